This is an optimization exercise on Yosys and OpenROAD, whose aim is small area, not a production implementation. Only simulation tests tie the RTL to the original design; equivalence was not proved. Order is by start time. A run may have started before the one above it ended, and the first run may already hold edits. Not every run is shown, and edits may drop behaviour that the tests do not exercise. Power figures rest on the tool's default switching activity, not on a simulated workload.

==> flow/design.v <==
`timescale 1ns / 1ps
    module uart_rx #(
    parameter CLK_FREQ = 100_000_000,
    parameter BAUD_RATE = 115200
)(
    input wire clk,
    input wire rst_n,
    input wire rx,             
    output reg [7:0] rx_data,  
    output reg rx_done         
);
    localparam BAUD_DIV = CLK_FREQ / BAUD_RATE;
    reg [15:0] baud_cnt;
    reg [3:0] bit_idx;
    reg [9:0] rx_shift;
    reg rx_busy;
    reg rx_d1, rx_d2;
    always @(posedge clk) begin
        rx_d1 <= rx;
        rx_d2 <= rx_d1;
    end
    always @(posedge clk or negedge rst_n) begin
        if (!rst_n) begin
            baud_cnt <= 0;
            bit_idx <= 0;
            rx_busy <= 0;
            rx_done <= 0;
            rx_data <= 8'b0;
        end else begin
            rx_done <= 0;
            if (!rx_busy) begin
                if (rx_d2 == 0) begin  
                    rx_busy <= 1;
                    baud_cnt <= BAUD_DIV / 2; 
                    bit_idx <= 0;
                end
            end else begin
                if (baud_cnt == BAUD_DIV - 1) begin
                    baud_cnt <= 0;
                    bit_idx <= bit_idx + 1;
                    case (bit_idx)
                        0: ; 
                        1,2,3,4,5,6,7,8: rx_shift[bit_idx-1] <= rx_d2;
                        9: begin
                            rx_busy <= 0;
                            rx_data <= rx_shift[7:0];
                            rx_done <= 1;
                        end
                    endcase
                end else begin
                    baud_cnt <= baud_cnt + 1;
                end
            end
        end
    end
endmodule
`timescale 1ns / 1ps
module uart_tx #(
    parameter CLK_FREQ = 100000000,
    parameter BAUD_RATE = 115200
)(
    input wire clk,
    input wire rst_n,
    input wire tx_start,         
    input wire [7:0] tx_data,    
    output reg tx,               
    output reg tx_busy           
);
    localparam BAUD_DIV = CLK_FREQ / BAUD_RATE;
    reg [15:0] baud_cnt;
    reg [3:0] bit_idx;
    reg [9:0] tx_shift;
    always @(posedge clk or negedge rst_n) begin
        if(!rst_n) begin
            baud_cnt <= 0;
            bit_idx <= 0;
            tx_shift <= 10'b1111111111;
            tx <= 1'b1;
            tx_busy <= 1'b0;
        end else begin
            if(tx_start && !tx_busy) begin
                tx_shift <= {1'b1, tx_data, 1'b0};
                tx_busy <= 1'b1;
                baud_cnt <= 0;
                bit_idx <= 0;
            end else if(tx_busy) begin
                if(baud_cnt < BAUD_DIV - 1) begin
                    baud_cnt <= baud_cnt + 1;
                end else begin
                    baud_cnt <= 0;
                    tx <= tx_shift[0];
                    tx_shift <= {1'b1, tx_shift[9:1]};  
                    bit_idx <= bit_idx + 1;
                    if(bit_idx == 9) begin
                        tx_busy <= 1'b0;
                    end
                end
            end
        end
    end
endmodule
`timescale 1ns / 1ps
module config_manager (
    input wire clk,
    input wire rst_n,
    input wire [1:0] dip_sw,            
    output reg [2:0] max_per_type,     
    output reg config_changed         
);
reg [1:0] prev_dip_sw;
always @(posedge clk or negedge rst_n) begin
    if (!rst_n) begin
        prev_dip_sw <= 2'b00;
        config_changed <= 1'b0;
    end else begin
        prev_dip_sw <= dip_sw;
        if (prev_dip_sw != dip_sw) begin
            config_changed <= 1'b1;
        end else begin
            config_changed <= 1'b0;
        end
    end
end
always @(*) begin
    case(dip_sw)
        2'b00: max_per_type = 3'd2;   
        2'b01: max_per_type = 3'd3;   
        2'b10: max_per_type = 3'd4;   
        2'b11: max_per_type = 3'd5;   
        default: max_per_type = 3'd2;  
    endcase
end
endmodule
`timescale 1ns/1ps
module storage #(
    parameter MAX_MATRICES = 12,
    parameter MAX_PER_TYPE = 2
)(
    input wire clk,
    input wire rst_n,
    input wire [2:0] max_per_type,
    input wire wr_en,
    input wire [2:0] wr_rows,
    input wire [2:0] wr_cols,
    input wire [99:0] wr_data,
    output reg wr_done,
    output reg [3:0] wr_matrix_id,
    input wire query_en,
    input wire [3:0] query_id,
    output reg [2:0] q_rows,
    output reg [2:0] q_cols,
    output reg [99:0] q_data,
    output reg q_valid,
    output reg [3:0] total_matrices,
    output wire [124:0] matrix_info_flat
);
reg [99:0] matrix_data [0:MAX_MATRICES-1];
reg [2:0] matrix_rows [0:MAX_MATRICES-1];
reg [2:0] matrix_cols [0:MAX_MATRICES-1];
reg matrix_valid [0:MAX_MATRICES-1];
reg [4:0] matrix_spec [0:MAX_MATRICES-1];
reg [31:0] matrix_time [0:MAX_MATRICES-1];  
reg [4:0] spec_count [0:24];   
reg [31:0] global_time_counter;
localparam WR_IDLE = 1'b0;
localparam WR_DO   = 1'b1;
reg wr_state;
reg [4:0] current_spec;
reg [3:0] write_pos;
function [4:0] calc_spec_index;
    input [2:0] rows;
    input [2:0] cols;
    begin
        if (rows >= 1 && rows <= 5 && cols >= 1 && cols <= 5)
            calc_spec_index = (rows - 1) * 5 + (cols - 1);   
        else
            calc_spec_index = 5'd31;  
    end
endfunction
function [3:0] find_write_position;
    input [4:0] spec_idx;
    input [2:0] max_pt;
    integer i;
    reg [3:0] result_pos;
    reg found_empty;
    reg [31:0] oldest_time;
    begin
        if (spec_count[spec_idx] >= max_pt && spec_idx != 5'd31) begin
            oldest_time = 32'hFFFFFFFF;
            result_pos = 0;
            for (i = 0; i < MAX_MATRICES; i = i + 1) begin
                if (matrix_valid[i] && matrix_spec[i] == spec_idx) begin
                    if (matrix_time[i] < oldest_time) begin
                        oldest_time = matrix_time[i];
                        result_pos = i;
                    end
                end
            end
            find_write_position = result_pos;
        end 
        else begin
            found_empty = 1'b0;
            for (i = 0; i < MAX_MATRICES; i = i + 1) begin
                if (!found_empty && !matrix_valid[i]) begin 
                    result_pos = i;
                    found_empty = 1'b1; 
                end
            end
            if (found_empty) begin
                find_write_position = result_pos;
            end else begin
                oldest_time = 32'hFFFFFFFF;
                result_pos = 0;
                for (i = 0; i < MAX_MATRICES; i = i + 1) begin
                    if (matrix_valid[i] && matrix_time[i] < oldest_time) begin
                        oldest_time = matrix_time[i];
                        result_pos = i;
                    end
                end
                find_write_position = result_pos;
            end
        end
    end
endfunction
genvar gi;
generate
    for (gi = 0; gi < 25; gi = gi + 1) begin : spec_flat_gen
        assign matrix_info_flat[gi*5 +: 5] = spec_count[gi];
    end
endgenerate
integer j, k;  
reg was_valid;
reg [4:0] old_spec;
always @(posedge clk or negedge rst_n) begin
    if (!rst_n) begin
        wr_state <= WR_IDLE;
        wr_done <= 0;
        wr_matrix_id <= 0;
        total_matrices <= 0;
        q_valid <= 0;
        global_time_counter <= 0;
        for (j = 0; j < 25; j = j + 1) begin
            spec_count[j] <= 0;
        end
        for (k = 0; k < MAX_MATRICES; k = k + 1) begin
            matrix_valid[k] <= 0;
            matrix_rows[k] <= 0;
            matrix_cols[k] <= 0;
            matrix_data[k] <= 0;
            matrix_spec[k] <= 0;
            matrix_time[k] <= 0;
        end
        q_rows <= 0;
        q_cols <= 0;
        q_data <= 0;
    end else begin
        wr_done <= 0;
        q_valid <= 0;
        global_time_counter <= global_time_counter + 1;
        case (wr_state)
            WR_IDLE: begin
                if (wr_en) begin
                    current_spec <= calc_spec_index(wr_rows, wr_cols);
                    write_pos <= find_write_position(
                        calc_spec_index(wr_rows, wr_cols), 
                        max_per_type
                    );
                    wr_state <= WR_DO;
                end
            end
            WR_DO: begin
                wr_done <= 1'b1;
                was_valid = matrix_valid[write_pos];
                old_spec = matrix_spec[write_pos];
                matrix_valid[write_pos] <= 1'b1;
                matrix_rows[write_pos] <= wr_rows;
                matrix_cols[write_pos] <= wr_cols;
                matrix_data[write_pos] <= wr_data;
                matrix_spec[write_pos] <= current_spec;
                matrix_time[write_pos] <= global_time_counter;
                if (!was_valid) begin
                    total_matrices <= total_matrices + 1;
                    spec_count[current_spec] <= spec_count[current_spec] + 1;
                end else if (old_spec != current_spec) begin
                    spec_count[old_spec] <= spec_count[old_spec] - 1;
                    spec_count[current_spec] <= spec_count[current_spec] + 1;
                end
                wr_matrix_id <= write_pos;
                wr_state <= WR_IDLE;
            end
        endcase
        if (query_en) begin
            if (query_id < MAX_MATRICES) begin
                if (matrix_valid[query_id]) begin
                    q_rows <= matrix_rows[query_id];
                    q_cols <= matrix_cols[query_id];
                    q_data <= matrix_data[query_id];
                    q_valid <= 1'b1;
                end
            end
        end
    end
end
endmodule
`timescale 1ns / 1ps
module matrix_in #(
    parameter CLK_FREQ = 100_000_000,
    parameter BAUD_RATE = 115200,
    parameter SEND_END_MS = 50  
) (
    input wire clk,
    input wire rst_n,
    input wire en,
    input wire rx_done,
    input wire [7:0] rx_data,   
    output reg [2:0] matrix_rows,
    output reg [2:0] matrix_cols,
    output [99:0] matrix_data_flat,  
    output reg [4:0] data_index,    
    output reg input_rows_done,
    output reg input_cols_done,
    output reg input_data_done,
    output reg dimension_error,      
    output reg element_error,        
    output need_restart,
    output reg error_latched
);
integer i;
integer total;   
integer provided;   
localparam SEND_END_CYCLES = (CLK_FREQ/1000) * SEND_END_MS;
reg [7:0] matrix_raw [0:26];    
reg [3:0] matrix_data [0:26];   
reg [5:0] recv_count;           
reg [31:0] rx_quiet_cnt;       
reg element_err_tmp;           
always @(posedge clk or negedge rst_n) begin
    if (!rst_n) begin
        for (i = 0; i < 27; i = i + 1) begin
            matrix_raw[i] <= 8'd0;
            matrix_data[i] <= 4'd0;
        end
        recv_count <= 6'd0;
        rx_quiet_cnt <= 32'd0;
        error_latched <= 1'b0;
        dimension_error <= 1'b0;
        element_error <= 1'b0;
        input_rows_done <= 1'b0;
        input_cols_done <= 1'b0;
        input_data_done <= 1'b0;
        matrix_rows <= 3'd0;
        matrix_cols <= 3'd0;
        data_index <= 5'd0;
    end else begin
        input_data_done <= 1'b0;
        if (en && rx_done) begin
            if (recv_count < 6'd27) begin
                matrix_raw[recv_count] <= rx_data;   
                matrix_data[recv_count] <= rx_data[3:0];   
                recv_count <= recv_count + 1'b1;
            end
            rx_quiet_cnt <= 32'd0;  
        end else begin
            if (en && recv_count != 6'd0) begin
                if (rx_quiet_cnt < 32'hFFFFFFFF) rx_quiet_cnt <= rx_quiet_cnt + 1'b1;
            end else begin
                rx_quiet_cnt <= 32'd0;
            end
        end
        if (en && recv_count != 6'd0 && rx_quiet_cnt >= SEND_END_CYCLES) begin
            input_rows_done <= 1'b0;
            input_cols_done <= 1'b0;
            input_data_done <= 1'b0;
            dimension_error <= 1'b0;
            element_error <= 1'b0;
            error_latched <= 1'b0;
            if (recv_count >= 2) begin
                matrix_rows <= matrix_raw[0][2:0];   
                matrix_cols <= matrix_raw[1][2:0];
                input_rows_done <= 1'b1;
                input_cols_done <= 1'b1;
                if (matrix_raw[0] < 8'd1 || matrix_raw[0] > 8'd5 ||
                    matrix_raw[1] < 8'd1 || matrix_raw[1] > 8'd5) begin
                    dimension_error <= 1'b1;
                    error_latched <= 1'b1;
                end else begin
                    total = matrix_raw[0] * matrix_raw[1];
                    provided = recv_count - 2;  
                    element_err_tmp = 1'b0;
                    for (i = 0; i < 25; i = i + 1) begin   
                        if (i < provided) begin
                            if (matrix_raw[i+2] >= 8'd10) begin
                                element_err_tmp = 1'b1;
                            end
                        end
                    end
                    if (element_err_tmp) begin
                        element_error <= 1'b1;
                        error_latched <= 1'b1;
                    end else begin
                        data_index <= total[4:0];
                        input_data_done <= 1'b1;
                        for (i = 0; i < 25; i = i + 1) begin
                            matrix_data[i] <= (i < total && i < provided) ? matrix_data[i+2] : 4'd0;
                        end
                    end
                end
            end
            recv_count <= 6'd0;
            rx_quiet_cnt <= 32'd0;
        end
    end
end
genvar gi;
generate
    for (gi = 0; gi < 25; gi = gi + 1) begin : FLATTEN
        assign matrix_data_flat[(gi*4)+3 : (gi*4)] = matrix_data[gi];
    end
endgenerate
assign need_restart = 1'b0;  
endmodule
`timescale 1ns / 1ps
module gen #(
    parameter CLK_FREQ = 100_000_000,
    parameter BAUD_RATE = 115200,
    parameter SEND_END_MS = 50,
    parameter SUPPORT_MODE = 1,
    parameter MAX_MATRICES = 12,
    parameter MAX_ELEMENTS = 25,
    parameter RAND_SEED = 32'h87654321
) (
    input wire clk,
    input wire rst_n,
    input wire en,
    input wire rx_done,
    input wire [7:0] rx_data,
    output reg wr_en,
    output reg [2:0] wr_rows,
    output reg [2:0] wr_cols,
    output reg [99:0] wr_data,
    output reg [3:0] wr_matrix_id,
    output reg wr_done,
    output reg param_valid,
    output reg input_complete,
    output reg gen_done,
    output reg [3:0] gen_count,
    output reg error,
    output reg [2:0] error_code,
    output reg error_latched
);
localparam [2:0]
    STATE_IDLE        = 3'b000,
    STATE_RECV_PARAMS = 3'b001,
    STATE_CHECK_PARAMS= 3'b010,
    STATE_GEN_MATRIX  = 3'b011,
    STATE_WRITE_MATRIX= 3'b100,
    STATE_GEN_DONE    = 3'b101,
    STATE_ERROR       = 3'b110;
localparam [2:0]
    ERR_NONE       = 3'b000,
    ERR_DIMENSION  = 3'b001,
    ERR_COUNT      = 3'b010,
    ERR_MODE       = 3'b011,
    ERR_PARAM_CNT  = 3'b100;
reg [2:0] state;
reg [5:0] recv_count;
reg [3:0] expected_k;
reg [31:0] random_seed;
reg [7:0] param_raw [0:3];
reg [2:0] m_reg, n_reg;
reg [3:0] k_reg;
reg [1:0] mode_reg;
reg [4:0] total_elements;
localparam SEND_END_CYCLES = (CLK_FREQ/1000) * SEND_END_MS;
reg [31:0] rx_quiet_cnt;
reg [5:0] recv_index;
reg [3:0] matrix_counter;
reg [4:0] element_counter;
reg [3:0] current_matrix_id;
reg [99:0] current_matrix_data;
reg [4:0] elements_per_matrix;
reg [31:0] lfsr_reg;
wire [31:0] lfsr_next;
assign lfsr_next = {lfsr_reg[30:0], lfsr_reg[31] ^ lfsr_reg[21] ^ lfsr_reg[1] ^ lfsr_reg[0]};
wire [2:0] expected_params = (SUPPORT_MODE == 1) ? 3'd4 : 3'd3;
wire [2:0] row_idx;
wire [2:0] col_idx;
wire [3:0] lfsr_low;
wire [3:0] random_mod10;
assign row_idx = element_counter / n_reg;
assign col_idx = element_counter % n_reg;
assign lfsr_low = lfsr_reg[3:0];
assign random_mod10 = (lfsr_low >= 4'd10) ? (lfsr_low - 4'd10) : lfsr_low;
reg [3:0] elem_value;
always @* begin
    case (mode_reg)
        2'b00: begin 
            elem_value = random_mod10;
        end
        2'b01: begin 
            elem_value = element_counter % 4'd10;
        end
        2'b10: begin 
            elem_value = (row_idx + col_idx) % 4'd10;
        end
        2'b11: begin 
            elem_value = (row_idx == col_idx) ? 4'd1 : 4'd0;
        end
        default: begin
            elem_value = random_mod10;
        end
    endcase
end
integer i;
integer bit_offset;
reg chk_err;
always @(posedge clk or negedge rst_n) begin
    if (!rst_n) begin
        state <= STATE_IDLE;
        recv_index <= 6'd0;
        rx_quiet_cnt <= 32'd0;
        param_valid <= 1'b0;
        input_complete <= 1'b0;
        gen_done <= 1'b0;
        error <= 1'b0;
        error_code <= ERR_NONE;
        error_latched <= 1'b0;
        matrix_counter <= 4'd0;
        element_counter <= 5'd0;
        wr_en <= 1'b0;
        wr_done <= 1'b0;
        wr_rows <= 3'd0;
        wr_cols <= 3'd0;
        wr_data <= 100'd0;
        wr_matrix_id <= 4'd0;
        m_reg <= 3'd0;
        n_reg <= 3'd0;
        k_reg <= 4'd0;
        mode_reg <= 2'd0;
        total_elements <= 5'd0;
        elements_per_matrix <= 5'd0;
        expected_k <= 4'd0;
        current_matrix_id <= 4'd0;
        current_matrix_data <= 100'd0;
        random_seed <= RAND_SEED;
        lfsr_reg <= RAND_SEED;
        for (i = 0; i < 4; i = i + 1) begin
            param_raw[i] <= 8'd0;
        end
    end else begin
        wr_en <= 1'b0;
        wr_done <= 1'b0;
        case (state)
            STATE_IDLE: begin
                if (en) begin
                    state <= STATE_RECV_PARAMS;
                    recv_index <= 6'd0;
                    rx_quiet_cnt <= 32'd0;
                    param_valid <= 1'b0;
                    input_complete <= 1'b0;
                    gen_done <= 1'b0;
                    error <= 1'b0;
                    error_code <= ERR_NONE;
                    error_latched <= 1'b0;
                    matrix_counter <= 4'd0;
                    expected_k <= 4'd0;
                    recv_count <= 6'd0;
                    for (i = 0; i < 4; i = i + 1) begin
                        param_raw[i] <= 8'd0;
                    end
                    lfsr_reg <= random_seed;
                end
            end
            STATE_RECV_PARAMS: begin
                if (rx_done && recv_index < 4) begin
                    param_raw[recv_index] <= rx_data;
                    recv_index <= recv_index + 1'b1;
                    recv_count <= recv_index + 1'b1;
                    rx_quiet_cnt <= 32'd0;
                end else if (recv_index > 0) begin
                    if (rx_quiet_cnt < SEND_END_CYCLES) begin
                        rx_quiet_cnt <= rx_quiet_cnt + 1'b1;
                    end
                end
                if ((recv_index >= 3 && rx_quiet_cnt >= SEND_END_CYCLES) || 
                    (recv_index >= 4)) begin
                    state <= STATE_CHECK_PARAMS;
                    input_complete <= 1'b1;
                end
                if (!en) begin
                    state <= STATE_IDLE;
                end
            end
            STATE_CHECK_PARAMS: begin
                chk_err = 1'b0;
                error <= 1'b0;
                error_latched <= 1'b0;
                error_code <= ERR_NONE;
                if (recv_index < 3) begin
                    chk_err = 1'b1;
                    error_code <= ERR_PARAM_CNT;
                end else begin
                    m_reg <= param_raw[0][2:0];
                    if (param_raw[0] < 8'd1 || param_raw[0] > 8'd5) begin
                        chk_err = 1'b1;
                        error_code <= ERR_DIMENSION;
                    end
                    n_reg <= param_raw[1][2:0];
                    if (param_raw[1] < 8'd1 || param_raw[1] > 8'd5) begin
                        chk_err = 1'b1;
                        error_code <= ERR_DIMENSION;
                    end
                    k_reg <= param_raw[2][3:0];
                    if (param_raw[2] < 8'd1 || param_raw[2] > MAX_MATRICES) begin
                        chk_err = 1'b1;
                        error_code <= ERR_COUNT;
                    end
                    if (SUPPORT_MODE == 1) begin
                        if (recv_index >= 4) begin
                            mode_reg <= param_raw[3][1:0];
                        end else begin
                            mode_reg <= 2'b00;
                        end
                    end else begin
                        mode_reg <= 2'b00;
                    end
                end
                if (!chk_err) begin
                    param_valid <= 1'b1;
                    expected_k <= param_raw[2][3:0];
                    elements_per_matrix <= param_raw[0][2:0] * param_raw[1][2:0];
                    total_elements <= param_raw[0][2:0] * param_raw[1][2:0];
                    matrix_counter <= 4'd0;
                    current_matrix_id <= 4'd0;
                    element_counter <= 5'd0;
                    current_matrix_data <= 100'd0;
                    state <= STATE_GEN_MATRIX;
                end else begin
                    error <= 1'b1;
                    error_latched <= 1'b1;
                    state <= STATE_ERROR;
                end
            end
            STATE_GEN_MATRIX: begin
                if (matrix_counter < k_reg) begin
                    if (element_counter < elements_per_matrix) begin
                        bit_offset = element_counter * 4;
                        case (bit_offset)
                            0:   current_matrix_data[3:0]   <= elem_value;
                            4:   current_matrix_data[7:4]   <= elem_value;
                            8:   current_matrix_data[11:8]  <= elem_value;
                            12:  current_matrix_data[15:12] <= elem_value;
                            16:  current_matrix_data[19:16] <= elem_value;
                            20:  current_matrix_data[23:20] <= elem_value;
                            24:  current_matrix_data[27:24] <= elem_value;
                            28:  current_matrix_data[31:28] <= elem_value;
                            32:  current_matrix_data[35:32] <= elem_value;
                            36:  current_matrix_data[39:36] <= elem_value;
                            40:  current_matrix_data[43:40] <= elem_value;
                            44:  current_matrix_data[47:44] <= elem_value;
                            48:  current_matrix_data[51:48] <= elem_value;
                            52:  current_matrix_data[55:52] <= elem_value;
                            56:  current_matrix_data[59:56] <= elem_value;
                            60:  current_matrix_data[63:60] <= elem_value;
                            64:  current_matrix_data[67:64] <= elem_value;
                            68:  current_matrix_data[71:68] <= elem_value;
                            72:  current_matrix_data[75:72] <= elem_value;
                            76:  current_matrix_data[79:76] <= elem_value;
                            80:  current_matrix_data[83:80] <= elem_value;
                            84:  current_matrix_data[87:84] <= elem_value;
                            88:  current_matrix_data[91:88] <= elem_value;
                            92:  current_matrix_data[95:92] <= elem_value;
                            96:  current_matrix_data[99:96] <= elem_value;
                            default: current_matrix_data[3:0] <= elem_value;
                        endcase
                        lfsr_reg <= lfsr_next;
                        random_seed <= lfsr_next;
                        element_counter <= element_counter + 1'b1;
                    end else begin
                        element_counter <= 5'd0;
                        state <= STATE_WRITE_MATRIX;
                    end
                end else begin
                    state <= STATE_GEN_DONE;
                end
            end
            STATE_WRITE_MATRIX: begin
                wr_rows <= m_reg;
                wr_cols <= n_reg;
                wr_data <= current_matrix_data;
                wr_matrix_id <= current_matrix_id;
                wr_en <= 1'b1;
                wr_done <= 1'b1;
                matrix_counter <= matrix_counter + 1'b1;
                gen_count <= matrix_counter + 1'b1;
                current_matrix_id <= current_matrix_id + 1'b1;
                current_matrix_data <= 100'd0;
                if (matrix_counter + 1 >= k_reg) begin
                    state <= STATE_GEN_DONE;
                end else begin
                    state <= STATE_GEN_MATRIX;
                end
            end
            STATE_GEN_DONE: begin
                gen_done <= 1'b1;
                if (!en) begin
                    state <= STATE_IDLE;
                end
            end
            STATE_ERROR: begin
                if (!en) begin
                    state <= STATE_IDLE;
                end
            end
        endcase
    end
end
endmodule
`timescale 1ns/1ps
module matrix_display #(
    parameter CLK_FREQ = 100_000_000,       
    parameter BAUD_RATE = 115200,          
    parameter MAX_MATRICES = 12            
)(
    input wire clk,
    input wire rst_n,
    input wire display_en,                  
    output reg query_en,                    
    output reg [3:0] query_id,               
    input wire [2:0] q_rows,                
    input wire [2:0] q_cols,                
    input wire [99:0] q_data,               
    input wire q_valid,                     
    input wire [3:0] total_matrices,        
    input wire [124:0] matrix_info_flat,    
    output reg uart_tx_start,                
    output reg [7:0] uart_tx_data,           
    input wire uart_tx_busy,                 
    output reg display_done,                
    output reg [3:0] disp_state             
);
localparam ST_IDLE      = 4'b0000;  
localparam ST_START     = 4'b0001;  
localparam ST_QUERY     = 4'b0010;  
localparam ST_WAIT_DATA = 4'b0011;  
localparam ST_SEND_HDR  = 4'b0100;  
localparam ST_SEND_DATA = 4'b0101;  
localparam ST_NEXT      = 4'b0110;  
localparam ST_SEND_STAT = 4'b0111;  
localparam ST_DONE      = 4'b1000;  
reg [3:0] state, next_state;
reg [3:0] matrix_id;                
reg [2:0] row_idx;                 
reg [2:0] col_idx;                 
reg [99:0] data_buffer;            
reg [2:0] rows_buffer;             
reg [2:0] cols_buffer;             
reg [4:0] byte_counter;            
reg [2:0] char_counter;            
reg [7:0] tx_buffer;               
reg data_ready;
reg sep_phase;                      
wire tx_ready = !uart_tx_busy && !uart_tx_start;
wire [4:0] stat_last = (total_matrices >= 10) ? 5'd17 : 5'd16;                    
localparam ASCII_SPACE  = 8'h20;   
localparam ASCII_CR     = 8'h0D;   
localparam ASCII_LF     = 8'h0A;   
localparam ASCII_COLON  = 8'h3A;   
localparam ASCII_LBRACK = 8'h5B;    
localparam ASCII_RBRACK = 8'h5D;    
localparam ASCII_DASH   = 8'h2D;    
function [7:0] hex_to_ascii;
    input [3:0] hex;
    begin
        if (hex <= 4'h9)
            hex_to_ascii = 8'h30 + hex;   
        else
            hex_to_ascii = 8'h41 + (hex - 4'hA);   
    end
endfunction
always @(posedge clk or negedge rst_n) begin
    if (!rst_n) begin
        state <= ST_IDLE;
        disp_state <= ST_IDLE;
    end else begin
        state <= next_state;
        disp_state <= state;
    end
end
always @(*) begin
    next_state = state;
    case (state)
        ST_IDLE: begin
            if (display_en) begin
                next_state = ST_START;
            end
        end
        ST_START: begin
            next_state = ST_QUERY;
        end
        ST_QUERY: begin
            next_state = ST_WAIT_DATA;
        end
        ST_WAIT_DATA: begin
            if (data_ready) begin
                next_state = ST_SEND_HDR;
            end else if (matrix_id >= total_matrices) begin
                next_state = ST_SEND_STAT;
            end else if (!display_en) begin
                next_state = ST_IDLE;
            end
        end
        ST_SEND_HDR: begin
            if (byte_counter == 5'd19 && tx_ready) begin
                next_state = ST_SEND_DATA;
            end
        end
        ST_SEND_DATA: begin
            if (row_idx >= rows_buffer && tx_ready) begin
                next_state = ST_NEXT;
            end
        end
        ST_NEXT: begin
            if (matrix_id < total_matrices) begin
                next_state = ST_QUERY;
            end else begin
                next_state = ST_SEND_STAT;
            end
        end
        ST_SEND_STAT: begin
            if (byte_counter == stat_last && tx_ready) begin
                next_state = ST_DONE;
            end
        end
        ST_DONE: begin
            if (!display_en) begin
                next_state = ST_IDLE;
            end
        end
        default: next_state = ST_IDLE;
    endcase
end
always @(posedge clk or negedge rst_n) begin
    if (!rst_n) begin
        query_en <= 1'b0;
        query_id <= 4'b0;
        matrix_id <= 4'b0;
        uart_tx_start <= 1'b0;
        uart_tx_data <= 8'b0;
        display_done <= 1'b0;
        byte_counter <= 5'b0;
        char_counter <= 3'b0;
        row_idx <= 3'b0;
        col_idx <= 3'b0;
        data_buffer <= 100'b0;
        rows_buffer <= 3'b0;
        cols_buffer <= 3'b0;
        data_ready <= 1'b0;
        sep_phase <= 1'b0;
    end else begin
        query_en <= 1'b0;
        uart_tx_start <= 1'b0;
        case (state)
            ST_IDLE: begin
                matrix_id <= 4'b0;
                display_done <= 1'b0;
                data_ready <= 1'b0;
            end
            ST_START: begin
                matrix_id <= 4'b0;
                data_ready <= 1'b0;
            end
            ST_QUERY: begin
                if (matrix_id < total_matrices) begin
                    query_en <= 1'b1;
                    query_id <= matrix_id;
                    data_ready <= 1'b0;
                end
            end
            ST_WAIT_DATA: begin
                if (q_valid) begin
                    data_buffer <= q_data;
                    rows_buffer <= q_rows;
                    cols_buffer <= q_cols;
                    data_ready <= 1'b1;
                end
            end
            ST_SEND_HDR: begin
                if (tx_ready) begin
                    uart_tx_start <= 1'b1;
                    case (byte_counter)
                        5'd0:  uart_tx_data <= ASCII_CR;
                        5'd1:  uart_tx_data <= ASCII_LF;
                        5'd2:  uart_tx_data <= 8'h4D;   
                        5'd3:  uart_tx_data <= 8'h61;   
                        5'd4:  uart_tx_data <= 8'h74;   
                        5'd5:  uart_tx_data <= 8'h72;   
                        5'd6:  uart_tx_data <= 8'h69;   
                        5'd7:  uart_tx_data <= 8'h78;   
                        5'd8:  uart_tx_data <= ASCII_SPACE;
                        5'd9:  uart_tx_data <= 8'h23;   
                        5'd10: uart_tx_data <= hex_to_ascii(matrix_id[3:0]);
                        5'd11: uart_tx_data <= ASCII_COLON;
                        5'd12: uart_tx_data <= ASCII_SPACE;
                        5'd13: uart_tx_data <= ASCII_LBRACK;
                        5'd14: uart_tx_data <= hex_to_ascii({1'b0, rows_buffer});
                        5'd15: uart_tx_data <= 8'h78;   
                        5'd16: uart_tx_data <= hex_to_ascii({1'b0, cols_buffer});
                        5'd17: uart_tx_data <= ASCII_RBRACK;
                        5'd18: uart_tx_data <= ASCII_COLON;
                        5'd19: uart_tx_data <= ASCII_SPACE;
                        default: ; 
                    endcase
                    if (byte_counter < 5'd19) begin
                        byte_counter <= byte_counter + 1;
                    end else begin
                        byte_counter <= 5'd0;
                        row_idx <= 3'b0;
                        col_idx <= 3'b0;
                        sep_phase <= 1'b0;
                    end
                end
            end
            ST_SEND_DATA: begin
                if (tx_ready) begin
                    if (row_idx < rows_buffer) begin
                        uart_tx_start <= 1'b1;
                        if (!sep_phase) begin
                            uart_tx_data <= hex_to_ascii(
                                data_buffer[(row_idx * cols_buffer + col_idx) * 4 +: 4]
                            );
                            sep_phase <= 1'b1;
                        end else begin
                            sep_phase <= 1'b0;
                            if (col_idx + 1 < cols_buffer) begin
                                uart_tx_data <= ASCII_SPACE;
                                col_idx <= col_idx + 1;
                            end else begin
                                uart_tx_data <= ASCII_CR;
                                col_idx <= 3'b0;
                                row_idx <= row_idx + 1;
                            end
                        end
                    end
                end
            end
            ST_NEXT: begin
                sep_phase <= 1'b0;
                matrix_id <= matrix_id + 1;
                data_ready <= 1'b0;
                byte_counter <= 5'b0;
            end
            ST_SEND_STAT: begin
                if (tx_ready) begin
                    uart_tx_start <= 1'b1;
                    case (byte_counter)
                        5'd0:  uart_tx_data <= ASCII_CR;
                        5'd1:  uart_tx_data <= ASCII_LF;
                        5'd2:  uart_tx_data <= ASCII_DASH;
                        5'd3:  uart_tx_data <= ASCII_DASH;
                        5'd4:  uart_tx_data <= ASCII_DASH;
                        5'd5:  uart_tx_data <= ASCII_CR;
                        5'd6:  uart_tx_data <= ASCII_LF;
                        5'd7:  uart_tx_data <= 8'h54;   
                        5'd8:  uart_tx_data <= 8'h6F;   
                        5'd9:  uart_tx_data <= 8'h74;   
                        5'd10: uart_tx_data <= 8'h61;   
                        5'd11: uart_tx_data <= 8'h6C;   
                        5'd12: uart_tx_data <= ASCII_COLON;
                        5'd13: uart_tx_data <= ASCII_SPACE;
                        5'd14: begin
                            if (total_matrices < 10) begin
                                uart_tx_data <= 8'h30 + total_matrices;
                            end else begin
                                uart_tx_data <= 8'h30 + (total_matrices / 10);
                            end
                        end
                        5'd15: begin
                            if (total_matrices >= 10) begin
                                uart_tx_data <= 8'h30 + (total_matrices % 10);
                            end else begin
                                uart_tx_data <= ASCII_CR;
                            end
                        end
                        5'd16: begin
                            if (total_matrices >= 10) begin
                                uart_tx_data <= ASCII_CR;
                            end else begin
                                uart_tx_data <= ASCII_LF;
                            end
                        end
                        5'd17: begin
                            if (total_matrices >= 10) begin
                                uart_tx_data <= ASCII_LF;
                            end else begin
                                uart_tx_start <= 1'b0;
                            end
                        end
                        default: ; 
                    endcase
                    if (byte_counter < stat_last) begin
                        byte_counter <= byte_counter + 1;
                    end else begin
                        byte_counter <= 5'd0;
                    end
                end
            end
            ST_DONE: begin
                display_done <= 1'b1;
            end
        endcase
    end
end
endmodule
`timescale 1ns / 1ps
module top #(
    parameter CNT_MAX = 21'd63,   
    parameter CNT_WIDTH = 21            
) (
    input  wire clk,                     
    input  wire rst_n,      
    input  wire [7:0] key,              
    input  wire uart_rx,                 
    output wire uart_tx,                 
    output reg [4:0] state,             
    input  uart_tx_rst_n,                
    input  uart_rx_rst_n,                
    input  send_one,                    
    input  send_two,                     
    input  wire [1:0] mode,             
    output reg input_error,              
    output uart_tx_work,
    output uart_rx_work,
    output work
);
assign work = rst_n;
assign uart_rx_work = uart_rx_rst_n;
assign uart_tx_work = uart_tx_rst_n;
localparam IDLE       = 5'b00001;
localparam MATRIX_IN  = 5'b00010;
localparam MATRIX_GEN = 5'b00100;
localparam MATRIX_DIS = 5'b01000;
localparam MATRIX_OP  = 5'b10000;
wire [7:0] rx_data;
wire rx_done;
uart_rx #(
    .CLK_FREQ(100_000_000),
    .BAUD_RATE(6_250_000)
) uart_rx_inst (
    .clk(clk),
    .rst_n(uart_rx_rst_n),
    .rx(uart_rx),
    .rx_data(rx_data),
    .rx_done(rx_done)
);
reg send_one_d1, send_one_d2;
always @(posedge clk or negedge uart_tx_rst_n) begin
    if (!uart_tx_rst_n) begin
        send_one_d1 <= 1'b0;
        send_one_d2 <= 1'b0;
    end else begin 
        send_one_d1 <= send_one;
        send_one_d2 <= send_one_d1;
    end
end
wire send_flag = ~send_one_d1 & send_one_d2;
reg [CNT_WIDTH-1:0] cnt_20ms;
reg key_flag;
reg key_sync1, key_sync2;      
always @(posedge clk or negedge uart_tx_rst_n) begin
    if (!uart_tx_rst_n) begin
        key_sync1 <= 1'b0;  
        key_sync2 <= 1'b0;
    end else begin
        key_sync1 <= send_two;
        key_sync2 <= key_sync1;  
    end
end
always @(posedge clk or negedge uart_tx_rst_n) begin
    if (!uart_tx_rst_n) begin
        cnt_20ms <= {CNT_WIDTH{1'b0}};  
    end else if (key_sync2 == 1'b0) begin  
        cnt_20ms <= {CNT_WIDTH{1'b0}};
    end else if (cnt_20ms < CNT_MAX) begin  
        cnt_20ms <= cnt_20ms + 1'b1;
    end else begin
        cnt_20ms <= cnt_20ms;  
    end
end
always @(posedge clk or negedge uart_tx_rst_n) begin
    if (!uart_tx_rst_n) begin
        key_flag <= 1'b0;
    end else if (cnt_20ms == CNT_MAX - 1'b1) begin  
        key_flag <= 1'b1;
    end else begin
        key_flag <= 1'b0;
    end
end
wire [2:0] max_per_type;
wire config_changed;
config_manager config_manager_inst (
    .clk(clk),
    .rst_n(rst_n),
    .dip_sw(key[1:0]),            
    .max_per_type(max_per_type),
    .config_changed(config_changed)
);
wire storage_rst_n = rst_n && !config_changed;
wire storage_wr_done;
wire [3:0] storage_wr_matrix_id;
wire [2:0] storage_q_rows;
wire [2:0] storage_q_cols;
wire [99:0] storage_q_data;
wire storage_q_valid;
wire [3:0] storage_total_matrices;
wire [124:0] storage_matrix_info_flat; 
wire [2:0] matrix_rows;
wire [2:0] matrix_cols;
wire [99:0] matrix_data_flat;
wire [4:0] data_index;
wire input_rows_done;
wire input_cols_done;
wire input_data_done;
wire need_restart;
wire error_latched;
wire dimension_error;
wire element_error;
wire en_matrix_in = (state == MATRIX_IN);
wire gen_wr_en;
wire [2:0] gen_wr_rows;
wire [2:0] gen_wr_cols;
wire [99:0] gen_wr_data;
wire [3:0] gen_wr_matrix_id;
wire gen_wr_done;
wire gen_param_valid;
wire gen_input_complete;
wire gen_done;
wire [3:0] gen_count;
wire gen_error;
wire [2:0] gen_error_code;
wire gen_error_latched;
wire matrix_in_wr_en = (state == MATRIX_IN) && input_data_done && !error_latched;
wire display_done;
wire [4:0] disp_state;
wire display_query_en;
wire [3:0] display_query_id;
wire display_tx_start;
wire [7:0] display_tx_data;
wire en_display = (state == MATRIX_DIS);
reg [1:0] matrix_in_wr_cnt;
reg [2:0] matrix_in_rows_latched;
reg [2:0] matrix_in_cols_latched;
reg [99:0] matrix_in_data_latched;
reg [1:0] gen_wr_cnt;
reg [2:0] gen_rows_latched;
reg [2:0] gen_cols_latched;
reg [99:0] gen_data_latched;
reg [1:0] wr_done_cnt;
reg [1:0] q_valid_cnt;
reg [2:0] q_rows_latched;
reg [2:0] q_cols_latched;
reg [99:0] q_data_latched;
wire matrix_in_wr_en_wide = (matrix_in_wr_cnt > 0);
wire gen_wr_en_wide = (gen_wr_cnt > 0);
wire storage_wr_done_wide = (wr_done_cnt > 0);
wire storage_q_valid_wide = (q_valid_cnt > 0);
wire storage_wr_en = matrix_in_wr_en_wide || gen_wr_en_wide;
wire [2:0] storage_wr_rows = matrix_in_wr_en_wide ? matrix_in_rows_latched : gen_rows_latched;
wire [2:0] storage_wr_cols = matrix_in_wr_en_wide ? matrix_in_cols_latched : gen_cols_latched;
wire [99:0] storage_wr_data = matrix_in_wr_en_wide ? matrix_in_data_latched : gen_data_latched;
wire en_gen = (state == MATRIX_GEN);
gen #(
    .CLK_FREQ(100_000),
    .BAUD_RATE(6_250_000),
    .SEND_END_MS(3),
    .SUPPORT_MODE(1),           
    .MAX_MATRICES(12),
    .MAX_ELEMENTS(25),
    .RAND_SEED(32'h87654321)
) gen_inst (
    .clk(clk),
    .rst_n(rst_n),
    .en(en_gen),                 
    .rx_done(rx_done),
    .rx_data(rx_data),
    .wr_en(gen_wr_en),
    .wr_rows(gen_wr_rows),
    .wr_cols(gen_wr_cols),
    .wr_data(gen_wr_data),
    .wr_matrix_id(gen_wr_matrix_id),
    .wr_done(gen_wr_done),
    .param_valid(gen_param_valid),
    .input_complete(gen_input_complete),
    .gen_done(gen_done),
    .gen_count(gen_count),
    .error(gen_error),
    .error_code(gen_error_code),
    .error_latched(gen_error_latched)
);
wire storage_query_en = display_query_en;
wire [3:0] storage_query_id = display_query_id;
storage #(
    .MAX_MATRICES(12)
) storage_inst (
    .clk(clk),
    .rst_n(storage_rst_n),
    .max_per_type(max_per_type),
    .wr_en(storage_wr_en),
    .wr_rows(storage_wr_rows),
    .wr_cols(storage_wr_cols),
    .wr_data(storage_wr_data),
    .wr_done(storage_wr_done),
    .wr_matrix_id(storage_wr_matrix_id),
    .query_en(storage_query_en),
    .query_id(storage_query_id),
    .q_rows(storage_q_rows),
    .q_cols(storage_q_cols),
    .q_data(storage_q_data),
    .q_valid(storage_q_valid),
    .total_matrices(storage_total_matrices),
    .matrix_info_flat(storage_matrix_info_flat)
);
matrix_in #(
    .CLK_FREQ(100_000),
    .BAUD_RATE(6_250_000),
    .SEND_END_MS(3)
) matrix_in_inst (
    .clk(clk),
    .rst_n(rst_n),
    .en(en_matrix_in),
    .rx_done(rx_done),
    .rx_data(rx_data),
    .matrix_rows(matrix_rows),
    .matrix_cols(matrix_cols),
    .matrix_data_flat(matrix_data_flat),
    .data_index(data_index),
    .input_rows_done(input_rows_done),
    .input_cols_done(input_cols_done),
    .input_data_done(input_data_done),
    .dimension_error(dimension_error),
    .element_error(element_error),
    .need_restart(need_restart),
    .error_latched(error_latched)
);
wire tx_busy;
matrix_display #(
    .CLK_FREQ(100_000_000),
    .BAUD_RATE(6_250_000),
    .MAX_MATRICES(12)  
) display_inst (
    .clk(clk),
    .rst_n(rst_n),
    .display_en(en_display),
    .query_en(display_query_en),
    .query_id(display_query_id),
    .q_rows(q_rows_latched),
    .q_cols(q_cols_latched),
    .q_data(q_data_latched),
    .q_valid(storage_q_valid_wide),
    .total_matrices(storage_total_matrices),
    .matrix_info_flat(storage_matrix_info_flat),
    .uart_tx_start(display_tx_start),
    .uart_tx_data(display_tx_data),
    .uart_tx_busy(tx_busy),
    .display_done(display_done),
    .disp_state(disp_state[3:0])   
);
wire uart_tx_start_sel = (state == MATRIX_DIS) ? display_tx_start : send_flag;
wire [7:0] uart_tx_data_sel = (state == MATRIX_DIS) ? display_tx_data : key;
uart_tx #(
    .CLK_FREQ(100_000_000),
    .BAUD_RATE(6_250_000)
) uart_tx_inst (
    .clk(clk),
    .rst_n(uart_tx_rst_n),
    .tx_start(uart_tx_start_sel),
    .tx_data(uart_tx_data_sel),
    .tx(uart_tx),
    .tx_busy(tx_busy)
);
always @(posedge clk or negedge rst_n) begin
    if (!rst_n) begin
        matrix_in_wr_cnt <= 2'b00;
        matrix_in_rows_latched <= 3'b0;
        matrix_in_cols_latched <= 3'b0;
        matrix_in_data_latched <= 100'b0;
    end else begin
        if (matrix_in_wr_en) begin
            matrix_in_rows_latched <= matrix_rows;
            matrix_in_cols_latched <= matrix_cols;
            matrix_in_data_latched <= matrix_data_flat;
            matrix_in_wr_cnt <= 2'b10;   
        end else if (matrix_in_wr_cnt > 0) begin
            matrix_in_wr_cnt <= matrix_in_wr_cnt - 1'b1;
        end
    end
end
always @(posedge clk or negedge rst_n) begin
    if (!rst_n) begin
        gen_wr_cnt <= 2'b00;
        gen_rows_latched <= 3'b0;
        gen_cols_latched <= 3'b0;
        gen_data_latched <= 100'b0;
    end else begin
        if (gen_wr_done) begin
            gen_rows_latched <= gen_wr_rows;
            gen_cols_latched <= gen_wr_cols;
            gen_data_latched <= gen_wr_data;
            gen_wr_cnt <= 2'b10;   
        end else if (gen_wr_cnt > 0) begin
            gen_wr_cnt <= gen_wr_cnt - 1'b1;
        end
    end
end
always @(posedge clk or negedge rst_n) begin
    if (!rst_n) begin
        wr_done_cnt <= 2'b00;
    end else begin
        if (storage_wr_done) begin
            wr_done_cnt <= 2'b10;   
        end else if (wr_done_cnt > 0) begin
            wr_done_cnt <= wr_done_cnt - 1'b1;
        end
    end
end
always @(posedge clk or negedge rst_n) begin
    if (!rst_n) begin
        q_valid_cnt <= 2'b00;
        q_rows_latched <= 3'b0;
        q_cols_latched <= 3'b0;
        q_data_latched <= 100'b0;
    end else begin
        if (storage_q_valid) begin
            q_rows_latched <= storage_q_rows;
            q_cols_latched <= storage_q_cols;
            q_data_latched <= storage_q_data;
            q_valid_cnt <= 2'b10;   
        end else if (q_valid_cnt > 0) begin
            q_valid_cnt <= q_valid_cnt - 1'b1;
        end
    end
end
reg [CNT_WIDTH-1:0] err_cnt;
always @(posedge clk or negedge rst_n) begin
    if (!rst_n) begin
        input_error <= 1'b0;
        err_cnt <= {CNT_WIDTH{1'b0}};
    end else begin
        if (error_latched || gen_error_latched) begin
            err_cnt <= {CNT_WIDTH{1'b0}};
            input_error <= 1'b1;
        end else begin
            if (err_cnt < CNT_MAX) begin
                err_cnt <= err_cnt + 1'b1;
            end else begin
                input_error <= 1'b0;
            end
        end
    end
end
reg [4:0] next_state;
always @(posedge clk or negedge rst_n) begin
    if (!rst_n) begin
        state <= IDLE;
    end else begin
        state <= next_state;
    end
end
always @(*) begin
    next_state = state;
    case (state)
        IDLE: begin
            if (key_flag) begin
                case (mode)
                    2'b00: next_state = MATRIX_IN;
                    2'b01: next_state = MATRIX_GEN;
                    2'b10: next_state = MATRIX_DIS;
                    2'b11: next_state = MATRIX_OP;
                    default: next_state = IDLE;
                endcase
            end
        end
        MATRIX_IN: begin
            if (matrix_in_wr_en) begin
                next_state = IDLE;
            end
            else if (key_flag && (mode != 2'b00)) begin
                next_state = IDLE;
            end
        end
        MATRIX_GEN: begin
            if (gen_done) begin
                next_state = IDLE;
            end
            else if (key_flag && (mode != 2'b01)) begin
                next_state = IDLE;
            end
        end
        MATRIX_DIS: begin
            if (display_done) begin
                next_state = IDLE;
            end
            else if (key_flag && (mode != 2'b10)) begin
                next_state = IDLE;
            end
        end
        MATRIX_OP: begin
            if (key_flag && (mode != 2'b11)) begin
                next_state = IDLE;
            end
        end
        default: next_state = IDLE;
    endcase
end
endmodule
==> flow/run.sh <==
#!/bin/bash
# synth_recipe.tcl (not shown) runs the flow's synth.tcl, then flattens the netlist and writes it again
# the make line also repeats each setting of config.mk as NAME=value (left out here)
make -C /OpenROAD-flow-scripts/flow DESIGN_CONFIG=/design/flow/config.mk WORK_HOME=/design/flow/orfs CLKGATE_MAP_FILE= SYNTH_SCRIPT=/design/flow/synth_recipe.tcl finish
==> flow/config.mk <==
export PLATFORM = sky130hd
export DESIGN_NAME = top
export DESIGN_NICKNAME = top
export VERILOG_FILES = /design/flow/design.v
export SDC_FILE = /design/flow/constraint.sdc
export NUM_CORES = 4
export LEC_CHECK = 0
export CAP_MARGIN = 20
export CORE_MARGIN = 2
export CORE_UTILIZATION = 40
export SLEW_MARGIN = 20
==> flow/constraint.sdc <==
create_clock -name core_clock -period 44.0 [get_ports {clk}]
set_input_delay 8.8000 -clock core_clock [delete_from_list [all_inputs] [get_ports {clk}]]
set_output_delay 8.8000 -clock core_clock [all_outputs]
set_load 0.01 [all_outputs]
==> results of run 1 <==
-- report_power, final --
group          switching, mW  leakage (nW)  internal [mW]  total [mW]
clock                   1.32          6.01           1.84        3.16
combinational         0.0793          40.9         0.0129      0.0922
sequential           0.00539          45.3           3.05        3.06
-- synthesized netlist by cell type, types with 49 or more instances --
| master | instances | area, um2 |
|---|---|---|
| o21ai_0 | 1283 | 6420 |
| nand3_1 | 147 | 736 |
| nor4_1 | 86 | 538 |
| and2_1 | 116 | 726 |
| xnor2_1 | 120 | 1050 |
| inv_1 | 680 | 2550 |
| mux2_2 | 1317 | 14800 |
| nor2b_1 | 159 | 995 |
| and3_1 | 69 | 432 |
| o31ai_1 | 73 | 548 |
| dfrtp_1 | 3248 | 81300 |
| nand2_1 | 1835 | 6890 |
| nor3_1 | 169 | 846 |
| nor2_1 | 1725 | 6470 |
| nand4_1 | 312 | 1950 |
| clkbuf_1 | 997 | 3740 |
| a22oi_1 | 589 | 4420 |
| xor2_1 | 54 | 473 |
| o22ai_1 | 125 | 782 |
| o21ai_1 | 49 | 245 |
| a31oi_1 | 87 | 544 |
| a22o_1 | 75 | 657 |
| ha_1 | 848 | 10600 |
| a21o_1 | 131 | 983 |
| buf_1 | 132 | 495 |
| a21oi_1 | 1686 | 8440 |
| nand2b_1 | 127 | 795 |
| mux2i_1 | 369 | 3690 |
-- worst max-delay path: cells and delay by family, from the launching register on --
| kind | cells | cell delay (ns) |
|---|---|---|
| compound gates | 86 | 17.20 |
| simple gates | 63 | 10.29 |
| fa+ha+maj | 15 | 5.06 |
| buf+inv | 19 | 4.58 |
| mux | 5 | 2.03 |
| xor+xnor | 2 | 0.70 |
| flops | 1 | 0.39 |
-- cell type report --
| type | count | area [um2] |
|---|---|---|
| antenna | 15 | 37.5 |
| clock buffer | 534 | 10700 |
| clock inverter | 114 | 1580 |
| fill | 40400 | 234000 |
| inverter | 689 | 2590 |
| multi-input combinational | 12200 | 81300 |
| sequential | 3304 | 82800 |
| tap | 5663 | 7090 |
| timing repair buffer | 355 | 3090 |
-- stage by stage --
stage | utilization (%) | hold WS [ns] | area (um2)
after detailed placement | 41.7 | 0.323 | 177000
final | 44.7 | 0.330 | 189000
after CTS | 44.6 | 0.337 | 189000
after global placement | 41.7 | 0.320 | 177000
after global routing | 44.7 | 0.350 | 189000
after floorplan | - | 0.310 | 170000
-- per-layer routing --
metal	wire, um	up-vias	part of all wire [%]
met2	246000	4223	44
met1	253000	65600	46
met5	30	-	0.0054
met3	35500	926	6.4
met4	18300	4	3.3
li1	-	60200	-
-- worst paths after layout --
| path | to | start | cells past startpoint | slack, ns |
|---|---|---|---|---|
| setup / recovery | storage_inst.write_pos[2] | matrix_in_wr_cnt[0] | 190 | 3.27 |
| hold / removal | uart_rx_inst.rx_d2 | uart_rx_inst.rx_d1 | 0 | 0.33 |
| setup reg to reg | storage_inst.write_pos[2] | matrix_in_wr_cnt[0] | 190 | 3.27 |
| hold reg to reg | uart_rx_inst.rx_d2 | uart_rx_inst.rx_d1 | 0 | 0.33 |
| max in group asynchronous | storage_inst.matrix_data[10][17] | rst_n | 8 | 30.70 |
| min in group asynchronous | storage_inst.matrix_time[1][26] | config_manager_inst.config_changed | 1 | 0.43 |
-- kinds of logic after synthesis --
group | count (synthesis) | synth area share, %
simple gates | 4897 | 12.6
compound gates | 4446 | 15.4
flops | 3304 | 48.6
buf+inv | 1836 | 4.08
mux | 1749 | 11.5
fa+ha+maj | 902 | 6.82
xor+xnor | 176 | 0.915
other cells | 1 | 0.00220
-- placed cells by master (no fill, tap or decap), drive strengths merged, types with 370 or more instances in the layout --
cell,n
clkbuf,534
o21ai,1332
mux2,1350
nor2,1726
a22oi,589
mux2i,370
a21oi,1688
ha,848
inv,698
nand2,1835
dfrtp,3248
==> impl_results.md, run 1 <==
* Status: complete, no violations
* Setup TNS at 0 ns
* Post-synth EDFFs at 17
* Crit path time final at about 40 ns
* Final Power at about 6.3 mW
* First-pass GRT wire length at approximately 840 mm
* GRT met1 Usage at 36.6%
* Initial drt markers at 12.7k
* CTS Sinks at between 3k and 4k
* Area Growth Syn to Fin at 11.2%
* Post-Place Setup Slack at slightly above 2 ns
* Placed cell count at about 22k
* Initial antenna violation count at 15
* Met3 Track Usage GR at 3.26%
* Final WL at ~550 mm
* Mean Syn Cell Area at about 9.8 um2
* Total CTS buffers at ~370
* Vias in the first global route at ~130k
* Synthesized cell area at roughly 170,000 um2
* Worst Path Required at 44.71 ns
* Max incr delay on CP at ~0.68 ns
* Via Count at roughly 130k
* CTS Hold Bufs at 0
* Remaining Overflow, GRT at 0
* Initial core utilization at 40.2%
* Number of port buffers at 26
* Largest registers: storage_inst.matrix_data x1200, storage_inst.matrix_time x384, matrix_in_inst.matrix_raw x193
* FP Rows at between 200 and 250
* Met2 layer usage reported by global route at between 30% and 40%
* Slowest-stage cell, CP: mux2i_4
* Number of flip-flops under the largest register name at about 1.2k
* Hold crit path type: reg2reg
* Final ANT Viol Nets at 0
* Post-DP HPWL at 364 mm
* GRT busiest layer: met2
* CTS clock-pin slew for the worst setup and hold paths at 0.06 ns
* Root Buffer: clkbuf_16
* Worst setup margin at between 3 and 4 ns
* Setup Buffers After CTS at 0
* Post-CTS resize count at 0
* Primary FF master, synth: dfrtp_1
* Startpoint types: register
* VDD IR-drop max at 0.0000306 V
* Finish-stage setup viols at 0
* PwrDens at ~33 nW/um2
* Crit Path Max Fanout at 69
* Ratio of cells with drive above 1 in the final layout at ~15%
* Post-Syn Instances at 17.3k
* Crit. End Element: register
* Sequential share of the synthesized area at around half
* H-Tree Depth at 5
* Routed WL per cell at around 24 um
* Ys async rst share at 99.4%
* IO Pins at 27
* Clk latency of the worst-skew pair at roughly 1 ns
* Leakage at 92.3 nW
* Core ar. at around 420,000 um2
* Nets at 17.8k
* # DRC at 0
* CTS tree: built
* Largest net degree at the start of global routing at 214
* Period Utilization, post-route at 92.6%
* First-pass iteration count of the detailed router at 8
* Max Root-Sink Buffers at 4
* Fmax at about 25 MHz
* Biggest register: storage_inst.matrix_data
* Worst-margin pin slew at 1.25 ns
* Warnings, synthesis at 22
* Distinct cells, synth at about 120
* Final Hold Viols at 0
* Non-Filler Instances at ~23k
* Final Skew at about 0.086 ns
* Crit path DAT at around 41 ns
* Final Max Tran Viols at 0
* Most used cell along the critical path: a21oi_1
* GR Util All Layers at between 20% and 30%
* DIE HEIGHT at approximately 660 um
* Via density at approximately 5.7
* Max Cap Violations at 0
* GPL Wtd Cong at between 0.9 and 1
* Kind of critical path: reg2reg
* DIE AREA at around 430,000 um2
* Die width at 656 um
* Unrepaired setup endpoints after global routing: no
* Max-slew headroom at between 15 and 20%
* Synthesis-stage register bit count at roughly 3.3k
==> inputs of run 2 (changes only) <==
==> flow/design.v (replaced) <==
`timescale 1ns / 1ps
module uart_rx (
    input  wire       clk,
    input  wire       rst_n,
    input  wire       rx,
    output reg  [7:0] rx_data,
    output reg        rx_done
);
    reg [3:0] baud_cnt;
    reg [3:0] bit_idx;
    reg       rx_busy;
    reg       rx_d1, rx_d2;
    always @(posedge clk) begin
        rx_d1 <= rx;
        rx_d2 <= rx_d1;
    end
    wire tick = rx_busy && (baud_cnt == 4'd15);
    always @(posedge clk or negedge rst_n) begin
        if (!rst_n) begin
            baud_cnt <= 4'd0;
            bit_idx  <= 4'd0;
            rx_busy  <= 1'b0;
            rx_done  <= 1'b0;
        end else begin
            rx_done <= 1'b0;
            if (!rx_busy) begin
                if (!rx_d2) begin
                    rx_busy  <= 1'b1;
                    baud_cnt <= 4'd8;
                    bit_idx  <= 4'd0;
                end
            end else begin
                baud_cnt <= baud_cnt + 4'd1;
                if (tick) begin
                    bit_idx <= bit_idx + 4'd1;
                    if (bit_idx == 4'd9) begin
                        rx_busy <= 1'b0;
                        rx_done <= 1'b1;
                    end
                end
            end
        end
    end
    always @(posedge clk)
        if (tick && bit_idx != 4'd0 && bit_idx != 4'd9)
            rx_data <= {rx_d2, rx_data[7:1]};
endmodule
`timescale 1ns / 1ps
module uart_tx (
    input  wire       clk,
    input  wire       rst_n,
    input  wire       tx_start,
    input  wire [7:0] tx_data,
    output wire       tx,
    output wire       tx_busy
);
    reg [10:0] sh;
    reg [3:0]  baud_cnt;
    assign tx      = sh[0];
    assign tx_busy = |sh[10:1];
    always @(posedge clk or negedge rst_n) begin
        if (!rst_n) begin
            sh       <= 11'd1;
            baud_cnt <= 4'd0;
        end else if (tx_start && !tx_busy) begin
            sh <= {1'b1, tx_data, 1'b0, 1'b1};
        end else if (tx_busy) begin
            baud_cnt <= baud_cnt + 4'd1;
            if (baud_cnt == 4'd15)
                sh <= {1'b0, sh[10:1]};
        end
    end
endmodule
`timescale 1ns / 1ps
module config_manager (
    input  wire       clk,
    input  wire       rst_n,
    input  wire [1:0] dip_sw,
    output reg        config_changed
);
    reg [1:0] prev_dip_sw;
    always @(posedge clk or negedge rst_n) begin
        if (!rst_n) begin
            prev_dip_sw    <= 2'b00;
            config_changed <= 1'b0;
        end else begin
            prev_dip_sw    <= dip_sw;
            config_changed <= (prev_dip_sw != dip_sw);
        end
    end
endmodule
`timescale 1ns/1ps
module storage (
    input  wire        clk,
    input  wire        rst_n,        
    input  wire        srst_n,       
    input  wire [1:0]  dip_sw,       
    input  wire        wr_en,
    input  wire        wr_sel_in,    
    input  wire [2:0]  in_rows,
    input  wire [2:0]  in_cols,
    input  wire [2:0]  gen_rows,
    input  wire [2:0]  gen_cols,
    input  wire [4:0]  gen_off,
    input  wire        mw_en,        
    input  wire [3:0]  mw_dig,
    input  wire        gw_en,        
    input  wire [3:0]  gw_dig,
    input  wire        query_en,
    input  wire [3:0]  query_id,
    output reg         q_valid,
    output reg  [2:0]  q_rows,
    output reg  [2:0]  q_cols,
    input  wire [4:0]  rd_idx,       
    output wire [3:0]  rd_dig,
    output reg  [3:0]  total_matrices,
    output reg  [4:0]  ph
);
    localparam NB = 14;
    localparam [3:0] IN_BUF0 = 4'd12, GEN_BUF0 = 4'd13;
    always @(posedge clk or negedge rst_n)
        if (!rst_n) ph <= 5'd0;
        else        ph <= (ph == 5'd24) ? 5'd0 : ph + 5'd1;
    reg [3:0] in_buf, gen_buf;
    wire [3:0] tap [0:NB-1];
    genvar gb;
    generate
        for (gb = 0; gb < NB; gb = gb + 1) begin : ring
            reg [99:0] r;
            assign tap[gb] = r[3:0];
            wire [3:0] din = (gw_en && gen_buf == gb) ? gw_dig :
                             (mw_en && in_buf  == gb) ? mw_dig : r[3:0];
            always @(posedge clk)
                r <= {din, r[99:4]};
        end
    endgenerate
    reg [99:0] snap;
    reg [4:0]  copy_cnt;
    reg [3:0]  copy_src;
    reg [4:0]  snap_off;
    wire       copying = (copy_cnt != 5'd0);
    always @(posedge clk)
        snap <= {copying ? tap[copy_src] : snap[3:0], snap[99:4]};
    wire [5:0] rk0 = {1'b0, rd_idx} + {1'b0, snap_off};
    wire [5:0] rk1 = (rk0 >= 6'd25) ? rk0 - 6'd25 : rk0;
    wire [5:0] rk2 = (rk1 >= {1'b0, ph}) ? rk1 - {1'b0, ph} : rk1 + 6'd25 - {1'b0, ph};
    assign rd_dig = snap[rk2[4:0]*4 +: 4];
    reg  [35:0] s_rows;    
    reg  [35:0] s_cols;
    reg  [59:0] s_off;     
    reg  [143:0] older;    
    wire [2:0] w_rows = wr_sel_in ? in_rows : gen_rows;
    wire [2:0] w_cols = wr_sel_in ? in_cols : gen_cols;
    wire [2:0] max_pt = {1'b0, dip_sw} + 3'd2;
    reg  [11:0] same, valid;
    reg  [3:0]  same_cnt;
    integer i, j;
    always @(*) begin
        same_cnt = 4'd0;
        for (i = 0; i < 12; i = i + 1) begin
            valid[i] = (i < total_matrices);
            same[i]  = valid[i] && s_rows[3*i +: 3] == w_rows && s_cols[3*i +: 3] == w_cols;
            same_cnt = same_cnt + {3'd0, same[i]};
        end
    end
    wire        use_same = (same_cnt >= {1'b0, max_pt});
    wire [11:0] cand = use_same ? same : valid;
    reg [11:0] oldest;
    reg [3:0]  oldest_pos;
    always @(*) begin
        oldest_pos = 4'd0;
        for (i = 0; i < 12; i = i + 1) begin
            oldest[i] = cand[i];
            for (j = 0; j < 12; j = j + 1) begin
                if (j < i) oldest[i] = oldest[i] & (!cand[j] | !older[12*j+i]);
                if (j > i) oldest[i] = oldest[i] & (!cand[j] |  older[12*i+j]);
            end
            if (oldest[i]) oldest_pos = oldest_pos | i;
        end
    end
    wire [3:0] find_pos = (use_same || total_matrices == 4'd12) ? oldest_pos : total_matrices;
    reg       wr_state;
    reg [3:0] write_pos;
    reg [2:0] cur_rows, cur_cols;
    reg       cur_in;
    always @(posedge clk) begin
        if (!wr_state && wr_en) begin
            write_pos <= find_pos;
            cur_rows  <= w_rows;
            cur_cols  <= w_cols;
            cur_in    <= wr_sel_in;
        end
    end
    always @(posedge clk or negedge srst_n) begin
        if (!srst_n) begin
            wr_state       <= 1'b0;
            total_matrices <= 4'd0;
            q_valid        <= 1'b0;
        end else begin
            q_valid <= 1'b0;
            if (!wr_state) begin
                if (wr_en) wr_state <= 1'b1;
            end else begin
                wr_state <= 1'b0;
                if (write_pos == total_matrices)
                    total_matrices <= total_matrices + 4'd1;
            end
            if (query_en && query_id < total_matrices)
                q_valid <= 1'b1;
        end
    end
    always @(posedge clk) begin
        if (wr_state) begin
            for (i = 0; i < 12; i = i + 1) begin
                if (write_pos == i) begin
                    s_rows[3*i +: 3] <= cur_rows;
                    s_cols[3*i +: 3] <= cur_cols;
                    s_off[5*i +: 5]  <= cur_in ? 5'd0 : gen_off;
                end
                for (j = i + 1; j < 12; j = j + 1) begin
                    if (write_pos == j) older[12*i+j] <= 1'b1;
                    if (write_pos == i) older[12*i+j] <= 1'b0;
                end
            end
        end
    end
    reg [47:0] map;        
    wire [3:0] old_buf = map[4*write_pos +: 4];
    always @(posedge clk or negedge rst_n) begin
        if (!rst_n) begin
            map     <= {4'd11, 4'd10, 4'd9, 4'd8, 4'd7, 4'd6, 4'd5, 4'd4, 4'd3, 4'd2, 4'd1, 4'd0};
            in_buf  <= IN_BUF0;
            gen_buf <= GEN_BUF0;
        end else if (wr_state) begin
            map[4*write_pos +: 4] <= cur_in ? in_buf : gen_buf;
            if (cur_in) in_buf  <= old_buf;
            else        gen_buf <= old_buf;
        end
    end
    wire q_acc = query_en && (query_id < total_matrices);
    always @(posedge clk or negedge rst_n) begin
        if (!rst_n) begin
            copy_cnt <= 5'd0;
        end else if (q_acc) begin
            copy_cnt <= 5'd25;
        end else if (copying) begin
            copy_cnt <= copy_cnt - 5'd1;
        end
    end
    always @(posedge clk) begin
        if (q_acc) begin
            copy_src <= map[4*query_id +: 4];
            snap_off <= s_off[5*query_id +: 5];
            q_rows   <= s_rows[3*query_id +: 3];
            q_cols   <= s_cols[3*query_id +: 3];
        end
    end
endmodule
`timescale 1ns / 1ps
module matrix_in (
    input  wire       clk,
    input  wire       rst_n,
    input  wire       en,
    input  wire       rx_done,
    input  wire [7:0] rx_data,
    input  wire [4:0] ph,
    output reg  [2:0] matrix_rows,
    output reg  [2:0] matrix_cols,
    output reg        input_data_done,
    output reg        error_latched,
    output wire       mw_en,
    output wire [3:0] mw_dig
);
    reg [4:0] recv_count;     
    reg [8:0] rx_quiet_cnt;   
    reg       dim_bad;
    reg       elem_bad;
    reg       pend;           
    wire quiet_end = rx_quiet_cnt[8] & rx_quiet_cnt[5] & rx_quiet_cnt[3] & rx_quiet_cnt[2];
    wire commit    = en && (recv_count != 5'd0) && quiet_end;
    wire bad_dim   = (rx_data == 8'd0) || (rx_data > 8'd5);
    wire [4:0] n_elem = (recv_count >= 5'd2) ? recv_count - 5'd2 : 5'd0;
    wire       place  = pend && (ph == recv_count - 5'd3);
    wire       zero   = (recv_count != 5'd0) && (ph >= n_elem);
    assign mw_en  = place | zero;
    assign mw_dig = place ? rx_data[3:0] : 4'd0;
    always @(posedge clk or negedge rst_n) begin
        if (!rst_n) begin
            recv_count      <= 5'd0;
            rx_quiet_cnt    <= 9'd0;
            dim_bad         <= 1'b0;
            elem_bad        <= 1'b0;
            pend            <= 1'b0;
            error_latched   <= 1'b0;
            input_data_done <= 1'b0;
            matrix_rows     <= 3'd0;
            matrix_cols     <= 3'd0;
        end else begin
            input_data_done <= 1'b0;
            if (en && rx_done) begin
                if (recv_count < 5'd27 && !commit) begin
                    recv_count <= recv_count + 5'd1;
                    if (recv_count == 5'd0) begin
                        matrix_rows <= rx_data[2:0];
                        dim_bad     <= bad_dim;
                        elem_bad    <= 1'b0;
                    end else if (recv_count == 5'd1) begin
                        matrix_cols <= rx_data[2:0];
                        dim_bad     <= dim_bad | bad_dim;
                    end else begin
                        elem_bad <= elem_bad | (rx_data > 8'd9);
                        pend     <= 1'b1;
                    end
                end
                rx_quiet_cnt <= 9'd0;
            end else if (en && recv_count != 5'd0) begin
                rx_quiet_cnt <= rx_quiet_cnt + 9'd1;
            end else begin
                rx_quiet_cnt <= 9'd0;
            end
            if (commit) begin
                error_latched <= 1'b0;
                if (recv_count >= 5'd2) begin
                    if (dim_bad || elem_bad)
                        error_latched <= 1'b1;
                    else
                        input_data_done <= 1'b1;
                end
                recv_count   <= 5'd0;
                rx_quiet_cnt <= 9'd0;
            end
            if (place)
                pend <= 1'b0;
        end
    end
endmodule
`timescale 1ns / 1ps
module gen #(
    parameter RAND_SEED = 32'h87654321
) (
    input  wire       clk,
    input  wire       rst_n,
    input  wire       en,
    input  wire       rx_done,
    input  wire [7:0] rx_data,
    input  wire [4:0] ph,
    output reg  [2:0] m_reg,
    output reg  [2:0] n_reg,
    output reg        wr_done,
    output reg        gen_done,
    output reg        error_latched,
    output wire       gw_en,
    output wire [3:0] gw_dig,
    output reg  [4:0] gen_off
);
    localparam [2:0]
        S_IDLE  = 3'd0,
        S_RECV  = 3'd1,
        S_CHECK = 3'd2,
        S_GEN   = 3'd3,
        S_WRITE = 3'd4,
        S_DONE  = 3'd5,
        S_ERROR = 3'd6;
    reg [2:0]  state;
    reg [2:0]  recv_index;    
    reg [8:0]  rx_quiet_cnt;  
    reg [3:0]  k_reg;
    reg [1:0]  mode_reg;
    reg        dim_bad, k_bad;
    reg [3:0]  matrix_counter;
    reg [2:0]  row, col;      
    reg [3:0]  e_mod10;       
    reg [31:0] lfsr_reg;
    wire [31:0] lfsr_next = {lfsr_reg[30:0], lfsr_reg[31] ^ lfsr_reg[21] ^ lfsr_reg[1] ^ lfsr_reg[0]};
    wire quiet_end = rx_quiet_cnt[8] & rx_quiet_cnt[5] & rx_quiet_cnt[3] & rx_quiet_cnt[2];
    wire bad_dim   = (rx_data == 8'd0) || (rx_data > 8'd5);
    wire elem      = (state == S_GEN) && (row < m_reg);
    reg [3:0] elem_value;
    always @(*) begin
        case (mode_reg)
            2'b00: elem_value = (lfsr_reg[3:0] >= 4'd10) ? lfsr_reg[3:0] - 4'd10 : lfsr_reg[3:0];
            2'b01: elem_value = e_mod10;
            2'b10: elem_value = {1'b0, row} + {1'b0, col};
            default: elem_value = {3'b000, row == col};
        endcase
    end
    always @(posedge clk or negedge rst_n) begin
        if (!rst_n) begin
            state          <= S_IDLE;
            recv_index     <= 3'd0;
            rx_quiet_cnt   <= 9'd0;
            gen_done       <= 1'b0;
            error_latched  <= 1'b0;
            matrix_counter <= 4'd0;
            wr_done        <= 1'b0;
            m_reg          <= 3'd0;
            n_reg          <= 3'd0;
            k_reg          <= 4'd0;
            mode_reg       <= 2'd0;
            dim_bad        <= 1'b0;
            k_bad          <= 1'b0;
            row            <= 3'd0;
            col            <= 3'd0;
            e_mod10        <= 4'd0;
            lfsr_reg       <= RAND_SEED;
        end else begin
            wr_done <= 1'b0;
            case (state)
                S_IDLE: begin
                    if (en) begin
                        state         <= S_RECV;
                        recv_index    <= 3'd0;
                        rx_quiet_cnt  <= 9'd0;
                        gen_done      <= 1'b0;
                        error_latched <= 1'b0;
                    end
                end
                S_RECV: begin
                    if (rx_done && recv_index < 3'd4) begin
                        case (recv_index[1:0])
                            2'd0: begin
                                m_reg    <= rx_data[2:0];
                                dim_bad  <= bad_dim;
                                mode_reg <= 2'd0;
                            end
                            2'd1: begin
                                n_reg   <= rx_data[2:0];
                                dim_bad <= dim_bad | bad_dim;
                            end
                            2'd2: begin
                                k_reg <= rx_data[3:0];
                                k_bad <= (rx_data == 8'd0) || (rx_data > 8'd12);
                            end
                            default: mode_reg <= rx_data[1:0];
                        endcase
                        recv_index   <= recv_index + 3'd1;
                        rx_quiet_cnt <= 9'd0;
                    end else if (recv_index != 3'd0) begin
                        if (!quiet_end)
                            rx_quiet_cnt <= rx_quiet_cnt + 9'd1;
                    end
                    if ((recv_index >= 3'd3 && quiet_end) || recv_index[2])
                        state <= S_CHECK;
                    if (!en)
                        state <= S_IDLE;
                end
                S_CHECK: begin
                    matrix_counter <= 4'd0;
                    row            <= 3'd0;
                    col            <= 3'd0;
                    e_mod10        <= 4'd0;
                    if (dim_bad || k_bad || recv_index < 3'd3) begin
                        error_latched <= 1'b1;
                        state         <= S_ERROR;
                    end else begin
                        error_latched <= 1'b0;
                        state         <= S_GEN;
                    end
                end
                S_GEN: begin
                    if (elem) begin
                        lfsr_reg <= lfsr_next;
                        e_mod10  <= (e_mod10 == 4'd9) ? 4'd0 : e_mod10 + 4'd1;
                        if (col + 3'd1 == n_reg) begin
                            col <= 3'd0;
                            row <= row + 3'd1;
                        end else begin
                            col <= col + 3'd1;
                        end
                    end else begin
                        row     <= 3'd0;
                        col     <= 3'd0;
                        e_mod10 <= 4'd0;
                        state   <= S_WRITE;
                    end
                end
                S_WRITE: begin
                    wr_done        <= 1'b1;
                    matrix_counter <= matrix_counter + 4'd1;
                    if (matrix_counter + 4'd1 >= k_reg)
                        state <= S_DONE;
                    else
                        state <= S_GEN;
                end
                S_DONE: begin
                    gen_done <= 1'b1;
                    if (!en) state <= S_IDLE;
                end
                S_ERROR: begin
                    if (!en) state <= S_IDLE;
                end
                default: state <= S_IDLE;
            endcase
        end
    end
    reg [3:0] pv;
    reg       pv5;
    reg [3:0] pd1, pd2, pd3, pd4;
    always @(posedge clk or negedge rst_n) begin
        if (!rst_n) begin
            pv  <= 4'd0;
            pv5 <= 1'b0;
        end else begin
            pv  <= {pv[2:0], elem};
            pv5 <= pv[3];
        end
    end
    always @(posedge clk) begin
        pd1 <= elem_value;
        pd2 <= pd1;
        pd3 <= pd2;
        pd4 <= pd3;
        if (pv[3] && !pv5)
            gen_off <= ph;
    end
    assign gw_en  = pv[3];
    assign gw_dig = pd4;
endmodule
`timescale 1ns/1ps
module matrix_display (
    input  wire       clk,
    input  wire       rst_n,
    input  wire       display_en,
    output reg        query_en,
    output reg  [3:0] matrix_id,
    input  wire [2:0] q_rows,
    input  wire [2:0] q_cols,
    input  wire       q_valid,
    output wire [4:0] rd_idx,
    input  wire [3:0] rd_dig,
    input  wire [3:0] total_matrices,
    output reg        uart_tx_start,
    output reg  [7:0] uart_tx_data,
    input  wire       uart_tx_busy,
    output reg        display_done
);
    localparam ST_IDLE      = 4'd0;
    localparam ST_START     = 4'd1;
    localparam ST_QUERY     = 4'd2;
    localparam ST_WAIT_DATA = 4'd3;
    localparam ST_SEND_HDR  = 4'd4;
    localparam ST_SEND_DATA = 4'd5;
    localparam ST_NEXT      = 4'd6;
    localparam ST_SEND_STAT = 4'd7;
    localparam ST_DONE      = 4'd8;
    reg [3:0] state, next_state;
    reg [2:0] row_idx, col_idx;
    reg [4:0] byte_counter;
    reg       data_ready;
    reg       sep_phase;
    wire tx_ready = !uart_tx_busy && !uart_tx_start;
    wire ge10 = (total_matrices >= 4'd10);
    wire [4:0] stat_last = ge10 ? 5'd17 : 5'd16;
    wire has_more = (matrix_id < total_matrices);
    assign rd_idx = row_idx * q_cols + col_idx;
    always @(posedge clk or negedge rst_n) begin
        if (!rst_n) state <= ST_IDLE;
        else        state <= next_state;
    end
    always @(*) begin
        next_state = state;
        case (state)
            ST_IDLE:      if (display_en) next_state = ST_START;
            ST_START:     next_state = ST_QUERY;
            ST_QUERY:     next_state = ST_WAIT_DATA;
            ST_WAIT_DATA: begin
                if (data_ready)       next_state = ST_SEND_HDR;
                else if (!has_more)   next_state = ST_SEND_STAT;
                else if (!display_en) next_state = ST_IDLE;
            end
            ST_SEND_HDR:  if (byte_counter == 5'd19 && tx_ready) next_state = ST_SEND_DATA;
            ST_SEND_DATA: if (row_idx >= q_rows && tx_ready) next_state = ST_NEXT;
            ST_NEXT:      next_state = has_more ? ST_QUERY : ST_SEND_STAT;
            ST_SEND_STAT: if (byte_counter == stat_last && tx_ready) next_state = ST_DONE;
            ST_DONE:      if (!display_en) next_state = ST_IDLE;
            default:      next_state = ST_IDLE;
        endcase
    end
    reg [7:0] hdr;
    always @(*) begin
        case (byte_counter)
            5'd0:  hdr = 8'h0D;
            5'd1:  hdr = 8'h0A;
            5'd2:  hdr = 8'h4D;
            5'd3:  hdr = 8'h61;
            5'd4:  hdr = 8'h74;
            5'd5:  hdr = 8'h72;
            5'd6:  hdr = 8'h69;
            5'd7:  hdr = 8'h78;
            5'd8:  hdr = 8'h20;
            5'd9:  hdr = 8'h23;
            5'd10: hdr = (matrix_id > 4'd9) ? 8'h37 + {4'd0, matrix_id} : 8'h30 + {4'd0, matrix_id};
            5'd11: hdr = 8'h3A;
            5'd12: hdr = 8'h20;
            5'd13: hdr = 8'h5B;
            5'd14: hdr = 8'h30 + {5'd0, q_rows};
            5'd15: hdr = 8'h78;
            5'd16: hdr = 8'h30 + {5'd0, q_cols};
            5'd17: hdr = 8'h5D;
            5'd18: hdr = 8'h3A;
            default: hdr = 8'h20;
        endcase
    end
    reg [7:0] stat;
    always @(*) begin
        case (byte_counter)
            5'd0:  stat = 8'h0D;
            5'd1:  stat = 8'h0A;
            5'd2:  stat = 8'h2D;
            5'd3:  stat = 8'h2D;
            5'd4:  stat = 8'h2D;
            5'd5:  stat = 8'h0D;
            5'd6:  stat = 8'h0A;
            5'd7:  stat = 8'h54;
            5'd8:  stat = 8'h6F;
            5'd9:  stat = 8'h74;
            5'd10: stat = 8'h61;
            5'd11: stat = 8'h6C;
            5'd12: stat = 8'h3A;
            5'd13: stat = 8'h20;
            5'd14: stat = ge10 ? 8'h31 : 8'h30 + {4'd0, total_matrices};
            5'd15: stat = ge10 ? 8'h30 + {4'd0, total_matrices - 4'd10} : 8'h0D;
            5'd16: stat = ge10 ? 8'h0D : 8'h0A;
            default: stat = 8'h0A;
        endcase
    end
    always @(posedge clk or negedge rst_n) begin
        if (!rst_n) begin
            query_en      <= 1'b0;
            matrix_id     <= 4'd0;
            uart_tx_start <= 1'b0;
            uart_tx_data  <= 8'd0;
            display_done  <= 1'b0;
            byte_counter  <= 5'd0;
            row_idx       <= 3'd0;
            col_idx       <= 3'd0;
            data_ready    <= 1'b0;
            sep_phase     <= 1'b0;
        end else begin
            query_en      <= 1'b0;
            uart_tx_start <= 1'b0;
            case (state)
                ST_IDLE: begin
                    matrix_id    <= 4'd0;
                    display_done <= 1'b0;
                    data_ready   <= 1'b0;
                end
                ST_START: begin
                    matrix_id  <= 4'd0;
                    data_ready <= 1'b0;
                end
                ST_QUERY: begin
                    if (has_more) begin
                        query_en   <= 1'b1;
                        data_ready <= 1'b0;
                    end
                end
                ST_WAIT_DATA: begin
                    if (q_valid) data_ready <= 1'b1;
                end
                ST_SEND_HDR: begin
                    if (tx_ready) begin
                        uart_tx_start <= 1'b1;
                        uart_tx_data  <= hdr;
                        if (byte_counter < 5'd19) begin
                            byte_counter <= byte_counter + 5'd1;
                        end else begin
                            byte_counter <= 5'd0;
                            row_idx      <= 3'd0;
                            col_idx      <= 3'd0;
                            sep_phase    <= 1'b0;
                        end
                    end
                end
                ST_SEND_DATA: begin
                    if (tx_ready && row_idx < q_rows) begin
                        uart_tx_start <= 1'b1;
                        if (!sep_phase) begin
                            uart_tx_data <= {4'h3, rd_dig};
                            sep_phase    <= 1'b1;
                        end else begin
                            sep_phase <= 1'b0;
                            if (col_idx + 3'd1 < q_cols) begin
                                uart_tx_data <= 8'h20;
                                col_idx      <= col_idx + 3'd1;
                            end else begin
                                uart_tx_data <= 8'h0D;
                                col_idx      <= 3'd0;
                                row_idx      <= row_idx + 3'd1;
                            end
                        end
                    end
                end
                ST_NEXT: begin
                    sep_phase    <= 1'b0;
                    matrix_id    <= matrix_id + 4'd1;
                    data_ready   <= 1'b0;
                    byte_counter <= 5'd0;
                end
                ST_SEND_STAT: begin
                    if (tx_ready) begin
                        uart_tx_start <= (byte_counter != 5'd17) || ge10;
                        if (byte_counter != 5'd17 || ge10)
                            uart_tx_data <= stat;
                        byte_counter <= (byte_counter < stat_last) ? byte_counter + 5'd1 : 5'd0;
                    end
                end
                ST_DONE: begin
                    display_done <= 1'b1;
                end
                default: ;
            endcase
        end
    end
endmodule
`timescale 1ns / 1ps
module top #(
    parameter CNT_MAX = 6'd63
) (
    input  wire clk,
    input  wire rst_n,
    input  wire [7:0] key,
    input  wire uart_rx,
    output wire uart_tx,
    output reg [4:0] state,
    input  uart_tx_rst_n,
    input  uart_rx_rst_n,
    input  send_one,
    input  send_two,
    input  wire [1:0] mode,
    output reg input_error,
    output uart_tx_work,
    output uart_rx_work,
    output work
);
assign work = rst_n;
assign uart_rx_work = uart_rx_rst_n;
assign uart_tx_work = uart_tx_rst_n;
localparam IDLE       = 5'b00001;
localparam MATRIX_IN  = 5'b00010;
localparam MATRIX_GEN = 5'b00100;
localparam MATRIX_DIS = 5'b01000;
localparam MATRIX_OP  = 5'b10000;
wire [7:0] rx_data;
wire rx_done;
uart_rx uart_rx_inst (
    .clk(clk), .rst_n(uart_rx_rst_n), .rx(uart_rx),
    .rx_data(rx_data), .rx_done(rx_done)
);
reg send_one_d1, send_one_d2;
always @(posedge clk or negedge uart_tx_rst_n) begin
    if (!uart_tx_rst_n) begin
        send_one_d1 <= 1'b0;
        send_one_d2 <= 1'b0;
    end else begin
        send_one_d1 <= send_one;
        send_one_d2 <= send_one_d1;
    end
end
wire send_flag = ~send_one_d1 & send_one_d2;
reg [5:0] cnt_20ms;
reg key_flag;
reg key_sync1, key_sync2;
always @(posedge clk or negedge uart_tx_rst_n) begin
    if (!uart_tx_rst_n) begin
        key_sync1 <= 1'b0;
        key_sync2 <= 1'b0;
        cnt_20ms  <= 6'd0;
        key_flag  <= 1'b0;
    end else begin
        key_sync1 <= send_two;
        key_sync2 <= key_sync1;
        if (!key_sync2)
            cnt_20ms <= 6'd0;
        else if (cnt_20ms != CNT_MAX)
            cnt_20ms <= cnt_20ms + 6'd1;
        key_flag <= (cnt_20ms == CNT_MAX - 6'd1);
    end
end
wire config_changed;
config_manager config_manager_inst (
    .clk(clk), .rst_n(rst_n), .dip_sw(key[1:0]), .config_changed(config_changed)
);
wire storage_rst_n = rst_n && !config_changed;
wire [4:0] ph;
wire [2:0] in_rows, in_cols;
wire input_data_done, error_latched;
wire mw_en;
wire [3:0] mw_dig;
matrix_in matrix_in_inst (
    .clk(clk), .rst_n(rst_n), .en(state == MATRIX_IN),
    .rx_done(rx_done), .rx_data(rx_data), .ph(ph),
    .matrix_rows(in_rows), .matrix_cols(in_cols),
    .input_data_done(input_data_done), .error_latched(error_latched),
    .mw_en(mw_en), .mw_dig(mw_dig)
);
wire matrix_in_wr_en = (state == MATRIX_IN) && input_data_done && !error_latched;
wire [2:0] gen_rows, gen_cols;
wire gen_wr_done, gen_done, gen_error_latched;
wire gw_en;
wire [3:0] gw_dig;
wire [4:0] gen_off;
gen #(.RAND_SEED(32'h87654321)) gen_inst (
    .clk(clk), .rst_n(rst_n), .en(state == MATRIX_GEN),
    .rx_done(rx_done), .rx_data(rx_data), .ph(ph),
    .m_reg(gen_rows), .n_reg(gen_cols),
    .wr_done(gen_wr_done), .gen_done(gen_done), .error_latched(gen_error_latched),
    .gw_en(gw_en), .gw_dig(gw_dig), .gen_off(gen_off)
);
reg [1:0] matrix_in_wr_cnt, gen_wr_cnt, q_valid_cnt;
wire storage_q_valid;
always @(posedge clk or negedge rst_n) begin
    if (!rst_n) begin
        matrix_in_wr_cnt <= 2'd0;
        gen_wr_cnt       <= 2'd0;
        q_valid_cnt      <= 2'd0;
    end else begin
        if (matrix_in_wr_en)            matrix_in_wr_cnt <= 2'd2;
        else if (matrix_in_wr_cnt != 0) matrix_in_wr_cnt <= matrix_in_wr_cnt - 2'd1;
        if (gen_wr_done)                gen_wr_cnt <= 2'd2;
        else if (gen_wr_cnt != 0)       gen_wr_cnt <= gen_wr_cnt - 2'd1;
        if (storage_q_valid)            q_valid_cnt <= 2'd2;
        else if (q_valid_cnt != 0)      q_valid_cnt <= q_valid_cnt - 2'd1;
    end
end
wire matrix_in_wr_en_wide = (matrix_in_wr_cnt != 2'd0);
wire gen_wr_en_wide = (gen_wr_cnt != 2'd0);
wire display_query_en;
wire [3:0] display_query_id;
wire [2:0] q_rows, q_cols;
wire [4:0] rd_idx;
wire [3:0] rd_dig;
wire [3:0] total_matrices;
storage storage_inst (
    .clk(clk), .rst_n(rst_n), .srst_n(storage_rst_n), .dip_sw(key[1:0]),
    .wr_en(matrix_in_wr_en_wide || gen_wr_en_wide), .wr_sel_in(matrix_in_wr_en_wide),
    .in_rows(in_rows), .in_cols(in_cols),
    .gen_rows(gen_rows), .gen_cols(gen_cols), .gen_off(gen_off),
    .mw_en(mw_en), .mw_dig(mw_dig), .gw_en(gw_en), .gw_dig(gw_dig),
    .query_en(display_query_en), .query_id(display_query_id),
    .q_valid(storage_q_valid), .q_rows(q_rows), .q_cols(q_cols),
    .rd_idx(rd_idx), .rd_dig(rd_dig),
    .total_matrices(total_matrices), .ph(ph)
);
wire tx_busy;
wire display_done;
wire display_tx_start;
wire [7:0] display_tx_data;
matrix_display display_inst (
    .clk(clk), .rst_n(rst_n), .display_en(state == MATRIX_DIS),
    .query_en(display_query_en), .matrix_id(display_query_id),
    .q_rows(q_rows), .q_cols(q_cols), .q_valid(q_valid_cnt != 2'd0),
    .rd_idx(rd_idx), .rd_dig(rd_dig),
    .total_matrices(total_matrices),
    .uart_tx_start(display_tx_start), .uart_tx_data(display_tx_data),
    .uart_tx_busy(tx_busy), .display_done(display_done)
);
wire dis = (state == MATRIX_DIS);
uart_tx uart_tx_inst (
    .clk(clk), .rst_n(uart_tx_rst_n),
    .tx_start(dis ? display_tx_start : send_flag),
    .tx_data(dis ? display_tx_data : key),
    .tx(uart_tx), .tx_busy(tx_busy)
);
reg [5:0] err_cnt;
always @(posedge clk or negedge rst_n) begin
    if (!rst_n) begin
        input_error <= 1'b0;
        err_cnt <= 6'd0;
    end else if (error_latched || gen_error_latched) begin
        err_cnt <= 6'd0;
        input_error <= 1'b1;
    end else if (err_cnt != CNT_MAX) begin
        err_cnt <= err_cnt + 6'd1;
    end else begin
        input_error <= 1'b0;
    end
end
reg [4:0] next_state;
always @(posedge clk or negedge rst_n) begin
    if (!rst_n) state <= IDLE;
    else        state <= next_state;
end
always @(*) begin
    next_state = state;
    case (state)
        IDLE: begin
            if (key_flag) begin
                case (mode)
                    2'b00: next_state = MATRIX_IN;
                    2'b01: next_state = MATRIX_GEN;
                    2'b10: next_state = MATRIX_DIS;
                    default: next_state = MATRIX_OP;
                endcase
            end
        end
        MATRIX_IN:  if (matrix_in_wr_en || (key_flag && mode != 2'b00)) next_state = IDLE;
        MATRIX_GEN: if (gen_done || (key_flag && mode != 2'b01)) next_state = IDLE;
        MATRIX_DIS: if (display_done || (key_flag && mode != 2'b10)) next_state = IDLE;
        MATRIX_OP:  if (key_flag && mode != 2'b11) next_state = IDLE;
        default: next_state = IDLE;
    endcase
end
endmodule
==> run 2 against run 1 <==
Register-to-register slack improved by 32 ns. Clock skew fell by 0.018 ns. Final cell count fell by 70%. Global-route usage fell by 9.6 points. Setup slack improved by 22 ns. Worst hold slack got worse by 0.039 ns. Flip-flop and latch count fell by 1281. Synthesized cell count fell by 73%. Critical path depth fell by 188.
==> impl_results.md, run 2 <==
* Status: complete, no violations
* Total CTS buffers at approximately 190
* # DRC at 0
* Primary FF master, synth: dfxtp_1
* Flip-flop and latch area at about 44,000 um2
* Placed cell count at 6,510
* Synthesis-stage register bit count at between 2k and 2.5k
* Synthesized cell area at 61,000 um2
* Setup Buffers After CTS at 0
* Initial drt markers at between 2k and 2.5k
* Nets at between 4k and 5k
* Final Max Tran Viols at 0
* Post-CTS resize count at 0
* Fill count at 13.5k
* Post-Place Setup Slack at about 25 ns
* Kind of critical path: in2out
* Remaining Overflow, GRT at 0
* CP Launch Point: uart_rx_rst_n
* Distinct cells, synth at between 90 and 100
* FP Rows at roughly 140
* CTS clock-pin slew for the worst setup and hold paths at about 0.06 ns
* Post-synth EDFFs at about 240
* First-pass GRT wire length at roughly 190 mm
* Largest net degree at the start of global routing at a little under 100
* Hold crit path type: reg2reg
* Max Cap Violations at 0
* Worst-margin pin slew at 1.11 ns
* Root Buffer: clkbuf_16
* DIE AREA at 156,000 um2
* CTS tree: built
* Crit path time final at between 15 and 20 ns
* Footprint of the multi-input gates at approximately 16,000 um2
* Fmax at 52.7 MHz
* Count leader, synth: dfxtp_1
* Initial antenna violation count at 5
* Reg2reg start: matrix_in_wr_cnt[0]
* First-pass iteration count of the detailed router at 5
* Post-synth top area cell: dfxtp_1
* Clk latency of the worst-skew pair at 0.84 ns
* Final WL at between 100 and 150 mm
* CP endpoint: uart_rx_work
* Period Utilization, post-route at approximately 43%
* Vias in the first global route at roughly 33k
* Crit. path cell count at 2
* Slowest-stage cell, CP: clkdlybuf4s50_1
* Worst setup margin at 25.01 ns
* Routed WL per cell at about 18 um
* Largest registers: storage_inst.ring.r x1400, storage_inst.snap x100, storage_inst.older x66
* Worst Reg-to-Reg Cells at 27
* CTS Sinks at roughly 2.0k
* DIE HEIGHT at between 300 and 400 um
* Final Hold Viols at 0
* Max-slew headroom at 25.2%
* Setup TNS at 0 ns
* Most used cell along the critical path: clkdlybuf4s50_1
* Die width at slightly below 400 um
* CTS Hold Bufs at 0
* Via Count at between 30k and 40k
* Mean Syn Cell Area at 13.3 um2
* GPL Wtd Cong at 0.895
* CP delay by family, top: buffers and inverters
* Number of flip-flops under the largest register name at roughly 1.4k
* Crit Path Max Fanout at 11
* WP buf/inv at 2
* Area contributors post-synth: dfxtp_1, edfxtp_1, dfrtp_1
* Worst reg-to-reg setup slack at 35.06 ns
* Worst Path Required at 35.20 ns
* Non-Filler Instances at 6,871
* Reg-to-Reg End: storage_inst.write_pos[0]
* Crit. End Element: output pin
* Warnings, synthesis at 8
* Sequential share of the synthesized area at 72.5%
* Highest-count cells in the layout ignoring fill and taps: dfxtp_1, nand2_1, edfxtp_1
* Top-area cell type share of the netlist area at ~50%
* Max incr delay on CP at between 0.7 and 0.8 ns
* IO Pins at 27
* Area Growth Syn to Fin at 15.2%
* Core ar. at 152,000 um2
* H-Tree Depth at 4
* Via density at 4.85
* Initial core utilization at between 40% and 50%
* Ratio of cells with drive above 1 in the final layout at between 10% and 20%
* Unrepaired setup endpoints after global routing: no
* Post-DP HPWL at just over 80 mm
* Startpoint types: input port
* Commonest non-fill, non-tap cell in the layout: dfxtp_1
* Crit path DAT at around 10 ns
* Number of port buffers at 26
* Biggest register: storage_inst.ring.r
* GR Util All Layers at 15.5%
* Final ANT Viol Nets at 0
* Final Skew at ~0.068 ns
* Ys async rst share at 13.2%
* Max Root-Sink Buffers at 3
* Finish-stage setup viols at 0
* Sequence of cells on the critical path: clkdlybuf4s50_1, clkdlybuf4s50_1
* Post-synth top cells: dfxtp_1, nand2_1, edfxtp_1
* Post-Syn Instances at 4,591
run 2: cell count changes in the layout (fill, tap and decap cells not counted), sizes merged, moves of 740 or more:
cell / delta
nand2: -1394
a21oi: -1559
nor2: -1506
mux2: -1322
dfrtp: -3020
o21ai: -1117
dfxtp: +1516
ha: -740
run 2: worst register-to-register path, stage by stage (launching register included):
cell       delay (ns)
dfrtp_1          0.39
inv_1            0.06
ha_1             0.73
mux2i_4          0.79
xnor2_1          0.13
or4_1            0.60
nor4_2           0.31
ha_1             0.32
fa_1             0.54
inv_1            0.06
fa_1             0.50
fa_1             0.54
inv_1            0.05
fa_1             0.44
inv_1            0.09
fa_1             0.43
inv_1            0.08
ha_1             0.13
a21oi_1          0.04
o21ai_1          0.14
buf_4            0.24
o2bb2a_1         0.52
inv_1            0.12
a222oi_1         0.39
nand4_1          0.17
a2111oi_0        0.60
a31o_2           0.23
o32a_1           0.15
run 2: worst min path at each step:
stage,from,to,slack [ns],depth (start not counted)
after floorplan,config_manager_inst.config_changed,storage_inst.q_valid,0.27,1
after global placement,storage_inst.ring[0].r[47],storage_inst.ring[0].r[43],0.31,0
after detailed placement,storage_inst.ring[0].r[28],storage_inst.ring[0].r[24],0.31,0
after CTS,storage_inst.snap[15],storage_inst.snap[11],0.28,0
after global routing,storage_inst.ring[3].r[16],storage_inst.ring[3].r[12],0.29,0
final,storage_inst.ring[3].r[16],storage_inst.ring[3].r[12],0.29,0
run 2: area by class of cell:
| cell class | instances | share of cell area [%] |
|---|---|---|
| Sequential cell | 2023 | 63.0 |
| Multi-Input combinational cell | 2238 | 22.1 |
| Clock buffer | 257 | 7.74 |
| Tap cell | 2030 | 3.61 |
| Clock inverter | 96 | 1.95 |
| Inverter | 160 | 0.855 |
| Timing Repair Buffer | 59 | 0.730 |
| Antenna cell | 8 | 0.0285 |
run 2: cell families (layout without fill, tap and decap cells):
family / after synthesis / after routing / synth area share, %
compound gates: 727 / 727 / 7.85
xor+xnor: 149 / 149 / 2.14
fa+ha+maj: 124 / 124 / 2.72
buf+inv: 330 / 572 / 2.14
flops: 2023 / 2023 / 72.5
mux: 213 / 213 / 4.86
other cells: 0 / 8 / 0
simple gates: 1025 / 1025 / 7.76
run 2: through the flow:
step           hold WS (ns)  utilization, %  cell area, um2
6_report              0.291            46.3           70300
3_5_place_dp          0.312            41.8           63400
5_1_grt               0.292            46.3           70300
4_1_cts               0.284            46.3           70300
2_1_floorplan         0.266               -           61000
3_3_place_gp          0.310            41.8           63400
run 2: metal layers:
metal,track usage (%),vias up,wire length [um]
met5,0,-,20
met2,23.2,789,53000
li1,-,16100,-
met1,22.6,16200,59700
met4,5.22,2,3040
met3,2.98,222,5700
Power of run 2 is not shown: the default activity estimate is doubtful for this run.
==> inputs of run 3 (changes only) <==
--- a/flow/design.v
+++ b/flow/design.v
@@ -111,7 +111,7 @@
     output reg         q_valid,
     output reg  [2:0]  q_rows,
     output reg  [2:0]  q_cols,
-    input  wire [4:0]  rd_idx,       
+    input  wire        rd_adv,       
     output wire [3:0]  rd_dig,
     output reg  [3:0]  total_matrices,
     output reg  [4:0]  ph
@@ -137,14 +137,11 @@
     reg [99:0] snap;
     reg [4:0]  copy_cnt;
     reg [3:0]  copy_src;
-    reg [4:0]  snap_off;
     wire       copying = (copy_cnt != 5'd0);
     always @(posedge clk)
         snap <= {copying ? tap[copy_src] : snap[3:0], snap[99:4]};
-    wire [5:0] rk0 = {1'b0, rd_idx} + {1'b0, snap_off};
-    wire [5:0] rk1 = (rk0 >= 6'd25) ? rk0 - 6'd25 : rk0;
-    wire [5:0] rk2 = (rk1 >= {1'b0, ph}) ? rk1 - {1'b0, ph} : rk1 + 6'd25 - {1'b0, ph};
-    assign rd_dig = snap[rk2[4:0]*4 +: 4];
+    reg [4:0] rd_ptr;
+    assign rd_dig = snap[rd_ptr*4 +: 4];
     reg  [35:0] s_rows;    
     reg  [35:0] s_cols;
     reg  [59:0] s_off;     
@@ -247,10 +244,18 @@
             copy_cnt <= copy_cnt - 5'd1;
         end
     end
+    wire [4:0] q_off = s_off[5*query_id +: 5];
+    wire [5:0] qp0 = {1'b0, q_off} - {1'b0, ph} - 6'd1;
+    wire [5:0] qp1 = qp0[5] ? qp0 + 6'd25 : qp0;
+    always @(posedge clk) begin
+        if (q_acc)
+            rd_ptr <= qp1[4:0];
+        else if (!rd_adv)
+            rd_ptr <= (rd_ptr == 5'd0) ? 5'd24 : rd_ptr - 5'd1;
+    end
     always @(posedge clk) begin
         if (q_acc) begin
             copy_src <= map[4*query_id +: 4];
-            snap_off <= s_off[5*query_id +: 5];
             q_rows   <= s_rows[3*query_id +: 3];
             q_cols   <= s_cols[3*query_id +: 3];
         end
@@ -279,6 +284,21 @@
     wire quiet_end = rx_quiet_cnt[8] & rx_quiet_cnt[5] & rx_quiet_cnt[3] & rx_quiet_cnt[2];
     wire commit    = en && (recv_count != 5'd0) && quiet_end;
     wire bad_dim   = (rx_data == 8'd0) || (rx_data > 8'd5);
+    wire take = en && rx_done && recv_count < 5'd27 && !commit;
+    always @(posedge clk) begin
+        if (take) begin
+            if (recv_count == 5'd0) begin
+                matrix_rows <= rx_data[2:0];
+                dim_bad     <= bad_dim;
+                elem_bad    <= 1'b0;
+            end else if (recv_count == 5'd1) begin
+                matrix_cols <= rx_data[2:0];
+                dim_bad     <= dim_bad | bad_dim;
+            end else begin
+                elem_bad <= elem_bad | (rx_data > 8'd9);
+            end
+        end
+    end
     wire [4:0] n_elem = (recv_count >= 5'd2) ? recv_count - 5'd2 : 5'd0;
     wire       place  = pend && (ph == recv_count - 5'd3);
     wire       zero   = (recv_count != 5'd0) && (ph >= n_elem);
@@ -288,29 +308,16 @@
         if (!rst_n) begin
             recv_count      <= 5'd0;
             rx_quiet_cnt    <= 9'd0;
-            dim_bad         <= 1'b0;
-            elem_bad        <= 1'b0;
             pend            <= 1'b0;
             error_latched   <= 1'b0;
             input_data_done <= 1'b0;
-            matrix_rows     <= 3'd0;
-            matrix_cols     <= 3'd0;
         end else begin
             input_data_done <= 1'b0;
             if (en && rx_done) begin
                 if (recv_count < 5'd27 && !commit) begin
                     recv_count <= recv_count + 5'd1;
-                    if (recv_count == 5'd0) begin
-                        matrix_rows <= rx_data[2:0];
-                        dim_bad     <= bad_dim;
-                        elem_bad    <= 1'b0;
-                    end else if (recv_count == 5'd1) begin
-                        matrix_cols <= rx_data[2:0];
-                        dim_bad     <= dim_bad | bad_dim;
-                    end else begin
-                        elem_bad <= elem_bad | (rx_data > 8'd9);
-                        pend     <= 1'b1;
-                    end
+                    if (recv_count >= 5'd2)
+                        pend <= 1'b1;
                 end
                 rx_quiet_cnt <= 9'd0;
             end else if (en && recv_count != 5'd0) begin
@@ -375,6 +382,7 @@
     wire quiet_end = rx_quiet_cnt[8] & rx_quiet_cnt[5] & rx_quiet_cnt[3] & rx_quiet_cnt[2];
     wire bad_dim   = (rx_data == 8'd0) || (rx_data > 8'd5);
     wire elem      = (state == S_GEN) && (row < m_reg);
+    wire take      = (state == S_RECV) && rx_done && (recv_index < 3'd4);
     reg [3:0] elem_value;
     always @(*) begin
         case (mode_reg)
@@ -386,23 +394,13 @@
     end
     always @(posedge clk or negedge rst_n) begin
         if (!rst_n) begin
-            state          <= S_IDLE;
-            recv_index     <= 3'd0;
-            rx_quiet_cnt   <= 9'd0;
-            gen_done       <= 1'b0;
-            error_latched  <= 1'b0;
-            matrix_counter <= 4'd0;
-            wr_done        <= 1'b0;
-            m_reg          <= 3'd0;
-            n_reg          <= 3'd0;
-            k_reg          <= 4'd0;
-            mode_reg       <= 2'd0;
-            dim_bad        <= 1'b0;
-            k_bad          <= 1'b0;
-            row            <= 3'd0;
-            col            <= 3'd0;
-            e_mod10        <= 4'd0;
-            lfsr_reg       <= RAND_SEED;
+            state         <= S_IDLE;
+            recv_index    <= 3'd0;
+            rx_quiet_cnt  <= 9'd0;
+            gen_done      <= 1'b0;
+            error_latched <= 1'b0;
+            wr_done       <= 1'b0;
+            lfsr_reg      <= RAND_SEED;
         end else begin
             wr_done <= 1'b0;
             case (state)
@@ -416,23 +414,7 @@
                     end
                 end
                 S_RECV: begin
-                    if (rx_done && recv_index < 3'd4) begin
-                        case (recv_index[1:0])
-                            2'd0: begin
-                                m_reg    <= rx_data[2:0];
-                                dim_bad  <= bad_dim;
-                                mode_reg <= 2'd0;
-                            end
-                            2'd1: begin
-                                n_reg   <= rx_data[2:0];
-                                dim_bad <= dim_bad | bad_dim;
-                            end
-                            2'd2: begin
-                                k_reg <= rx_data[3:0];
-                                k_bad <= (rx_data == 8'd0) || (rx_data > 8'd12);
-                            end
-                            default: mode_reg <= rx_data[1:0];
-                        endcase
+                    if (take) begin
                         recv_index   <= recv_index + 3'd1;
                         rx_quiet_cnt <= 9'd0;
                     end else if (recv_index != 3'd0) begin
@@ -445,10 +427,6 @@
                         state <= S_IDLE;
                 end
                 S_CHECK: begin
-                    matrix_counter <= 4'd0;
-                    row            <= 3'd0;
-                    col            <= 3'd0;
-                    e_mod10        <= 4'd0;
                     if (dim_bad || k_bad || recv_index < 3'd3) begin
                         error_latched <= 1'b1;
                         state         <= S_ERROR;
@@ -458,25 +436,13 @@
                     end
                 end
                 S_GEN: begin
-                    if (elem) begin
+                    if (elem)
                         lfsr_reg <= lfsr_next;
-                        e_mod10  <= (e_mod10 == 4'd9) ? 4'd0 : e_mod10 + 4'd1;
-                        if (col + 3'd1 == n_reg) begin
-                            col <= 3'd0;
-                            row <= row + 3'd1;
-                        end else begin
-                            col <= col + 3'd1;
-                        end
-                    end else begin
-                        row     <= 3'd0;
-                        col     <= 3'd0;
-                        e_mod10 <= 4'd0;
-                        state   <= S_WRITE;
-                    end
+                    else
+                        state <= S_WRITE;
                 end
                 S_WRITE: begin
-                    wr_done        <= 1'b1;
-                    matrix_counter <= matrix_counter + 4'd1;
+                    wr_done <= 1'b1;
                     if (matrix_counter + 4'd1 >= k_reg)
                         state <= S_DONE;
                     else
@@ -493,6 +459,43 @@
             endcase
         end
     end
+    always @(posedge clk) begin
+        if (take) begin
+            case (recv_index[1:0])
+                2'd0: begin
+                    m_reg    <= rx_data[2:0];
+                    dim_bad  <= bad_dim;
+                    mode_reg <= 2'd0;
+                end
+                2'd1: begin
+                    n_reg   <= rx_data[2:0];
+                    dim_bad <= dim_bad | bad_dim;
+                end
+                2'd2: begin
+                    k_reg <= rx_data[3:0];
+                    k_bad <= (rx_data == 8'd0) || (rx_data > 8'd12);
+                end
+                default: mode_reg <= rx_data[1:0];
+            endcase
+        end
+        if (state == S_CHECK)
+            matrix_counter <= 4'd0;
+        else if (state == S_WRITE)
+            matrix_counter <= matrix_counter + 4'd1;
+        if (elem) begin
+            e_mod10 <= (e_mod10 == 4'd9) ? 4'd0 : e_mod10 + 4'd1;
+            if (col + 3'd1 == n_reg) begin
+                col <= 3'd0;
+                row <= row + 3'd1;
+            end else begin
+                col <= col + 3'd1;
+            end
+        end else if (state == S_CHECK || state == S_GEN) begin
+            row     <= 3'd0;
+            col     <= 3'd0;
+            e_mod10 <= 4'd0;
+        end
+    end
     reg [3:0] pv;
     reg       pv5;
     reg [3:0] pd1, pd2, pd3, pd4;
@@ -526,7 +529,7 @@
     input  wire [2:0] q_rows,
     input  wire [2:0] q_cols,
     input  wire       q_valid,
-    output wire [4:0] rd_idx,
+    output wire       rd_adv,
     input  wire [3:0] rd_dig,
     input  wire [3:0] total_matrices,
     output reg        uart_tx_start,
@@ -552,7 +555,7 @@
     wire ge10 = (total_matrices >= 4'd10);
     wire [4:0] stat_last = ge10 ? 5'd17 : 5'd16;
     wire has_more = (matrix_id < total_matrices);
-    assign rd_idx = row_idx * q_cols + col_idx;
+    assign rd_adv = (state == ST_SEND_DATA) && tx_ready && (row_idx < q_rows) && sep_phase;
     always @(posedge clk or negedge rst_n) begin
         if (!rst_n) state <= ST_IDLE;
         else        state <= next_state;
@@ -828,7 +831,7 @@
 wire display_query_en;
 wire [3:0] display_query_id;
 wire [2:0] q_rows, q_cols;
-wire [4:0] rd_idx;
+wire rd_adv;
 wire [3:0] rd_dig;
 wire [3:0] total_matrices;
 storage storage_inst (
@@ -839,7 +842,7 @@
     .mw_en(mw_en), .mw_dig(mw_dig), .gw_en(gw_en), .gw_dig(gw_dig),
     .query_en(display_query_en), .query_id(display_query_id),
     .q_valid(storage_q_valid), .q_rows(q_rows), .q_cols(q_cols),
-    .rd_idx(rd_idx), .rd_dig(rd_dig),
+    .rd_adv(rd_adv), .rd_dig(rd_dig),
     .total_matrices(total_matrices), .ph(ph)
 );
 wire tx_busy;
@@ -850,7 +853,7 @@
     .clk(clk), .rst_n(rst_n), .display_en(state == MATRIX_DIS),
     .query_en(display_query_en), .matrix_id(display_query_id),
     .q_rows(q_rows), .q_cols(q_cols), .q_valid(q_valid_cnt != 2'd0),
-    .rd_idx(rd_idx), .rd_dig(rd_dig),
+    .rd_adv(rd_adv), .rd_dig(rd_dig),
     .total_matrices(total_matrices),
     .uart_tx_start(display_tx_start), .uart_tx_data(display_tx_data),
     .uart_tx_busy(tx_busy), .display_done(display_done)
--- a/flow/config.mk
+++ b/flow/config.mk
@@ -5,7 +5,12 @@
 export SDC_FILE = /design/flow/constraint.sdc
 export NUM_CORES = 4
 export LEC_CHECK = 0
+export ABC_AREA = 1
 export CAP_MARGIN = 20
 export CORE_MARGIN = 2
-export CORE_UTILIZATION = 40
+export CORE_UTILIZATION = 60
+export CTS_BUF_LIST = sky130_fd_sc_hd__clkbuf_16
+export CTS_CLUSTER_DIAMETER = 70
+export CTS_CLUSTER_SIZE = 28
+export PLACE_DENSITY = 0.7
 export SLEW_MARGIN = 20
==> run 3 against run 2 <==
Core utilization is 19 points higher. Critical path depth is 1 higher. First-iteration DRC count rose by 21%. Final cell count down 2.0%. Count of clock-buffer cells in the layout fell by 159. Clock skew fell by 0.033 ns. Wire length is 0.90% higher. Worst hold slack better by 0.022 ns. Fmax is essentially flat. Sequential share of layout area rose by 5.5 points. Flip-flop and latch count stayed put. Cell area is 7.8% lower. Critical path type unchanged. Critical endpoint is now uart_tx_work. Largest cell class unchanged.
==> impl_results.md, run 3 <==
* Status: complete, no violations
* Most used cell along the critical path: clkdlybuf4s50_1
* Biggest register: storage_inst.ring.r
* Primary FF master, synth: dfxtp_1
* VDD IR-drop max at between 0.00004 and 0.00005 V
* PwrDens at 45.0 nW/um2
* Initial antenna violation count at 0
* Final Max Tran Viols at 0
* Via density at approximately 5.2
* DIE HEIGHT at about 320 um
* Final Power at 2.92 mW
* Unrepaired setup endpoints after global routing: no
* CTS tree: built
* Crit path time final at around 19 ns
* IO Pins at 27
* Post-DP HPWL at around 83 mm
* Nets at between 5k and 6k
* Cell internal pwr at 2.32 mW
* Final Hold Viols at 0
* CTS Hold Bufs at 0
* Count leader, synth: dfxtp_1
* Mean Syn Cell Area at roughly 11 um2
* Combinational share of power at 0.7%
* Setup Buffers After CTS at 0
* Final WL at ~120 mm
* Core ar. at roughly 100,000 um2
* Startpoint types: input port
* Leakage at 27.6 nW
* Clock share of power at between 30% and 40%
* Number of flip-flops under the largest register name at roughly 1.4k
* Number of port buffers at 26
* # DRC at 0
* First-pass iteration count of the detailed router at 6
* Root Buffer: clkbuf_16
* Initial drt markers at around 2.9k
* Crit Path Max Fanout at 27
* Via Count at between 30k and 40k
* Largest net degree at the start of global routing at 80
* Flop pwr share at between 60% and 70%
* Finish-stage setup viols at 0
* Warnings, synthesis at 8
* Sequential share of the synthesized area at about three quarters
* Hold crit path type: reg2reg
* Max incr delay on CP at ~0.6 ns
* Fill count at 7,602
* Placed cell count at 6,580
* Post-synth EDFFs at ~270
* Max-slew headroom at a little under a quarter
* Clk latency of the worst-skew pair at about 0.70 ns
* Synthesized cell area at ~60,000 um2
* Remaining Overflow, GRT at 0
* Worst reg-to-reg setup slack at 35.54 ns
* Post-synth top area cell: dfxtp_1
* Area Growth Syn to Fin at 7.74%
* CTS clock-pin slew for the worst setup and hold paths at 0.10 ns
* Synthesis-stage register bit count at 2,023
* Distinct cells, synth at 64
* Non-Filler Instances at 6,731
* Commonest non-fill, non-tap cell in the layout: dfxtp_1
* Fmax at about 53 MHz
* Largest registers: storage_inst.ring.r x1400, storage_inst.snap x100, storage_inst.older x66
* GR Util All Layers at between 20% and 30%
* Vias in the first global route at roughly 34k
* Total CTS buffers at 96
* CTS Sinks at approximately 2.0k
* Crit. End Element: output pin
* Ratio of cells with drive above 1 in the final layout at under 10%
* Max Root-Sink Buffers at 3
* First-pass GRT wire length at ~190 mm
* GPL Wtd Cong at between 0.9 and 1
* Slowest-stage cell, CP: clkdlybuf4s50_1
* FP Rows at 116
* Area contributors post-synth: dfxtp_1, edfxtp_1, dfrtp_1
* Highest-count cells in the layout ignoring fill and taps: dfxtp_1, nand2_1, inv_1
* Post-synth top cells: dfxtp_1, nand2_1, inv_1
* Period Utilization, post-route at 43.1%
* Net Switching at between 0.6 and 0.7 mW
* H-Tree Depth at 3
* Hold_ws at 0.313 ns
* Sw frac at 20.6%
* Initial core utilization at 60.3%
* Util after Layout at roughly two thirds
* Routed WL per cell at around 18 um
* Final ANT Viol Nets at 0
* Top-area cell type share of the netlist area at about half
* Post-CTS resize count at 0
* Setup TNS at 0 ns
* Final Skew at 0.0348 ns
* Ys async rst share at approximately 11%
* DIE AREA at roughly 100,000 um2
* Die width at 321 um
* Post-Syn Instances at 5,344
* Sequence of cells on the critical path: clkdlybuf4s50_1, buf_4, clkdlybuf4s50_1
* Worst-margin pin slew at about 1.2 ns
* Kind of critical path: in2out
* Crit path DAT at 10.18 ns
* Max Cap Violations at 0
* Worst Path Required at 35.20 ns
==> run 3: changes by cell type after synthesis, moves of 61 or more <==
cell,before,now
inv_1,155,489
mux2i_1,121,1
mux4_2,61,0
nand2_1,441,1025
nand3_1,77,214
nor2_1,220,422
o21ai_0,210,443
xnor2_1,105,18
==> run 3: final timing paths <==
path | to | start | cells past startpoint
worst max-delay path | uart_tx_work | uart_tx_rst_n | 3
worst min-delay path | storage_inst.ring[0].r[47] | storage_inst.ring[0].r[51] | 0
worst max register to register | storage_inst.write_pos[1] | matrix_in_wr_cnt[0] | 33
worst min register to register | storage_inst.ring[0].r[47] | storage_inst.ring[0].r[51] | 0
max in group asynchronous | gen_inst.lfsr_reg[28] | rst_n | 3
min in group asynchronous | storage_inst.q_valid | config_manager_inst.config_changed | 1
==> run 3: cells by family (layout without fill, tap and decap cells) <==
family                     Yosys count  count (layout)  synth area share, %
other                                0               1                    0
adders and majority gates          100             100                 2.19
muxes                                3               3               0.0541
AOI/OAI and AO/OA                  785             785                 7.30
and+or+nand+nor                   1761            1761                 11.9
buffers and inverters              624             712                 4.09
DFF                               2023            2023                 73.8
xor gates and xnor gates            48              48                0.699
==> run 3: per-layer routing <==
| layer | GRT usage, % | vias up | wire length, um |
|---|---|---|---|
| li1 | - | 17300 | - |
| met1 | 33.4 | 16600 | 55700 |
| met2 | 38.7 | 988 | 56300 |
| met3 | 3.09 | 242 | 6170 |
| met4 | 9.01 | 0 | 4440 |
| met5 | 0 | - | 0 |
==> run 3: power by group through the flow <==
stage	logic [mW]	clock network, mW	registers (mW)
3_5_place_dp	0.0194	0	1.92
6_report	0.0193	1.02	1.88
3_3_place_gp	0.0181	0	1.92
2_1_floorplan	0.00965	0	1.92
5_1_grt	0.0218	1.11	1.88
4_1_cts	0.0197	1.05	1.88
==> run 3: final cells by class <==
| cell class | instances | area, um2 | area share [%] |
|---|---|---|---|
| Antenna cell | 1 | 2.50 | 0.00386 |
| Clock buffer | 98 | 2450 | 3.78 |
| Clock inverter | 52 | 614 | 0.948 |
| Inverter | 509 | 1920 | 2.96 |
| Multi-Input combinational cell | 2697 | 13300 | 20.6 |
| Sequential cell | 2023 | 44400 | 68.5 |
| Tap cell | 1298 | 1620 | 2.51 |
| Timing Repair Buffer | 53 | 467 | 0.720 |
==> run 3: metrics by stage <==
| step | setup WS, ns | cell area, um2 |
|---|---|---|
| finish | 25.02 | 64800 |
| global route | 24.92 | 64800 |
| CTS | 25.00 | 64800 |
| detailed placement | 25.00 | 61700 |
| global placement | 25.00 | 61700 |
| floorplan | 26.28 | 60200 |
==> run 3: critical path, delay by kind of cell <==
| family | cells | cell delay [ns] |
|---|---|---|
| buffers and inverters | 3 | 1.36 |
==> inputs of run 4 (changes only) <==
--- a/flow/config.mk
+++ b/flow/config.mk
@@ -9,8 +9,8 @@
 export CAP_MARGIN = 20
 export CORE_MARGIN = 2
 export CORE_UTILIZATION = 60
-export CTS_BUF_LIST = sky130_fd_sc_hd__clkbuf_16
-export CTS_CLUSTER_DIAMETER = 70
-export CTS_CLUSTER_SIZE = 28
+export CTS_BUF_LIST = sky130_fd_sc_hd__clkbuf_8
+export CTS_CLUSTER_DIAMETER = 50
+export CTS_CLUSTER_SIZE = 16
 export PLACE_DENSITY = 0.7
 export SLEW_MARGIN = 20
==> run 4 against run 3 <==
Critical path depth unchanged. Clock skew increased by 0.016 ns. Count of clock-buffer cells in the layout grew 69. Setup slack improved by 0.0012 ns. Power shrank 1.7%. First-iteration DRC count shrank 7.3%. Register-to-register slack improved by 0.06 ns. Final cell count grew 1.5%. Worst hold slack worse by 0.0079 ns.
==> impl_results.md, run 4 <==
* Met3 Track Usage GR at between 3 and 4%
* Sequence of cells on the critical path: clkdlybuf4s50_1, buf_4, clkdlybuf4s50_1
* DIE AREA at 103,000 um2
* DIE HEIGHT at about 320 um
* GRT busiest layer: met2
* Crit path time final at between 15 and 20 ns
* Sequential share of the synthesized area at approximately 74%
* Biggest register: storage_inst.ring.r
* Largest registers: storage_inst.ring.r x1400, storage_inst.snap x100, storage_inst.older x66
* Final Power at 2.87 mW
* Via density at 5.18
* Initial antenna violation count at 3
* Startpoint types: input port
* CTS tree: built
* Max Cap Violations at 0
* Setup Buffers After CTS at 0
* Max incr delay on CP at ~0.6 ns
* Nets at 5,564
* Worst-margin pin slew at approximately 1.2 ns
* Design Area, Final at 64,700 um2
* CTS clock-pin slew for the worst setup and hold paths at ~0.11 ns
* First-pass GRT wire length at 189 mm
* Post-synth EDFFs at around 270
* Vias in the first global route at about 34k
* Period Utilization, post-route at approximately 43%
* Final ANT Viol Nets at 0
* Crit Path Max Fanout at 27
* Final Hold Viols at 0
* GPL Wtd Cong at about 0.98
* Final WL at around 120 mm
* GRT met1 Usage at roughly a third
* Post-synth top cells: dfxtp_1, nand2_1, inv_1
* Count leader, synth: dfxtp_1
* Area contributors post-synth: dfxtp_1, edfxtp_1, dfrtp_1
* Synthesis-stage register bit count at a little over 2k
* Met2 layer usage reported by global route at 37.5%
* Post-Syn Instances at 5,344
* Initial core utilization at between 60% and 70%
* Area Growth Syn to Fin at 7.62%
* Max-slew headroom at between 20% and 30%
* Finish-stage setup viols at 0
* Number of flip-flops under the largest register name at about 1.4k
* Status: complete, no violations
* Via Count at about 35k
* Kind of critical path: in2out
* Util after Layout at ~65%
* Most used cell along the critical path: clkdlybuf4s50_1
* Fmax at ~53 MHz
* Footprint of the multi-input gates at 13,300 um2
* Final Skew at around 0.051 ns
* Final Max Tran Viols at 0
* VDD IR-drop max at 0.0000424 V
* CTS Sinks at approximately 2k
* Highest-count cells in the layout ignoring fill and taps: dfxtp_1, nand2_1, inv_1
* Remaining Overflow, GRT at 0
* Slowest-stage cell, CP: clkdlybuf4s50_1
* # DRC at 0
* Root Buffer: clkbuf_8
* Fill count at approximately 7.6k
* Core ar. at 99,700 um2
* Worst Path Required at between 30 and 40 ns
* Die width at about 320 um
* Clk latency of the worst-skew pair at just under 0.9 ns
* Post-synth top area cell: dfxtp_1
* Placed Area at around 60,000 um2
* GR Util All Layers at 23.8%
* Post-CTS resize count at 0
* Number of port buffers at 26
* Hold crit path type: reg2reg
* First-pass iteration count of the detailed router at 6
* Routed WL per cell at about 18 um
* Distinct cells, synth at 64
* Ratio of cells with drive above 1 in the final layout at 6.18%
* Initial drt markers at between 2k and 3k
* Unrepaired setup endpoints after global routing: no
* Synthesized cell area at approximately 60,000 um2
* Leakage at 27.7 nW
* Warnings, synthesis at 8
* Max Root-Sink Buffers at 3
* CTS Hold Bufs at 0
* Flip-flop and latch area at 44,400 um2
* Mean Syn Cell Area at between 10 and 15 um2
* Top-area cell type share of the netlist area at between 50% and 60%
* Total CTS buffers at around 160
* Crit. End Element: output pin
* PwrDens at 44.3 nW/um2
* H-Tree Depth at 4
* Ys async rst share at a little under an eighth
* Primary FF master, synth: dfxtp_1
* Largest net degree at the start of global routing at 80
* Setup TNS at 0 ns
* Commonest non-fill, non-tap cell in the layout: dfxtp_1
* IO Pins at 27
* FP Rows at 116
* Post-DP HPWL at between 80 and 90 mm
* Crit path DAT at 10.18 ns
[run 4: cell counts after synthesis]
Identical to the previous run, type by type.
[run 4: logic make-up (layout without fill, tap and decap cells)]
family | after synthesis | after routing | synth area share [%]
compound gates | 785 | 785 | 7.30
xor+xnor | 48 | 48 | 0.699
fa+ha+maj | 100 | 100 | 2.19
buf+inv | 624 | 810 | 4.09
flops | 2023 | 2023 | 73.8
mux | 3 | 3 | 0.0541
other cells | 0 | 4 | 0
simple gates | 1761 | 1761 | 11.9
[run 4: final cells by class]
type	count	area share (%)
sequential	2023	68.6
multi-input combinational	2697	20.6
clock buffer	167	3.55
inverter	509	2.96
tap	1298	2.51
clock inverter	81	1.06
timing repair buffer	53	0.721
antenna	4	0.0155
[run 4: worst paths after layout]
check	startpoint	to	slack [ns]	cells past startpoint
max	uart_tx_rst_n	uart_tx_work	25.02	3
min	storage_inst.ring[13].r[25]	storage_inst.ring[13].r[21]	0.31	0
max reg2reg	matrix_in_wr_cnt[0]	storage_inst.write_pos[1]	35.60	33
min reg2reg	storage_inst.ring[13].r[25]	storage_inst.ring[13].r[21]	0.31	0
max in group asynchronous	rst_n	gen_inst.lfsr_reg[15]	33.85	3
min in group asynchronous	config_manager_inst.config_changed	storage_inst.q_valid	0.46	1
[run 4: per-stage QoR]
| stage | hold WS, ns | worst slack (ns) | std cells |
|---|---|---|---|
| global route | 0.311 | 24.92 | 6830 |
| global placement | 0.310 | 25.00 | 6580 |
| finish | 0.305 | 25.02 | 6832 |
| detailed placement | 0.312 | 25.00 | 6580 |
| CTS | 0.296 | 25.00 | 6828 |
| floorplan | 0.254 | 26.28 | 5344 |
[run 4: routing by layer]
layer	routed length, um	part of all wire, %
met1	55600	46
met2	55000	45
met3	5880	4.8
met4	4930	4.1
met5	0	0
[run 4: where the power goes]
group | switching (mW) | total (mW) | internal [mW] | leakage, nW
logic | 0.0126 | 0.0192 | 0.00662 | 8.07
registers | 0.00375 | 1.88 | 1.87 | 18.0
clock network | 0.585 | 0.975 | 0.390 | 1.62
total | 0.601 | 2.87 | 2.27 | 27.7
[run 4: worst max-delay path, delay by kind of cell]
kind / cells / cell delay (ns)
buffers and inverters: 3 / 1.36
==> inputs of run 5 (changes only) <==
--- a/flow/design.v
+++ b/flow/design.v
@@ -138,10 +138,24 @@
     reg [4:0]  copy_cnt;
     reg [3:0]  copy_src;
     wire       copying = (copy_cnt != 5'd0);
+    reg [3:0] src_tap;
+    integer sb;
+    always @(*) begin
+        src_tap = 4'd0;
+        for (sb = 0; sb < NB; sb = sb + 1)
+            if (copy_src == sb) src_tap = tap[sb];
+    end
     always @(posedge clk)
-        snap <= {copying ? tap[copy_src] : snap[3:0], snap[99:4]};
+        snap <= {copying ? src_tap : snap[3:0], snap[99:4]};
     reg [4:0] rd_ptr;
-    assign rd_dig = snap[rd_ptr*4 +: 4];
+    reg [3:0] rd_sel;
+    integer c;
+    always @(*) begin
+        rd_sel = 4'd0;
+        for (c = 0; c < 25; c = c + 1)
+            if (rd_ptr == c) rd_sel = snap[4*c +: 4];
+    end
+    assign rd_dig = rd_sel;
     reg  [35:0] s_rows;    
     reg  [35:0] s_cols;
     reg  [59:0] s_off;     
@@ -222,14 +236,21 @@
         end
     end
     reg [47:0] map;        
-    wire [3:0] old_buf = map[4*write_pos +: 4];
+    reg [3:0] old_buf;
+    integer mb;
+    always @(*) begin
+        old_buf = 4'd0;
+        for (mb = 0; mb < 12; mb = mb + 1)
+            if (write_pos == mb) old_buf = map[4*mb +: 4];
+    end
     always @(posedge clk or negedge rst_n) begin
         if (!rst_n) begin
             map     <= {4'd11, 4'd10, 4'd9, 4'd8, 4'd7, 4'd6, 4'd5, 4'd4, 4'd3, 4'd2, 4'd1, 4'd0};
             in_buf  <= IN_BUF0;
             gen_buf <= GEN_BUF0;
         end else if (wr_state) begin
-            map[4*write_pos +: 4] <= cur_in ? in_buf : gen_buf;
+            for (mb = 0; mb < 12; mb = mb + 1)
+                if (write_pos == mb) map[4*mb +: 4] <= cur_in ? in_buf : gen_buf;
             if (cur_in) in_buf  <= old_buf;
             else        gen_buf <= old_buf;
         end
@@ -244,7 +265,20 @@
             copy_cnt <= copy_cnt - 5'd1;
         end
     end
-    wire [4:0] q_off = s_off[5*query_id +: 5];
+    reg [4:0] q_off;
+    reg [3:0] q_buf;
+    reg [2:0] q_r, q_c;
+    integer qb;
+    always @(*) begin
+        q_off = 5'd0; q_buf = 4'd0; q_r = 3'd0; q_c = 3'd0;
+        for (qb = 0; qb < 12; qb = qb + 1)
+            if (query_id == qb) begin
+                q_off = s_off[5*qb +: 5];
+                q_buf = map[4*qb +: 4];
+                q_r   = s_rows[3*qb +: 3];
+                q_c   = s_cols[3*qb +: 3];
+            end
+    end
     wire [5:0] qp0 = {1'b0, q_off} - {1'b0, ph} - 6'd1;
     wire [5:0] qp1 = qp0[5] ? qp0 + 6'd25 : qp0;
     always @(posedge clk) begin
@@ -255,9 +289,9 @@
     end
     always @(posedge clk) begin
         if (q_acc) begin
-            copy_src <= map[4*query_id +: 4];
-            q_rows   <= s_rows[3*query_id +: 3];
-            q_cols   <= s_cols[3*query_id +: 3];
+            copy_src <= q_buf;
+            q_rows   <= q_r;
+            q_cols   <= q_c;
         end
     end
 endmodule
@@ -274,14 +308,14 @@
     output reg        input_data_done,
     output reg        error_latched,
     output wire       mw_en,
-    output wire [3:0] mw_dig
+    output wire [3:0] mw_dig,
+    input  wire       quiet_end,   
+    output wire       quiet_inc    
 );
     reg [4:0] recv_count;     
-    reg [8:0] rx_quiet_cnt;   
     reg       dim_bad;
     reg       elem_bad;
     reg       pend;           
-    wire quiet_end = rx_quiet_cnt[8] & rx_quiet_cnt[5] & rx_quiet_cnt[3] & rx_quiet_cnt[2];
     wire commit    = en && (recv_count != 5'd0) && quiet_end;
     wire bad_dim   = (rx_data == 8'd0) || (rx_data > 8'd5);
     wire take = en && rx_done && recv_count < 5'd27 && !commit;
@@ -302,12 +336,12 @@
     wire [4:0] n_elem = (recv_count >= 5'd2) ? recv_count - 5'd2 : 5'd0;
     wire       place  = pend && (ph == recv_count - 5'd3);
     wire       zero   = (recv_count != 5'd0) && (ph >= n_elem);
+    assign quiet_inc = en && !rx_done && (recv_count != 5'd0) && !commit;
     assign mw_en  = place | zero;
     assign mw_dig = place ? rx_data[3:0] : 4'd0;
     always @(posedge clk or negedge rst_n) begin
         if (!rst_n) begin
             recv_count      <= 5'd0;
-            rx_quiet_cnt    <= 9'd0;
             pend            <= 1'b0;
             error_latched   <= 1'b0;
             input_data_done <= 1'b0;
@@ -319,11 +353,6 @@
                     if (recv_count >= 5'd2)
                         pend <= 1'b1;
                 end
-                rx_quiet_cnt <= 9'd0;
-            end else if (en && recv_count != 5'd0) begin
-                rx_quiet_cnt <= rx_quiet_cnt + 9'd1;
-            end else begin
-                rx_quiet_cnt <= 9'd0;
             end
             if (commit) begin
                 error_latched <= 1'b0;
@@ -334,7 +363,6 @@
                         input_data_done <= 1'b1;
                 end
                 recv_count   <= 5'd0;
-                rx_quiet_cnt <= 9'd0;
             end
             if (place)
                 pend <= 1'b0;
@@ -358,7 +386,10 @@
     output reg        error_latched,
     output wire       gw_en,
     output wire [3:0] gw_dig,
-    output reg  [4:0] gen_off
+    output reg  [4:0] gen_off,
+    input  wire       quiet_end,   
+    output wire       quiet_inc,   
+    output wire       quiet_hold   
 );
     localparam [2:0]
         S_IDLE  = 3'd0,
@@ -370,7 +401,6 @@
         S_ERROR = 3'd6;
     reg [2:0]  state;
     reg [2:0]  recv_index;    
-    reg [8:0]  rx_quiet_cnt;  
     reg [3:0]  k_reg;
     reg [1:0]  mode_reg;
     reg        dim_bad, k_bad;
@@ -379,10 +409,12 @@
     reg [3:0]  e_mod10;       
     reg [31:0] lfsr_reg;
     wire [31:0] lfsr_next = {lfsr_reg[30:0], lfsr_reg[31] ^ lfsr_reg[21] ^ lfsr_reg[1] ^ lfsr_reg[0]};
-    wire quiet_end = rx_quiet_cnt[8] & rx_quiet_cnt[5] & rx_quiet_cnt[3] & rx_quiet_cnt[2];
     wire bad_dim   = (rx_data == 8'd0) || (rx_data > 8'd5);
     wire elem      = (state == S_GEN) && (row < m_reg);
     wire take      = (state == S_RECV) && rx_done && (recv_index < 3'd4);
+    wire counting   = (state == S_RECV) && !take && (recv_index != 3'd0);
+    assign quiet_inc  = counting && !quiet_end;
+    assign quiet_hold = counting && quiet_end;
     reg [3:0] elem_value;
     always @(*) begin
         case (mode_reg)
@@ -396,7 +428,6 @@
         if (!rst_n) begin
             state         <= S_IDLE;
             recv_index    <= 3'd0;
-            rx_quiet_cnt  <= 9'd0;
             gen_done      <= 1'b0;
             error_latched <= 1'b0;
             wr_done       <= 1'b0;
@@ -408,19 +439,13 @@
                     if (en) begin
                         state         <= S_RECV;
                         recv_index    <= 3'd0;
-                        rx_quiet_cnt  <= 9'd0;
-                        gen_done      <= 1'b0;
+                                    gen_done      <= 1'b0;
                         error_latched <= 1'b0;
                     end
                 end
                 S_RECV: begin
-                    if (take) begin
-                        recv_index   <= recv_index + 3'd1;
-                        rx_quiet_cnt <= 9'd0;
-                    end else if (recv_index != 3'd0) begin
-                        if (!quiet_end)
-                            rx_quiet_cnt <= rx_quiet_cnt + 9'd1;
-                    end
+                    if (take)
+                        recv_index <= recv_index + 3'd1;
                     if ((recv_index >= 3'd3 && quiet_end) || recv_index[2])
                         state <= S_CHECK;
                     if (!en)
@@ -627,21 +652,20 @@
             default: stat = 8'h0A;
         endcase
     end
+    wire send_hdr  = (state == ST_SEND_HDR)  && tx_ready;
+    wire send_data = (state == ST_SEND_DATA) && tx_ready && (row_idx < q_rows);
+    wire send_stat = (state == ST_SEND_STAT) && tx_ready;
     always @(posedge clk or negedge rst_n) begin
         if (!rst_n) begin
             query_en      <= 1'b0;
             matrix_id     <= 4'd0;
             uart_tx_start <= 1'b0;
-            uart_tx_data  <= 8'd0;
             display_done  <= 1'b0;
             byte_counter  <= 5'd0;
-            row_idx       <= 3'd0;
-            col_idx       <= 3'd0;
             data_ready    <= 1'b0;
-            sep_phase     <= 1'b0;
         end else begin
             query_en      <= 1'b0;
-            uart_tx_start <= 1'b0;
+            uart_tx_start <= send_hdr || send_data || (send_stat && (byte_counter != 5'd17 || ge10));
             case (state)
                 ST_IDLE: begin
                     matrix_id    <= 4'd0;
@@ -662,51 +686,17 @@
                     if (q_valid) data_ready <= 1'b1;
                 end
                 ST_SEND_HDR: begin
-                    if (tx_ready) begin
-                        uart_tx_start <= 1'b1;
-                        uart_tx_data  <= hdr;
-                        if (byte_counter < 5'd19) begin
-                            byte_counter <= byte_counter + 5'd1;
-                        end else begin
-                            byte_counter <= 5'd0;
-                            row_idx      <= 3'd0;
-                            col_idx      <= 3'd0;
-                            sep_phase    <= 1'b0;
-                        end
-                    end
-                end
-                ST_SEND_DATA: begin
-                    if (tx_ready && row_idx < q_rows) begin
-                        uart_tx_start <= 1'b1;
-                        if (!sep_phase) begin
-                            uart_tx_data <= {4'h3, rd_dig};
-                            sep_phase    <= 1'b1;
-                        end else begin
-                            sep_phase <= 1'b0;
-                            if (col_idx + 3'd1 < q_cols) begin
-                                uart_tx_data <= 8'h20;
-                                col_idx      <= col_idx + 3'd1;
-                            end else begin
-                                uart_tx_data <= 8'h0D;
-                                col_idx      <= 3'd0;
-                                row_idx      <= row_idx + 3'd1;
-                            end
-                        end
-                    end
+                    if (tx_ready)
+                        byte_counter <= (byte_counter < 5'd19) ? byte_counter + 5'd1 : 5'd0;
                 end
                 ST_NEXT: begin
-                    sep_phase    <= 1'b0;
                     matrix_id    <= matrix_id + 4'd1;
                     data_ready   <= 1'b0;
                     byte_counter <= 5'd0;
                 end
                 ST_SEND_STAT: begin
-                    if (tx_ready) begin
-                        uart_tx_start <= (byte_counter != 5'd17) || ge10;
-                        if (byte_counter != 5'd17 || ge10)
-                            uart_tx_data <= stat;
+                    if (tx_ready)
                         byte_counter <= (byte_counter < stat_last) ? byte_counter + 5'd1 : 5'd0;
-                    end
                 end
                 ST_DONE: begin
                     display_done <= 1'b1;
@@ -715,6 +705,36 @@
             endcase
         end
     end
+    always @(posedge clk) begin
+        if (send_hdr) begin
+            uart_tx_data <= hdr;
+            if (byte_counter == 5'd19) begin
+                row_idx   <= 3'd0;
+                col_idx   <= 3'd0;
+                sep_phase <= 1'b0;
+            end
+        end
+        if (send_data) begin
+            if (!sep_phase) begin
+                uart_tx_data <= {4'h3, rd_dig};
+                sep_phase    <= 1'b1;
+            end else begin
+                sep_phase <= 1'b0;
+                if (col_idx + 3'd1 < q_cols) begin
+                    uart_tx_data <= 8'h20;
+                    col_idx      <= col_idx + 3'd1;
+                end else begin
+                    uart_tx_data <= 8'h0D;
+                    col_idx      <= 3'd0;
+                    row_idx      <= row_idx + 3'd1;
+                end
+            end
+        end
+        if (state == ST_NEXT)
+            sep_phase <= 1'b0;
+        if (send_stat && (byte_counter != 5'd17 || ge10))
+            uart_tx_data <= stat;
+    end
 endmodule
 `timescale 1ns / 1ps
 module top #(
@@ -786,6 +806,17 @@
 );
 wire storage_rst_n = rst_n && !config_changed;
 wire [4:0] ph;
+reg [8:0] quiet_cnt;
+wire quiet_end = quiet_cnt[8] & quiet_cnt[5] & quiet_cnt[3] & quiet_cnt[2];
+wire in_quiet_inc, gen_quiet_inc, gen_quiet_hold;
+always @(posedge clk or negedge rst_n) begin
+    if (!rst_n)
+        quiet_cnt <= 9'd0;
+    else if (in_quiet_inc || gen_quiet_inc)
+        quiet_cnt <= quiet_cnt + 9'd1;
+    else if (!gen_quiet_hold)
+        quiet_cnt <= 9'd0;
+end
 wire [2:0] in_rows, in_cols;
 wire input_data_done, error_latched;
 wire mw_en;
@@ -795,7 +826,8 @@
     .rx_done(rx_done), .rx_data(rx_data), .ph(ph),
     .matrix_rows(in_rows), .matrix_cols(in_cols),
     .input_data_done(input_data_done), .error_latched(error_latched),
-    .mw_en(mw_en), .mw_dig(mw_dig)
+    .mw_en(mw_en), .mw_dig(mw_dig),
+    .quiet_end(quiet_end), .quiet_inc(in_quiet_inc)
 );
 wire matrix_in_wr_en = (state == MATRIX_IN) && input_data_done && !error_latched;
 wire [2:0] gen_rows, gen_cols;
@@ -808,7 +840,8 @@
     .rx_done(rx_done), .rx_data(rx_data), .ph(ph),
     .m_reg(gen_rows), .n_reg(gen_cols),
     .wr_done(gen_wr_done), .gen_done(gen_done), .error_latched(gen_error_latched),
-    .gw_en(gw_en), .gw_dig(gw_dig), .gen_off(gen_off)
+    .gw_en(gw_en), .gw_dig(gw_dig), .gen_off(gen_off),
+    .quiet_end(quiet_end), .quiet_inc(gen_quiet_inc), .quiet_hold(gen_quiet_hold)
 );
 reg [1:0] matrix_in_wr_cnt, gen_wr_cnt, q_valid_cnt;
 wire storage_q_valid;
--- a/flow/config.mk
+++ b/flow/config.mk
@@ -8,9 +8,9 @@
 export ABC_AREA = 1
 export CAP_MARGIN = 20
 export CORE_MARGIN = 2
-export CORE_UTILIZATION = 60
+export CORE_UTILIZATION = 75
 export CTS_BUF_LIST = sky130_fd_sc_hd__clkbuf_8
 export CTS_CLUSTER_DIAMETER = 50
 export CTS_CLUSTER_SIZE = 16
-export PLACE_DENSITY = 0.7
+export PLACE_DENSITY = 0.82
 export SLEW_MARGIN = 20
==> run 5 against run 4 <==
First-iteration DRC count up 67%. Register-to-register slack worse by 0.26 ns. Cell area down 2.1%. Non-clock buffer count down 5. Synthesized cell count down 7.1%. Via count up 5.6%. Critical endpoint is now work. Still clean on timing, DRC and antenna. Clock power up 2%. Flip-flop and latch count down 9.
==> impl_results.md, run 5 <==
* Post-Syn Instances at just under 5k
* Largest net degree at the start of global routing at slightly below 100
* Sequential share of the synthesized area at around three quarters
* Number of flip-flops under the largest register name at roughly 1.4k
* First-pass iteration count of the detailed router at 7
* Finish-stage setup viols at 0
* Hold crit path type: reg2reg
* Die width at 285 um
* Remaining Overflow, GRT at 0
* First-pass GRT wire length at between 200 and 250 mm
* Max incr delay on CP at 0.73 ns
* Area contributors post-synth: dfxtp_1, edfxtp_1, dfrtp_1
* Status: complete, no violations
* FP Rows at around 100
* Warnings, synthesis at 8
* Worst Reg-to-Reg Cells at 36
* Footprint of the multi-input gates at about 13,000 um2
* Post-synth top cells: dfxtp_1, nand2_1, inv_1
* Mean Syn Cell Area at 11.9 um2
* WP buf/inv at 2
* Hold_sp: storage_inst.ring[10].r[65]
* Root Buffer: clkbuf_8
* Min-Delay Endpoint: storage_inst.ring[10].r[61]
* Final Max Tran Viols at 0
* Mux cell area share after synthesis at 0.104%
* Post-CTS resize count at 0
* Post-DP HPWL at roughly 94 mm
* Setup Buffers After CTS at 0
* Final Power at 2.88 mW
* Hold Path Depth at 0
* Max-slew headroom at 25.5%
* DIE HEIGHT at approximately 280 um
* Distinct cells, synth at 76
* Post-synth top area cell: dfxtp_1
* Crit path time final at between 15 and 20 ns
* Synth Area in Compound Gates at 7.88%
* CTS Hold Bufs at 0
* Crit path DAT at a little over 10 ns
* Max Root-Sink Buffers at 3
* CP delay by family, top: buffers and inverters
* Final ANT Viol Nets at 0
* VDD IR-drop max at ~0.000044 V
* IO Pins at 27
* Max Cap Violations at 0
* Initial antenna violation count at 6
* Largest registers: storage_inst.ring.r x1400, storage_inst.snap x100, storage_inst.older x66
* Slowest-stage cell, CP: clkdlybuf4s50_1
* Setup TNS at 0 ns
* Ys async rst share at just over 10%
* Count leader, synth: dfxtp_1
* Crit. End Element: output pin
* Via Count at between 30k and 40k
* Core ar. at around 78,000 um2
* CTS Sinks at between 2k and 2.5k
* Initial drt markers at ~4.5k
* PwrDens at around 45 nW/um2
* Flip-flop and latch area at about 44,000 um2
* Reg2reg start: matrix_in_wr_cnt[0]
* Synthesis-stage register bit count at ~2.0k
* CTS clock-pin slew for the worst setup and hold paths at approximately 0.10 ns
* Final Skew at ~0.086 ns
* CTS tree: built
* Crit Path Max Fanout at 97
* Number of port buffers at 26
* Unrepaired setup endpoints after global routing: no
* Vias in the first global route at 38.0k
* DIE AREA at approximately 80,000 um2
* Commonest non-fill, non-tap cell in the layout: dfxtp_1
* Routed WL per cell at around 23 um
* Nets at ~5.2k
* Worst reg-to-reg setup slack at 35.34 ns
* Highest-count cells in the layout ignoring fill and taps: dfxtp_1, nand2_1, inv_1
* Via density at around 6
* Clk latency of the worst-skew pair at just over 0.9 ns
* Worst-margin pin slew at 1.11 ns
* Synth Area in Simple Gates at 9.95%
* GPL Wtd Cong at 0.940
* Initial core utilization at approximately 76%
* Post-synth EDFFs at roughly 280
* Startpoint types: input port
* Largest family of logic cells by synthesized area: simple AND/OR/NAND/NOR gates
* Sequence of cells on the critical path: buf_6, clkdlybuf4s50_1
* GR Util All Layers at 36.1%
* Synthesized cell area at between 50,000 and 60,000 um2
* Area Growth Syn to Fin at 7.33%
* Period Utilization, post-route at between 40% and 50%
* Kind of critical path: in2out
* Worst Path Required at ~35 ns
* Final WL at 145 mm
* Area share of fa/ha/maj cells after synthesis at under 10%
* Biggest register: storage_inst.ring.r
* Reg-to-Reg End: storage_inst.write_pos[3]
* Ratio of cells with drive above 1 in the final layout at approximately 7%
* Primary FF master, synth: dfxtp_1
* Fill count at approximately 3.8k
* # DRC at 0
* Leakage at 26.4 nW
* Synth Area in XOR/XNOR at between 1 and 1.5%
* Total CTS buffers at ~160
* Fmax at 52.6 MHz
* Top-area cell type share of the netlist area at 51.8%
* Final Hold Viols at 0
* H-Tree Depth at 4
## run 5: changes by cell type in the layout (fill, tap and decap cells not counted), sizes merged, moves of 21 or more
cell,delta
nand2,-189
nor2,-129
o21ai,-87
nand3,-85
o211ai,+66
a21oi,-64
nor3,+26
dfrtp,-23
inv,+22
xor2,+22
nand4,+21
## run 5: how the worst max path moves through the flow
stage | from | endpoint | slack [ns] | depth (start not counted)
2_1_floorplan | uart_rx_rst_n | uart_rx_work | 26.28 | 1
5_1_grt | rst_n | work | 24.83 | 2
3_3_place_gp | uart_tx_rst_n | uart_tx_work | 24.43 | 2
4_1_cts | uart_tx_rst_n | uart_tx_work | 24.37 | 2
3_5_place_dp | uart_tx_rst_n | uart_tx_work | 24.37 | 2
6_report | rst_n | work | 24.99 | 2
## run 5: per-layer routing
layer  part of all wire [%]  GRT usage (%)
met5                  0.023              0
met4                    6.3           21.1
met1                     37           44.3
met2                     48           59.7
met3                    8.6           7.44
## run 5: report_power, final
| group | leakage (nW) | internal [mW] | switching [mW] |
|---|---|---|---|
| sequential | 17.7 | 1.86 | 0.00533 |
| clock | 1.60 | 0.388 | 0.605 |
| combinational | 7.04 | 0.00596 | 0.0135 |
## run 5: cells by family after synthesis
logic type / Yosys count
AO/OA/AOI/OAI: 754
XOR/XNOR: 72
adder cells (fa/ha/maj): 100
buffers and inverters: 603
flip-flops: 2014
multiplexers: 6
AND/OR/NAND/NOR: 1415
## run 5: stage by stage
stage | instance area (um2) | worst slack, ns | cells | hold WS [ns] | util (%)
2_1_floorplan | 59100 | 26.28 | 4964 | 0.254 | -
3_3_place_gp | 60500 | 24.43 | 5974 | 0.310 | 77.8
3_5_place_dp | 60500 | 24.37 | 5974 | 0.312 | 77.8
4_1_cts | 63400 | 24.37 | 6204 | 0.288 | 81.6
5_1_grt | 63400 | 24.83 | 6205 | 0.294 | 81.6
6_report | 63400 | 24.99 | 6208 | 0.285 | 81.6
## run 5: layout make-up
class,count,area share [%]
flip-flops and latches,2014,69.7
multi-input cells,2347,19.8
clock buffers,162,3.52
inverters,525,3.12
well taps,1040,2.05
clock inverters,68,1.12
repair buffers,48,0.665
diodes,4,0.0158
==> inputs of run 6 (changes only) <==
--- a/flow/config.mk
+++ b/flow/config.mk
@@ -8,9 +8,9 @@
 export ABC_AREA = 1
 export CAP_MARGIN = 20
 export CORE_MARGIN = 2
-export CORE_UTILIZATION = 75
+export CORE_UTILIZATION = 70
 export CTS_BUF_LIST = sky130_fd_sc_hd__clkbuf_8
-export CTS_CLUSTER_DIAMETER = 50
-export CTS_CLUSTER_SIZE = 16
-export PLACE_DENSITY = 0.82
+export CTS_CLUSTER_DIAMETER = 40
+export CTS_CLUSTER_SIZE = 20
+export PLACE_DENSITY = 0.78
 export SLEW_MARGIN = 20
==> run 6 against run 5 <==
Wire length is 10% lower. Largest cell class unchanged. Critical endpoint is now uart_rx_work. Global-route usage is 5.6 points lower. Still clean. First-iteration DRC count is 31% lower. Register-to-register slack better by 0.17 ns. Core utilization is 4.7 points lower. Count of clock-buffer cells in the layout is 15 higher. Power is 4.3% higher. Critical path depth stayed put. Highest routed layer unchanged.
==> impl_results.md, run 6 <==
* Cell internal pwr at ~2.3 mW
* Number of port buffers at 26
* Largest registers: storage_inst.ring.r x1400, storage_inst.snap x100, storage_inst.older x66
* VDD IR-drop max at 0.0000471 V
* Startpoint types: input port
* Distinct cells, synth at 76
* Worst Reg-to-Reg Cells at 36
* GPL Wtd Cong at 0.938
* Final Hold Viols at 0
* Ratio of cells with drive above 1 in the final layout at between 8 and 9%
* Crit. path cell count at 2
* CTS clock-pin slew for the worst setup and hold paths at 0.12 ns
* DIE HEIGHT at 295 um
* Fmax at 52.7 MHz
* Leakage at around 27 nW
* Design Area, Final at ~64,000 um2
* Setup Buffers After CTS at 0
* Clk latency of the worst-skew pair at 0.91 ns
* Initial drt markers at approximately 3k
* Remaining Overflow, GRT at 0
* Footprint of the multi-input gates at about 13,000 um2
* Status: complete, no violations
* Sequential share of the synthesized area at 74.8%
* Unrepaired setup endpoints after global routing: no
* Setup TNS at 0 ns
* Util after Layout at about three quarters
* Net Switching at 0.657 mW
* Warnings, synthesis at 8
* Period Utilization, post-route at approximately 43%
* Synthesis-stage register bit count at approximately 2k
* Commonest non-fill, non-tap cell in the layout: dfxtp_1
* First-pass iteration count of the detailed router at 6
* Flip-flop and latch area at approximately 44,000 um2
* Kind of critical path: in2out
* Total CTS buffers at 164
* Highest-count cells in the layout ignoring fill and taps: dfxtp_1, nand2_1, inv_1
* GR Util All Layers at 30.5%
* PwrDens at ~47 nW/um2
* Fill count at about 4.8k
* Placed Area at a little over 60,000 um2
* Root Buffer: clkbuf_8
* H-Tree Depth at 4
* Flop pwr share at approximately 62%
* Worst reg-to-reg setup slack at between 30 and 40 ns
* Area contributors post-synth: dfxtp_1, edfxtp_1, dfrtp_1
* Max Root-Sink Buffers at 3
* Slowest-stage cell, CP: clkdlybuf4s50_1
* Final ANT Viol Nets at 0
* Worst Path Required at 35.20 ns
* Mean Syn Cell Area at 11.9 um2
* CTS Sinks at 2,014
* Vias in the first global route at 35.5k
* Count leader, synth: dfxtp_1
* Sw frac at 21.9%
* Crit path DAT at slightly above 10 ns
* Initial antenna violation count at 6
* FP Rows at around 110
* CTS tree: built
* Crit path time final at around 19 ns
* Clock share of power at between 30% and 40%
* Area Growth Syn to Fin at 8.72%
* Final Skew at between 0.06 and 0.07 ns
* Most used cell along the critical path: clkdlybuf4s50_1
* Synthesized cell area at between 50,000 and 60,000 um2
* Ys async rst share at 10.4%
* CTS Hold Bufs at 0
* Post-Syn Instances at between 4k and 5k
* Largest net degree at the start of global routing at between 70 and 80
* Hold Path Depth at 0
* Crit Path Max Fanout at 11
* Via Count at 35.3k
* Via density at 5.60
* # DRC at 0
* Final Max Tran Viols at 0
* Routed WL per cell at between 20 and 25 um
* Top-area cell type share of the netlist area at 51.8%
* Number of flip-flops under the largest register name at ~1.4k
* IO Pins at 27
* Crit. End Element: output pin
* Hold crit path type: reg2reg
* Core ar. at about 84,000 um2
* WP buf/inv at 2
* Worst-margin pin slew at around 1.1 ns
* Primary FF master, synth: dfxtp_1
* Max Cap Violations at 0
* Biggest register: storage_inst.ring.r
* Post-synth top area cell: dfxtp_1
* First-pass GRT wire length at roughly 200 mm
* Max incr delay on CP at around 0.74 ns
* DIE AREA at 86,700 um2
* Post-synth top cells: dfxtp_1, nand2_1, inv_1
* Initial core utilization at 70.7%
* Nets at 5,220
* Max-slew headroom at between 20% and 30%
* Combinational share of power at 0.6%
* Post-DP HPWL at about 86 mm
* Post-CTS resize count at 0
* Post-synth EDFFs at 276
* Sequence of cells on the critical path: clkdlybuf4s50_1, clkdlybuf4s50_1
* Die width at 295 um
* CP delay by family, top: buffers and inverters
* Final WL at approximately 130 mm
* Finish-stage setup viols at 0
==> run 6: cell types whose count changed in the layout (fill, tap and decap cells not counted), sizes merged <==
cell,previous run,this run
clkinv,14,36
clkbuf,162,177
clkinvlp,0,12
bufinv,5,13
inv,574,580
buf,24,26
clkdlybuf4s50,24,25
diode,4,5
==> run 6: kinds of logic after synthesis <==
group / count (synthesis) / synth area share, %
xor gates and xnor gates: 72 / 1.07
DFF: 2014 / 74.8
muxes: 6 / 0.104
and+or+nand+nor: 1415 / 9.95
buffers and inverters: 603 / 3.99
adders and majority gates: 100 / 2.23
AOI/OAI and AO/OA: 754 / 7.88
==> run 6: cell type report <==
| class | instances | area share [%] |
|---|---|---|
| Sequential cell | 2014 | 68.8 |
| Tap cell | 1080 | 2.10 |
| Antenna cell | 5 | 0.0195 |
| Clock buffer | 177 | 3.79 |
| Multi-Input combinational cell | 2347 | 19.6 |
| Inverter | 525 | 3.08 |
| Timing Repair Buffer | 51 | 0.711 |
| Clock inverter | 116 | 1.93 |
==> run 6: metrics by stage <==
step / hold WS (ns) / instances / power, mW / worst slack (ns)
floorplan: 0.254 / 4964 / 1.92 / 26.28
global placement: 0.310 / 6016 / 1.93 / 25.03
detailed placement: 0.312 / 6016 / 1.93 / 25.04
CTS: 0.296 / 6309 / 3.02 / 25.02
global route: 0.299 / 6312 / 3.09 / 24.93
finish: 0.297 / 6315 / 3.01 / 25.03
==> run 6: final timing paths <==
| kind | start | end |
|---|---|---|
| max in group asynchronous | rst_n | storage_inst.q_valid |
| hold reg to reg | storage_inst.ring[7].r[37] | storage_inst.ring[7].r[33] |
| min in group asynchronous | config_manager_inst.config_changed | storage_inst.total_matrices[1] |
| setup / recovery | uart_rx_rst_n | uart_rx_work |
| hold / removal | storage_inst.ring[7].r[37] | storage_inst.ring[7].r[33] |
| setup reg to reg | matrix_in_wr_cnt[0] | storage_inst.write_pos[3] |
==> run 6: metal layers <==
metal	track usage (%)	up-vias	wire length, um
met2	50.7	1431	63000
met5	0	-	12
met3	5.36	334	8630
li1	-	16600	-
met1	40.0	17000	54000
met4	12.2	2	4590
==> run 6: power by group through the flow <==
stage | clock (mW) | sequential (mW) | combinational (mW)
floorplan | 0 | 1.91 | 0.00878
CTS | 1.13 | 1.87 | 0.0181
global route | 1.20 | 1.87 | 0.0205
detailed placement | 0 | 1.91 | 0.0174
finish | 1.12 | 1.87 | 0.0177
global placement | 0 | 1.91 | 0.0161
==> inputs of run 7 (changes only) <==
==> flow/flow/run.sh (new file) <==
#!/bin/bash
set -euo pipefail
export CTS_ARGS="-sink_clustering_enable -repair_clock_nets -dont_use_dummy_load -sink_clustering_size 16 -sink_clustering_max_diameter 50 -buf_list sky130_fd_sc_hd__clkbuf_8"
bash standard.sh > standard.log 2>&1
==> flow/standard.sh (new file) <==
#!/bin/bash
# synth_recipe.tcl (not shown) runs the flow's synth.tcl, then flattens the netlist and writes it again
# the make line also repeats each setting of config.mk as NAME=value (left out here)
make -C /OpenROAD-flow-scripts/flow DESIGN_CONFIG=/design/flow/config.mk WORK_HOME=/design/flow/orfs CLKGATE_MAP_FILE= SYNTH_SCRIPT=/design/flow/synth_recipe.tcl "${@:-finish}"
--- a/flow/config.mk
+++ b/flow/config.mk
@@ -8,9 +8,9 @@
 export ABC_AREA = 1
 export CAP_MARGIN = 20
 export CORE_MARGIN = 2
-export CORE_UTILIZATION = 70
+export CORE_UTILIZATION = 60
 export CTS_BUF_LIST = sky130_fd_sc_hd__clkbuf_8
-export CTS_CLUSTER_DIAMETER = 40
-export CTS_CLUSTER_SIZE = 20
-export PLACE_DENSITY = 0.78
+export CTS_CLUSTER_DIAMETER = 50
+export CTS_CLUSTER_SIZE = 16
+export PLACE_DENSITY = 0.7
 export SLEW_MARGIN = 20
removed: flow/run.sh
==> run 7 against run 6 <==
Still clean. Non-clock buffer count down 3. Wire length down 14%. Die area up 16%. Synthesized area unchanged. Critical path type unchanged. Critical endpoint is now uart_tx_work.
==> impl_results.md, run 7 <==
* GRT busiest layer: met2
* Final WL at roughly 110 mm
* First-pass GRT wire length at ~180 mm
* IO Pins at 27
* Initial drt markers at 2,795
* Period Utilization, post-route at about 43%
* Worst-margin pin slew at between 1 and 1.5 ns
* Core ar. at between 90,000 and 100,000 um2
* GPL Wtd Cong at a little over 0.9
* Hold Path Depth at 0
* First-pass iteration count of the detailed router at 6
* Min-Delay Endpoint: storage_inst.ring[12].r[47]
* Commonest non-fill, non-tap cell in the layout: dfxtp_1
* Largest net degree at the start of global routing at between 70 and 80
* Crit. End Element: output pin
* CTS Sinks at 2,014
* Mux cell area share after synthesis at less than 1%
* Synthesized cell area at approximately 59,000 um2
* Status: complete, no violations
* Post-DP HPWL at roughly 79 mm
* Total CTS buffers at about 170
* Largest registers: storage_inst.ring.r x1400, storage_inst.snap x100, storage_inst.older x66
* Reg2reg start: matrix_in_wr_cnt[0]
* Met2 layer usage reported by global route at 34.3%
* Hold crit path type: reg2reg
* Area share of fa/ha/maj cells after synthesis at about 2.2%
* Reg-to-Reg End: storage_inst.write_pos[1]
* Fmax at around 53 MHz
* Synth Area in Compound Gates at under 10%
* Primary FF master, synth: dfxtp_1
* DIE AREA at 101,000 um2
* GR Util All Layers at between 20% and 30%
* Ys async rst share at 10.4%
* Post-Syn Instances at slightly below 5k
* Non-Filler Instances at between 6k and 7k
* Highest-count cells in the layout ignoring fill and taps: dfxtp_1, nand2_1, inv_1
* Hold_sp: storage_inst.ring[12].r[51]
* Worst Path Required at about 35 ns
* Post-CTS resize count at 0
* Worst Reg-to-Reg Cells at 32
* Clk latency of the worst-skew pair at around 0.86 ns
* Unrepaired setup endpoints after global routing: no
* Final Skew at 0.0860 ns
* CTS Hold Bufs at 0
* Startpoint types: input port
* Final Hold Viols at 0
* Root Buffer: clkbuf_8
* Crit Path Max Fanout at 27
* Synth Area in XOR/XNOR at roughly 1.1%
* Die width at roughly 320 um
* Sequential share of the synthesized area at between 70% and 80%
* GRT met1 Usage at approximately 32%
* Setup TNS at 0 ns
* Initial antenna violation count at 5
* Synth Area in Simple Gates at around a tenth
* Final ANT Viol Nets at 0
* Max-slew headroom at between 20% and 30%
* Post-synth top cells: dfxtp_1, nand2_1, inv_1
* Via density at approximately 5.3
* Routed WL per cell at approximately 17 um
* CTS tree: built
* Crit path DAT at roughly 10 ns
* Via Count at between 30k and 40k
* CTS clock-pin slew for the worst setup and hold paths at roughly 0.080 ns
* Top-area cell type share of the netlist area at 51.8%
* Nets at approximately 5.2k
* Finish-stage setup viols at 0
* Max Cap Violations at 0
* Setup Buffers After CTS at 0
* H-Tree Depth at 4
* Warnings, synthesis at 8
* Number of port buffers at 26
* Count leader, synth: dfxtp_1
* Ratio of cells with drive above 1 in the final layout at 6.25%
* Final Max Tran Viols at 0
* Initial core utilization at between 60% and 70%
* Placed cell count at just over 6k
* Mean Syn Cell Area at 11.9 um2
* Largest family of logic cells by synthesized area: simple AND/OR/NAND/NOR gates
* Vias in the first global route at about 32k
* Max Root-Sink Buffers at 3
* Kind of critical path: in2out
* FP Rows at roughly 120
* Worst reg-to-reg setup slack at around 36 ns
* Remaining Overflow, GRT at 0
* Crit path time final at between 15 and 20 ns
* Post-synth EDFFs at ~280
* # DRC at 0
* Distinct cells, synth at between 70 and 80
* Placed Area at around 61,000 um2
* Number of flip-flops under the largest register name at 1,400
* Area contributors post-synth: dfxtp_1, edfxtp_1, dfrtp_1
* Synthesis-stage register bit count at slightly above 2k
* DIE HEIGHT at around 320 um
* Met3 Track Usage GR at under 10%
* Area Growth Syn to Fin at 6.76%
* Post-synth top area cell: dfxtp_1
* Biggest register: storage_inst.ring.r
* Design Area, Final at around 63,000 um2
==> run 7: cell families after synthesis <==
family          Yosys count
simple gates           1415
fa+ha+maj               100
xor+xnor                 72
buf+inv                 603
flops                  2014
mux                       6
compound gates          754
==> run 7: cell type report <==
type | count | area, um2
multi-input combinational | 2347 | 12600
tap | 1287 | 1610
antenna | 5 | 12.5
fill | 7444 | 34900
clock buffer | 166 | 2280
inverter | 525 | 1980
sequential | 2014 | 44200
timing repair buffer | 48 | 430
==> run 7: metrics by stage <==
stage | hold WS (ns) | utilization, % | worst slack (ns)
CTS | 0.269 | 64.3 | 24.97
detailed placement | 0.312 | 62.0 | 24.96
global route | 0.278 | 64.4 | 24.88
global placement | 0.310 | 62.0 | 24.97
floorplan | 0.254 | - | 26.28
finish | 0.268 | 64.4 | 24.99
==> run 7: critical path, cell delays in order <==
cell	delay (ns)
clkdlybuf4s50_1	0.45
buf_4	0.33
clkdlybuf4s50_1	0.61
==> run 7: metal layers <==
metal / vias up / routed length, um
met4: 0 / 3010
met3: 241 / 6650
met5: - / 0
met1: 15900 / 52800
li1: 16400 / -
met2: 941 / 49300
==> run 7: worst max path at each step <==
stage	start	end	slack (ns)	depth (start not counted)
2_1_floorplan	uart_rx_rst_n	uart_rx_work	26.28	1
3_3_place_gp	uart_tx_rst_n	uart_tx_work	24.97	3
3_5_place_dp	uart_tx_rst_n	uart_tx_work	24.96	3
4_1_cts	uart_tx_rst_n	uart_tx_work	24.97	3
5_1_grt	uart_tx_rst_n	uart_tx_work	24.88	3
6_report	uart_tx_rst_n	uart_tx_work	24.99	3
Power of run 7 is not shown: the default activity estimate is doubtful for this run.
==> inputs of run 8 (changes only) <==
--- a/flow/config.mk
+++ b/flow/config.mk
@@ -8,9 +8,9 @@
 export ABC_AREA = 1
 export CAP_MARGIN = 20
 export CORE_MARGIN = 2
-export CORE_UTILIZATION = 60
+export CORE_UTILIZATION = 75
 export CTS_BUF_LIST = sky130_fd_sc_hd__clkbuf_8
 export CTS_CLUSTER_DIAMETER = 50
 export CTS_CLUSTER_SIZE = 16
-export PLACE_DENSITY = 0.7
+export PLACE_DENSITY = 0.82
 export SLEW_MARGIN = 20
==> run 8 against run 7 <==
Global-route usage grew 12 points. Synthesized cell count is the same. Critical path depth shrank 1. Synthesized area is the same. Setup slack lost 0.12 ns. Critical path type unchanged. Flip-flop and latch count is the same. Clock skew grew 0.050 ns. First-iteration DRC count grew 48%. Non-clock buffer count grew 2. Wire length grew 25%. Via count grew 9.5%. Sequential share of layout area grew 0.46 points.
==> impl_results.md, run 8 <==
* Core ar. at 77,700 um2
* Synth Area in Compound Gates at 7.88%
* Finish-stage setup viols at 0
* Crit Path Max Fanout at 97
* Number of port buffers at 26
* Placed Area at slightly above 60,000 um2
* Worst-margin pin slew at approximately 1.0 ns
* CTS tree: built
* Crit. End Element: output pin
* Final WL at approximately 140 mm
* Initial antenna violation count at 7
* Worst Path Required at between 30 and 40 ns
* Initial core utilization at 76.0%
* Final Hold Viols at 0
* Crit. path cell count at 2
* Via density at 5.99
* Footprint of the multi-input gates at about 13,000 um2
* FP Rows at 102
* DIE HEIGHT at roughly 280 um
* Setup Buffers After CTS at 0
* Post-synth EDFFs at about 280
* # DRC at 0
* GPL Wtd Cong at 0.940
* IO Pins at 27
* Worst Reg-to-Reg Cells at 36
* VDD IR-drop max at about 0.000043 V
* WP buf/inv at 2
* Mux cell area share after synthesis at less than 1%
* Largest net degree at the start of global routing at 98
* Post-synth top area cell: dfxtp_1
* Synthesized cell area at ~60,000 um2
* CTS clock-pin slew for the worst setup and hold paths at 0.09 ns
* Nets at about 5.2k
* Highest-count cells in the layout ignoring fill and taps: dfxtp_1, nand2_1, inv_1
* PwrDens at about 44 nW/um2
* Unrepaired setup endpoints after global routing: no
* Status: complete, no violations
* Ys async rst share at roughly a tenth
* Period Utilization, post-route at a little over two fifths
* Ratio of cells with drive above 1 in the final layout at slightly above 6%
* Synth Area in Simple Gates at 9.95%
* Final Power at ~2.7 mW
* Root Buffer: clkbuf_8
* Startpoint types: input port
* Design Area, Final at ~63,000 um2
* Fill count at ~4k
* Sequential share of the synthesized area at about 75%
* Final Skew at between 0.1 and 0.15 ns
* First-pass GRT wire length at ~210 mm
* Hold crit path type: reg2reg
* Remaining Overflow, GRT at 0
* Hold_sp: storage_inst.ring[10].r[65]
* Vias in the first global route at approximately 37k
* Synthesis-stage register bit count at just over 2k
* Primary FF master, synth: dfxtp_1
* First-pass iteration count of the detailed router at 7
* Crit path DAT at between 10 and 15 ns
* Via Count at 36.8k
* Max incr delay on CP at 0.81 ns
* Area contributors post-synth: dfxtp_1, edfxtp_1, dfrtp_1
* Top-area cell type share of the netlist area at between 50% and 60%
* Hold Path Depth at 0
* Number of flip-flops under the largest register name at 1,400
* CTS Sinks at 2,014
* Initial drt markers at roughly 4.1k
* Post-synth top cells: dfxtp_1, nand2_1, inv_1
* Final ANT Viol Nets at 0
* Post-Syn Instances at a little under 5k
* Total CTS buffers at 158
* CP Launch Point: rst_n
* Setup TNS at 0 ns
* Max Root-Sink Buffers at 3
* CTS Hold Bufs at 0
* Clk latency of the worst-skew pair at 0.87 ns
* Count leader, synth: dfxtp_1
* CP delay by family, top: buffers and inverters
* Flip-flop and latch area at 44,200 um2
* Area Growth Syn to Fin at 6.07%
* GR Util All Layers at between 30% and 40%
* Max-slew headroom at 30.8%
* Routed WL per cell at around 23 um
* Reg2reg start: matrix_in_wr_cnt[0]
* Post-CTS resize count at 0
* Sequence of cells on the critical path: buf_6, clkdlybuf4s50_1
* Max Cap Violations at 0
* H-Tree Depth at 4
* Area share of fa/ha/maj cells after synthesis at 2.23%
* Warnings, synthesis at 8
* Mean Syn Cell Area at about 12 um2
* Synth Area in XOR/XNOR at ~1.1%
* Post-DP HPWL at 94.3 mm
* Final Max Tran Viols at 0
* Commonest non-fill, non-tap cell in the layout: dfxtp_1
* Kind of critical path: in2out
* Largest registers: storage_inst.ring.r x1400, storage_inst.snap x100, storage_inst.older x66
* Slowest-stage cell, CP: clkdlybuf4s50_1
* Die width at 285 um
* Largest family of logic cells by synthesized area: simple AND/OR/NAND/NOR gates
* Fmax at roughly 52 MHz
* DIE AREA at 81,000 um2
* Distinct cells, synth at 76
* Leakage at around 26 nW
* Crit path time final at ~19 ns
* Biggest register: storage_inst.ring.r
-- run 8: cell counts after synthesis --
No cell type changed its count.
-- run 8: metrics by stage --
stage | setup WS [ns] | utilization, % | hold slack (ns) | cells
detailed placement | 24.37 | 77.8 | 0.312 | 5974
global placement | 24.43 | 77.8 | 0.310 | 5974
finish | 24.86 | 80.6 | 0.279 | 6136
CTS | 24.37 | 80.6 | 0.255 | 6132
floorplan | 26.28 | - | 0.254 | 4964
global route | 24.74 | 80.6 | 0.280 | 6136
-- run 8: logic make-up (layout without fill, tap and decap cells) --
| logic type | count (synthesis) | in the layout |
|---|---|---|
| flip-flops | 2014 | 2014 |
| AND/OR/NAND/NOR | 1415 | 1415 |
| AO/OA/AOI/OAI | 754 | 754 |
| buffers and inverters | 603 | 733 |
| adder cells (fa/ha/maj) | 100 | 100 |
| XOR/XNOR | 72 | 72 |
| multiplexers | 6 | 6 |
| other | 0 | 2 |
-- run 8: worst paths after layout --
kind | endpoint | slack [ns]
hold / removal | storage_inst.ring[10].r[61] | 0.28
max in group asynchronous | storage_inst.copy_cnt[1] | 34.19
min in group asynchronous | storage_inst.q_valid | 0.31
setup / recovery | work | 24.86
hold reg to reg | storage_inst.ring[10].r[61] | 0.28
setup reg to reg | storage_inst.write_pos[3] | 35.21
-- run 8: metal layers --
layer / vias up / GRT usage (%) / wire, um
met5: - / 0 / 34
met4: 6 / 18.2 / 8090
met3: 664 / 7.51 / 12400
met2: 2208 / 58.0 / 67700
met1: 17500 / 42.8 / 51800
li1: 16400 / - / -
-- run 8: cell type report --
class | count | share of cell area [%]
diodes | 2 | 0.00799
multi-input cells | 2347 | 20.1
inverters | 525 | 3.16
repair buffers | 50 | 0.715
clock buffers | 158 | 3.47
flip-flops and latches | 2014 | 70.5
well taps | 1040 | 2.08
-- run 8: power breakdown --
group / switching, mW / total (mW) / internal [mW] / leakage [nW]
logic: 0.0123 / 0.0181 / 0.00576 / 7.05
clock network: 0.539 / 0.860 / 0.321 / 1.14
registers: 0.00530 / 1.87 / 1.86 / 17.7
total: 0.556 / 2.75 / 2.19 / 25.9
==> inputs of run 9 (changes only) <==
--- a/flow/config.mk
+++ b/flow/config.mk
@@ -6,11 +6,11 @@
 export NUM_CORES = 4
 export LEC_CHECK = 0
 export ABC_AREA = 1
-export CAP_MARGIN = 20
+export CAP_MARGIN = 0
 export CORE_MARGIN = 2
 export CORE_UTILIZATION = 75
 export CTS_BUF_LIST = sky130_fd_sc_hd__clkbuf_8
 export CTS_CLUSTER_DIAMETER = 50
 export CTS_CLUSTER_SIZE = 16
 export PLACE_DENSITY = 0.82
-export SLEW_MARGIN = 20
+export SLEW_MARGIN = 0
==> run 9 against run 8 <==
Still clean on timing, DRC and antenna. Synthesized area did not move. Final cell count hardly changed. Synthesized cell count unchanged. Count of clock-buffer cells in the layout is the same. Clock power about the same. Via count decreased by 0.33%. First-iteration DRC count decreased by 2.3%. Wire length fell by 0.15%. Worst hold slack worse by 0.0097 ns.
==> impl_results.md, run 9 <==
* Reg2reg start: matrix_in_wr_cnt[0]
* Area contributors post-synth: dfxtp_1, edfxtp_1, dfrtp_1
* Initial core utilization at roughly three quarters
* Design Area, Final at 62,600 um2
* Clk latency of the worst-skew pair at just under 0.9 ns
* Synthesized cell area at ~59,000 um2
* Mean Syn Cell Area at 11.9 um2
* Setup TNS at 0 ns
* Initial drt markers at ~4.0k
* WP buf/inv at 2
* Highest-count cells in the layout ignoring fill and taps: dfxtp_1, nand2_1, inv_1
* Most used cell along the critical path: clkdlybuf4s50_1
* CTS tree: built
* Max Root-Sink Buffers at 3
* Nets at about 5.2k
* Post-CTS resize count at 0
* Crit path DAT at between 10 and 15 ns
* Sequence of cells on the critical path: clkdlybuf4s50_1, clkdlybuf4s50_1
* Initial antenna violation count at 7
* Commonest non-fill, non-tap cell in the layout: dfxtp_1
* Flip-flop and latch area at around 44,000 um2
* Final ANT Viol Nets at 0
* CTS clock-pin slew for the worst setup and hold paths at 0.09 ns
* Largest net degree at the start of global routing at ~100
* Kind of critical path: in2out
* Post-Syn Instances at between 4k and 5k
* Unrepaired setup endpoints after global routing: no
* Area Growth Syn to Fin at 6.02%
* Non-Filler Instances at around 6.1k
* IO Pins at 27
* Synthesis-stage register bit count at between 2k and 2.5k
* Max incr delay on CP at roughly 1.3 ns
* Number of flip-flops under the largest register name at approximately 1.4k
* Final WL at ~140 mm
* Finish-stage setup viols at 0
* Remaining Overflow, GRT at 0
* Max-slew headroom at 18.5%
* Final Power at 2.75 mW
* Slowest-stage cell, CP: clkdlybuf4s50_1
* CP delay by family, top: buffers and inverters
* Primary FF master, synth: dfxtp_1
* Total CTS buffers at 158
* Fmax at 51.0 MHz
* Warnings, synthesis at 8
* Root Buffer: clkbuf_8
* DIE HEIGHT at between 200 and 300 um
* Hold_sp: storage_inst.ring[10].r[65]
* Post-DP HPWL at roughly 94 mm
* Vias in the first global route at between 30k and 40k
* Placed cell count at between 5k and 6k
* CTS Sinks at a little over 2k
* Period Utilization, post-route at 44.5%
* Via density at about 6.0
* PwrDens at between 40 and 50 nW/um2
* Crit. End Element: output pin
* Final Skew at 0.133 ns
* Core ar. at just under 80,000 um2
* Crit Path Max Fanout at 27
* Leakage at 25.9 nW
* Distinct cells, synth at between 70 and 80
* Top-area cell type share of the netlist area at 51.8%
* Worst reg-to-reg setup slack at 35.26 ns
* Max Cap Violations at 0
* GPL Wtd Cong at 0.940
* FP Rows at roughly 100
* Final Hold Viols at 0
* Placed Area at roughly 60,000 um2
* Crit path time final at a little under 20 ns
* Post-synth top area cell: dfxtp_1
* Footprint of the multi-input gates at around 13,000 um2
* Post-Place Setup Slack at between 20 and 25 ns
* First-pass iteration count of the detailed router at 7
* GR Util All Layers at about a third
* Sequential share of the synthesized area at between 70 and 80%
* Setup Buffers After CTS at 0
* Startpoint types: input port
* First-pass GRT wire length at between 200 and 250 mm
* # DRC at 0
* Post-synth EDFFs at around 280
* Ys async rst share at between 10% and 20%
* Util after Layout at roughly four fifths
* Ratio of cells with drive above 1 in the final layout at under 10%
* VDD IR-drop max at about 0.000043 V
* Largest registers: storage_inst.ring.r x1400, storage_inst.snap x100, storage_inst.older x66
* Number of port buffers at 26
* Worst Path Required at between 30 and 40 ns
* DIE AREA at a little over 80,000 um2
* Final Max Tran Viols at 0
* Hold_ws at around 0.27 ns
* Worst setup margin at 24.40 ns
* Routed WL per cell at around 23 um
* Post-synth top cells: dfxtp_1, nand2_1, inv_1
* Worst-margin pin slew at ~1.2 ns
* Fill count at roughly 3.9k
* Status: complete, no violations
* Die width at 285 um
* Via Count at around 37k
* H-Tree Depth at 4
* CTS Hold Bufs at 0
* Hold crit path type: reg2reg
* Count leader, synth: dfxtp_1
* Biggest register: storage_inst.ring.r
* CP Launch Point: uart_tx_rst_n
run 9: cell counts after synthesis:
No cell type changed its count.
run 9: routing by layer:
| layer | vias to the layer above | part of all wire [%] | wire length (um) | global-route usage [%] |
|---|---|---|---|---|
| met3 | 634 | 8.6 | 12000 | 7.51 |
| met2 | 2167 | 49 | 67800 | 58.0 |
| met4 | 6 | 5.6 | 7890 | 18.2 |
| met5 | - | 0.029 | 41 | 0 |
| li1 | 16400 | - | - | - |
| met1 | 17400 | 37 | 52000 | 42.8 |
run 9: cell type report:
| type | instances | area share [%] |
|---|---|---|
| timing repair buffer | 48 | 0.681 |
| tap | 1040 | 2.08 |
| clock buffer | 158 | 3.47 |
| inverter | 525 | 3.16 |
| multi-input combinational | 2347 | 20.1 |
| antenna | 2 | 0.00799 |
| sequential | 2014 | 70.5 |
run 9: final timing paths:
kind,to,depth (start not counted)
max,uart_tx_work,2
min in group asynchronous,storage_inst.q_valid,1
min,storage_inst.ring[10].r[61],0
max in group asynchronous,storage_inst.copy_cnt[1],2
min reg2reg,storage_inst.ring[10].r[61],0
max reg2reg,storage_inst.write_pos[3],36
run 9: report_power, final:
| group | leakage (nW) | switching (mW) | total [mW] | internal (mW) |
|---|---|---|---|---|
| Sequential | 17.7 | 0.00527 | 1.87 | 1.86 |
| Clock | 1.14 | 0.539 | 0.860 | 0.321 |
| Combinational | 7.04 | 0.0123 | 0.0181 | 0.00577 |
| Total | 25.9 | 0.556 | 2.75 | 2.19 |
run 9: logic make-up after synthesis:
logic type                 share of synthesized area (%)
DFF                                                 74.8
xor gates and xnor gates                            1.07
AOI/OAI and AO/OA                                   7.88
adders and majority gates                           2.23
buffers and inverters                               3.99
and+or+nand+nor                                     9.95
muxes                                              0.104
==> inputs of run 10 (changes only) <==
==> flow/flow/run.sh (replaced) <==
#!/bin/bash
set -euo pipefail
export RECOVER_POWER=100
export CTS_ARGS="-sink_clustering_enable -repair_clock_nets -dont_use_dummy_load -sink_clustering_size 16 -sink_clustering_max_diameter 50 -buf_list sky130_fd_sc_hd__clkbuf_8"
bash standard.sh > standard.log 2>&1
--- a/flow/config.mk
+++ b/flow/config.mk
@@ -6,11 +6,11 @@
 export NUM_CORES = 4
 export LEC_CHECK = 0
 export ABC_AREA = 1
-export CAP_MARGIN = 0
+export CAP_MARGIN = 20
 export CORE_MARGIN = 2
 export CORE_UTILIZATION = 75
 export CTS_BUF_LIST = sky130_fd_sc_hd__clkbuf_8
 export CTS_CLUSTER_DIAMETER = 50
 export CTS_CLUSTER_SIZE = 16
 export PLACE_DENSITY = 0.82
-export SLEW_MARGIN = 0
+export SLEW_MARGIN = 20
==> run 10 against run 9 <==
Now fails the layout checks on max-capacitance violations, max-slew violations. Via count grew 0.26%. Clock power barely moved. Flip-flop and latch count did not move. Setup slack lost 2.9 ns. Non-clock buffer count up 2. Fmax down 13%. Count of clock-buffer cells in the layout is the same. Worst hold slack improved by 0.0089 ns. Final cell count barely moved. Sequential power about the same. Critical endpoint is now work. Largest power group unchanged.
==> impl_results.md, run 10 <==
* Status: complete, but fails checks
* Failed Checks: max-capacitance violations, max-slew violations
* WP buf/inv at 2
* Final ANT Viol Nets at 0
* Total CTS buffers at 158
* Number of flip-flops under the largest register name at about 1.4k
* CTS Hold Bufs at 0
* Die width at approximately 280 um
* Nets at 5,213
* FP Rows at roughly 100
* Crit path time final at between 20 and 25 ns
* Period Utilization, post-route at 51.2%
* Final Skew at ~0.13 ns
* Worst-margin pin slew at approximately 5.5 ns
* Initial core utilization at roughly 76%
* Finish-stage setup viols at 0
* GR Util All Layers at approximately a third
* Reg2reg start: matrix_in_wr_cnt[0]
* H-Tree Depth at 4
* CP endpoint: work
* Reg-to-Reg End: storage_inst.write_pos[1]
* Largest registers: storage_inst.ring.r x1400, storage_inst.snap x100, storage_inst.older x66
* Via Count at around 37k
* Post-DP HPWL at 94.3 mm
* Ys async rst share at just over 10%
* Worst Path Required at 35.20 ns
* Post-Place Setup Slack at roughly 24 ns
* Crit Path Max Fanout at between 90 and 100
* First-pass iteration count of the detailed router at 9
* Max incr delay on CP at approximately 3.8 ns
* Crit. End Element: output pin
* Hold crit path type: reg2reg
* Area contributors post-synth: dfxtp_1, edfxtp_1, dfrtp_1
* CTS clock-pin slew for the worst setup and hold paths at approximately 0.10 ns
* Post-synth top cells: dfxtp_1, nand2_1, inv_1
* Biggest register: storage_inst.ring.r
* Initial drt markers at between 4k and 5k
* CP delay by family, top: buffers and inverters
* Primary FF master, synth: dfxtp_1
* Largest net degree at the start of global routing at slightly below 100
* Worst setup margin at 21.47 ns
* Warnings, synthesis at 8
* CTS Sinks at 2,014
* Clk latency of the worst-skew pair at around 0.87 ns
* Post-synth top area cell: dfxtp_1
* Util after Layout at around four fifths
* Root Buffer: clkbuf_8
* Remaining Overflow, GRT at 0
* GPL Wtd Cong at approximately 0.94
* Post-synth EDFFs at about 280
* DIE AREA at between 80,000 and 90,000 um2
* PwrDens at between 40 and 50 nW/um2
* Synthesized cell area at around 59,000 um2
* Routed WL per cell at about 23 um
* Mean Syn Cell Area at roughly 12 um2
* Ratio of cells with drive above 1 in the final layout at 5.52%
* Commonest non-fill, non-tap cell in the layout: dfxtp_1
* Post-Syn Instances at around 5.0k
* Distinct cells, synth at 76
* First-pass GRT wire length at ~210 mm
* Kind of critical path: in2out
* Crit. path cell count at 2
* # DRC at 0
* Max Root-Sink Buffers at 3
* Sequence of cells on the critical path: clkbuf_1, dlygate4sd3_1
* Fmax at 44.4 MHz
* Setup Buffers After CTS at 0
* Synthesis-stage register bit count at ~2.0k
* Area Growth Syn to Fin at 5.85%
* VDD IR-drop max at roughly 0.000043 V
* CTS tree: built
* Final Max Tran Viols at between 300 and 400
* Number of port buffers at 26
* Vias in the first global route at 37.1k
* Count leader, synth: dfxtp_1
* Top-area cell type share of the netlist area at about half
* Post-CTS resize count at 0
* Startpoint types: input port
* Worst Reg-to-Reg Cells at 32
* Sequential share of the synthesized area at 74.8%
* Unrepaired setup endpoints after global routing: no
* Final WL at around 140 mm
* Leakage at 25.9 nW
* Fill count at about 3.9k
* CP Launch Point: rst_n
* Placed Area at roughly 60,000 um2
* Highest-count cells in the layout ignoring fill and taps: dfxtp_1, nand2_1, inv_1
* Core ar. at 77,700 um2
* Via density at around 6
* Max Cap Violations at 8
* Crit path DAT at 13.73 ns
* DIE HEIGHT at 285 um
* Final Power at approximately 2.7 mW
* Worst reg-to-reg setup slack at about 34 ns
* Setup TNS at 0 ns
* Design Area, Final at 62,500 um2
* Final Hold Viols at 0
* Initial antenna violation count at 7
* Max-slew headroom at -266%
* IO Pins at 27
* Slowest-stage cell, CP: clkbuf_1
[run 10: cell counts after synthesis]
No cell type changed its count.
[run 10: per-layer routing]
layer | vias up | wire length (um) | global-route usage (%)
li1 | 16400 | - | -
met1 | 17500 | 51800 | 42.8
met2 | 2187 | 67700 | 58.0
met3 | 667 | 12200 | 7.51
met4 | 6 | 8240 | 18.2
met5 | - | 34 | 0
[run 10: how the worst min path moves through the flow]
stage,start,to,slack (ns),cells past startpoint
after floorplan,config_manager_inst.config_changed,storage_inst.q_valid,0.25,1
after detailed placement,storage_inst.ring[10].r[97],storage_inst.ring[10].r[93],0.31,0
after CTS,storage_inst.ring[8].r[17],storage_inst.ring[8].r[13],0.26,0
after global routing,storage_inst.ring[10].r[65],storage_inst.ring[10].r[61],0.28,0
after global placement,storage_inst.ring[11].r[88],storage_inst.ring[11].r[84],0.31,0
final,storage_inst.ring[10].r[51],storage_inst.ring[10].r[47],0.28,0
[run 10: report_power, final]
group          switching, mW  internal [mW]  leakage [nW]
combinational         0.0122        0.00533          7.00
clock                  0.539          0.321          1.14
sequential           0.00533           1.86          17.7
total                  0.556           2.19          25.9
[run 10: per-stage QoR]
step	cells	hold slack (ns)
4_1_cts	6132	0.255
6_report	6137	0.278
2_1_floorplan	4964	0.254
3_5_place_dp	5974	0.312
3_3_place_gp	5974	0.310
5_1_grt	6136	0.280
[run 10: cell type report]
cell class / count / area [um2] / area share [%]
Sequential cell: 2014 / 44200 / 70.6
Multi-Input combinational cell: 2347 / 12500 / 20.0
Clock buffer: 158 / 2170 / 3.48
Inverter: 525 / 1980 / 3.17
Tap cell: 1040 / 1300 / 2.08
Timing Repair Buffer: 50 / 387 / 0.618
Antenna cell: 3 / 7.51 / 0.0120
[run 10: cells by family (layout without fill, tap and decap cells)]
family,Yosys count,count (layout),synth area share [%]
AO/OA/AOI/OAI,754,754,7.88
XOR/XNOR,72,72,1.07
adder cells (fa/ha/maj),100,100,2.23
buffers and inverters,603,733,3.99
flip-flops,2014,2014,74.8
multiplexers,6,6,0.104
other,0,3,0
AND/OR/NAND/NOR,1415,1415,9.95
==> inputs of run 11 (changes only) <==
==> flow/flow/run.sh (replaced) <==
#!/bin/bash
set -euo pipefail
rm -rf myscripts
cp -r "$FLOW_HOME/scripts" myscripts
cp flow/abc_area.script myscripts/abc_area.script
export CTS_ARGS="-sink_clustering_enable -repair_clock_nets -dont_use_dummy_load -sink_clustering_size 16 -sink_clustering_max_diameter 50 -buf_list sky130_fd_sc_hd__clkbuf_8"
bash standard.sh "SCRIPTS_DIR=$PWD/myscripts" finish > standard.log 2>&1
==> flow/flow/abc_area.script (new file) <==
strash
dch -f
map -a
strash
dch -f
map -a
strash
dch -f
amap
topo
==> run 11 against run 10 <==
Now clean on timing, DRC and antenna. Clock skew shrank 0.0070 ns. Sequential share of layout area grew 1.6 points. Fmax grew 19%. Final cell count shrank 10%. Wire length grew 4.5%.
==> impl_results.md, run 11 <==
* Finish-stage setup viols at 0
* Crit path DAT at 10.20 ns
* Final Max Tran Viols at 0
* Area Growth Syn to Fin at 7.05%
* DIE HEIGHT at around 280 um
* Max-slew headroom at a little under a fifth
* Post-synth top area cell: dfxtp_1
* Placed Area at ~59,000 um2
* Crit Path Max Fanout at 11
* Sequence of cells on the critical path: clkdlybuf4s50_1, clkdlybuf4s50_1
* Worst-margin pin slew at about 1.2 ns
* IO Pins at 27
* Setup Buffers After CTS at 0
* FP Rows at 101
* CTS Sinks at between 2k and 2.5k
* First-pass GRT wire length at approximately 220 mm
* Core ar. at between 70,000 and 80,000 um2
* Initial antenna violation count at 10
* Design Area, Final at 61,200 um2
* Number of flip-flops under the largest register name at around 1.4k
* Startpoint types: input port
* DIE AREA at ~78,000 um2
* Setup TNS at 0 ns
* Final Skew at 0.127 ns
* Sequential share of the synthesized area at 77.3%
* Max incr delay on CP at approximately 0.76 ns
* Clk latency of the worst-skew pair at between 0.8 and 0.9 ns
* Largest registers: storage_inst.ring.r x1400, storage_inst.snap x100, storage_inst.older x66
* Biggest register: storage_inst.ring.r
* Synthesized cell area at about 57,000 um2
* GPL Wtd Cong at slightly below 1
* Period Utilization, post-route at between 40% and 50%
* Remaining Overflow, GRT at 0
* Via density at roughly 6.5
* Crit path time final at ~19 ns
* Kind of critical path: in2out
* Initial core utilization at 75.5%
* H-Tree Depth at 4
* Post-synth top cells: dfxtp_1, nor2_1, clkinv_1
* Post-Syn Instances at 4,314
* GR Util All Layers at between 30% and 40%
* CTS clock-pin slew for the worst setup and hold paths at ~0.09 ns
* Worst reg-to-reg setup slack at 33.64 ns
* Unrepaired setup endpoints after global routing: no
* Count leader, synth: dfxtp_1
* Final ANT Viol Nets at 0
* CP delay by family, top: buffers and inverters
* Vias in the first global route at between 30k and 40k
* Largest net degree at the start of global routing at a little under 70
* Max Cap Violations at 0
* Post-DP HPWL at just under 100 mm
* Final WL at about 150 mm
* Mean Syn Cell Area at roughly 13 um2
* Nets at between 4k and 5k
* Ratio of cells with drive above 1 in the final layout at ~5.7%
* Routed WL per cell at ~27 um
* Synthesis-stage register bit count at 2,014
* CP Launch Point: uart_rx_rst_n
* Post-CTS resize count at 0
* Die width at 280 um
* Primary FF master, synth: dfxtp_1
* Area contributors post-synth: dfxtp_1, edfxtp_1, dfrtp_1
* Worst Path Required at ~35 ns
* Final Hold Viols at 0
* Via Count at ~36k
* Reg2reg start: matrix_in_wr_cnt[1]
* CTS tree: built
* Hold_sp: storage_inst.ring[1].r[76]
* Warnings, synthesis at 8
* Number of port buffers at 26
* WP buf/inv at 2
* Distinct cells, synth at 61
* Fmax at 52.6 MHz
* CTS Hold Bufs at 0
* Initial drt markers at between 4k and 5k
* Post-synth EDFFs at 276
* Root Buffer: clkbuf_8
* Commonest non-fill, non-tap cell in the layout: dfxtp_1
* Max Root-Sink Buffers at 3
* Ys async rst share at roughly a tenth
* # DRC at 0
* Top-area cell type share of the netlist area at around 54%
* Highest-count cells in the layout ignoring fill and taps: dfxtp_1, nor2_1, clkinv_1
* First-pass iteration count of the detailed router at 9
* Status: complete, no violations
* Hold crit path type: reg2reg
* Total CTS buffers at approximately 160
* Slowest-stage cell, CP: clkdlybuf4s50_1
* Most used cell along the critical path: clkdlybuf4s50_1
* Crit. End Element: output pin
run 11: cell types whose count changed in the layout (fill, tap and decap cells not counted), moves of 101 or more:
cell      before  now
o22ai_1       44  162
nand3_1      129   28
nor2_1       290  417
clkinv_1       3  381
nand2_1      845  257
o21ai_0      349  129
inv_1        505    0
run 11: cells by family (layout without fill, tap and decap cells):
logic type,count (synthesis),after routing,share of synthesized area (%)
flops,2014,2014,77.3
fa+ha+maj,100,100,2.31
simple gates,952,952,7.20
other cells,0,9,0
compound gates,863,863,10.6
buf+inv,385,603,2.55
run 11: worst paths after layout:
path / to / cells past startpoint
worst max-delay path: uart_rx_work / 2
worst min-delay path: storage_inst.ring[1].r[72] / 0
worst max register to register: storage_inst.write_pos[0] / 34
worst min register to register: storage_inst.ring[1].r[72] / 0
max in group asynchronous: storage_inst.map[42] / 2
min in group asynchronous: storage_inst.wr_state / 1
run 11: area by class of cell:
type | count | area [um2]
fill | 3610 | 14500
tap | 978 | 1220
sequential | 2014 | 44200
clock buffer | 156 | 2150
antenna | 9 | 22.5
multi-input combinational | 1915 | 11600
inverter | 381 | 1430
timing repair buffer | 66 | 569
run 11: layer usage:
layer  wire length, um  global-route usage [%]  part of all wire (%)
met5                53                       0                 0.036
met4             10700                    23.4                   7.3
met3             14600                    8.79                    10
met2             68300                    60.5                    47
met1             52600                    46.3                    36
run 11: through the flow:
stage          hold WS [ns]  setup slack, ns  utilization [%]  instances
2_1_floorplan         0.266            26.28                -       4314
4_1_cts               0.266            24.99             80.7       5508
6_report              0.277            25.00             80.8       5519
5_1_grt               0.282            24.90             80.8       5511
3_5_place_dp          0.312            24.99             77.9       5352
3_3_place_gp          0.309            25.01             77.9       5352
Power of run 11 is not shown: the default activity estimate is doubtful for this run.
==> inputs of run 12 (changes only) <==
==> flow/flow/abc_area.script (replaced) <==
strash
&get -n
&deepsyn -T 60
&put
dch -f
map -a
strash
dch -f
map -a
strash
dch -f
amap
topo
--- a/flow/config.mk
+++ b/flow/config.mk
@@ -8,9 +8,9 @@
 export ABC_AREA = 1
 export CAP_MARGIN = 20
 export CORE_MARGIN = 2
-export CORE_UTILIZATION = 75
+export CORE_UTILIZATION = 70
 export CTS_BUF_LIST = sky130_fd_sc_hd__clkbuf_8
 export CTS_CLUSTER_DIAMETER = 50
 export CTS_CLUSTER_SIZE = 16
-export PLACE_DENSITY = 0.82
+export PLACE_DENSITY = 0.78
 export SLEW_MARGIN = 20
==> run 12 against run 11 <==
Flip-flop and latch count did not move. Synthesized area fell by 1.2%. Critical endpoint unchanged. Sequential share of layout area increased by 0.86 points. Largest cell class unchanged. Register-to-register slack improved by 0.42 ns. Critical path depth is the same. Clock skew is 0.023 ns lower. Final cell count down 1.1%. Count of clock-buffer cells in the layout is 1 higher.
==> impl_results.md, run 12 <==
* GPL Wtd Cong at between 0.9 and 1
* Mean Syn Cell Area at about 13 um2
* CTS clock-pin slew for the worst setup and hold paths at 0.09 ns
* Final WL at approximately 120 mm
* First-pass iteration count of the detailed router at 7
* Kind of critical path: in2out
* Hold crit path type: reg2reg
* Design Area, Final at roughly 60,000 um2
* Initial drt markers at between 3k and 4k
* Post-Place Setup Slack at 24.96 ns
* Crit Path Max Fanout at 11
* # DRC at 0
* FP Rows at 104
* Largest family of logic cells by synthesized area: compound AO/OA/AOI/OAI gates
* Area share of fa/ha/maj cells after synthesis at under 10%
* CTS Sinks at 2,014
* GR Util All Layers at between 20 and 30%
* Min-Delay Endpoint: storage_inst.ring[5].r[32]
* Area contributors post-synth: dfxtp_1, edfxtp_1, dfrtp_1
* Crit path DAT at just over 10 ns
* Worst-margin pin slew at between 1 and 1.5 ns
* Worst reg-to-reg setup slack at 34.06 ns
* Reg-to-Reg End: storage_inst.write_pos[2]
* Worst setup margin at about 25 ns
* Final Max Tran Viols at 0
* Final Hold Viols at 0
* Post-Syn Instances at 4,187
* Initial core utilization at between 70 and 80%
* Sequence of cells on the critical path: clkdlybuf4s50_1, clkdlybuf4s50_1
* Ys async rst share at between 10% and 20%
* DIE AREA at approximately 83,000 um2
* Max-slew headroom at approximately 16%
* Core ar. at 80,200 um2
* DIE HEIGHT at ~290 um
* Util after Layout at roughly three quarters
* Total CTS buffers at roughly 160
* Synthesis-stage register bit count at between 2k and 2.5k
* Setup Buffers After CTS at 0
* First-pass GRT wire length at roughly 180 mm
* Vias in the first global route at ~32k
* CTS Hold Bufs at 0
* Mux cell area share after synthesis at 0%
* Setup TNS at 0 ns
* Via Count at between 30k and 40k
* Via density at ~6
* Placed Area at between 50,000 and 60,000 um2
* Slowest-stage cell, CP: clkdlybuf4s50_1
* Sequential share of the synthesized area at about four fifths
* Primary FF master, synth: dfxtp_1
* Synth Area in Compound Gates at about a tenth
* Synthesized cell area at ~56,000 um2
* Post-CTS resize count at 0
* CTS tree: built
* Post-synth top cells: dfxtp_1, nor2_1, clkinv_1
* Reg2reg start: matrix_in_wr_cnt[0]
* Biggest register: storage_inst.ring.r
* Max incr delay on CP at 0.76 ns
* Hold_sp: storage_inst.ring[5].r[36]
* Post-synth top area cell: dfxtp_1
* Largest net degree at the start of global routing at 80
* Crit path time final at ~19 ns
* Nets at approximately 4.5k
* IO Pins at 27
* Warnings, synthesis at 8
* Max Cap Violations at 0
* WP buf/inv at 2
* Finish-stage setup viols at 0
* CP delay by family, top: buffers and inverters
* Routed WL per cell at between 20 and 25 um
* Post-DP HPWL at a little over 80 mm
* Post-synth EDFFs at approximately 280
* Worst Reg-to-Reg Cells at 29
* Fmax at about 53 MHz
* Synth Area in XOR/XNOR at 0%
* Root Buffer: clkbuf_8
* Area Growth Syn to Fin at 7.07%
* CP Launch Point: uart_rx_rst_n
* Worst Path Required at 35.20 ns
* Unrepaired setup endpoints after global routing: no
* Fill count at between 4k and 5k
* Max Root-Sink Buffers at 3
* Synth Area in Simple Gates at around 6.7%
* Ratio of cells with drive above 1 in the final layout at roughly 5.4%
* Distinct cells, synth at 63
* Final Skew at about 0.10 ns
* Remaining Overflow, GRT at 0
* Status: complete, no violations
* Top-area cell type share of the netlist area at between 50% and 60%
* Number of flip-flops under the largest register name at around 1.4k
* Number of port buffers at 26
* Final ANT Viol Nets at 0
* H-Tree Depth at 4
* Most used cell along the critical path: clkdlybuf4s50_1
* Largest registers: storage_inst.ring.r x1400, storage_inst.snap x100, storage_inst.older x66
* Crit. End Element: output pin
* Startpoint types: input port
* Die width at around 290 um
* Clk latency of the worst-skew pair at just over 0.8 ns
* Period Utilization, post-route at a little over two fifths
* Initial antenna violation count at 11
* Hold Path Depth at 0
* Count leader, synth: dfxtp_1
* Highest-count cells in the layout ignoring fill and taps: dfxtp_1, nor2_1, clkinv_1
* Commonest non-fill, non-tap cell in the layout: dfxtp_1
## run 12: cell types whose count changed after synthesis, sizes merged, moves of 17 or more
cell    change
a21oi      -17
a22oi      +24
clkinv     -23
nand2      -22
nor2       -51
nor2b      -21
o32ai      -31
## run 12: logic make-up after synthesis
family / count (synthesis)
AO/OA/AOI/OAI: 842
adder cells (fa/ha/maj): 100
buffers and inverters: 362
flip-flops: 2014
AND/OR/NAND/NOR: 869
## run 12: how the worst max path moves through the flow
stage,end,slack (ns),cells past startpoint
4_1_cts,uart_rx_work,24.97,2
3_5_place_dp,uart_rx_work,24.96,2
3_3_place_gp,uart_tx_work,24.99,3
2_1_floorplan,uart_rx_work,26.28,1
5_1_grt,uart_rx_work,24.85,2
6_report,uart_rx_work,25.00,2
## run 12: per-layer routing
metal  part of all wire, %  vias to the layer above  global-route usage (%)  wire, um
li1                      -                    15000                       -         -
met1                    41                    15500                    40.4     49600
met2                    45                     1749                    45.6     54300
met3                   9.6                      416                    6.25     11500
met4                   4.0                        4                    11.9      4840
met5                 0.022                        -                       0        27
## run 12: stage by stage
| step | hold WS, ns | instances |
|---|---|---|
| after floorplan | 0.266 | 4187 |
| after global placement | 0.309 | 5295 |
| after detailed placement | 0.312 | 5295 |
| after CTS | 0.263 | 5452 |
| after global routing | 0.277 | 5457 |
| final | 0.276 | 5459 |
## run 12: layout make-up
cell class	count	area (um2)	area share (%)
Multi-Input combinational cell	1811	10900	18.1
Timing Repair Buffer	54	479	0.793
Inverter	358	1340	2.22
Antenna cell	5	12.5	0.0207
Clock buffer	157	2160	3.57
Tap cell	1060	1330	2.19
Sequential cell	2014	44200	73.1
Power of run 12 is not shown: the default activity estimate is doubtful for this run.

-- re-timing with driven ports --
The flow's constraints put no driver on any port. The routed layouts listed below were extracted and timed again, unchanged, in two steps.
Step 1, drivers: a clkbuf_16 drives clk and a buf_2 each remaining input, both assumed.
Step 2, shift: input delay + t, output delay - t, t = (earliest + latest rising clock arrival at the registers) / 2. This alone moves slack from input paths to output paths.
Three values: ideal ports, drivers, drivers and shift; two values: the first two.
run	t, ns	setup WS [ns]	hold slack, ns	worst setup path at the end	worst register clock-pin slew, ns
run 1	1.043	3.266 / 3.266 / 3.266	0.330 / 0.330 / 0.330	register to register	0.07 / 0.07
run 2	0.865	25.010 / 24.988 / 24.988	0.291 / 0.291 / 0.291	input to output	0.07 / 0.07
run 3	0.756	25.019 / 24.997 / 24.997	0.313 / 0.313 / 0.313	input to output	0.10 / 0.10
run 4	0.916	25.020 / 24.998 / 24.998	0.305 / 0.305 / 0.305	input to output	0.11 / 0.11
run 5	0.923	24.986 / 24.947 / 24.947	0.285 / 0.285 / 0.285	input to output	0.11 / 0.11
run 6	0.942	25.032 / 25.010 / 25.010	0.297 / 0.297 / 0.297	input to output	0.12 / 0.12
run 7	0.867	24.987 / 24.960 / 24.960	0.268 / 0.268 / 0.268	input to output	0.10 / 0.10
run 8	0.849	24.863 / 24.824 / 24.824	0.279 / 0.279 / 0.279	input to output	0.11 / 0.11
run 9	0.847	24.404 / 24.382 / 24.382	0.269 / 0.269 / 0.269	input to output	0.11 / 0.11
run 10	0.849	21.471 / 21.401 / 21.401	0.278 / 0.278 / 0.278	input to output	0.11 / 0.11
run 11	0.881	24.995 / 24.974 / 24.974	0.277 / 0.277 / 0.277	input to output	0.11 / 0.11
run 12	0.837	25.000 / 24.978 / 24.978	0.276 / 0.276 / 0.276	input to output	0.10 / 0.10
The setup slack of run 10, which loses most, moves by -0.070 ns with the drivers and by -0.070 ns with both steps.
